From an optimization exercise on the open Yosys and OpenROAD flow, aimed at a short achievable clock period and few clock cycles; shortcuts taken in it are not production practice. The RTL was checked by simulation tests, not by an equivalence proof against the original design. Order is by start time. A run may have started before the one above it ended, and the first run may already hold edits. Not every run is shown, and edits may drop behaviour that the tests do not exercise. No activity file was given, so power comes from the tool's default toggle rates.

==> design.v <==
 `timescale 1ns / 1ps
module alu (
	input wire [31:0] a, b,   
	input wire [3:0] oper,   
	output reg [31:0] result   
	);
localparam
	PC_NEXT    = 0,
	PC_JUMP    = 1,
	PC_JR      = 2,
	PC_BEQ     = 4,
	PC_BNE     = 5;
localparam
	EXE_A_RS     = 0,
	EXE_A_SA     = 1,
	EXE_A_LINK   = 2,
	EXE_A_BRANCH = 3;
localparam
	EXE_B_RT     = 0,
	EXE_B_IMM    = 1,
	EXE_B_LINK   = 2,
	EXE_B_BRANCH = 3;
localparam
	EXE_ALU_ADD    = 0,
	EXE_ALU_SUB    = 1,
	EXE_ALU_SLT    = 2,
	EXE_ALU_LUI    = 3,
	EXE_ALU_AND    = 4,
	EXE_ALU_OR     = 5,
	EXE_ALU_SR     = 9;
localparam
	WB_ADDR_RD    = 0,
	WB_ADDR_RT    = 1,
	WB_ADDR_LINK  = 2;
localparam
	WB_DATA_ALU   = 0,
	WB_DATA_MEM   = 1;
localparam
	PC_RESET  = 32'h0000_0000;
localparam   
	INST_R          = 6'b000000,   
	R_FUNC_SRL      = 6'b000010,   
	R_FUNC_JR       = 6'b001000,
	R_FUNC_ADD      = 6'b100000,
	R_FUNC_SUB      = 6'b100010,
	R_FUNC_AND      = 6'b100100,
	R_FUNC_OR       = 6'b100101,
	R_FUNC_SLT      = 6'b101010,
	INST_J          = 6'b000010,
	INST_JAL        = 6'b000011,
	INST_BEQ        = 6'b000100,
	INST_BNE        = 6'b000101,
	INST_ADDI       = 6'b001000,
	INST_SLTI       = 6'b001010,
	INST_ANDI       = 6'b001100,
	INST_ORI        = 6'b001101,
	INST_LUI        = 6'b001111,
	INST_LW         = 6'b100011,
	INST_SW         = 6'b101011;
localparam
	GPR_ZERO = 0,
	GPR_AT = 1,
	GPR_V0 = 2,
	GPR_V1 = 3,
	GPR_A0 = 4,
	GPR_A1 = 5,
	GPR_A2 = 6,
	GPR_A3 = 7,
	GPR_T0 = 8,
	GPR_T1 = 9,
	GPR_T2 = 10,
	GPR_T3 = 11,
	GPR_T4 = 12,
	GPR_T5 = 13,
	GPR_T6 = 14,
	GPR_T7 = 15,
	GPR_S0 = 16,
	GPR_S1 = 17,
	GPR_S2 = 18,
	GPR_S3 = 19,
	GPR_S4 = 20,
	GPR_S5 = 21,
	GPR_S6 = 22,
	GPR_S7 = 23,
	GPR_T8 = 24,
	GPR_T9 = 25,
	GPR_K0 = 26,
	GPR_K1 = 27,
	GPR_GP = 28,
	GPR_SP = 29,
	GPR_FP = 30,
	GPR_RA = 31;
	always @(*) begin
		result = 0;
		case (oper)
			EXE_ALU_ADD: begin
				result = a + b;
			end
			EXE_ALU_SUB: begin
				result = a - b;
			end
			EXE_ALU_SLT: begin
				result = $signed(a) < $signed(b);
			end
			EXE_ALU_AND: begin
				result = a & b;
			end
			EXE_ALU_OR: begin
				result = a | b;
			end
			EXE_ALU_LUI: begin
				result = b << 16;
			end
			EXE_ALU_SR: begin
				result = b >> a[4:0];
			end
		endcase
	end
endmodule
 `timescale 1ns / 1ps
module regfile (
	input wire clk,   
	input wire [4:0] addr_a,
	output wire [31:0] data_a,
	input wire [4:0] addr_b,
	output wire [31:0] data_b,
	input wire en_w,
	input wire [4:0] addr_w,
	input wire [31:0] data_w
	);
	reg [31:0] regfile [1:31];   
	always @(negedge clk) begin
		if (en_w && addr_w != 0)
			regfile[addr_w] <= data_w;
	end
	assign data_a = (addr_a == 0) ? 0 : regfile[addr_a];
	assign data_b = (addr_b == 0) ? 0 : regfile[addr_b];
endmodule
 `timescale 1ns / 1ps
module controller ( 
	input wire clk,   
	input wire rst,   
	input wire [31:0] inst,   
	input wire is_jump_exe,   
	input wire [4:0] regw_addr_exe,   
	input wire wb_wen_exe,   
	input wire is_jump_mem,   
	input wire [4:0] regw_addr_mem,   
	input wire wb_wen_mem,   
	output reg [2:0] pc_src,   
	output reg imm_ext,   
	output reg [1:0] exe_a_src,   
	output reg [1:0] exe_b_src,   
	output reg [3:0] exe_alu_oper,   
	output reg mem_ren,   
	output reg mem_wen,   
	output reg [1:0] wb_addr_src,   
	output reg wb_data_src,   
	output reg wb_wen,   
	output reg unrecognized,   
	output reg if_rst,   
	output reg if_en,   
	input wire if_valid,   
	output reg id_rst,
	output reg id_en,
	input wire id_valid,
	output reg exe_rst,
	output reg exe_en,
	input wire exe_valid,
	output reg mem_rst,
	output reg mem_en,
	input wire mem_valid,
	output reg wb_rst,
	output reg wb_en,
	input wire wb_valid,
	output reg [1:0] forwards,
	output reg [1:0] forwardt,
	input wire mem_ren_exe,
	input wire mem_ren_mem,
	input wire predict_wrong
	);
localparam
	PC_NEXT    = 0,
	PC_JUMP    = 1,
	PC_JR      = 2,
	PC_BEQ     = 4,
	PC_BNE     = 5;
localparam
	EXE_A_RS     = 0,
	EXE_A_SA     = 1,
	EXE_A_LINK   = 2,
	EXE_A_BRANCH = 3;
localparam
	EXE_B_RT     = 0,
	EXE_B_IMM    = 1,
	EXE_B_LINK   = 2,
	EXE_B_BRANCH = 3;
localparam
	EXE_ALU_ADD    = 0,
	EXE_ALU_SUB    = 1,
	EXE_ALU_SLT    = 2,
	EXE_ALU_LUI    = 3,
	EXE_ALU_AND    = 4,
	EXE_ALU_OR     = 5,
	EXE_ALU_SR     = 9;
localparam
	WB_ADDR_RD    = 0,
	WB_ADDR_RT    = 1,
	WB_ADDR_LINK  = 2;
localparam
	WB_DATA_ALU   = 0,
	WB_DATA_MEM   = 1;
localparam
	PC_RESET  = 32'h0000_0000;
localparam   
	INST_R          = 6'b000000,   
	R_FUNC_SRL      = 6'b000010,   
	R_FUNC_JR       = 6'b001000,
	R_FUNC_ADD      = 6'b100000,
	R_FUNC_SUB      = 6'b100010,
	R_FUNC_AND      = 6'b100100,
	R_FUNC_OR       = 6'b100101,
	R_FUNC_SLT      = 6'b101010,
	INST_J          = 6'b000010,
	INST_JAL        = 6'b000011,
	INST_BEQ        = 6'b000100,
	INST_BNE        = 6'b000101,
	INST_ADDI       = 6'b001000,
	INST_SLTI       = 6'b001010,
	INST_ANDI       = 6'b001100,
	INST_ORI        = 6'b001101,
	INST_LUI        = 6'b001111,
	INST_LW         = 6'b100011,
	INST_SW         = 6'b101011;
localparam
	GPR_ZERO = 0,
	GPR_AT = 1,
	GPR_V0 = 2,
	GPR_V1 = 3,
	GPR_A0 = 4,
	GPR_A1 = 5,
	GPR_A2 = 6,
	GPR_A3 = 7,
	GPR_T0 = 8,
	GPR_T1 = 9,
	GPR_T2 = 10,
	GPR_T3 = 11,
	GPR_T4 = 12,
	GPR_T5 = 13,
	GPR_T6 = 14,
	GPR_T7 = 15,
	GPR_S0 = 16,
	GPR_S1 = 17,
	GPR_S2 = 18,
	GPR_S3 = 19,
	GPR_S4 = 20,
	GPR_S5 = 21,
	GPR_S6 = 22,
	GPR_S7 = 23,
	GPR_T8 = 24,
	GPR_T9 = 25,
	GPR_K0 = 26,
	GPR_K1 = 27,
	GPR_GP = 28,
	GPR_SP = 29,
	GPR_FP = 30,
	GPR_RA = 31;
	reg rs_used, rt_used;
	reg is_save;
	always @(*) begin
		pc_src = PC_NEXT;
		imm_ext = 0;
		exe_a_src = EXE_A_RS;
		exe_b_src = EXE_B_RT;
		exe_alu_oper = EXE_ALU_ADD;
		mem_ren = 0;
		mem_wen = 0;
		wb_addr_src = WB_ADDR_RD;
		wb_data_src = WB_DATA_ALU;
		wb_wen = 0;
		rs_used = 0;
		rt_used = 0;
		unrecognized = 0;
		is_save = 0;
		case (inst[31:26])
			INST_R: begin
				case (inst[5:0])
					R_FUNC_JR: begin
						pc_src = PC_JR;
						rs_used = 1;
					end
					R_FUNC_ADD: begin
						exe_alu_oper = EXE_ALU_ADD;
						wb_addr_src = WB_ADDR_RD;
						wb_data_src = WB_DATA_ALU;
						wb_wen = 1;
						rs_used = 1;
						rt_used = 1;
					end
					R_FUNC_SUB: begin
						exe_alu_oper = EXE_ALU_SUB;
						wb_addr_src = WB_ADDR_RD;
						wb_data_src = WB_DATA_ALU;
						wb_wen = 1;
						rs_used = 1;
						rt_used = 1;
					end
					R_FUNC_AND: begin
						exe_alu_oper = EXE_ALU_AND;
						wb_addr_src = WB_ADDR_RD;
						wb_data_src = WB_DATA_ALU;
						wb_wen = 1;
						rs_used = 1;
						rt_used = 1;
					end
					R_FUNC_OR: begin
						exe_alu_oper = EXE_ALU_OR;
						wb_addr_src = WB_ADDR_RD;
						wb_data_src = WB_DATA_ALU;
						wb_wen = 1;
						rs_used = 1;
						rt_used = 1;
					end
					R_FUNC_SLT: begin
						exe_alu_oper = EXE_ALU_SLT;
						wb_addr_src = WB_ADDR_RD;
						wb_data_src = WB_DATA_ALU;
						wb_wen = 1;
						rs_used = 1;
						rt_used = 1;
					end
					R_FUNC_SRL: begin
						exe_alu_oper = EXE_ALU_SR;
						exe_a_src = EXE_A_SA;
						wb_addr_src = WB_ADDR_RD;
						wb_data_src = WB_DATA_ALU;
						wb_wen = 1;
						rt_used = 1;
					end
					default: begin
						unrecognized = 1;
					end
				endcase
			end
			INST_J: begin
				pc_src = PC_JUMP;
			end
			INST_JAL: begin
				pc_src = PC_JUMP;
				exe_a_src = EXE_A_LINK;
				exe_b_src = EXE_B_LINK;
				exe_alu_oper = EXE_ALU_ADD;
				wb_addr_src = WB_ADDR_LINK;
				wb_data_src = WB_DATA_ALU;
				wb_wen = 1;
			end
			INST_BEQ: begin
				pc_src = PC_BEQ;
				exe_a_src = EXE_A_BRANCH;
				exe_b_src = EXE_A_BRANCH;
				exe_alu_oper = EXE_ALU_ADD;
				imm_ext = 1;
				rs_used = 1;
				rt_used = 1;
			end
			INST_BNE: begin
				pc_src = PC_BNE;
				exe_a_src = EXE_A_BRANCH;
				exe_b_src = EXE_A_BRANCH;
				exe_alu_oper = EXE_ALU_ADD;
				imm_ext = 1;
				rs_used = 1;
				rt_used = 1;
			end
			INST_ADDI: begin
				imm_ext = 1;
				exe_b_src = EXE_B_IMM;
				exe_alu_oper = EXE_ALU_ADD;
				wb_addr_src = WB_ADDR_RT;
				wb_data_src = WB_DATA_ALU;
				wb_wen = 1;
				rs_used = 1;
			end
			INST_ANDI: begin
				imm_ext = 0;
				exe_b_src = EXE_B_IMM;
				exe_alu_oper = EXE_ALU_AND;
				wb_addr_src = WB_ADDR_RT;
				wb_data_src = WB_DATA_ALU;
				wb_wen = 1;
				rs_used = 1;
			end
			INST_ORI: begin
				imm_ext = 0;
				exe_b_src = EXE_B_IMM;
				exe_alu_oper = EXE_ALU_OR;
				wb_addr_src = WB_ADDR_RT;
				wb_data_src = WB_DATA_ALU;
				wb_wen = 1;
				rs_used = 1;
			end
			INST_SLTI: begin
				imm_ext = 1;
				exe_b_src = EXE_B_IMM;
				exe_alu_oper = EXE_ALU_SLT;
				wb_addr_src = WB_ADDR_RT;
				wb_data_src = WB_DATA_ALU;
				wb_wen = 1;
				rs_used = 1;
			end
			INST_LW: begin
				imm_ext = 1;
				exe_a_src = EXE_A_RS;
				exe_b_src = EXE_B_IMM;
				exe_alu_oper = EXE_ALU_ADD;
				mem_ren = 1;
				wb_addr_src = WB_ADDR_RT;
				wb_data_src = WB_DATA_MEM;
				wb_wen = 1;
				rs_used = 1;
			end
			INST_SW: begin
				imm_ext = 1;
				exe_a_src = EXE_A_RS;
				exe_b_src = EXE_B_IMM;
				exe_alu_oper = EXE_ALU_ADD;
				mem_wen = 1;
				rs_used = 1;
				rt_used = 1;
				is_save = 1;
			end
			INST_LUI: begin
				imm_ext = 1;
				exe_alu_oper = EXE_ALU_LUI;
				wb_addr_src = WB_ADDR_RT;
				wb_data_src = WB_DATA_ALU;
				exe_b_src = EXE_B_IMM;
				wb_wen = 1;
				rt_used = 1;
			end
			default: begin
				unrecognized = 1;
			end
		endcase
	end
	reg reg_stall;
	reg branch_stall;
	wire [4:0] addr_rs, addr_rt;
	assign
		addr_rs = inst[25:21],
		addr_rt = inst[20:16];
	always @(*) begin
		reg_stall = 0;
		forwards = 0;
		forwardt = 0;
		if (rs_used && addr_rs != 0) begin
			if (regw_addr_exe == addr_rs && wb_wen_exe) begin
				if (mem_ren_exe == 1) begin
					reg_stall = 1;
				end
				else 
					forwards = 1;
			end
			else if (regw_addr_mem == addr_rs && wb_wen_mem) begin
				if (mem_ren_mem == 0)
					forwards = 2;
				else
					forwards = 3;
			end
		end
		if (rt_used && addr_rt != 0) begin
			if (regw_addr_exe == addr_rt && wb_wen_exe) begin
				if (mem_ren_exe == 1) begin
					reg_stall = 1;
				end
				else 
					forwardt = 1;
			end
			else if (regw_addr_mem == addr_rt && wb_wen_mem) begin
				if (mem_ren_mem == 0)
					forwardt = 2;
				else
					forwardt = 3;
			end
		end
	end
	always @(*) begin
		branch_stall = 0;
		if (pc_src == PC_JUMP || pc_src == PC_JR || is_jump_exe || is_jump_mem) 
			branch_stall = 1;
	end
	always @(*) begin
		if_rst = 0;
		if_en = 1;
		id_rst = 0;
		id_en = 1;
		exe_rst = 0;
		exe_en = 1;
		mem_rst = 0;
		mem_en = 1;
		wb_rst = 0;
		wb_en = 1;
		if (rst) begin
			if_rst = 1;
			id_rst = 1;
			exe_rst = 1;
			mem_rst = 1;
			wb_rst = 1;
		end
		else if (predict_wrong) begin
			id_rst = 1;
			exe_rst = 1;
			mem_rst = 1;
		end
		else if (reg_stall) begin
			if_en = 0;
			id_en = 0;
			exe_rst = 1;
		end
		else if (branch_stall) begin
			id_rst = 1;
		end
	end
endmodule
 `timescale 1ns / 1ps
module datapath (
	input wire clk,   
	output reg [31:0] inst_data_id,   
	output reg is_jump_exe,   
	output reg [4:0] regw_addr_exe,   
	output reg wb_wen_exe,   
	output reg is_jump_mem,   
	output reg [4:0] regw_addr_mem,   
	output reg wb_wen_mem,   
	input wire [2:0] pc_src_ctrl,   
	input wire imm_ext_ctrl,   
	input wire [1:0] exe_a_src_ctrl,   
	input wire [1:0] exe_b_src_ctrl,   
	input wire [3:0] exe_alu_oper_ctrl,   
	input wire mem_ren_ctrl,   
	input wire mem_wen_ctrl,   
	input wire [1:0] wb_addr_src_ctrl,   
	input wire wb_data_src_ctrl,   
	input wire wb_wen_ctrl,   
	input wire if_rst,   
	input wire if_en,   
	output reg if_valid,   
	output reg inst_ren,   
	output reg [31:0] inst_addr,   
	input wire [31:0] inst_data,   
	input wire id_rst,
	input wire id_en,
	output reg id_valid,
	input wire exe_rst,
	input wire exe_en,
	output reg exe_valid,
	input wire mem_rst,
	input wire mem_en,
	output reg mem_valid,
	output wire mem_ren,   
	output wire mem_wen,   
	output wire [31:0] mem_addr,   
	output wire [31:0] mem_dout,   
	input wire [31:0] mem_din,   
	input wire wb_rst,
	input wire wb_en,
	output reg wb_valid,
	input wire [1:0] forwards,
	input wire [1:0] forwardt,
	output reg mem_ren_exe,
	output reg mem_ren_mem,
	output reg predict_wrong
	);
localparam
	PC_NEXT    = 0,
	PC_JUMP    = 1,
	PC_JR      = 2,
	PC_BEQ     = 4,
	PC_BNE     = 5;
localparam
	EXE_A_RS     = 0,
	EXE_A_SA     = 1,
	EXE_A_LINK   = 2,
	EXE_A_BRANCH = 3;
localparam
	EXE_B_RT     = 0,
	EXE_B_IMM    = 1,
	EXE_B_LINK   = 2,
	EXE_B_BRANCH = 3;
localparam
	EXE_ALU_ADD    = 0,
	EXE_ALU_SUB    = 1,
	EXE_ALU_SLT    = 2,
	EXE_ALU_LUI    = 3,
	EXE_ALU_AND    = 4,
	EXE_ALU_OR     = 5,
	EXE_ALU_SR     = 9;
localparam
	WB_ADDR_RD    = 0,
	WB_ADDR_RT    = 1,
	WB_ADDR_LINK  = 2;
localparam
	WB_DATA_ALU   = 0,
	WB_DATA_MEM   = 1;
localparam
	PC_RESET  = 32'h0000_0000;
localparam   
	INST_R          = 6'b000000,   
	R_FUNC_SRL      = 6'b000010,   
	R_FUNC_JR       = 6'b001000,
	R_FUNC_ADD      = 6'b100000,
	R_FUNC_SUB      = 6'b100010,
	R_FUNC_AND      = 6'b100100,
	R_FUNC_OR       = 6'b100101,
	R_FUNC_SLT      = 6'b101010,
	INST_J          = 6'b000010,
	INST_JAL        = 6'b000011,
	INST_BEQ        = 6'b000100,
	INST_BNE        = 6'b000101,
	INST_ADDI       = 6'b001000,
	INST_SLTI       = 6'b001010,
	INST_ANDI       = 6'b001100,
	INST_ORI        = 6'b001101,
	INST_LUI        = 6'b001111,
	INST_LW         = 6'b100011,
	INST_SW         = 6'b101011;
localparam
	GPR_ZERO = 0,
	GPR_AT = 1,
	GPR_V0 = 2,
	GPR_V1 = 3,
	GPR_A0 = 4,
	GPR_A1 = 5,
	GPR_A2 = 6,
	GPR_A3 = 7,
	GPR_T0 = 8,
	GPR_T1 = 9,
	GPR_T2 = 10,
	GPR_T3 = 11,
	GPR_T4 = 12,
	GPR_T5 = 13,
	GPR_T6 = 14,
	GPR_T7 = 15,
	GPR_S0 = 16,
	GPR_S1 = 17,
	GPR_S2 = 18,
	GPR_S3 = 19,
	GPR_S4 = 20,
	GPR_S5 = 21,
	GPR_S6 = 22,
	GPR_S7 = 23,
	GPR_T8 = 24,
	GPR_T9 = 25,
	GPR_K0 = 26,
	GPR_K1 = 27,
	GPR_GP = 28,
	GPR_SP = 29,
	GPR_FP = 30,
	GPR_RA = 31;
	reg [2:0] pc_src_exe, pc_src_mem;
	reg [1:0] exe_a_src_exe, exe_b_src_exe;
	reg [3:0] exe_alu_oper_exe;
	reg mem_wen_exe, mem_wen_mem;
	reg wb_data_src_exe, wb_data_src_mem, wb_data_src_wb;
	reg [31:0] inst_addr_id, inst_addr_exe, inst_addr_mem, inst_addr_wb;
	wire [31:0] inst_addr_next;
	reg [31:0] inst_addr_next_id;
	reg [4:0] regw_addr_id;
	wire [4:0] addr_rs, addr_rt, addr_rd, data_sa;
	wire [31:0] data_rs, data_rt, data_imm;
	reg [31:0] inst_addr_next_exe;
	reg [31:0] inst_data_exe;
	reg [31:0] data_rs_exe, data_rt_exe, data_imm_exe;
	reg [4:0] data_sa_exe;
	reg [31:0] opa_exe, opb_exe;
	wire [31:0] alu_out_exe;
	wire rs_rt_equal_exe;
	reg is_branch_exe;
	reg [31:0] inst_addr_next_mem;
	reg [31:0] inst_data_mem;
	reg [31:0] data_rs_mem;
	reg [31:0] data_rt_mem;
	reg [31:0] alu_out_mem;
	reg [31:0] branch_target_mem;
	reg rs_rt_equal_mem;
	reg is_branch_mem;
	reg wb_wen_wb;
	reg [31:0] alu_out_wb;
	reg [31:0] mem_din_wb;
	reg [4:0] regw_addr_wb;
	reg [31:0] regw_data_wb;
	assign
		inst_addr_next = inst_addr + 4;
	always @(*) begin
		if_valid = ~if_rst & if_en;
		inst_ren = ~if_rst;
	end
	always @(posedge clk) begin
		if (if_rst) begin
			inst_addr <= 0;
		end
		else if (if_en) begin
			if (is_branch_mem)
				inst_addr <= branch_target_mem;
			else
				inst_addr <= inst_addr_next;
		end
	end
	always @(posedge clk) begin
		if (id_rst) begin
			id_valid <= 0;
			inst_addr_id <= 0;
			inst_data_id <= 0;
			inst_addr_next_id <= 0;
		end
		else if (id_en) begin
			id_valid <= if_valid;
			inst_addr_id <= inst_addr;
			inst_data_id <= inst_data;
			inst_addr_next_id <= inst_addr_next;
		end
	end
	assign
		addr_rs = inst_data_id[25:21],
		addr_rt = inst_data_id[20:16],
		addr_rd = inst_data_id[15:11],
		data_sa = inst_data_id[10:6],
		data_imm = imm_ext_ctrl ? {{16{inst_data_id[15]}}, inst_data_id[15:0]} : {16'b0, inst_data_id[15:0]};
	always @(*) begin
		regw_addr_id = inst_data_id[15:11];
		case (wb_addr_src_ctrl)
			WB_ADDR_RD: regw_addr_id = addr_rd;
			WB_ADDR_RT: regw_addr_id = addr_rt;
			WB_ADDR_LINK: regw_addr_id = 5'd31;
		endcase
	end
	regfile REGFILE (
		.clk(clk),
		.addr_a(addr_rs),
		.data_a(data_rs),
		.addr_b(addr_rt),
		.data_b(data_rt),
		.en_w(wb_wen_wb),
		.addr_w(regw_addr_wb),
		.data_w(regw_data_wb)
		);
	always @(posedge clk) begin
		if (exe_rst) begin
			exe_valid <= 0;
			inst_addr_exe <= 0;
			inst_data_exe <= 0;
			inst_addr_next_exe <= 0;
			regw_addr_exe <= 0;
			pc_src_exe <= 0;
			exe_a_src_exe <= 0;
			exe_b_src_exe <= 0;
			data_rs_exe <= 0;
			data_rt_exe <= 0;
			data_imm_exe <= 0;
			exe_alu_oper_exe <= 0;
			mem_ren_exe <= 0;
			mem_wen_exe <= 0;
			wb_data_src_exe <= 0;
			wb_wen_exe <= 0;
		end
		else if (exe_en) begin
			exe_valid <= id_valid;
			inst_addr_exe <= inst_addr_id;
			inst_data_exe <= inst_data_id;
			inst_addr_next_exe <= inst_addr_next_id;
			regw_addr_exe <= regw_addr_id;
			pc_src_exe <= pc_src_ctrl;
			exe_a_src_exe <= exe_a_src_ctrl;
			exe_b_src_exe <= exe_b_src_ctrl;
			data_sa_exe <= data_sa;
			if (forwards == 3)
				data_rs_exe <= mem_din;
			else if (forwards == 2)
				data_rs_exe <= alu_out_mem;
			else if (forwards == 1)
				data_rs_exe <= alu_out_exe;
			else
				data_rs_exe <= data_rs;
			if (forwardt == 3)
				data_rt_exe <= mem_din;
			else if (forwardt == 2)
				data_rt_exe <= alu_out_mem;
			else if (forwardt == 1)
				data_rt_exe <= alu_out_exe;
			else
				data_rt_exe <= data_rt;
			data_imm_exe <= data_imm;
			exe_alu_oper_exe <= exe_alu_oper_ctrl;
			mem_ren_exe <= mem_ren_ctrl;
			mem_wen_exe <= mem_wen_ctrl;
			wb_data_src_exe <= wb_data_src_ctrl;
			wb_wen_exe <= wb_wen_ctrl;
		end
	end
	always @(*) begin
		is_jump_exe = (pc_src_exe == PC_JUMP) || (pc_src_exe == PC_JR);
		is_branch_exe = (pc_src_exe != PC_NEXT);
	end
	assign
		rs_rt_equal_exe = (data_rs_exe == data_rt_exe);
	always @(*) begin
		opa_exe = data_rs_exe;
		opb_exe = data_rt_exe;
		case (exe_a_src_exe)
			EXE_A_RS: opa_exe = data_rs_exe;
			EXE_A_SA: opa_exe = {27'b0, data_sa_exe};
			EXE_A_LINK: opa_exe = 0;
			EXE_A_BRANCH: opa_exe = inst_addr_next_exe;
		endcase
		case (exe_b_src_exe)
			EXE_B_RT: opb_exe = data_rt_exe;
			EXE_B_IMM: opb_exe = data_imm_exe;
			EXE_B_LINK: opb_exe = inst_addr_next_exe;   
			EXE_B_BRANCH: opb_exe = {data_imm_exe[29:0],2'b00};
		endcase
	end
	alu ALU (
		.a(opa_exe),
		.b(opb_exe),
		.oper(exe_alu_oper_exe),
		.result(alu_out_exe)
		);
	always @(posedge clk) begin
		if (mem_rst) begin
			mem_valid <= 0;
			pc_src_mem <= 0;
			inst_addr_mem <= 0;
			inst_data_mem <= 0;
			inst_addr_next_mem <= 0;
			regw_addr_mem <= 0;
			data_rs_mem <= 0;
			data_rt_mem <= 0;
			alu_out_mem <= 0;
			mem_ren_mem <= 0;
			mem_wen_mem <= 0;
			wb_data_src_mem <= 0;
			wb_wen_mem <= 0;
			rs_rt_equal_mem <= 0;
		end
		else if (mem_en) begin
			mem_valid <= exe_valid;
			pc_src_mem <= pc_src_exe;
			inst_addr_mem <= inst_addr_exe;
			inst_data_mem <= inst_data_exe;
			inst_addr_next_mem <= inst_addr_next_exe;
			regw_addr_mem <= regw_addr_exe;
			data_rs_mem <= data_rs_exe;
			data_rt_mem <= data_rt_exe;
			alu_out_mem <= alu_out_exe;
			mem_ren_mem <= mem_ren_exe;
			mem_wen_mem <= mem_wen_exe;
			wb_data_src_mem <= wb_data_src_exe;
			wb_wen_mem <= wb_wen_exe;
			rs_rt_equal_mem <= rs_rt_equal_exe;
		end
	end
	always @(*) begin
		is_jump_mem = (pc_src_mem == PC_JUMP) || (pc_src_mem == PC_JR);
		is_branch_mem = (pc_src_mem != PC_NEXT);
	end
	always @(*) begin
		case (pc_src_mem)
			PC_JUMP: branch_target_mem = {inst_addr_exe[31:28],inst_data_mem[25:0],2'b00};
			PC_JR: branch_target_mem = data_rs_mem;
			PC_BEQ: branch_target_mem = rs_rt_equal_mem? alu_out_mem : inst_addr_next;
			PC_BNE: branch_target_mem = rs_rt_equal_mem? inst_addr_next : alu_out_mem;
			default: branch_target_mem = inst_addr_next_mem;   
		endcase
		if (pc_src_mem == PC_BEQ && rs_rt_equal_mem || pc_src_mem == PC_BNE && !rs_rt_equal_mem)
			predict_wrong = 1;
		else predict_wrong = 0;
	end
	assign
		mem_ren = mem_ren_mem,
		mem_wen = mem_wen_mem,
		mem_addr = alu_out_mem,
		mem_dout = data_rt_mem;
	always @(posedge clk) begin
		if (wb_rst) begin
			wb_valid <= 0;
			wb_wen_wb <= 0;
			wb_data_src_wb <= 0;
			regw_addr_wb <= 0;
			alu_out_wb <= 0;
			mem_din_wb <= 0;
			inst_addr_wb <= 0;
		end
		else if (wb_en) begin
			inst_addr_wb <= inst_addr_mem;
			wb_valid <= mem_valid;
			wb_wen_wb <= wb_wen_mem;
			wb_data_src_wb <= wb_data_src_mem;
			regw_addr_wb <= regw_addr_mem;
			alu_out_wb <= alu_out_mem;
			mem_din_wb <= mem_din;
		end
	end
	always @(*) begin
		regw_data_wb = alu_out_wb;
		case (wb_data_src_wb)
			WB_DATA_ALU: regw_data_wb = alu_out_wb;
			WB_DATA_MEM: regw_data_wb = mem_din_wb;
		endcase
	end
endmodule
 `timescale 1ns / 1ps
module mips_core (
	input wire clk,   
	input wire rst,   
	output wire [31:0] inst_addr,   
	input wire [31:0] inst_data,   
	output wire mem_wen,   
	output wire [31:0] mem_addr,   
	output wire [31:0] mem_dout,   
	input wire [31:0] mem_din   
	);
	wire [31:0] inst_data_ctrl;
	wire [2:0] pc_src_ctrl;
	wire imm_ext_ctrl;
	wire [1:0] exe_a_src_ctrl, exe_b_src_ctrl;
	wire [3:0] exe_alu_oper_ctrl;
	wire mem_ren_ctrl;
	wire mem_wen_ctrl;
	wire [1:0] wb_addr_src_ctrl;
	wire wb_data_src_ctrl;
	wire wb_wen_ctrl;
	wire is_jump_exe, is_jump_mem;
	wire [4:0] regw_addr_exe, regw_addr_mem;
	wire wb_wen_exe, wb_wen_mem;
	wire if_rst, if_en, if_valid;
	wire id_rst, id_en, id_valid;
	wire exe_rst, exe_en, exe_valid;
	wire mem_rst, mem_en, mem_valid;
	wire wb_rst, wb_en, wb_valid;
	wire [1:0] forwards;
	wire [1:0] forwardt;
	wire predict_wrong;
	wire mem_ren_exe, mem_ren_mem;
	controller CONTROLLER (
		.clk(clk),
		.rst(rst),
		.inst(inst_data_ctrl),
		.is_jump_exe(is_jump_exe),
		.regw_addr_exe(regw_addr_exe),
		.wb_wen_exe(wb_wen_exe),
		.is_jump_mem(is_jump_mem),
		.regw_addr_mem(regw_addr_mem),
		.wb_wen_mem(wb_wen_mem),
		.pc_src(pc_src_ctrl),
		.imm_ext(imm_ext_ctrl),
		.exe_a_src(exe_a_src_ctrl),
		.exe_b_src(exe_b_src_ctrl),
		.exe_alu_oper(exe_alu_oper_ctrl),
		.mem_ren(mem_ren_ctrl),
		.mem_wen(mem_wen_ctrl),
		.wb_addr_src(wb_addr_src_ctrl),
		.wb_data_src(wb_data_src_ctrl),
		.wb_wen(wb_wen_ctrl),
		.unrecognized(),
		.if_rst(if_rst),
		.if_en(if_en),
		.if_valid(if_valid),
		.id_rst(id_rst),
		.id_en(id_en),
		.id_valid(id_valid),
		.exe_rst(exe_rst),
		.exe_en(exe_en),
		.exe_valid(exe_valid),
		.mem_rst(mem_rst),
		.mem_en(mem_en),
		.mem_valid(mem_valid),
		.wb_rst(wb_rst),
		.wb_en(wb_en),
		.wb_valid(wb_valid),
		.forwards(forwards),
		.forwardt(forwardt),
		.mem_ren_exe(mem_ren_exe),
		.mem_ren_mem(mem_ren_mem),
		.predict_wrong(predict_wrong)
	);
	datapath DATAPATH (
		.clk(clk),
		.inst_data_id(inst_data_ctrl),
		.is_jump_exe(is_jump_exe),
		.regw_addr_exe(regw_addr_exe),
		.wb_wen_exe(wb_wen_exe),
		.is_jump_mem(is_jump_mem),
		.regw_addr_mem(regw_addr_mem),
		.wb_wen_mem(wb_wen_mem),
		.pc_src_ctrl(pc_src_ctrl),
		.imm_ext_ctrl(imm_ext_ctrl),
		.exe_a_src_ctrl(exe_a_src_ctrl),
		.exe_b_src_ctrl(exe_b_src_ctrl),
		.exe_alu_oper_ctrl(exe_alu_oper_ctrl),
		.mem_ren_ctrl(mem_ren_ctrl),
		.mem_wen_ctrl(mem_wen_ctrl),
		.wb_addr_src_ctrl(wb_addr_src_ctrl),
		.wb_data_src_ctrl(wb_data_src_ctrl),
		.wb_wen_ctrl(wb_wen_ctrl),
		.if_rst(if_rst),
		.if_en(if_en),
		.if_valid(if_valid),
		.inst_ren(),
		.inst_addr(inst_addr),
		.inst_data(inst_data),
		.id_rst(id_rst),
		.id_en(id_en),
		.id_valid(id_valid),
		.exe_rst(exe_rst),
		.exe_en(exe_en),
		.exe_valid(exe_valid),
		.mem_rst(mem_rst),
		.mem_en(mem_en),
		.mem_valid(mem_valid),
		.mem_ren(),
		.mem_wen(mem_wen),
		.mem_addr(mem_addr),
		.mem_dout(mem_dout),
		.mem_din(mem_din),
		.wb_rst(wb_rst),
		.wb_en(wb_en),
		.wb_valid(wb_valid),
		.forwards(forwards),
		.forwardt(forwardt),
		.mem_ren_exe(mem_ren_exe),
		.mem_ren_mem(mem_ren_mem),
		.predict_wrong(predict_wrong)
	);
endmodule
==> run.sh <==
#!/bin/bash
# synth_recipe.tcl (not shown) runs the flow's synth.tcl, then flattens the netlist and writes it again
# the make line also repeats each setting of config.mk as NAME=value (left out here)
make -C /OpenROAD-flow-scripts/flow DESIGN_CONFIG=/design/flow/config.mk WORK_HOME=/design/flow/orfs CLKGATE_MAP_FILE= SYNTH_SCRIPT=/design/flow/synth_recipe.tcl finish
==> config.mk <==
export PLATFORM = sky130hd
export DESIGN_NAME = mips_core
export DESIGN_NICKNAME = mips_core
export VERILOG_FILES = /design/flow/design.v
export SDC_FILE = /design/flow/constraint.sdc
export NUM_CORES = 4
export LEC_CHECK = 0
export CAP_MARGIN = 20
export CORE_MARGIN = 2
export CORE_UTILIZATION = 40
export PLACE_DENSITY = 0.6
export SLEW_MARGIN = 20
==> constraint.sdc <==
create_clock -name core_clock -period 6.0 [get_ports {clk}]
set_input_delay 1.2000 -clock core_clock [delete_from_list [all_inputs] [get_ports {clk}]]
set_output_delay 1.2000 -clock core_clock [all_outputs]
set_load 0.01 [all_outputs]
==> results of run 1 <==
-- registers in the layout, summed over array words and instances (netlist names), 11 cells and up --
register,count
DATAPATH.REGFILE.regfile,992
DATAPATH.alu_out_mem,32
DATAPATH.alu_out_wb,32
DATAPATH.data_rs_exe,32
DATAPATH.data_rs_mem,32
DATAPATH.data_rt_exe,32
DATAPATH.data_rt_mem,32
DATAPATH.inst_addr,32
DATAPATH.inst_addr_next_exe,32
DATAPATH.inst_addr_next_id,32
DATAPATH.inst_addr_next_mem,32
DATAPATH.inst_data_id,32
DATAPATH.mem_din_wb,32
DATAPATH.inst_data_mem,26
DATAPATH.data_imm_exe,16
DATAPATH.inst_data_exe,11
-- worst max-delay path: cells and delay by family (launching register included) --
| family | cells | cell delay [ns] |
|---|---|---|
| buf+inv | 2 | 0.40 |
| compound gates | 6 | 2.16 |
| fa+ha+maj | 1 | 0.40 |
| flops | 1 | 0.69 |
| simple gates | 5 | 1.76 |
-- cell families (layout without fill, tap and decap cells) --
logic type	Yosys count	count (layout)	synth area share, %
other	0	4	0
and+or+nand+nor	1206	1206	8.21
buffers and inverters	509	1720	2.95
muxes	893	893	22.9
xor gates and xnor gates	104	104	1.26
AOI/OAI and AO/OA	843	843	7.73
DFF	1480	1480	54.9
adders and majority gates	116	116	2.03
-- per-stage QoR --
| stage | worst slack [ns] | area, µm² |
|---|---|---|
| finish | 0.437 | 86000 |
| global route | 0.239 | 86000 |
| CTS | 0.562 | 86000 |
| detailed placement | 0.584 | 76900 |
| global placement | 0.617 | 76900 |
| floorplan | 0.442 | 72100 |
-- layer usage --
| metal | global-route usage [%] | wire (µm) | share of wire, % |
|---|---|---|---|
| met1 | 33.5 | 97200 | 38 |
| met2 | 44.1 | 124000 | 48 |
| met3 | 6.65 | 21100 | 8.2 |
| met4 | 16.1 | 14100 | 5.5 |
| met5 | 0 | 15 | 0.0059 |
-- final cells by class --
type	count	area [µm²]
antenna	4	10.0
clock buffer	191	4420
clock inverter	1095	4710
fill	15900	92800
inverter	125	469
multi-input combinational	3162	30700
sequential	1480	39700
tap	2355	2950
timing repair buffer	309	3160
-- synthesized netlist by cell type, drive strengths merged, types with 114 or more instances --
cell type  count  share of area [%]
mux2i        232                3.3
o21ai        182                1.3
a21oi        261                1.8
dfxtp        483                 13
ha           114                2.0
inv          125               0.65
nand2        269                1.4
clkbuf       193                1.0
and2         153                1.3
buf          190                1.3
mux4         592                 18
nor2         358                1.9
edfxtp       997                 42
-- where the power goes --
| part | internal, mW | switching [mW] |
|---|---|---|
| clock network | 6.82 | 5.97 |
| registers | 11.3 | 0.584 |
| logic | 1.89 | 2.88 |
-- path summary, 6_finish.rpt --
path	from	endpoint	slack, ns	cells after the start
max	DATAPATH.exe_a_src_exe[1]$_SDFF_PP0_	DATAPATH.data_rt_exe[29]$_SDFF_PP0_	0.44	14
min	DATAPATH.inst_data_exe[16]$_SDFF_PP0_	DATAPATH.inst_data_mem[16]$_SDFF_PP0_	0.43	1
max reg2reg	DATAPATH.exe_a_src_exe[1]$_SDFF_PP0_	DATAPATH.data_rt_exe[29]$_SDFF_PP0_	0.44	14
min reg2reg	DATAPATH.inst_data_exe[16]$_SDFF_PP0_	DATAPATH.inst_data_mem[16]$_SDFF_PP0_	0.43	1
==> results.txt, run 1 <==
Yosys:
- The share of synthesized registers carrying an async set or reset is 0%.
- In this run the cell area of the synthesized design comes to 0.0721 mm².
- The post-synthesis sequential area ratio is 54.9%.
- After synthesis the netlist holds a flip-flop and latch count of 1480.
- For this run, the leading register cell type out of synthesis is edfxtp_1.
- The number of synthesized flops with an enable pin is 997.
- The Yosys step of the flow raised 4 warnings.
- Dividing the synthesized area by the synthesized cell count gives 14.0 µm².
- The number of nets in the synthesized netlist is 5333.
- The count of mapped cells out of synthesis is 5151.
- The number of unique standard cell types used by synthesis is 103.

Floorplan:
- The core area is 0.179 mm².
- The I/O pin total is 163.
- The initial core utilization is 40.3%.
- The floorplan die width is 429 µm.
- The initialized floorplan defines 155 standard-cell rows.
- The die height is 429 µm.
- The die covers 0.184 mm².

Detailed routing:
- The detailed router placed 51.8k vias in this run.
- The detailed-routing iteration count for the pre-antenna-repair pass is 6.
- The post-detailed-route DRC marker count is 0.
- The initial DRC count is 5280.
- The wire length after detailed routing is 256 mm.
- After detailed routing, the average wire length per cell comes to 29.4 µm.
- In the routed layout, each cell is associated on average with a via count of 5.93.
- The count of nets left with antenna violations after detail routing is 0.

Clock network:
- The root buffer cell chosen for the clock tree is clkbuf_16.
- The total CTS buffers is 162.
- The maximum buffer depth of the clock tree is 3.
- TritonCTS built the clock tree.
- Once the clock tree was built, the setup fixing pass inserted 0 buffers.
- Buffers inserted to repair hold after CTS numbered 0.
- After clock tree synthesis, the repair step resized 0 gates.
- For this design, the sink count on the clock tree is 1480.
- Clock-pin slew was measured on the worst setup and hold paths at 0.06 ns.
- The insertion delay of the later-clocked pin in the worst-skew pair is 0.83 ns.
- The clock tree synthesis step divided the H-tree into 4 levels.

GRT:
- Across every metal layer, demand over resource in global routing totals 27.4%.
- Summed over all layers, the global routing overflow is 0.
- The via count of the first global-routing pass was 52.9k.
- Entering global routing, the biggest net connects 114 pins.
- The first global-routing pass estimated 363 mm of wire.
- The initial antenna violation count is 10.

Place:
- In this run, placement finished with an instance count of 7432.
- Routability-driven placement finished with a final weighted congestion of 1.01.
- The HPWL after detailed placement is 163 mm.
- Port buffering added 162 buffers.

Pwr:
- The design draws 29.5 mW.
- The cell leakage power is 33.2 nW.
- The peak supply drop is 0.280 mV.
- The power density over the cells is 343 mW/mm².

STA:
- The worst-case hold slack is 0.425 ns.
- Setup violations remaining at the end of the flow were counted as 0.
- Across the routed clock network, the largest skew measured is 0.0631 ns.
- The max-slew headroom at the worst pin is 26.1%.
- The number of failing hold endpoints at the final stage is 0.
- Setup repair after global routing left no endpoint under its margin.
- The maximum clock frequency is 0.180 GHz.
- Setup total negative slack on the finished layout was measured at 0 ns.
- After layout, the worst path uses 92.7% of the clock period.
- The number of pins exceeding their max-slew limit in the final report is 0.
- The clock period minus worst slack is 5.56 ns.
- For the pin with the worst max-slew slack, the measured transition is 1.11 ns.

Layout:
- The count of cells in the finished layout, fillers not included, comes to 8721.
- Leaving out fill and tap cells, the most frequent cell in the layout is inv_1.
- Of the cells placed in the final design, the portion with a size suffix greater than 1 is 18.7%.
- The area growth from synthesis to final layout is 19.4%.
- The utilization after layout is 48.1%.
- The net count of the finished layout is 6414.
- In the layout the commonest cells are 1132 x inv_1, 997 x edfxtp_1, 592 x mux4_2.

Critical path:
- The worst setup path is captured at a flop.
- In this design, the stage delay of the slowest critical-path cell is 0.69 ns.
- The cell at the slowest stage of the critical path is dfxtp_1.
- The sort of element at the start of the critical path is a flop.
- At the worst endpoint, the required time is 6.69 ns.
- At the worst endpoint, the arrival time is 6.25 ns.
- The category of the most critical setup path is flop to flop.
- The largest fanout of any net on the critical path is 32.
- Walking the worst path, the cells encountered are and2_4 > a22o_1 > ha_1 > inv_1 > nand4_1 > a2111oi_2 > o31a_1 > o21ai_0 > nor4_1 > a2111oi_0 > nor3_1 > buf_4 > a2bb2oi_1 > nor2_1.

Min path:
- The path category of the worst min-delay check is flop to flop.

Outcome:
- The run finished with no timing, DRC or antenna violations.

Job:
- The number of max-cap violations is 0.
Testbench counts, summed over its fixed seeds: cycles 27,454.
==> run 2, diff against run 1 <==
==> design.v (replaced) <==
 `timescale 1ns / 1ps
module alu (
	input wire [31:0] a, b,
	input wire [4:0] sa,
	input wire op_add, op_sub, op_and, op_or, op_slt, op_srl, op_pass,
	output wire [31:0] result
	);
	wire [31:0] bx = op_sub ? ~b : b;
	wire [31:0] sum = a + bx + {31'b0, op_sub};
	wire lt = (a[31] ^ b[31]) ? a[31] : sum[31];
	wire [31:0] shr = b >> sa;
	assign result = ({32{op_add}} & sum)
		| ({32{op_and}} & (a & b))
		| ({32{op_or}} & (a | b))
		| {31'b0, op_slt & lt}
		| ({32{op_srl}} & shr)
		| ({32{op_pass}} & b);
endmodule
 `timescale 1ns / 1ps
module regfile (
	input wire clk,
	input wire [4:0] addr_a,
	output wire [31:0] data_a,
	input wire [4:0] addr_b,
	output wire [31:0] data_b,
	input wire en_w,
	input wire [4:0] addr_w,
	input wire [31:0] data_w
	);
	reg [31:0] regfile [1:31];   
	always @(posedge clk) begin
		if (en_w && addr_w != 0)
			regfile[addr_w] <= data_w;
	end
	assign data_a = (addr_a == 0) ? 32'b0 : regfile[addr_a];
	assign data_b = (addr_b == 0) ? 32'b0 : regfile[addr_b];
endmodule
 `timescale 1ns / 1ps
module controller (
	input wire [31:0] inst,
	output reg rs_used,       
	output reg rt_used,       
	output reg b_is_rt,       
	output reg [2:0] b_imm,   
	output reg wen,           
	output reg [4:0] dst,     
	output reg is_load,
	output reg is_store,
	output reg is_branch,
	output reg is_beq,
	output reg is_jr,
	output reg op_add,        
	output reg op_sub,        
	output reg op_and,
	output reg op_or,
	output reg op_slt,
	output reg op_srl,
	output reg op_pass       
	);
localparam
	PC_NEXT    = 0,
	PC_JUMP    = 1,
	PC_JR      = 2,
	PC_BEQ     = 4,
	PC_BNE     = 5;
localparam
	EXE_A_RS     = 0,
	EXE_A_SA     = 1,
	EXE_A_LINK   = 2,
	EXE_A_BRANCH = 3;
localparam
	EXE_B_RT     = 0,
	EXE_B_IMM    = 1,
	EXE_B_LINK   = 2,
	EXE_B_BRANCH = 3;
localparam
	EXE_ALU_ADD    = 0,
	EXE_ALU_SUB    = 1,
	EXE_ALU_SLT    = 2,
	EXE_ALU_LUI    = 3,
	EXE_ALU_AND    = 4,
	EXE_ALU_OR     = 5,
	EXE_ALU_SR     = 9;
localparam
	WB_ADDR_RD    = 0,
	WB_ADDR_RT    = 1,
	WB_ADDR_LINK  = 2;
localparam
	WB_DATA_ALU   = 0,
	WB_DATA_MEM   = 1;
localparam
	PC_RESET  = 32'h0000_0000;
localparam   
	INST_R          = 6'b000000,   
	R_FUNC_SRL      = 6'b000010,   
	R_FUNC_JR       = 6'b001000,
	R_FUNC_ADD      = 6'b100000,
	R_FUNC_SUB      = 6'b100010,
	R_FUNC_AND      = 6'b100100,
	R_FUNC_OR       = 6'b100101,
	R_FUNC_SLT      = 6'b101010,
	INST_J          = 6'b000010,
	INST_JAL        = 6'b000011,
	INST_BEQ        = 6'b000100,
	INST_BNE        = 6'b000101,
	INST_ADDI       = 6'b001000,
	INST_SLTI       = 6'b001010,
	INST_ANDI       = 6'b001100,
	INST_ORI        = 6'b001101,
	INST_LUI        = 6'b001111,
	INST_LW         = 6'b100011,
	INST_SW         = 6'b101011;
localparam
	GPR_ZERO = 0,
	GPR_AT = 1,
	GPR_V0 = 2,
	GPR_V1 = 3,
	GPR_A0 = 4,
	GPR_A1 = 5,
	GPR_A2 = 6,
	GPR_A3 = 7,
	GPR_T0 = 8,
	GPR_T1 = 9,
	GPR_T2 = 10,
	GPR_T3 = 11,
	GPR_T4 = 12,
	GPR_T5 = 13,
	GPR_T6 = 14,
	GPR_T7 = 15,
	GPR_S0 = 16,
	GPR_S1 = 17,
	GPR_S2 = 18,
	GPR_S3 = 19,
	GPR_S4 = 20,
	GPR_S5 = 21,
	GPR_S6 = 22,
	GPR_S7 = 23,
	GPR_T8 = 24,
	GPR_T9 = 25,
	GPR_K0 = 26,
	GPR_K1 = 27,
	GPR_GP = 28,
	GPR_SP = 29,
	GPR_FP = 30,
	GPR_RA = 31;
	always @(*) begin
		rs_used = 0; rt_used = 0; b_is_rt = 0; b_imm = 0;
		wen = 0; dst = inst[15:11];
		is_load = 0; is_store = 0; is_branch = 0; is_beq = 0; is_jr = 0;
		op_add = 0; op_sub = 0; op_and = 0; op_or = 0; op_slt = 0; op_srl = 0; op_pass = 0;
		case (inst[31:26])
			INST_R: begin
				case (inst[5:0])
					R_FUNC_JR: begin is_jr = 1; rs_used = 1; end
					R_FUNC_ADD: begin op_add = 1; wen = 1; rs_used = 1; rt_used = 1; b_is_rt = 1; end
					R_FUNC_SUB: begin op_add = 1; op_sub = 1; wen = 1; rs_used = 1; rt_used = 1; b_is_rt = 1; end
					R_FUNC_AND: begin op_and = 1; wen = 1; rs_used = 1; rt_used = 1; b_is_rt = 1; end
					R_FUNC_OR:  begin op_or = 1; wen = 1; rs_used = 1; rt_used = 1; b_is_rt = 1; end
					R_FUNC_SLT: begin op_slt = 1; op_sub = 1; wen = 1; rs_used = 1; rt_used = 1; b_is_rt = 1; end
					R_FUNC_SRL: begin op_srl = 1; wen = 1; rt_used = 1; b_is_rt = 1; end
					default: ;
				endcase
			end
			INST_JAL: begin op_pass = 1; b_imm = 3; wen = 1; dst = 5'd31; end
			INST_BEQ: begin is_branch = 1; is_beq = 1; rs_used = 1; rt_used = 1; b_is_rt = 1; end
			INST_BNE: begin is_branch = 1; rs_used = 1; rt_used = 1; b_is_rt = 1; end
			INST_ADDI: begin op_add = 1; b_imm = 0; wen = 1; dst = inst[20:16]; rs_used = 1; end
			INST_SLTI: begin op_slt = 1; op_sub = 1; b_imm = 0; wen = 1; dst = inst[20:16]; rs_used = 1; end
			INST_ANDI: begin op_and = 1; b_imm = 1; wen = 1; dst = inst[20:16]; rs_used = 1; end
			INST_ORI:  begin op_or = 1; b_imm = 1; wen = 1; dst = inst[20:16]; rs_used = 1; end
			INST_LUI:  begin op_pass = 1; b_imm = 2; wen = 1; dst = inst[20:16]; end
			INST_LW:   begin op_add = 1; b_imm = 0; is_load = 1; wen = 1; dst = inst[20:16]; rs_used = 1; end
			INST_SW:   begin op_add = 1; b_imm = 0; is_store = 1; rs_used = 1; rt_used = 1; end
			default: ;
		endcase
		if (dst == 5'd0)
			wen = 0;
	end
endmodule
 `timescale 1ns / 1ps
module datapath (
	input wire clk,
	input wire rst,
	output wire [31:0] inst_addr,
	input wire [31:0] inst_data,
	output wire mem_wen,
	output wire [31:0] mem_addr,
	output wire [31:0] mem_dout,
	input wire [31:0] mem_din
	);
localparam
	PC_NEXT    = 0,
	PC_JUMP    = 1,
	PC_JR      = 2,
	PC_BEQ     = 4,
	PC_BNE     = 5;
localparam
	EXE_A_RS     = 0,
	EXE_A_SA     = 1,
	EXE_A_LINK   = 2,
	EXE_A_BRANCH = 3;
localparam
	EXE_B_RT     = 0,
	EXE_B_IMM    = 1,
	EXE_B_LINK   = 2,
	EXE_B_BRANCH = 3;
localparam
	EXE_ALU_ADD    = 0,
	EXE_ALU_SUB    = 1,
	EXE_ALU_SLT    = 2,
	EXE_ALU_LUI    = 3,
	EXE_ALU_AND    = 4,
	EXE_ALU_OR     = 5,
	EXE_ALU_SR     = 9;
localparam
	WB_ADDR_RD    = 0,
	WB_ADDR_RT    = 1,
	WB_ADDR_LINK  = 2;
localparam
	WB_DATA_ALU   = 0,
	WB_DATA_MEM   = 1;
localparam
	PC_RESET  = 32'h0000_0000;
localparam   
	INST_R          = 6'b000000,   
	R_FUNC_SRL      = 6'b000010,   
	R_FUNC_JR       = 6'b001000,
	R_FUNC_ADD      = 6'b100000,
	R_FUNC_SUB      = 6'b100010,
	R_FUNC_AND      = 6'b100100,
	R_FUNC_OR       = 6'b100101,
	R_FUNC_SLT      = 6'b101010,
	INST_J          = 6'b000010,
	INST_JAL        = 6'b000011,
	INST_BEQ        = 6'b000100,
	INST_BNE        = 6'b000101,
	INST_ADDI       = 6'b001000,
	INST_SLTI       = 6'b001010,
	INST_ANDI       = 6'b001100,
	INST_ORI        = 6'b001101,
	INST_LUI        = 6'b001111,
	INST_LW         = 6'b100011,
	INST_SW         = 6'b101011;
localparam
	GPR_ZERO = 0,
	GPR_AT = 1,
	GPR_V0 = 2,
	GPR_V1 = 3,
	GPR_A0 = 4,
	GPR_A1 = 5,
	GPR_A2 = 6,
	GPR_A3 = 7,
	GPR_T0 = 8,
	GPR_T1 = 9,
	GPR_T2 = 10,
	GPR_T3 = 11,
	GPR_T4 = 12,
	GPR_T5 = 13,
	GPR_T6 = 14,
	GPR_T7 = 15,
	GPR_S0 = 16,
	GPR_S1 = 17,
	GPR_S2 = 18,
	GPR_S3 = 19,
	GPR_S4 = 20,
	GPR_S5 = 21,
	GPR_S6 = 22,
	GPR_S7 = 23,
	GPR_T8 = 24,
	GPR_T9 = 25,
	GPR_K0 = 26,
	GPR_K1 = 27,
	GPR_GP = 28,
	GPR_SP = 29,
	GPR_FP = 30,
	GPR_RA = 31;
	reg [31:0] pc;
	wire [31:0] pc4 = pc + 32'd4;
	wire [5:0] if_op = inst_data[31:26];
	wire if_jump = (if_op == INST_J) || (if_op == INST_JAL);
	wire if_rs_eq_rt = (inst_data[25:21] == inst_data[20:16]);
	wire if_pred = ((if_op == INST_BEQ) && if_rs_eq_rt) || ((if_op == INST_BNE) && !if_rs_eq_rt);
	wire [31:0] jump_target = {4'b0000, inst_data[25:0], 2'b00};
	wire [16:0] bt_lo = {1'b0, pc4[17:2]} + {1'b0, inst_data[15:0]};
	wire [13:0] pc4_hi_inc = pc4[31:18] + 14'd1;
	wire [13:0] pc4_hi_dec = pc4[31:18] - 14'd1;
	wire [13:0] bt_hi = (bt_lo[16] == inst_data[15]) ? pc4[31:18] : (bt_lo[16] ? pc4_hi_inc : pc4_hi_dec);
	wire [31:0] branch_target = {bt_hi, bt_lo[15:0], pc4[1:0]};
	reg id_valid;
	reg [31:0] id_inst;
	reg [31:0] id_pc4;
	reg [31:0] id_alt;    
	reg id_pred;
	wire d_rs_used, d_rt_used, d_b_is_rt, d_wen, d_load, d_store, d_branch, d_beq, d_jr;
	wire [2:0] d_b_imm;
	wire [4:0] d_dst;
	wire d_add, d_sub, d_and, d_or, d_slt, d_srl, d_pass;
	controller CONTROLLER (
		.inst(id_inst),
		.rs_used(d_rs_used), .rt_used(d_rt_used), .b_is_rt(d_b_is_rt), .b_imm(d_b_imm),
		.wen(d_wen), .dst(d_dst),
		.is_load(d_load), .is_store(d_store), .is_branch(d_branch), .is_beq(d_beq), .is_jr(d_jr),
		.op_add(d_add), .op_sub(d_sub), .op_and(d_and), .op_or(d_or), .op_slt(d_slt),
		.op_srl(d_srl), .op_pass(d_pass)
	);
	wire [4:0] rs = id_inst[25:21];
	wire [4:0] rt = id_inst[20:16];
	reg ex_wen, ex_load, ex_store, ex_branch, ex_beq, ex_pred;
	reg [4:0] ex_dst;
	reg mem_wen_r, mem_load, mem_store;
	reg [4:0] mem_dst;
	reg [31:0] mem_res;
	reg [31:0] mem_sd;
	wire [31:0] rf_rs, rf_rt;
	wire [31:0] mem_wdata = mem_load ? mem_din : mem_res;
	regfile REGFILE (
		.clk(clk),
		.addr_a(rs), .data_a(rf_rs),
		.addr_b(rt), .data_b(rf_rt),
		.en_w(mem_wen_r), .addr_w(mem_dst), .data_w(mem_wdata)
	);
	wire rs_ex_hit = ex_wen && (ex_dst == rs);
	wire rt_ex_hit = ex_wen && (ex_dst == rt);
	wire rs_mem_hit = mem_wen_r && (mem_dst == rs);
	wire rt_mem_hit = mem_wen_r && (mem_dst == rt);
	wire [31:0] fwd_rs = rs_mem_hit ? mem_wdata : rf_rs;
	wire [31:0] fwd_rt = rt_mem_hit ? mem_wdata : rf_rt;
	wire stall = id_valid && (
		(d_rs_used && rs_ex_hit && (ex_load || d_jr)) ||
		(d_rt_used && rt_ex_hit && ex_load));
	reg [31:0] ex_a, ex_b, ex_sd, ex_alt;
	reg [4:0] ex_sa;
	reg ex_byp_a, ex_byp_b, ex_byp_sd;
	reg ex_add, ex_sub, ex_and, ex_or, ex_slt, ex_srl, ex_pass;
	wire [31:0] opa = ex_byp_a ? mem_res : ex_a;
	wire [31:0] opb = ex_byp_b ? mem_res : ex_b;
	wire [31:0] sd = ex_byp_sd ? mem_res : ex_sd;
	wire [31:0] alu_out;
	alu ALU (
		.a(opa), .b(opb), .sa(ex_sa),
		.op_add(ex_add), .op_sub(ex_sub), .op_and(ex_and), .op_or(ex_or),
		.op_slt(ex_slt), .op_srl(ex_srl), .op_pass(ex_pass),
		.result(alu_out)
	);
	wire ex_eq = (opa == opb);
	wire ex_taken = ex_beq ? ex_eq : !ex_eq;
	wire mispredict = ex_branch && (ex_taken != ex_pred);
	wire jr_redirect = id_valid && d_jr && !stall && !mispredict;
	always @(posedge clk) begin
		if (rst)
			pc <= PC_RESET;
		else if (mispredict)
			pc <= ex_alt;
		else if (stall)
			pc <= pc;
		else if (jr_redirect)
			pc <= fwd_rs;
		else if (if_jump)
			pc <= jump_target;
		else if (if_pred)
			pc <= branch_target;
		else
			pc <= pc4;
	end
	assign inst_addr = pc;
	always @(posedge clk) begin
		if (rst || mispredict || (jr_redirect))
			id_valid <= 0;
		else if (!stall)
			id_valid <= 1;
	end
	always @(posedge clk) begin
		if (!stall) begin
			id_inst <= inst_data;
			id_pc4 <= pc4;
			id_alt <= if_pred ? pc4 : branch_target;
			id_pred <= if_pred;
		end
	end
	wire id_go = id_valid && !stall && !mispredict;
	always @(posedge clk) begin
		if (rst || !id_go) begin
			ex_wen <= 0;
			ex_load <= 0;
			ex_store <= 0;
			ex_branch <= 0;
		end
		else begin
			ex_wen <= d_wen;
			ex_load <= d_load;
			ex_store <= d_store;
			ex_branch <= d_branch;
		end
	end
	always @(posedge clk) begin
		ex_dst <= d_dst;
		ex_beq <= d_beq;
		ex_pred <= id_pred;
		ex_alt <= id_alt;
		ex_sa <= id_inst[10:6];
		ex_add <= d_add;
		ex_sub <= d_sub;
		ex_and <= d_and;
		ex_or <= d_or;
		ex_slt <= d_slt;
		ex_srl <= d_srl;
		ex_pass <= d_pass;
		ex_a <= fwd_rs;
		ex_byp_a <= rs_ex_hit;
		ex_sd <= fwd_rt;
		ex_byp_sd <= rt_ex_hit;
		if (d_b_is_rt) begin
			ex_b <= fwd_rt;
			ex_byp_b <= rt_ex_hit;
		end
		else begin
			ex_byp_b <= 0;
			case (d_b_imm)
				3'd0: ex_b <= {{16{id_inst[15]}}, id_inst[15:0]};
				3'd1: ex_b <= {16'b0, id_inst[15:0]};
				3'd2: ex_b <= {id_inst[15:0], 16'b0};
				default: ex_b <= id_pc4;
			endcase
		end
	end
	always @(posedge clk) begin
		if (rst) begin
			mem_wen_r <= 0;
			mem_load <= 0;
			mem_store <= 0;
		end
		else begin
			mem_wen_r <= ex_wen;
			mem_load <= ex_load;
			mem_store <= ex_store;
		end
	end
	always @(posedge clk) begin
		mem_dst <= ex_dst;
		mem_res <= alu_out;
		mem_sd <= sd;
	end
	assign
		mem_wen = mem_store,
		mem_addr = mem_res,
		mem_dout = mem_sd;
endmodule
 `timescale 1ns / 1ps
module mips_core (
	input wire clk,   
	input wire rst,   
	output wire [31:0] inst_addr,   
	input wire [31:0] inst_data,   
	output wire mem_wen,   
	output wire [31:0] mem_addr,   
	output wire [31:0] mem_dout,   
	input wire [31:0] mem_din   
	);
	datapath DATAPATH (
		.clk(clk),
		.rst(rst),
		.inst_addr(inst_addr),
		.inst_data(inst_data),
		.mem_wen(mem_wen),
		.mem_addr(mem_addr),
		.mem_dout(mem_dout),
		.mem_din(mem_din)
	);
endmodule
==> run 2 against run 1 <==
  * Via count shrank 18%
  * Synthesized area shrank 7.6%
  * Design area shrank 11%
  * Synthesized cell count shrank 14%
  * First-iteration DRC count shrank 6.6%
  * Hold slack lost 0.093 ns
  * Register-to-register slack is essentially flat
  * Critical path depth grew 10
  * Final cell count shrank 21%
  * Critical endpoint is now DATAPATH.pc[31]$_SDFFE_PP0P_
  * Highest routed layer unchanged
==> results.txt, run 2 <==
GRT:
- The total grt overflow is 0 (unchanged).
- The via count of the first global-routing pass was 42.2k (-20%).
- The combined global-route utilization of all metal layers is 26.0% (-1.4 points).
- The initial antenna violation count is 2 (-8).
- The global-route wire length before repair was 314 mm (-14%).
- The pin count of the biggest net entering global routing is 102 (-11%).

Yosys:
- The synthesis-stage register bit count is 1356 (-8.4%).
- The number of synthesized flops with an enable pin is 1087 (+9.0%).
- After synthesis, the cell types taking the most area are edfxtp_1 49%, mux4_2 19%, dfxtp_1 8.1%.
- After synthesis, the most frequently instantiated cells are 1087 x edfxtp_1, 566 x mux4_2, 269 x dfxtp_1, 263 x mux2i_1, 254 x nor2_1.
- The area share of the largest cell type after synthesis is 49.0% (+7.5 points).
- The warning count from the yosys run was 3 (-1).
- The summed instance area of the synthesized netlist is 0.0666 mm² (-7.6%).
- The mean post-synth cell area was 15.1 µm² (+7.8%).
- The post-synthesis sequential area ratio was 57.1% (+2.1 points).
- The count of mapped cells out of synthesis is 4416 (-14%).
- The number of unique standard cell types used by synthesis is 86 (-17%).
- The share of synthesized registers carrying an async set or reset is 0% (unchanged).
- The most common cell in the netlist is edfxtp_1.
- The most instantiated flip-flop cell in the synthesis netlist is edfxtp_1.
- The cell type contributing the most total cell area after synthesis is edfxtp_1.
- The total nets after synthesis was 4608 (-14%).

STA:
- The clock period minus worst slack came to 5.57 ns (+0.00667 ns).
- The minimum setup slack in the final design is 0.431 ns (-0.00667 ns).
- Setup repair after global routing left no endpoint under its margin.
- The sum of negative setup slack is 0 ns (unchanged).
- The worst-case hold slack is 0.332 ns (-0.0929 ns).
- The max-slew headroom at the worst pin is 18.9% (-7.2 points).
- The transition at the pin with the smallest max-transition slack is 1.22 ns (+0.111 ns).
- The setup skew after layout was 0.0228 ns (-0.0403 ns).
- The number of pins exceeding their max-slew limit in the final report is 0 (unchanged).
- The final count of negative-setup-slack endpoints is 0 (unchanged).
- The number of failing hold endpoints at the final stage was 0 (unchanged).
- The period utilization is 92.8% (+0.11 points).
- The maximum clock frequency came to 0.180 GHz (-0.12%).

Layout:
- From synthesis to final layout, the design area changed by 14.5%.
- The number of cells in the finished layout apart from fillers is 6912 (-21%).
- The flip-flop count of the largest register after layout is 992 (unchanged).
- The cell area after layout is 0.0763 mm² (-11%).
- The area taken by flip-flops and latches is 0.0381 mm² (-4.0%).
- The number of inserted filler cells in the final layout is 14.4k (-9.9%).
- The fraction of final layout cells sized beyond drive strength 1 came to 23.2% (+4.5 points).
- The commonest non-fill, non-tap cell in the layout is edfxtp_1.
- The utilization after layout is 46.2% (-1.9 points).
- The top cell types in the final layout, fill and taps aside, are 1087 x edfxtp_1, 566 x mux4_2, 261 x mux2i_1.
- The number of nets in the final layout is 4793 (-25%).
- DATAPATH.REGFILE.regfile holds more flip-flops than any other register.
- The area taken by multi-input logic gates is 0.0269 mm² (-12%).

Floorplan:
- The initial core utilization was 40.3% (about the same).
- The floorplan die width is 412 µm (-3.8%).
- The die area is 0.170 mm² (-7.5%).
- The die height is 412 µm (-3.8%).
- The I/O pin total is 163 (unchanged).
- The core area was 0.165 mm² (-7.6%).
- The number of cell rows was 149 (-3.9%).

Clock network:
- The maximum level of the CTS H-tree was 4 (unchanged).
- The insertion delay of the later-clocked pin in the worst-skew pair is 0.80 ns (-0.03 ns).
- The total CTS buffers was 146 (-9.9%).
- The count of hold buffers inserted by post-cts repair was 0 (unchanged).
- The clock sink count came to 1356 (-8.4%).
- The TritonCTS clock tree is yes.
- The clock-pin slew reported for the worst setup and hold paths after clock tree synthesis came to 0.06 ns (about the same).
- The post-CTS setup buffer count is 0 (unchanged).
- In this run the clock root is driven by a clkbuf_16.
- The maximum buffer depth of the clock tree is 3 (unchanged).

Pwr:
- The combinational share of power is 11.6% (-4.6 points).
- The portion of total power attributed to the clock network is 40.8% (-2.6 points).
- The total design power is 22.3 mW (-24%).
- The sequential share of power is 47.6% (+7.2 points).
- The proportion of total power due to net switching is 25.1% (-6.9 points).
- The cell leakage power is 26.4 nW (-21%).
- The cell-internal power is 16.7 mW (-17%).
- The net switching component of the power was 5.62 mW (-41%).
- The peak supply drop was 0.316 mV (+13%).
- The power density over the cells is 293 mW/mm² (-14%).

Detailed routing:
- The initial DRC count is 4933 (-6.6%).
- The wire length per cell after detailed routing came to 32.1 µm (+9.4%).
- The post-detailed-route DRC marker count is 0 (unchanged).
- The via density per instance is 6.15 (+3.7%).
- The count of nets left with antenna violations after detail routing is 0 (unchanged).
- The wire length after detailed routing is 222 mm (-13%).
- The via count is 42.5k (-18%).
- The detailed-routing iteration count for the pre-antenna-repair pass was 5 (-1).

Min path:
- The path category of the worst min-delay check is flop to flop.
- The startpoint identified for the worst hold timing path is DATAPATH.id_alt[27]$_DFFE_PN_.

Critical path:
- The critical path arrival is 6.24 ns (about the same).
- The endpoint type of the worst setup path is a flop.
- The critical path launch point is DATAPATH.pc[2]$_SDFFE_PP0P_.
- The largest fanout of any net on the critical path is 8 (-75%).
- The required time of the critical path is 6.67 ns (-0.02 ns).
- The delay of the slowest critical-path stage was 0.47 ns (-0.22 ns).
- The combined buffer and inverter count along the critical path came to 5 (+3).
- The launch instance of the worst register-to-register path is DATAPATH.pc[2]$_SDFFE_PP0P_.
- STA classifies the critical path startpoint as a flop.
- The critical path goes through ha_1 > nand3_1 > nor3_2 > buf_4 > nand2_1 > xor2_1 > inv_1 > ha_1 > nand4_1 > o21ai_2 > inv_1 > buf_4 > ha_1 > a21oi_1 > o21ai_0 > nor2b_1 > nor4_1 > buf_4 > o41ai_2 > mux2_2 > nor2_1 > xnor2_1 > a221oi_2 > nor3_1.
- The critical path is of the flop to flop type.
- The cell at the slowest stage of the critical path is dfxtp_1.
- Among cell families on the critical path, the largest total delay comes from simple AND/OR/NAND/NOR gates.

Outcome:
- The flow ran to the end and the layout has no timing, DRC or antenna violations.

Place:
- The total placed cells including tap cells is 6641 (-11%).
- The instance area after placement was 0.0714 mm² (-7.1%).
- The minimum setup slack after placement came to -0.457 ns (-1.04 ns).
- The HPWL after detailed placement came to 144 mm (-11%).
- The weighted congestion at the end of routability-driven global placement is 0.933 (-7.2%).
- The number of buffers added on ports is 162 (unchanged).

Job:
- The number of max-cap violations is 0 (unchanged).
==> run 2: cell count changes after synthesis, moves of 50 or more <==
cell,before,now
nor2_1,356,254
and2_1,152,12
a211oi_1,20,90
and3_1,70,17
edfxtp_1,997,1087
dfxtp_1,483,269
nor2b_1,96,12
xnor2_1,37,87
==> run 2: worst register-to-register path, cell delays in order, from the launching register on <==
cell and delay, ns:
dfxtp_1 0.47, ha_1 0.24, nand3_1 0.18, nor3_2 0.34, buf_4 0.24, nand2_1 0.08
xor2_1 0.23, inv_1 0.10, ha_1 0.43, nand4_1 0.19, o21ai_2 0.25, inv_1 0.07
buf_4 0.18, ha_1 0.33, a21oi_1 0.09, o21ai_0 0.30, nor2b_1 0.23, nor4_1 0.08
buf_4 0.16, o41ai_2 0.36, mux2_2 0.39, nor2_1 0.12, xnor2_1 0.09, a221oi_2 0.26
nor3_1 0.07
==> run 2: cells by family after synthesis <==
| family | synth area share, % |
|---|---|
| muxes | 23.9 |
| DFF | 57.1 |
| adders and majority gates | 2.40 |
| xor gates and xnor gates | 1.75 |
| AOI/OAI and AO/OA | 7.00 |
| buffers and inverters | 2.95 |
| and+or+nand+nor | 4.92 |
==> run 2: area by class of cell <==
cell class | count | area share (%)
inverters | 154 | 0.761
multi-input cells | 2601 | 35.3
clock buffers | 174 | 5.04
diodes | 2 | 0.00656
flip-flops and latches | 1356 | 49.9
repair buffers | 342 | 4.15
well taps | 2189 | 3.59
clock inverters | 94 | 1.23
==> run 2: final timing paths <==
path,to,slack [ns],depth (start not counted)
worst min-delay path,DATAPATH.ex_alt[27]$_DFF_P_,0.33,0
worst max register to register,DATAPATH.pc[31]$_SDFFE_PP0P_,0.43,24
worst max-delay path,DATAPATH.pc[31]$_SDFFE_PP0P_,0.43,24
worst min register to register,DATAPATH.ex_alt[27]$_DFF_P_,0.33,0
==> run 2: timing repair <==
item                                    in CTS  in global routing
endpoints found under the hold margin        0                  0
endpoints found under the setup margin       0                  7
gates resized for setup                      0                  4
==> run 2: power groups by stage <==
stage / Clock [mW] / Sequential (mW) / Combinational [mW]
6_report: 9.12 / 10.6 / 2.59
5_1_grt: 9.58 / 10.6 / 2.75
4_1_cts: 9.23 / 10.6 / 2.55
3_5_place_dp: 0 / 10.8 / 2.55
3_3_place_gp: 0 / 10.8 / 2.54
2_1_floorplan: 0 / 10.7 / 1.63
==> run 2: routing by layer <==
metal	part of all wire (%)	vias to the layer above	track usage, %
li1	-	18000	-
met1	39	22100	33.9
met2	48	2056	42.0
met3	8.2	409	5.04
met4	5.3	2	12.5
met5	0.0059	-	0
Testbench counts for the RTL of run 2, summed over its fixed seeds: cycles 22,628.
==> run 3, diff against run 2 <==
--- a/design.v
+++ b/design.v
@@ -1,13 +1,13 @@
  `timescale 1ns / 1ps
 module alu (
-	input wire [31:0] a, b,
+	input wire [31:0] a, b,   
 	input wire [4:0] sa,
 	input wire op_add, op_sub, op_and, op_or, op_slt, op_srl, op_pass,
 	output wire [31:0] result
 	);
-	wire [31:0] bx = op_sub ? ~b : b;
-	wire [31:0] sum = a + bx + {31'b0, op_sub};
-	wire lt = (a[31] ^ b[31]) ? a[31] : sum[31];
+	wire [31:0] sum;
+	prefix_add #(32) ADDER (.a(a), .b(b), .cin(op_sub), .sum(sum), .cout());
+	wire lt = (a[31] ^ ~b[31]) ? a[31] : sum[31];
 	wire [31:0] shr = b >> sa;
 	assign result = ({32{op_add}} & sum)
 		| ({32{op_and}} & (a & b))
@@ -16,6 +16,36 @@
 		| ({32{op_srl}} & shr)
 		| ({32{op_pass}} & b);
 endmodule
+module prefix_add #(parameter W = 32) (
+	input wire [W-1:0] a, b,
+	input wire cin,
+	output wire [W-1:0] sum,
+	output wire cout
+	);
+	localparam N = W + 1;   
+	localparam L = (N <= 2) ? 1 : (N <= 4) ? 2 : (N <= 8) ? 3 : (N <= 16) ? 4 : (N <= 32) ? 5 : 6;
+	wire [N-1:0] g [0:L];
+	wire [N-1:0] p [0:L];
+	assign g[0] = {a & b, cin};
+	assign p[0] = {a ^ b, 1'b0};
+	genvar k, i;
+	generate
+		for (k = 0; k < L; k = k + 1) begin : level
+			for (i = 0; i < N; i = i + 1) begin : col
+				if (((i >> k) & 1) == 1) begin : merge
+					assign g[k+1][i] = g[k][i] | (p[k][i] & g[k][((i >> k) << k) - 1]);
+					assign p[k+1][i] = p[k][i] & p[k][((i >> k) << k) - 1];
+				end
+				else begin : pass
+					assign g[k+1][i] = g[k][i];
+					assign p[k+1][i] = p[k][i];
+				end
+			end
+		end
+	endgenerate
+	assign sum = p[0][N-1:1] ^ g[L][N-2:0];
+	assign cout = g[L][N-1];
+endmodule
  `timescale 1ns / 1ps
 module regfile (
 	input wire clk,
@@ -275,22 +305,15 @@
 	GPR_FP = 30,
 	GPR_RA = 31;
 	reg [31:0] pc;
-	wire [31:0] pc4 = pc + 32'd4;
+	wire [29:0] pc4_w;
+	prefix_add #(30) PC_INC (.a(pc[31:2]), .b(30'd0), .cin(1'b1), .sum(pc4_w), .cout());
+	wire [31:0] pc4 = {pc4_w, pc[1:0]};
 	wire [5:0] if_op = inst_data[31:26];
 	wire if_jump = (if_op == INST_J) || (if_op == INST_JAL);
-	wire if_rs_eq_rt = (inst_data[25:21] == inst_data[20:16]);
-	wire if_pred = ((if_op == INST_BEQ) && if_rs_eq_rt) || ((if_op == INST_BNE) && !if_rs_eq_rt);
 	wire [31:0] jump_target = {4'b0000, inst_data[25:0], 2'b00};
-	wire [16:0] bt_lo = {1'b0, pc4[17:2]} + {1'b0, inst_data[15:0]};
-	wire [13:0] pc4_hi_inc = pc4[31:18] + 14'd1;
-	wire [13:0] pc4_hi_dec = pc4[31:18] - 14'd1;
-	wire [13:0] bt_hi = (bt_lo[16] == inst_data[15]) ? pc4[31:18] : (bt_lo[16] ? pc4_hi_inc : pc4_hi_dec);
-	wire [31:0] branch_target = {bt_hi, bt_lo[15:0], pc4[1:0]};
 	reg id_valid;
 	reg [31:0] id_inst;
 	reg [31:0] id_pc4;
-	reg [31:0] id_alt;    
-	reg id_pred;
 	wire d_rs_used, d_rt_used, d_b_is_rt, d_wen, d_load, d_store, d_branch, d_beq, d_jr;
 	wire [2:0] d_b_imm;
 	wire [4:0] d_dst;
@@ -305,11 +328,22 @@
 	);
 	wire [4:0] rs = id_inst[25:21];
 	wire [4:0] rt = id_inst[20:16];
-	reg ex_wen, ex_load, ex_store, ex_branch, ex_beq, ex_pred;
+	wire id_rs_eq_rt = (rs == rt);
+	wire id_pred = d_branch && (d_beq == id_rs_eq_rt);
+	wire [15:0] bt_lo;
+	wire bt_c;
+	prefix_add #(16) BT_ADD (.a(id_pc4[17:2]), .b(id_inst[15:0]), .cin(1'b0), .sum(bt_lo), .cout(bt_c));
+	wire [13:0] pc_hi_inc, pc_hi_dec;
+	prefix_add #(14) HI_INC (.a(id_pc4[31:18]), .b(14'd0), .cin(1'b1), .sum(pc_hi_inc), .cout());
+	prefix_add #(14) HI_DEC (.a(id_pc4[31:18]), .b(14'h3FFF), .cin(1'b0), .sum(pc_hi_dec), .cout());
+	wire [13:0] bt_hi = (bt_c == id_inst[15]) ? id_pc4[31:18] : (bt_c ? pc_hi_inc : pc_hi_dec);
+	wire [31:0] branch_target = {bt_hi, bt_lo, id_pc4[1:0]};
+	reg ex_wen, ex_load, ex_store, ex_branch;
 	reg [4:0] ex_dst;
 	reg mem_wen_r, mem_load, mem_store;
 	reg [4:0] mem_dst;
 	reg [31:0] mem_res;
+	reg [31:0] mem_res_n;   
 	reg [31:0] mem_sd;
 	wire [31:0] rf_rs, rf_rt;
 	wire [31:0] mem_wdata = mem_load ? mem_din : mem_res;
@@ -330,11 +364,11 @@
 		(d_rt_used && rt_ex_hit && ex_load));
 	reg [31:0] ex_a, ex_b, ex_sd, ex_alt;
 	reg [4:0] ex_sa;
-	reg ex_byp_a, ex_byp_b, ex_byp_sd;
+	reg ex_byp_a, ex_byp_b, ex_byp_bn, ex_byp_sd, ex_mis_eq;
 	reg ex_add, ex_sub, ex_and, ex_or, ex_slt, ex_srl, ex_pass;
-	wire [31:0] opa = ex_byp_a ? mem_res : ex_a;
-	wire [31:0] opb = ex_byp_b ? mem_res : ex_b;
-	wire [31:0] sd = ex_byp_sd ? mem_res : ex_sd;
+	wire [31:0] opa = ex_a | ({32{ex_byp_a}} & mem_res);
+	wire [31:0] opb = ex_b | ({32{ex_byp_b}} & mem_res) | ({32{ex_byp_bn}} & mem_res_n);
+	wire [31:0] sd = ex_sd | ({32{ex_byp_sd}} & mem_res);
 	wire [31:0] alu_out;
 	alu ALU (
 		.a(opa), .b(opb), .sa(ex_sa),
@@ -343,28 +377,21 @@
 		.result(alu_out)
 	);
 	wire ex_eq = (opa == opb);
-	wire ex_taken = ex_beq ? ex_eq : !ex_eq;
-	wire mispredict = ex_branch && (ex_taken != ex_pred);
+	wire mispredict = ex_branch && (ex_eq == ex_mis_eq);
 	wire jr_redirect = id_valid && d_jr && !stall && !mispredict;
+	wire br_redirect = id_valid && id_pred && !stall && !mispredict;
+	wire [31:0] pc_seq = jr_redirect ? fwd_rs : br_redirect ? branch_target : if_jump ? jump_target : pc4;
 	always @(posedge clk) begin
 		if (rst)
 			pc <= PC_RESET;
 		else if (mispredict)
 			pc <= ex_alt;
-		else if (stall)
-			pc <= pc;
-		else if (jr_redirect)
-			pc <= fwd_rs;
-		else if (if_jump)
-			pc <= jump_target;
-		else if (if_pred)
-			pc <= branch_target;
-		else
-			pc <= pc4;
+		else if (!stall)
+			pc <= pc_seq;
 	end
 	assign inst_addr = pc;
 	always @(posedge clk) begin
-		if (rst || mispredict || (jr_redirect))
+		if (rst || mispredict || jr_redirect || br_redirect)
 			id_valid <= 0;
 		else if (!stall)
 			id_valid <= 1;
@@ -373,8 +400,6 @@
 		if (!stall) begin
 			id_inst <= inst_data;
 			id_pc4 <= pc4;
-			id_alt <= if_pred ? pc4 : branch_target;
-			id_pred <= if_pred;
 		end
 	end
 	wire id_go = id_valid && !stall && !mispredict;
@@ -394,9 +419,7 @@
 	end
 	always @(posedge clk) begin
 		ex_dst <= d_dst;
-		ex_beq <= d_beq;
-		ex_pred <= id_pred;
-		ex_alt <= id_alt;
+		ex_alt <= id_pred ? id_pc4 : branch_target;
 		ex_sa <= id_inst[10:6];
 		ex_add <= d_add;
 		ex_sub <= d_sub;
@@ -405,18 +428,21 @@
 		ex_slt <= d_slt;
 		ex_srl <= d_srl;
 		ex_pass <= d_pass;
-		ex_a <= fwd_rs;
+		ex_mis_eq <= d_beq ? !id_pred : id_pred;
+		ex_a <= rs_ex_hit ? 32'b0 : fwd_rs;
 		ex_byp_a <= rs_ex_hit;
-		ex_sd <= fwd_rt;
+		ex_sd <= rt_ex_hit ? 32'b0 : fwd_rt;
 		ex_byp_sd <= rt_ex_hit;
 		if (d_b_is_rt) begin
-			ex_b <= fwd_rt;
-			ex_byp_b <= rt_ex_hit;
+			ex_b <= rt_ex_hit ? 32'b0 : (d_sub ? ~fwd_rt : fwd_rt);
+			ex_byp_b <= rt_ex_hit && !d_sub;
+			ex_byp_bn <= rt_ex_hit && d_sub;
 		end
 		else begin
 			ex_byp_b <= 0;
+			ex_byp_bn <= 0;
 			case (d_b_imm)
-				3'd0: ex_b <= {{16{id_inst[15]}}, id_inst[15:0]};
+				3'd0: ex_b <= d_sub ? ~{{16{id_inst[15]}}, id_inst[15:0]} : {{16{id_inst[15]}}, id_inst[15:0]};
 				3'd1: ex_b <= {16'b0, id_inst[15:0]};
 				3'd2: ex_b <= {id_inst[15:0], 16'b0};
 				default: ex_b <= id_pc4;
@@ -438,6 +464,7 @@
 	always @(posedge clk) begin
 		mem_dst <= ex_dst;
 		mem_res <= alu_out;
+		mem_res_n <= ~alu_out;
 		mem_sd <= sd;
 	end
 	assign
--- a/config.mk
+++ b/config.mk
@@ -9,4 +9,5 @@
 export CORE_MARGIN = 2
 export CORE_UTILIZATION = 40
 export PLACE_DENSITY = 0.6
+export SETUP_SLACK_MARGIN = 3.0
 export SLEW_MARGIN = 20
==> run 3 against run 2 <==
  * Still clean on timing, DRC and antenna
  * Wire length increased by 7.3%
  * Die area fell by 0.79%
  * Power up 2.4%
  * Maximum frequency increased by 46%
  * Critical endpoint is now DATAPATH.pc[28]$_SDFFE_PP0P_
==> results.txt, run 3 <==
Clock network:
- The clock-pin slew reported for the worst setup and hold paths after clock tree synthesis came to 0.07 ns (about the same).
- The maximum buffer depth of the clock tree came to 3 (unchanged).
- The insertion delay of the later-clocked pin in the worst-skew pair came to 0.81 ns (about the same).
- TritonCTS built the clock tree.
- The total CTS buffers is 146 (unchanged).
- The count of hold buffers inserted by post-cts repair was 0 (unchanged).
- Clock tree synthesis selected as its root buffer the cell clkbuf_16.
- The clock sink count was 1357 (+0.074%).
- The maximum level of the CTS H-tree was 4 (unchanged).

Yosys:
- By count the netlist is led by 1056 x edfxtp_1, 542 x mux4_2, 301 x dfxtp_1, 263 x nor2_1, 241 x nand2_1.
- The most instantiated flip-flop cell in the synthesis netlist is edfxtp_1.
- The share of synthesized registers carrying an async set or reset came to 0% (unchanged).
- The most common cell in the netlist is edfxtp_1.
- Sorting the synthesized cells by area gives the leading types as edfxtp_1 48%, mux4_2 18%, dfxtp_1 9.1%.
- The summed instance area of the synthesized netlist is 0.0661 mm² (-0.79%).
- The warning count from the yosys run is 7 (+4).
- The biggest area contributor in the post-synthesis netlist is edfxtp_1.
- The count of mapped cells out of synthesis came to 4429 (+0.29%).
- The synthesis-stage register bit count is 1357 (+0.074%).
- The post-synthesis sequential area ratio is 57.1% (about the same).
- The area share of the largest cell type after synthesis is 48.0% (-1.0 points).
- The mean post-synth cell area is 14.9 µm² (-1.1%).
- The total nets after synthesis is 4594 (-0.30%).
- The number of synthesized flops with an enable pin is 1056 (-2.9%).
- The number of unique standard cell types used by synthesis is 82 (-4.7%).

GRT:
- The global routing met3 resource utilization is 4.99% (-0.043 points).
- The global-route wire length before repair is 332 mm (+5.7%).
- The via count of the first global-routing pass was 43.5k (+3.0%).
- The initial antenna violation count is 4 (+2).
- The total grt overflow came to 0 (unchanged).
- The pin count of the biggest net entering global routing is 76 (-25%).
- The routing usage on met1 is 36.3% (+2.5 points).
- The most used routing layer is met2.
- The combined global-route utilization of all metal layers is 27.8% (+1.8 points).
- The met2 capacity usage during global routing is 44.3% (+2.4 points).

Detailed routing:
- The count of nets left with antenna violations after detail routing was 0 (unchanged).
- The via density per instance is 6.31 (+2.6%).
- The wire length per cell after detailed routing is 33.7 µm (+4.8%).
- The initial DRC count is 5529 (+12%).
- The via count is 44.7k (+5.0%).
- The post-detailed-route DRC marker count is 0 (unchanged).
- The detailed-routing iteration count for the pre-antenna-repair pass is 6 (+1).
- The wire length after detailed routing is 238 mm (+7.3%).

Place:
- The total placed cells including tap cells is 6579 (-0.93%).
- The weighted congestion at the end of routability-driven global placement is 0.987 (+5.9%).
- The HPWL after detailed placement is 150 mm (+4.1%).
- The number of buffers added on ports came to 162 (unchanged).

Critical path:
- The delay of the slowest critical-path stage was 0.58 ns (+0.11 ns).
- The critical path arrival is 4.51 ns (-1.73 ns).
- The cell at the slowest stage of the critical path is or4_4.
- The largest fanout of any net on the critical path is 7 (-1).
- The critical path goes through clkbuf_16 > a221o_2 > ha_4 > nor4_4 > nand4_1 > or3_4 > a31o_4 > buf_6 > or4_4 > nor2_2 > o21ai_1 > a311oi_1.
- The endpoint type of the worst setup path is a flop.
- STA classifies the critical path startpoint as a flop.
- The required time of the critical path came to 6.70 ns (+0.03 ns).
- The category of the most critical setup path is flop to flop.

Floorplan:
- The number of cell rows is 149 (unchanged).
- The core area was 0.164 mm² (-0.45%).
- The floorplan die width was 410 µm (-0.39%).
- The die area is 0.168 mm² (-0.79%).
- The initial core utilization is 40.2% (-0.14 points).
- The I/O pin total was 163 (unchanged).
- The die height is 410 µm (-0.39%).

Layout:
- Ranked by flip-flop count, first place goes to DATAPATH.REGFILE.regfile.
- The area growth from synthesis to final layout is 21.1%.
- The library cell used most frequently in the layout, excluding fill and tap cells, is edfxtp_1.
- The fraction of final layout cells sized beyond drive strength 1 was 31.8% (+8.6 points).
- The utilization after layout was 48.7% (+2.5 points).
- The flip-flop count of the largest register after layout was 992 (unchanged).
- The number of cells in the finished layout apart from fillers is 7076 (+2.4%).
- The area taken by flip-flops and latches is 0.0379 mm² (-0.53%).
- The number of inserted filler cells in the final layout came to 14.0k (-2.7%).
- The number of nets in the final layout is 4932 (+2.9%).
- In the layout the commonest cells are 1056 x edfxtp_1, 542 x mux4_2, 259 x buf_4.
- The area taken by multi-input logic gates is 0.0288 mm² (+7.2%).

STA:
- The number of pins exceeding their max-slew limit in the final report is 0 (unchanged).
- Setup repair after global routing could not meet its margin everywhere.
- The transition at the pin with the smallest max-transition slack was 1.10 ns (-0.114 ns).
- The sum of negative setup slack is 0 ns (unchanged).
- The period utilization came to 63.5% (-29 points).
- The clock period minus worst slack is 3.81 ns (-1.76 ns).
- The maximum clock frequency is 0.263 GHz (+46%).
- The number of failing hold endpoints at the final stage is 0 (unchanged).
- The final count of negative-setup-slack endpoints is 0 (unchanged).
- The worst-case hold slack is 0.400 ns (+0.0677 ns).
- The setup skew after layout is 0.0257 ns (+0.00288 ns).
- The max-slew headroom at the worst pin is 26.4% (+7.5 points).

Pwr:
- The sequential share of power was 46.0% (-1.6 points).
- The peak supply drop is 0.341 mV (+7.9%).
- The net switching component of the power is 5.88 mW (+4.7%).
- The combinational share of power is 13.9% (+2.3 points).
- The portion of total power attributed to the clock network is 40.0% (-0.8 points).
- The total design power was 22.9 mW (+2.4%).
- The proportion of total power due to net switching was 25.7% (+0.58 points).
- The cell-internal power is 17.0 mW (+1.6%).
- The power density over the cells was 286 mW/mm² (-2.5%).
- The cell leakage power is 28.3 nW (+7.5%).

Outcome:
- The flow ran to the end and the layout has no timing, DRC or antenna violations.

Min path:
- The worst hold path belongs to the class flop to flop.

Job:
- The number of max-cap violations is 0 (unchanged).
==> run 3: logic make-up after synthesis <==
group | share of synthesized area (%)
DFF | 57.1
AOI/OAI and AO/OA | 8.50
muxes | 22.5
and+or+nand+nor | 5.18
buffers and inverters | 2.81
xor gates and xnor gates | 1.88
adders and majority gates | 1.99
==> run 3: cell type report <==
cell class	count	share of cell area [%]
sequential	1357	47.3
multi-input combinational	2619	36.0
timing repair buffer	519	6.66
clock buffer	191	4.97
tap	2189	3.42
clock inverter	74	0.972
inverter	124	0.586
antenna	3	0.00938
==> run 3: worst max-delay path: cells and delay by family, from the launching register on <==
| family | cells | cell delay (ns) |
|---|---|---|
| flops | 1 | 0.41 |
| compound gates | 4 | 1.03 |
| fa+ha+maj | 1 | 0.27 |
| simple gates | 5 | 1.69 |
| buf+inv | 2 | 0.30 |
==> run 3: worst paths after layout <==
kind,depth (start not counted),slack (ns),start,end
worst min-delay path,0,0.40,DATAPATH.ex_dst[1]$_DFF_P_,DATAPATH.mem_dst[1]$_DFF_P_
worst max register to register,12,2.19,DATAPATH.ex_byp_b$_SDFF_PN0_,DATAPATH.pc[28]$_SDFFE_PP0P_
worst max-delay path,12,2.19,DATAPATH.ex_byp_b$_SDFF_PN0_,DATAPATH.pc[28]$_SDFFE_PP0P_
worst min register to register,0,0.40,DATAPATH.ex_dst[1]$_DFF_P_,DATAPATH.mem_dst[1]$_DFF_P_
==> run 3: power groups by stage <==
stage	clock network (mW)	logic, mW	registers (mW)
after floorplan	0	1.66	10.6
after global placement	0	2.56	10.8
after detailed placement	0	2.56	10.8
after CTS	9.23	2.95	10.5
after global routing	9.56	3.32	10.5
final	9.15	3.18	10.5
==> run 3: per-stage QoR <==
stage          instance area, µm²  setup WS (ns)
4_1_cts                     78500           2.22
3_5_place_dp                70800           1.35
2_1_floorplan               66400           2.62
6_report                    80000           2.19
5_1_grt                     80000           2.14
3_3_place_gp                70800           1.37
==> run 3: metal layers <==
layer,up-vias,share of wire (%)
met2,2378,47
met4,2,6.0
met3,503,8.7
li1,18400,-
met5,-,0.018
met1,23400,38
==> run 3: repair_timing <==
| item | CTS | global route |
|---|---|---|
| resized for setup | 393 | 162 |
| pin swaps | 80 | 92 |
| setup endpoints to repair | 408 | 312 |
| buffers inserted | 128 | 83 |
| gates cloned | 13 | 5 |
Testbench counts for the RTL of run 3, summed over its fixed seeds: cycles 23,869.
==> run 4, diff against run 3 <==
--- a/design.v
+++ b/design.v
@@ -311,9 +311,18 @@
 	wire [5:0] if_op = inst_data[31:26];
 	wire if_jump = (if_op == INST_J) || (if_op == INST_JAL);
 	wire [31:0] jump_target = {4'b0000, inst_data[25:0], 2'b00};
+	wire if_rs_eq_rt = (inst_data[25:21] == inst_data[20:16]);
+	wire if_pred = ((if_op == INST_BEQ) && if_rs_eq_rt) || ((if_op == INST_BNE) && !if_rs_eq_rt);
+	wire [9:0] fast_lo;
+	wire fast_c;
+	prefix_add #(10) FAST_ADD (.a(pc[11:2]), .b(inst_data[9:0]), .cin(1'b1), .sum(fast_lo), .cout(fast_c));
+	wire fast_ok = fast_c ? (inst_data[15:10] == 6'h3F) : (inst_data[15:10] == 6'h00);
+	wire if_fast = if_pred && fast_ok;
+	wire [31:0] fast_target = {pc[31:12], fast_lo, pc[1:0]};
 	reg id_valid;
 	reg [31:0] id_inst;
 	reg [31:0] id_pc4;
+	reg id_pred;   
 	wire d_rs_used, d_rt_used, d_b_is_rt, d_wen, d_load, d_store, d_branch, d_beq, d_jr;
 	wire [2:0] d_b_imm;
 	wire [4:0] d_dst;
@@ -328,8 +337,6 @@
 	);
 	wire [4:0] rs = id_inst[25:21];
 	wire [4:0] rt = id_inst[20:16];
-	wire id_rs_eq_rt = (rs == rt);
-	wire id_pred = d_branch && (d_beq == id_rs_eq_rt);
 	wire [15:0] bt_lo;
 	wire bt_c;
 	prefix_add #(16) BT_ADD (.a(id_pc4[17:2]), .b(id_inst[15:0]), .cin(1'b0), .sum(bt_lo), .cout(bt_c));
@@ -376,11 +383,13 @@
 		.op_slt(ex_slt), .op_srl(ex_srl), .op_pass(ex_pass),
 		.result(alu_out)
 	);
-	wire ex_eq = (opa == opb);
+	wire eq_regs = (ex_a == ex_b);
+	wire eq_mem_b = (mem_res == ex_b);
+	wire eq_a_mem = (ex_a == mem_res);
+	wire ex_eq = ex_byp_a ? (ex_byp_b || eq_mem_b) : (ex_byp_b ? eq_a_mem : eq_regs);
 	wire mispredict = ex_branch && (ex_eq == ex_mis_eq);
 	wire jr_redirect = id_valid && d_jr && !stall && !mispredict;
-	wire br_redirect = id_valid && id_pred && !stall && !mispredict;
-	wire [31:0] pc_seq = jr_redirect ? fwd_rs : br_redirect ? branch_target : if_jump ? jump_target : pc4;
+	wire [31:0] pc_seq = jr_redirect ? fwd_rs : if_jump ? jump_target : if_fast ? fast_target : pc4;
 	always @(posedge clk) begin
 		if (rst)
 			pc <= PC_RESET;
@@ -391,7 +400,7 @@
 	end
 	assign inst_addr = pc;
 	always @(posedge clk) begin
-		if (rst || mispredict || jr_redirect || br_redirect)
+		if (rst || mispredict || jr_redirect)
 			id_valid <= 0;
 		else if (!stall)
 			id_valid <= 1;
@@ -400,6 +409,7 @@
 		if (!stall) begin
 			id_inst <= inst_data;
 			id_pc4 <= pc4;
+			id_pred <= if_fast;
 		end
 	end
 	wire id_go = id_valid && !stall && !mispredict;
==> run 4 against run 3 <==
  * Largest power group unchanged
  * Sequential cell count increased by 1
  * Register-to-register slack got worse by 0.23 ns
  * Highest routed layer unchanged
  * Maximum frequency decreased by 5.6%
  * Clock skew increased by 0.0027 ns
  * Critical path depth increased by 6
  * Sequential power about the same
  * Core utilization decreased by 0.23 points
==> results.txt, run 4 <==
Outcome:
- The flow ran to the end and the layout has no timing, DRC or antenna violations.

Min path:
- The worst hold path terminates at DATAPATH.mem_dst[4]$_DFF_P_.
- The min-delay analysis places its worst path in the category flop to flop.
- The hold path depth was 0 (unchanged).
- The origin of the worst min-delay path is DATAPATH.ex_dst[4]$_DFF_P_.

Floorplan:
- The die height is 413 µm (+0.70%).
- The core area came to 0.167 mm² (+1.5%).
- The floorplan die width is 413 µm (+0.70%).
- The die area is 0.171 mm² (+1.4%).
- The number of cell rows came to 150 (+0.67%).
- The I/O pin total is 163 (unchanged).
- The initial core utilization is 40.2% (about the same).

GRT:
- The initial antenna violation count came to 4 (unchanged).
- The global-route wire length before repair came to 331 mm (about the same).
- The combined global-route utilization of all metal layers is 27.4% (-0.42 points).
- The via count of the first global-routing pass is 44.3k (+1.8%).
- The pin count of the biggest net entering global routing came to 72 (-5.3%).
- The total grt overflow is 0 (unchanged).

Layout:
- The library cell used most frequently in the layout, excluding fill and tap cells, is edfxtp_1.
- The top cell types in the final layout, fill and taps aside, are 1057 x edfxtp_1, 522 x mux4_2, 236 x nor2_1.
- The flip-flop count of the largest register after layout is 992 (unchanged).
- The register containing the most flip-flops in the final layout is DATAPATH.REGFILE.regfile.
- The number of cells in the finished layout apart from fillers is 7216 (+2.0%).
- The area growth from synthesis to final layout is 20.6%.
- The number of nets in the final layout is 5065 (+2.7%).
- The fraction of final layout cells sized beyond drive strength 1 is 30.2% (-1.6 points).
- The number of inserted filler cells in the final layout is 13.9k (-0.41%).

Place:
- The number of buffers added on ports is 162 (unchanged).
- The HPWL after detailed placement is 150 mm (-0.39%).
- The total placed cells including tap cells is 6730 (+2.3%).
- The weighted congestion at the end of routability-driven global placement was 0.990 (+0.25%).

Yosys:
- In the post-synthesis netlist, the biggest area contributors are edfxtp_1 47%, mux4_2 18%, dfxtp_1 9.0%.
- The post-synthesis sequential area ratio is 56.4% (-0.75 points).
- The most common cell in the netlist is edfxtp_1.
- The total nets after synthesis is 4725 (+2.9%).
- The xor and xnor fraction of the mapped netlist area is 2.71% (+0.82 points).
- The summed instance area of the synthesized netlist is 0.0670 mm² (+1.4%).
- The mean post-synth cell area came to 14.7 µm² (-1.2%).
- The share of synthesized registers carrying an async set or reset is 0% (unchanged).
- The number of unique standard cell types used by synthesis is 91 (+11%).
- The multiplexer share of the synthesized area is 21.6% (-0.94 points).
- The cell type contributing the most total cell area after synthesis is edfxtp_1.
- The number of synthesized flops with an enable pin is 1057 (+0.095%).
- The synthesis-stage register bit count is 1358 (+0.074%).
- The basic-gate share of the synthesized area counting and, or, nand and nor cells was 5.50% (+0.32 points).
- The count of mapped cells out of synthesis is 4547 (+2.7%).
- The compound-cell area share of the yosys netlist is 8.76% (+0.26 points).
- The most used flip-flop cell after synthesis is edfxtp_1.
- The warning count from the yosys run is 8 (+1).
- The combinational family with the most area after synthesis is multiplexers.
- Counting instances in the post-synthesis netlist gives the leading cell types as 1057 x edfxtp_1, 522 x mux4_2, 301 x dfxtp_1, 278 x nor2_1, 229 x nand2_1.
- The area share of the largest cell type after synthesis is 47.4% (-0.62 points).
- The arithmetic-cell share of the synthesized area counting full adders, half adders and majority gates is 2.24% (+0.25 points).

STA:
- The number of failing hold endpoints at the final stage is 0 (unchanged).
- The sum of negative setup slack is 0 ns (unchanged).
- The worst-case hold slack is 0.399 ns (-0.000454 ns).
- The number of pins exceeding their max-slew limit in the final report is 0 (unchanged).
- The final count of negative-setup-slack endpoints is 0 (unchanged).
- The maximum clock frequency is 0.248 GHz (-5.6%).
- Setup repair after global routing could not meet its margin everywhere.
- The transition at the pin with the smallest max-transition slack is 1.12 ns (+0.0201 ns).
- The clock period minus worst slack came to 4.03 ns (+0.227 ns).
- The max-slew headroom at the worst pin is 25.0% (-1.3 points).
- The setup skew after layout is 0.0284 ns (+0.00271 ns).
- The period utilization came to 67.2% (+3.8 points).

Pwr:
- The peak supply drop is 0.223 mV (-35%).
- The total design power was 22.9 mW (+0.18%).
- The cell leakage power was 28.6 nW (+1.1%).
- The power density over the cells came to 283 mW/mm² (-0.81%).

Clock network:
- The maximum level of the CTS H-tree is 4 (unchanged).
- The clock sink count is 1358 (+0.074%).
- The clock-pin slew reported for the worst setup and hold paths after clock tree synthesis came to 0.06 ns (about the same).
- The insertion delay of the later-clocked pin in the worst-skew pair was 0.80 ns (about the same).
- TritonCTS built the clock tree.
- The buffer type at the clock tree root is clkbuf_16.
- The total CTS buffers is 149 (+2.1%).
- The maximum buffer depth of the clock tree is 3 (unchanged).

Detailed routing:
- The via count is 46.0k (+2.9%).
- The routed length on met1 was 92.3 mm (+1.1%).
- The detailed-routing iteration count for the pre-antenna-repair pass is 8 (+2).
- The count of nets left with antenna violations after detail routing came to 0 (unchanged).
- The top layer used by detailed routing is met5.
- The wire length per cell after detailed routing is 33.0 µm (-2.1%).
- The via density per instance is 6.37 (+0.92%).
- The wire length on met2 is 108 mm (-3.9%).
- The post-detailed-route DRC marker count is 0 (unchanged).
- The initial DRC count is 6315 (+14%).
- The routed length on met3 is 23.4 mm (+13%).
- The wire length after detailed routing is 238 mm (-0.14%).

Critical path:
- The worst-case reg-to-reg path depth is 18 (+6).
- STA classifies the critical path startpoint as a flop.
- The critical path arrival is 4.73 ns (+0.22 ns).
- The launch instance of the worst register-to-register path is DATAPATH.ex_byp_b$_SDFF_PN0_.
- The required time of the critical path is 6.70 ns (about the same).
- The critical path launch point is DATAPATH.ex_byp_b$_SDFF_PN0_.
- The endpoint type of the worst setup path is a flop.
- The largest fanout of any net on the critical path is 6 (-1).
- The capturing point of the worst reg2reg path is DATAPATH.mem_res_n[0]$_DFF_P_.
- The reg2reg setup slack was 1.97 ns (-0.23 ns).
- The critical path in this run is classified as flop to flop.

Job:
- The number of max-cap violations is 0 (unchanged).
run 4: changes by cell type after synthesis, sizes merged, moves of 19 or more:
cell	delta
xor2	+64
a21oi	+29
clkbuf	-29
a22oi	-28
o21ai	+23
and2	-22
o211ai	-21
a221oi	+20
mux4	-20
nor2b	+19
run 4: area by class of cell:
| cell class | count | area, µm² | share of cell area [%] |
|---|---|---|---|
| well taps | 2204 | 2760 | 3.41 |
| repair buffers | 507 | 5480 | 6.78 |
| multi-input cells | 2755 | 29300 | 36.3 |
| clock buffers | 196 | 4010 | 4.96 |
| flip-flops and latches | 1358 | 38000 | 47.0 |
| inverters | 116 | 458 | 0.567 |
| clock inverters | 79 | 832 | 1.03 |
| diodes | 1 | 2.50 | 0.00310 |
run 4: per-stage QoR:
stage                     setup slack (ns)  area [µm²]  util (%)
after floorplan                       2.28       67300         -
after global placement                1.44       71700      43.0
after detailed placement              1.39       71700      43.0
after CTS                             2.14       79600      47.7
after global routing                  1.89       80800      48.4
final                                 1.97       80800      48.4
run 4: metal layers:
metal | vias to the layer above | track usage (%)
li1 | 18900 | -
met1 | 23800 | 37.1
met2 | 2743 | 41.9
met3 | 538 | 5.23
met4 | 2 | 14.3
met5 | - | 0
run 4: worst max path at each step:
stage | to | slack, ns
floorplan | DATAPATH.mem_res[31]$_DFF_P_ | 2.28
global placement | DATAPATH.mem_res[31]$_DFF_P_ | 1.44
detailed placement | DATAPATH.mem_res[31]$_DFF_P_ | 1.39
CTS | DATAPATH.mem_res[31]$_DFF_P_ | 2.14
global route | DATAPATH.mem_res_n[0]$_DFF_P_ | 1.89
finish | DATAPATH.mem_res_n[0]$_DFF_P_ | 1.97
run 4: cells by family after synthesis:
logic type / Yosys count
xor gates and xnor gates: 207
muxes: 788
AOI/OAI and AO/OA: 859
and+or+nand+nor: 786
DFF: 1358
buffers and inverters: 437
adders and majority gates: 112
run 4: critical path, stage by stage, from the launching register on:
cell and delay [ns]:
dfxtp_4 0.39, a221o_1 0.40, fa_2 0.37, a211oi_2 0.23, o21bai_2 0.12, a41oi_2 0.17, o31a_1 0.32, nor4_4 0.08
buf_4 0.16, o21a_1 0.22, o211ai_1 0.22, nand2_1 0.11, a31o_2 0.22, fa_2 0.34, nor2b_2 0.15, a211oi_2 0.04
o21ai_1 0.14, nor3_2 0.08, buf_4 0.15
run 4: what timing repair did:
| item | CTS | global route |
|---|---|---|
| endpoints found under the setup margin | 356 | 233 |
| hold buffers | 0 | 0 |
| resized for setup | 412 | 144 |
| hold endpoints to repair | 0 | 0 |
| setup buffers | 139 | 53 |
| cloned | 11 | 7 |
| pin swaps | 51 | 45 |
run 4: power breakdown:
part	internal, mW	total [mW]	switching (mW)
Clock	5.27	9.23	3.96
Sequential	10.3	10.6	0.278
Combinational	1.33	3.06	1.72
Testbench counts for the RTL of run 4, summed over its fixed seeds: cycles 22,628.
==> run 5, diff against run 4 <==
--- a/design.v
+++ b/design.v
@@ -2,11 +2,22 @@
 module alu (
 	input wire [31:0] a, b,   
 	input wire [4:0] sa,
+	input wire [31:0] a_reg, b_reg,   
+	input wire [31:0] res, res_n,     
+	input wire sel_rr,   
+	input wire sel_mr,   
+	input wire sel_rm,   
+	input wire sel_rn,   
 	input wire op_add, op_sub, op_and, op_or, op_slt, op_srl, op_pass,
 	output wire [31:0] result
 	);
-	wire [31:0] sum;
-	prefix_add #(32) ADDER (.a(a), .b(b), .cin(op_sub), .sum(sum), .cout());
+	wire [31:0] sum_rr, sum_mr, sum_rm, sum_rn;
+	prefix_add #(32) ADD_RR (.a(a_reg), .b(b_reg), .cin(op_sub), .sum(sum_rr), .cout());
+	prefix_add #(32) ADD_MR (.a(res), .b(b_reg), .cin(op_sub), .sum(sum_mr), .cout());
+	prefix_add #(32) ADD_RM (.a(a_reg), .b(res), .cin(1'b0), .sum(sum_rm), .cout());
+	prefix_add #(32) ADD_RN (.a(a_reg), .b(res_n), .cin(1'b1), .sum(sum_rn), .cout());
+	wire [31:0] sum = ({32{sel_rr}} & sum_rr) | ({32{sel_mr}} & sum_mr)
+		| ({32{sel_rm}} & sum_rm) | ({32{sel_rn}} & sum_rn);
 	wire lt = (a[31] ^ ~b[31]) ? a[31] : sum[31];
 	wire [31:0] shr = b >> sa;
 	assign result = ({32{op_add}} & sum)
@@ -319,10 +330,13 @@
 	wire fast_ok = fast_c ? (inst_data[15:10] == 6'h3F) : (inst_data[15:10] == 6'h00);
 	wire if_fast = if_pred && fast_ok;
 	wire [31:0] fast_target = {pc[31:12], fast_lo, pc[1:0]};
+	wire [29:0] bt_w;
+	prefix_add #(30) BT_ADD (.a(pc[31:2]), .b({{14{inst_data[15]}}, inst_data[15:0]}), .cin(1'b1), .sum(bt_w), .cout());
 	reg id_valid;
 	reg [31:0] id_inst;
 	reg [31:0] id_pc4;
 	reg id_pred;   
+	reg [31:0] id_target;
 	wire d_rs_used, d_rt_used, d_b_is_rt, d_wen, d_load, d_store, d_branch, d_beq, d_jr;
 	wire [2:0] d_b_imm;
 	wire [4:0] d_dst;
@@ -337,14 +351,6 @@
 	);
 	wire [4:0] rs = id_inst[25:21];
 	wire [4:0] rt = id_inst[20:16];
-	wire [15:0] bt_lo;
-	wire bt_c;
-	prefix_add #(16) BT_ADD (.a(id_pc4[17:2]), .b(id_inst[15:0]), .cin(1'b0), .sum(bt_lo), .cout(bt_c));
-	wire [13:0] pc_hi_inc, pc_hi_dec;
-	prefix_add #(14) HI_INC (.a(id_pc4[31:18]), .b(14'd0), .cin(1'b1), .sum(pc_hi_inc), .cout());
-	prefix_add #(14) HI_DEC (.a(id_pc4[31:18]), .b(14'h3FFF), .cin(1'b0), .sum(pc_hi_dec), .cout());
-	wire [13:0] bt_hi = (bt_c == id_inst[15]) ? id_pc4[31:18] : (bt_c ? pc_hi_inc : pc_hi_dec);
-	wire [31:0] branch_target = {bt_hi, bt_lo, id_pc4[1:0]};
 	reg ex_wen, ex_load, ex_store, ex_branch;
 	reg [4:0] ex_dst;
 	reg mem_wen_r, mem_load, mem_store;
@@ -368,8 +374,10 @@
 	wire [31:0] fwd_rt = rt_mem_hit ? mem_wdata : rf_rt;
 	wire stall = id_valid && (
 		(d_rs_used && rs_ex_hit && (ex_load || d_jr)) ||
-		(d_rt_used && rt_ex_hit && ex_load));
-	reg [31:0] ex_a, ex_b, ex_sd, ex_alt;
+		(d_rt_used && rt_ex_hit && ex_load) ||
+		(d_rs_used && d_b_is_rt && !d_branch && rs_ex_hit && rt_ex_hit));
+	reg [31:0] ex_a, ex_b, ex_sd, ex_pc4, ex_target;
+	reg ex_pred;
 	reg [4:0] ex_sa;
 	reg ex_byp_a, ex_byp_b, ex_byp_bn, ex_byp_sd, ex_mis_eq;
 	reg ex_add, ex_sub, ex_and, ex_or, ex_slt, ex_srl, ex_pass;
@@ -379,6 +387,9 @@
 	wire [31:0] alu_out;
 	alu ALU (
 		.a(opa), .b(opb), .sa(ex_sa),
+		.a_reg(ex_a), .b_reg(ex_b), .res(mem_res), .res_n(mem_res_n),
+		.sel_rr(!ex_byp_a && !ex_byp_b && !ex_byp_bn), .sel_mr(ex_byp_a),
+		.sel_rm(ex_byp_b), .sel_rn(ex_byp_bn),
 		.op_add(ex_add), .op_sub(ex_sub), .op_and(ex_and), .op_or(ex_or),
 		.op_slt(ex_slt), .op_srl(ex_srl), .op_pass(ex_pass),
 		.result(alu_out)
@@ -390,13 +401,13 @@
 	wire mispredict = ex_branch && (ex_eq == ex_mis_eq);
 	wire jr_redirect = id_valid && d_jr && !stall && !mispredict;
 	wire [31:0] pc_seq = jr_redirect ? fwd_rs : if_jump ? jump_target : if_fast ? fast_target : pc4;
+	wire [31:0] ex_alt = ex_pred ? ex_pc4 : ex_target;
+	wire [31:0] pc_keep = rst ? PC_RESET : (stall ? pc : pc_seq);
 	always @(posedge clk) begin
-		if (rst)
-			pc <= PC_RESET;
-		else if (mispredict)
+		if (mispredict && !rst)
 			pc <= ex_alt;
-		else if (!stall)
-			pc <= pc_seq;
+		else
+			pc <= pc_keep;
 	end
 	assign inst_addr = pc;
 	always @(posedge clk) begin
@@ -410,6 +421,7 @@
 			id_inst <= inst_data;
 			id_pc4 <= pc4;
 			id_pred <= if_fast;
+			id_target <= {bt_w, pc[1:0]};
 		end
 	end
 	wire id_go = id_valid && !stall && !mispredict;
@@ -429,7 +441,9 @@
 	end
 	always @(posedge clk) begin
 		ex_dst <= d_dst;
-		ex_alt <= id_pred ? id_pc4 : branch_target;
+		ex_pred <= id_pred;
+		ex_pc4 <= id_pc4;
+		ex_target <= id_target;
 		ex_sa <= id_inst[10:6];
 		ex_add <= d_add;
 		ex_sub <= d_sub;
==> run 5 against run 4 <==
  * Still clean
  * Sequential power rose by 6%
  * Global-route usage is 1.0 points higher
  * Hold slack got worse by 0.058 ns
  * Clock power rose by 5.0%
  * Via count is 9.5% higher
  * Highest routed layer unchanged
==> results.txt, run 5 <==
STA:
- The number of pins exceeding their max-slew limit in the final report is 0 (unchanged).
- The max-slew headroom at the worst pin is 13.1% (-12 points).
- The setup skew after layout is 0.0623 ns (+0.0339 ns).
- The sum of negative setup slack is 0 ns (unchanged).
- The final count of negative-setup-slack endpoints came to 0 (unchanged).
- The number of failing hold endpoints at the final stage is 0 (unchanged).
- The maximum clock frequency is 0.295 GHz (+19%).
- The clock period minus worst slack was 3.38 ns (-0.651 ns).
- The transition at the pin with the smallest max-transition slack was 1.30 ns (+0.180 ns).
- Setup repair after global routing could not meet its margin everywhere.
- The period utilization is 56.4% (-11 points).

Floorplan:
- The die height is 428 µm (+3.6%).
- The floorplan die width is 428 µm (+3.6%).
- The die area is 0.184 mm² (+7.4%).
- The core area is 0.179 mm² (+7.1%).
- The initial core utilization is 40.3% (+0.17 points).
- The number of cell rows is 155 (+3.3%).
- The I/O pin total is 163 (unchanged).

Layout:
- The cell area after layout is 0.0895 mm² (+11%).
- The commonest non-fill, non-tap cell in the layout is edfxtp_1.
- The fraction of final layout cells sized beyond drive strength 1 is 34.0% (+3.8 points).
- The area growth from synthesis to final layout is 24.2%.
- The number of nets in the final layout is 5730 (+13%).
- The top cell types in the final layout, fill and taps aside, are 1119 x edfxtp_1, 551 x mux4_2, 357 x buf_4.
- The flip-flop count of the largest register after layout is 992 (unchanged).
- The number of inserted filler cells in the final layout is 14.8k (+6.2%).
- The register containing the most flip-flops in the final layout is DATAPATH.REGFILE.regfile.

Place:
- The HPWL after detailed placement was 169 mm (+12%).
- The weighted congestion at the end of routability-driven global placement was 0.960 (-3.0%).
- The instance area after placement is 0.0772 mm² (+7.6%).
- The number of buffers added on ports was 162 (unchanged).

Yosys:
- The multiplexer share of the synthesized area was 21.3% (-0.27 points).
- The most common cell in the netlist is edfxtp_1.
- The most used flip-flop cell after synthesis is edfxtp_1.
- The compound-cell area share of the yosys netlist is 9.37% (+0.61 points).
- The total nets after synthesis is 5209 (+10%).
- The summed instance area of the synthesized netlist is 0.0720 mm² (+7.5%).
- The xor and xnor fraction of the mapped netlist area is 3.03% (+0.32 points).
- Sorting the synthesized cells by how often they occur yields 1119 x edfxtp_1, 551 x mux4_2, 332 x nor2_1, 300 x dfxtp_1, 262 x a21oi_1.
- The largest total area in the synthesized netlist belongs to edfxtp_1.
- The synthesis-stage register bit count was 1419 (+4.5%).
- The arithmetic-cell share of the synthesized area counting full adders, half adders and majority gates is 3.36% (+1.1 points).
- The post-synthesis sequential area ratio is 55.0% (-1.4 points).
- The mean post-synth cell area came to 14.5 µm² (-1.5%).
- The area share of the largest cell type after synthesis is 46.6% (-0.72 points).
- The count of mapped cells out of synthesis was 4963 (+9.1%).
- The basic-gate share of the synthesized area counting and, or, nand and nor cells is 5.47% (-0.026 points).
- The combinational family with the most area after synthesis is multiplexers.
- The share of synthesized registers carrying an async set or reset was 0% (unchanged).
- Sorting the synthesized cells by area gives the leading types as edfxtp_1 47%, mux4_2 17%, dfxtp_1 8.3%.
- The number of synthesized flops with an enable pin is 1119 (+5.9%).
- The number of unique standard cell types used by synthesis came to 96 (+5.5%).
- The warning count from the yosys run is 6 (-2).

Clock network:
- The total CTS buffers is 155 (+4.0%).
- The insertion delay of the later-clocked pin in the worst-skew pair came to 0.86 ns (+0.06 ns).
- The count of hold buffers inserted by post-cts repair came to 0 (unchanged).
- The maximum buffer depth of the clock tree came to 3 (unchanged).
- The clock-pin slew reported for the worst setup and hold paths after clock tree synthesis is 0.06 ns (about the same).
- The maximum level of the CTS H-tree is 4 (unchanged).
- The clock sink count is 1419 (+4.5%).
- TritonCTS built the clock tree.
- The cell sitting at the root of the clock tree is a clkbuf_16.

Pwr:
- The power density over the cells is 277 mW/mm² (-2.1%).
- The proportion of total power due to net switching is 27.3% (+1.2 points).
- The portion of total power attributed to the clock network is 39.0% (-1.3 points).
- The cell-internal power was 18.0 mW (+6.5%).
- The combinational share of power came to 15.9% (+2.6 points).
- The net switching component of the power is 6.77 mW (+13%).
- The sequential share of power is 45.0% (-1.3 points).
- The cell leakage power is 31.8 nW (+11%).
- The peak supply drop came to 0.362 mV (+62%).

Critical path:
- The delay of the slowest critical-path stage is 0.65 ns (+0.25 ns).
- The worst setup path is of the flop to flop kind.
- The required time of the critical path is 6.70 ns (about the same).
- The kind of cell with the highest combined delay along the critical path is compound AO/OA/AOI/OAI gates.
- The critical path arrival is 4.09 ns (-0.64 ns).
- Counting stages on the worst path, the most repeated cell is a21o_1.
- On the critical path, the stage with the largest delay is an instance of nor2_1.
- The largest fanout of any net on the critical path is 5 (-1).
- Traced cell by cell, the critical path runs through ha_1 > a21o_1 > a21o_1 > a21oi_1 > nor2_1 > nor2_2 > o21bai_2 > xor2_1 > a32o_2 > a211o_1 > a221o_1.
- The worst setup path is captured at a flop.
- The combined buffer and inverter count along the critical path is 0 (-2).
- The sort of element at the start of the critical path is a flop.

Detailed routing:
- The count of nets left with antenna violations after detail routing is 0 (unchanged).
- The initial DRC count is 6003 (-4.9%).
- The post-detailed-route DRC marker count is 0 (unchanged).
- The wire length per cell after detailed routing came to 33.6 µm (+2.0%).
- The via count is 50.3k (+9.5%).
- The via density per instance is 6.32 (-0.88%).
- The wire length after detailed routing was 268 mm (+13%).
- The detailed-routing iteration count for the pre-antenna-repair pass is 6 (-2).

GRT:
- The pin count of the biggest net entering global routing was 60 (-17%).
- The combined global-route utilization of all metal layers came to 28.4% (+1.0 points).
- The global-route wire length before repair is 371 mm (+12%).
- The total grt overflow came to 0 (unchanged).
- The initial antenna violation count was 4 (unchanged).
- The via count of the first global-routing pass came to 49.3k (+11%).

Job:
- The number of max-cap violations is 0 (unchanged).

Outcome:
- The flow ran to the end and the layout has no timing, DRC or antenna violations.

Min path:
- The tightest min-delay check is of the flop to flop type.
## run 5: changes by cell type after synthesis, moves of 28 or more
cell | before | now
o21ai_0 | 125 | 171
xnor2_1 | 101 | 141
ha_1 | 99 | 158
clkbuf_1 | 181 | 212
edfxtp_1 | 1057 | 1119
mux4_2 | 522 | 551
a221o_1 | 56 | 28
nor2_1 | 278 | 332
nor2b_1 | 45 | 76
a21oi_1 | 208 | 262
nand2_1 | 229 | 197
## run 5: layout make-up
type / instances / area, µm² / area share [%]
Tap cell: 2355 / 2950 / 3.29
Timing Repair inverter: 4 / 27.5 / 0.0308
Clock inverter: 88 / 952 / 1.06
Timing Repair Buffer: 684 / 7330 / 8.19
Antenna cell: 7 / 17.5 / 0.0196
Multi-Input combinational cell: 3125 / 33900 / 37.9
Sequential cell: 1419 / 39800 / 44.5
Clock buffer: 193 / 4120 / 4.60
Inverter: 95 / 379 / 0.424
## run 5: path summary, 6_finish.rpt
path                                    startpoint                              to  slack (ns)  cells after the start
setup / recovery      DATAPATH.ex_a[11]$_SDFF_PP0_    DATAPATH.mem_res[23]$_DFF_P_        2.62                     11
hold / removal    DATAPATH.id_target[12]$_DFFE_PP_  DATAPATH.ex_target[12]$_DFF_P_        0.34                      0
setup reg to reg      DATAPATH.ex_a[11]$_SDFF_PP0_    DATAPATH.mem_res[23]$_DFF_P_        2.62                     11
hold reg to reg   DATAPATH.id_target[12]$_DFFE_PP_  DATAPATH.ex_target[12]$_DFF_P_        0.34                      0
## run 5: what timing repair did
item,CTS,global route
resized for setup,653,222
endpoints found under the setup margin,440,472
pin swaps,126,111
setup buffers,219,122
gates cloned,25,14
## run 5: metrics by stage
| step | util [%] | power (mW) | hold slack (ns) | instances | worst slack [ns] |
|---|---|---|---|---|---|
| after floorplan | - | 13.3 | 0.323 | 4963 | 2.23 |
| after global placement | 43.2 | 14.5 | 0.324 | 7302 | 1.24 |
| after detailed placement | 43.2 | 14.6 | 0.329 | 7302 | 1.18 |
| after CTS | 48.8 | 24.6 | 0.342 | 7827 | 2.68 |
| after global routing | 50.1 | 25.5 | 0.346 | 7963 | 2.50 |
| final | 50.1 | 24.8 | 0.342 | 7970 | 2.62 |
## run 5: logic make-up after synthesis
logic type | Yosys count
AND/OR/NAND/NOR | 842
adder cells (fa/ha/maj) | 180
AO/OA/AOI/OAI | 1009
multiplexers | 840
XOR/XNOR | 249
flip-flops | 1419
buffers and inverters | 424
## run 5: per-layer routing
metal / track usage, % / wire length, µm / vias to the layer above
met5: 0 / 34 / -
met4: 18.7 / 21300 / 4
met3: 5.51 / 22500 / 729
met2: 45.8 / 127000 / 2793
met1: 34.7 / 97800 / 25900
li1: - / - / 20900
## run 5: power groups by stage
stage | logic, mW | registers, mW | clock network, mW
final | 3.95 | 11.2 | 9.69
after global routing | 4.16 | 11.2 | 10.2
after CTS | 3.67 | 11.2 | 9.75
after detailed placement | 3.15 | 11.4 | 0
after global placement | 3.13 | 11.4 | 0
after floorplan | 2.09 | 11.2 | 0
Testbench counts for the RTL of run 5, summed over its fixed seeds: cycles 22,675.
==> run 6, diff against run 5 <==
--- a/design.v
+++ b/design.v
@@ -4,34 +4,35 @@
 	input wire [4:0] sa,
 	input wire [31:0] a_reg, b_reg,   
 	input wire [31:0] res, res_n,     
-	input wire sel_rr,   
-	input wire sel_mr,   
-	input wire sel_rm,   
-	input wire sel_rn,   
-	input wire op_add, op_sub, op_and, op_or, op_slt, op_srl, op_pass,
+	input wire sub,      
+	input wire [3:0] sum_sel,   
+	input wire [3:0] slt_sel,   
+	input wire op_and, op_or, op_srl,
 	output wire [31:0] result
 	);
 	wire [31:0] sum_rr, sum_mr, sum_rm, sum_rn;
-	prefix_add #(32) ADD_RR (.a(a_reg), .b(b_reg), .cin(op_sub), .sum(sum_rr), .cout());
-	prefix_add #(32) ADD_MR (.a(res), .b(b_reg), .cin(op_sub), .sum(sum_mr), .cout());
-	prefix_add #(32) ADD_RM (.a(a_reg), .b(res), .cin(1'b0), .sum(sum_rm), .cout());
-	prefix_add #(32) ADD_RN (.a(a_reg), .b(res_n), .cin(1'b1), .sum(sum_rn), .cout());
-	wire [31:0] sum = ({32{sel_rr}} & sum_rr) | ({32{sel_mr}} & sum_mr)
-		| ({32{sel_rm}} & sum_rm) | ({32{sel_rn}} & sum_rn);
-	wire lt = (a[31] ^ ~b[31]) ? a[31] : sum[31];
+	wire c_rr, c_mr, c_rn;
+	prefix_add #(32) ADD_RR (.a(a_reg), .b(b_reg), .cin(sub), .sum(sum_rr), .cout(), .cmsb(c_rr));
+	prefix_add #(32) ADD_MR (.a(res), .b(b_reg), .cin(sub), .sum(sum_mr), .cout(), .cmsb(c_mr));
+	prefix_add #(32) ADD_RM (.a(a_reg), .b(res), .cin(1'b0), .sum(sum_rm), .cout(), .cmsb());
+	prefix_add #(32) ADD_RN (.a(a_reg), .b(res_n), .cin(1'b1), .sum(sum_rn), .cout(), .cmsb(c_rn));
+	wire [31:0] sum = ({32{sum_sel[0]}} & sum_rr) | ({32{sum_sel[1]}} & sum_mr)
+		| ({32{sum_sel[2]}} & sum_rm) | ({32{sum_sel[3]}} & sum_rn);
+	wire carry31 = (slt_sel[0] & c_rr) | (slt_sel[1] & c_mr) | (slt_sel[3] & c_rn);
+	wire is_slt = |slt_sel;
+	wire lt = (a[31] ^ ~b[31]) ? a[31] : ~carry31;
 	wire [31:0] shr = b >> sa;
-	assign result = ({32{op_add}} & sum)
-		| ({32{op_and}} & (a & b))
+	wire [31:0] other = ({32{op_and}} & (a & b))
 		| ({32{op_or}} & (a | b))
-		| {31'b0, op_slt & lt}
-		| ({32{op_srl}} & shr)
-		| ({32{op_pass}} & b);
+		| ({32{op_srl}} & shr);
+	assign result = sum | other | {31'b0, is_slt & lt};
 endmodule
 module prefix_add #(parameter W = 32) (
 	input wire [W-1:0] a, b,
 	input wire cin,
 	output wire [W-1:0] sum,
-	output wire cout
+	output wire cout,
+	output wire cmsb   
 	);
 	localparam N = W + 1;   
 	localparam L = (N <= 2) ? 1 : (N <= 4) ? 2 : (N <= 8) ? 3 : (N <= 16) ? 4 : (N <= 32) ? 5 : 6;
@@ -56,6 +57,7 @@
 	endgenerate
 	assign sum = p[0][N-1:1] ^ g[L][N-2:0];
 	assign cout = g[L][N-1];
+	assign cmsb = g[L][N-2];
 endmodule
  `timescale 1ns / 1ps
 module regfile (
@@ -317,7 +319,7 @@
 	GPR_RA = 31;
 	reg [31:0] pc;
 	wire [29:0] pc4_w;
-	prefix_add #(30) PC_INC (.a(pc[31:2]), .b(30'd0), .cin(1'b1), .sum(pc4_w), .cout());
+	prefix_add #(30) PC_INC (.a(pc[31:2]), .b(30'd0), .cin(1'b1), .sum(pc4_w), .cout(), .cmsb());
 	wire [31:0] pc4 = {pc4_w, pc[1:0]};
 	wire [5:0] if_op = inst_data[31:26];
 	wire if_jump = (if_op == INST_J) || (if_op == INST_JAL);
@@ -326,16 +328,18 @@
 	wire if_pred = ((if_op == INST_BEQ) && if_rs_eq_rt) || ((if_op == INST_BNE) && !if_rs_eq_rt);
 	wire [9:0] fast_lo;
 	wire fast_c;
-	prefix_add #(10) FAST_ADD (.a(pc[11:2]), .b(inst_data[9:0]), .cin(1'b1), .sum(fast_lo), .cout(fast_c));
+	prefix_add #(10) FAST_ADD (.a(pc[11:2]), .b(inst_data[9:0]), .cin(1'b1), .sum(fast_lo), .cout(fast_c), .cmsb());
+	wire fast_hi = (inst_data[15:10] == 6'h3F) || (inst_data[15:10] == 6'h00);
 	wire fast_ok = fast_c ? (inst_data[15:10] == 6'h3F) : (inst_data[15:10] == 6'h00);
-	wire if_fast = if_pred && fast_ok;
+	wire if_fast = if_pred && fast_hi;
 	wire [31:0] fast_target = {pc[31:12], fast_lo, pc[1:0]};
 	wire [29:0] bt_w;
-	prefix_add #(30) BT_ADD (.a(pc[31:2]), .b({{14{inst_data[15]}}, inst_data[15:0]}), .cin(1'b1), .sum(bt_w), .cout());
+	prefix_add #(30) BT_ADD (.a(pc[31:2]), .b({{14{inst_data[15]}}, inst_data[15:0]}), .cin(1'b1), .sum(bt_w), .cout(), .cmsb());
 	reg id_valid;
 	reg [31:0] id_inst;
 	reg [31:0] id_pc4;
 	reg id_pred;   
+	reg id_bad;    
 	reg [31:0] id_target;
 	wire d_rs_used, d_rt_used, d_b_is_rt, d_wen, d_load, d_store, d_branch, d_beq, d_jr;
 	wire [2:0] d_b_imm;
@@ -377,10 +381,11 @@
 		(d_rt_used && rt_ex_hit && ex_load) ||
 		(d_rs_used && d_b_is_rt && !d_branch && rs_ex_hit && rt_ex_hit));
 	reg [31:0] ex_a, ex_b, ex_sd, ex_pc4, ex_target;
-	reg ex_pred;
+	reg ex_pred, ex_bad, ex_beq;
 	reg [4:0] ex_sa;
 	reg ex_byp_a, ex_byp_b, ex_byp_bn, ex_byp_sd, ex_mis_eq;
-	reg ex_add, ex_sub, ex_and, ex_or, ex_slt, ex_srl, ex_pass;
+	reg ex_sub, ex_and, ex_or, ex_srl;
+	reg [3:0] ex_sum_sel, ex_slt_sel;
 	wire [31:0] opa = ex_a | ({32{ex_byp_a}} & mem_res);
 	wire [31:0] opb = ex_b | ({32{ex_byp_b}} & mem_res) | ({32{ex_byp_bn}} & mem_res_n);
 	wire [31:0] sd = ex_sd | ({32{ex_byp_sd}} & mem_res);
@@ -388,30 +393,38 @@
 	alu ALU (
 		.a(opa), .b(opb), .sa(ex_sa),
 		.a_reg(ex_a), .b_reg(ex_b), .res(mem_res), .res_n(mem_res_n),
-		.sel_rr(!ex_byp_a && !ex_byp_b && !ex_byp_bn), .sel_mr(ex_byp_a),
-		.sel_rm(ex_byp_b), .sel_rn(ex_byp_bn),
-		.op_add(ex_add), .op_sub(ex_sub), .op_and(ex_and), .op_or(ex_or),
-		.op_slt(ex_slt), .op_srl(ex_srl), .op_pass(ex_pass),
+		.sub(ex_sub), .sum_sel(ex_sum_sel), .slt_sel(ex_slt_sel),
+		.op_and(ex_and), .op_or(ex_or), .op_srl(ex_srl),
 		.result(alu_out)
 	);
 	wire eq_regs = (ex_a == ex_b);
 	wire eq_mem_b = (mem_res == ex_b);
 	wire eq_a_mem = (ex_a == mem_res);
 	wire ex_eq = ex_byp_a ? (ex_byp_b || eq_mem_b) : (ex_byp_b ? eq_a_mem : eq_regs);
-	wire mispredict = ex_branch && (ex_eq == ex_mis_eq);
-	wire jr_redirect = id_valid && d_jr && !stall && !mispredict;
+	wire mispredict = ex_branch && !mis_r && (ex_bad || (ex_eq == ex_mis_eq));
+	wire ex_taken = ex_beq ? ex_eq : !ex_eq;
+	reg mis_r;
+	reg [31:0] mis_pc4, mis_target;
+	reg mis_to_pc4;
+	always @(posedge clk) begin
+		mis_r <= mispredict && !rst;
+		mis_pc4 <= ex_pc4;
+		mis_target <= ex_target;
+		mis_to_pc4 <= ex_bad ? !ex_taken : ex_pred;
+	end
+	wire [31:0] mis_pc = mis_to_pc4 ? mis_pc4 : mis_target;
+	wire jr_redirect = id_valid && d_jr && !stall && !mis_r;
 	wire [31:0] pc_seq = jr_redirect ? fwd_rs : if_jump ? jump_target : if_fast ? fast_target : pc4;
-	wire [31:0] ex_alt = ex_pred ? ex_pc4 : ex_target;
 	wire [31:0] pc_keep = rst ? PC_RESET : (stall ? pc : pc_seq);
 	always @(posedge clk) begin
-		if (mispredict && !rst)
-			pc <= ex_alt;
+		if (mis_r && !rst)
+			pc <= mis_pc;
 		else
 			pc <= pc_keep;
 	end
 	assign inst_addr = pc;
 	always @(posedge clk) begin
-		if (rst || mispredict || jr_redirect)
+		if (rst || mis_r || jr_redirect)
 			id_valid <= 0;
 		else if (!stall)
 			id_valid <= 1;
@@ -421,10 +434,11 @@
 			id_inst <= inst_data;
 			id_pc4 <= pc4;
 			id_pred <= if_fast;
+			id_bad <= if_fast && !fast_ok;
 			id_target <= {bt_w, pc[1:0]};
 		end
 	end
-	wire id_go = id_valid && !stall && !mispredict;
+	wire id_go = id_valid && !stall && !mis_r;
 	always @(posedge clk) begin
 		if (rst || !id_go) begin
 			ex_wen <= 0;
@@ -442,18 +456,19 @@
 	always @(posedge clk) begin
 		ex_dst <= d_dst;
 		ex_pred <= id_pred;
+		ex_bad <= id_bad;
+		ex_beq <= d_beq;
 		ex_pc4 <= id_pc4;
 		ex_target <= id_target;
 		ex_sa <= id_inst[10:6];
-		ex_add <= d_add;
 		ex_sub <= d_sub;
 		ex_and <= d_and;
 		ex_or <= d_or;
-		ex_slt <= d_slt;
 		ex_srl <= d_srl;
-		ex_pass <= d_pass;
+		ex_sum_sel <= {4{d_add}} & sum_choice | {3'b0, d_pass};
+		ex_slt_sel <= {4{d_slt}} & sum_choice;
 		ex_mis_eq <= d_beq ? !id_pred : id_pred;
-		ex_a <= rs_ex_hit ? 32'b0 : fwd_rs;
+		ex_a <= (rs_ex_hit || d_pass) ? 32'b0 : fwd_rs;
 		ex_byp_a <= rs_ex_hit;
 		ex_sd <= rt_ex_hit ? 32'b0 : fwd_rt;
 		ex_byp_sd <= rt_ex_hit;
@@ -473,6 +488,8 @@
 			endcase
 		end
 	end
+	wire b_hit = d_b_is_rt && rt_ex_hit;
+	wire [3:0] sum_choice = {b_hit && d_sub, b_hit && !d_sub, rs_ex_hit, !rs_ex_hit && !b_hit};
 	always @(posedge clk) begin
 		if (rst) begin
 			mem_wen_r <= 0;
@@ -480,9 +497,9 @@
 			mem_store <= 0;
 		end
 		else begin
-			mem_wen_r <= ex_wen;
-			mem_load <= ex_load;
-			mem_store <= ex_store;
+			mem_wen_r <= ex_wen && !mis_r;
+			mem_load <= ex_load && !mis_r;
+			mem_store <= ex_store && !mis_r;
 		end
 	end
 	always @(posedge clk) begin
==> run 6 against run 5 <==
  * Sequential cell count grew 72
  * Die area rose by 2.3%
  * Via count rose by 3.4%
  * Maximum frequency up 5.3%
  * Clock skew rose by 0.0020 ns
  * Setup slack better by 0.17 ns
  * Sequential share of layout area is 0.084 points higher
  * Power grew 6.4%
  * Combinational power is 7.1% higher
  * Register-to-register slack improved by 0.17 ns
==> results.txt, run 6 <==
Critical path:
- The worst register-to-register path begins at DATAPATH.id_inst[31]$_DFFE_PP_.
- The critical path's most frequent cell is buf_6.
- The largest fanout of any net on the critical path came to 5 (unchanged).
- The endpoint type of the worst setup path is a flop.
- The critical path launch point is DATAPATH.id_inst[31]$_DFFE_PP_.
- The cell at the slowest stage of the critical path is edfxtp_1.
- Broken down by cell family, the worst path's largest delay share belongs to simple AND/OR/NAND/NOR gates.
- The worst-case reg-to-reg path depth is 14 (+3).
- The critical path goes through or2_4 > or3_4 > nor2b_4 > buf_6 > a21o_4 > nand2_4 > nor2_4 > o311ai_4 > a21boi_4 > buf_12 > clkinvlp_4 > buf_4 > buf_6 > clkbuf_16.
- The critical path arrival was 3.82 ns (-0.27 ns).
- The delay of the slowest critical-path stage is 0.51 ns (-0.14 ns).
- The category of the most critical setup path is flop to flop.
- The combined buffer and inverter count along the critical path is 6 (+6).
- The path length in cells of the critical path is 14 (+3).
- The required time of the critical path is 6.60 ns (-0.10 ns).
- The worst setup path is launched from a flop.

STA:
- The worst-case hold slack was 0.321 ns (-0.0201 ns).
- The maximum clock frequency is 0.311 GHz (+5.3%).
- The number of failing hold endpoints at the final stage came to 0 (unchanged).
- The max-slew headroom at the worst pin was 24.8% (+12 points).
- Setup repair after global routing could not meet its margin everywhere.
- The setup skew after layout is 0.0644 ns (+0.00204 ns).
- The minimum setup slack in the final design is 2.79 ns (+0.170 ns).
- The clock period minus worst slack is 3.21 ns (-0.170 ns).
- The final count of negative-setup-slack endpoints is 0 (unchanged).
- The transition at the pin with the smallest max-transition slack came to 1.13 ns (-0.177 ns).
- The number of pins exceeding their max-slew limit in the final report is 0 (unchanged).
- The period utilization is 53.6% (-2.8 points).
- The sum of negative setup slack came to 0 ns (unchanged).

Detailed routing:
- The initial DRC count is 6510 (+8.4%).
- The detailed-routing iteration count for the pre-antenna-repair pass came to 6 (unchanged).
- The via count is 52.0k (+3.4%).
- The count of nets left with antenna violations after detail routing came to 0 (unchanged).
- The wire length after detailed routing is 276 mm (+2.9%).
- The post-detailed-route DRC marker count is 0 (unchanged).
- The via density per instance is 6.31 (about the same).
- The wire length per cell after detailed routing was 33.5 µm (-0.48%).

Clock network:
- The total CTS buffers is 166 (+7.1%).
- TritonCTS built the clock tree.
- The clock sink count is 1491 (+5.1%).
- The maximum buffer depth of the clock tree is 3 (unchanged).
- The maximum level of the CTS H-tree is 4 (unchanged).
- The clock-pin slew reported for the worst setup and hold paths after clock tree synthesis came to 0.06 ns (about the same).
- The count of hold buffers inserted by post-cts repair is 0 (unchanged).
- The tree is rooted in a clkbuf_16.
- The insertion delay of the later-clocked pin in the worst-skew pair is 0.84 ns (-0.02 ns).

Floorplan:
- The core area came to 0.183 mm² (+2.5%).
- The floorplan die width is 433 µm (+1.2%).
- The die height is 433 µm (+1.2%).
- The die area is 0.188 mm² (+2.3%).
- The I/O pin total is 163 (unchanged).
- The initial core utilization is 40.3% (-0.054 points).
- The number of cell rows is 157 (+1.3%).

Layout:
- The fraction of final layout cells sized beyond drive strength 1 is 34.4% (+0.42 points).
- Ranked by flip-flop count, first place goes to DATAPATH.REGFILE.regfile.
- The utilization after layout was 50.6% (+0.48 points).
- The number of nets in the final layout is 5876 (+2.5%).
- Leaving out fill and tap cells, the most frequent cells in the layout are 1120 x edfxtp_1, 560 x mux4_2, 398 x buf_4.
- Leaving out fill and tap cells, the most frequent cell in the layout is edfxtp_1.
- Compared with the post-synthesis result, the final layout area differs by 25.6%.
- The flip-flop count of the largest register after layout is 992 (unchanged).

GRT:
- After global routing, the most crowded layer is met2.
- The met2 capacity usage during global routing came to 43.9% (-1.9 points).
- The via count of the first global-routing pass was 49.5k (+0.34%).
- The total grt overflow is 0 (unchanged).
- The global-route wire length before repair was 373 mm (+0.38%).
- The combined global-route utilization of all metal layers is 28.2% (-0.14 points).
- The global routing met3 resource utilization is 5.81% (+0.29 points).
- The pin count of the biggest net entering global routing is 97 (+62%).
- The routing usage on met1 is 35.6% (+0.91 points).
- The initial antenna violation count was 12 (+8).

Pwr:
- The peak supply drop came to 0.254 mV (-30%).
- The sequential share of power was 44.5% (-0.5 points).
- The combinational share of power is 16.0% (about the same).
- The cell leakage power is 33.2 nW (+4.2%).
- The power density over the cells came to 285 mW/mm² (+2.9%).
- The portion of total power attributed to the clock network is 39.5% (+0.5 points).
- The proportion of total power due to net switching was 27.0% (-0.27 points).
- The cell-internal power is 19.3 mW (+6.8%).
- The net switching component of the power is 7.13 mW (+5.4%).

Yosys:
- In the post-synthesis netlist, the cell with the most instances is edfxtp_1.
- The number of synthesized flops with an enable pin came to 1120 (+0.089%).
- The synthesis-stage register bit count is 1491 (+5.1%).
- The total nets after synthesis was 5271 (+1.2%).
- The most used flip-flop cell after synthesis is edfxtp_1.
- The post-synthesis sequential area ratio was 55.7% (+0.70 points).
- Sorting the synthesized cells by area gives the leading types as edfxtp_1 46%, mux4_2 17%, dfxtp_1 10%.
- The share of synthesized registers carrying an async set or reset was 0% (unchanged).
- Ranked by instance count, the synthesized netlist is headed by 1120 x edfxtp_1, 560 x mux4_2, 371 x dfxtp_1, 277 x nor2_1, 276 x a21oi_1.
- The warning count from the yosys run is 6 (unchanged).
- edfxtp_1 takes more of the synthesized area than any other cell.
- The area share of the largest cell type after synthesis is 45.6% (-1.0 points).
- The number of unique standard cell types used by synthesis came to 102 (+6.3%).
- The mean post-synth cell area is 14.7 µm² (+1.1%).
- The count of mapped cells out of synthesis came to 5025 (+1.2%).
- The summed instance area of the synthesized netlist is 0.0737 mm² (+2.4%).

Place:
- The number of buffers added on ports is 162 (unchanged).
- The HPWL after detailed placement came to 169 mm (+0.50%).
- The minimum setup slack after placement was 1.54 ns (+0.360 ns).
- The weighted congestion at the end of routability-driven global placement is 1.00 (+4.2%).

Min path:
- In this run the worst hold path is classified as flop to flop.
- The hold path depth is 0 (unchanged).
- The startpoint identified for the worst hold timing path is DATAPATH.ex_pc4[25]$_DFF_P_.

Job:
- The number of max-cap violations is 0 (unchanged).

Outcome:
- The run finished with no timing, DRC or antenna violations.
## run 6: logic make-up (layout without fill, tap and decap cells)
family,Yosys count,after routing,synth area share (%)
DFF,1491,1491,55.7
AOI/OAI and AO/OA,990,990,8.94
and+or+nand+nor,862,864,5.66
muxes,855,855,21.2
buffers and inverters,410,1152,2.41
xor gates and xnor gates,236,236,2.80
adders and majority gates,180,180,3.28
other,1,10,0.00509
## run 6: routing by layer
| layer | vias to the layer above | wire, µm |
|---|---|---|
| met3 | 765 | 26500 |
| met5 | - | 98 |
| met1 | 26600 | 101000 |
| li1 | 21400 | - |
| met4 | 14 | 22400 |
| met2 | 3276 | 126000 |
## run 6: timing repair
action	CTS	global route
pin swaps	60	158
buffers inserted	193	205
endpoints found under the setup margin	461	327
gates cloned	13	40
resized for setup	519	375
## run 6: final timing paths
path	endpoint	slack (ns)
setup / recovery	DATAPATH.id_pc4[25]$_DFFE_PP_	2.79
hold / removal	DATAPATH.mis_pc4[25]$_DFF_P_	0.32
setup reg to reg	DATAPATH.id_pc4[25]$_DFFE_PP_	2.79
hold reg to reg	DATAPATH.mis_pc4[25]$_DFF_P_	0.32
## run 6: stage by stage
stage | cells | total power [mW] | cell area [µm²]
2_1_floorplan | 5025 | 13.9 | 74000
3_3_place_gp | 7472 | 15.2 | 78700
3_5_place_dp | 7474 | 15.2 | 78800
4_1_cts | 7987 | 25.9 | 88400
5_1_grt | 8235 | 27.1 | 92600
6_report | 8242 | 26.4 | 92600
## run 6: power groups by stage
stage	clock, mW	sequential (mW)	combinational [mW]
floorplan	0	11.8	2.12
global placement	0	12.0	3.17
detailed placement	0	12.0	3.20
CTS	10.5	11.7	3.71
global route	10.9	11.8	4.43
finish	10.4	11.7	4.23
## run 6: cell type report
cell class | count | area, µm²
fill | 15200 | 90500
multi-input combinational | 3126 | 34100
timing repair inverter | 1 | 7.51
timing repair buffer | 749 | 8170
sequential | 1491 | 41300
clock inverter | 93 | 1070
clock buffer | 214 | 4450
antenna | 9 | 22.5
inverter | 95 | 370
tap | 2464 | 3080
Testbench counts for the RTL of run 6, summed over its fixed seeds: cycles 23,076.
==> run 7, diff against run 6 <==
--- a/design.v
+++ b/design.v
@@ -5,7 +5,7 @@
 	input wire [31:0] a_reg, b_reg,   
 	input wire [31:0] res, res_n,     
 	input wire sub,      
-	input wire [3:0] sum_sel,   
+	input wire [4:0] sum_sel,   
 	input wire [3:0] slt_sel,   
 	input wire op_and, op_or, op_srl,
 	output wire [31:0] result
@@ -16,8 +16,9 @@
 	prefix_add #(32) ADD_MR (.a(res), .b(b_reg), .cin(sub), .sum(sum_mr), .cout(), .cmsb(c_mr));
 	prefix_add #(32) ADD_RM (.a(a_reg), .b(res), .cin(1'b0), .sum(sum_rm), .cout(), .cmsb());
 	prefix_add #(32) ADD_RN (.a(a_reg), .b(res_n), .cin(1'b1), .sum(sum_rn), .cout(), .cmsb(c_rn));
+	wire [31:0] sum_mm = {res[30:0], 1'b0};
 	wire [31:0] sum = ({32{sum_sel[0]}} & sum_rr) | ({32{sum_sel[1]}} & sum_mr)
-		| ({32{sum_sel[2]}} & sum_rm) | ({32{sum_sel[3]}} & sum_rn);
+		| ({32{sum_sel[2]}} & sum_rm) | ({32{sum_sel[3]}} & sum_rn) | ({32{sum_sel[4]}} & sum_mm);
 	wire carry31 = (slt_sel[0] & c_rr) | (slt_sel[1] & c_mr) | (slt_sel[3] & c_rn);
 	wire is_slt = |slt_sel;
 	wire lt = (a[31] ^ ~b[31]) ? a[31] : ~carry31;
@@ -62,21 +63,31 @@
  `timescale 1ns / 1ps
 module regfile (
 	input wire clk,
-	input wire [4:0] addr_a,
+	input wire [31:0] sel_a,   
 	output wire [31:0] data_a,
-	input wire [4:0] addr_b,
+	input wire [31:0] sel_b,   
 	output wire [31:0] data_b,
 	input wire en_w,
 	input wire [4:0] addr_w,
 	input wire [31:0] data_w
 	);
-	reg [31:0] regfile [1:31];   
+	reg [31:0] rf [0:31];   
 	always @(posedge clk) begin
 		if (en_w && addr_w != 0)
-			regfile[addr_w] <= data_w;
+			rf[addr_w] <= data_w;
 	end
-	assign data_a = (addr_a == 0) ? 32'b0 : regfile[addr_a];
-	assign data_b = (addr_b == 0) ? 32'b0 : regfile[addr_b];
+	reg [31:0] rd_a, rd_b;
+	integer i;
+	always @(*) begin
+		rd_a = 32'b0;
+		rd_b = 32'b0;
+		for (i = 1; i < 32; i = i + 1) begin
+			rd_a = rd_a | (sel_a[i] ? rf[i] : 32'b0);
+			rd_b = rd_b | (sel_b[i] ? rf[i] : 32'b0);
+		end
+	end
+	assign data_a = rd_a;
+	assign data_b = rd_b;
 endmodule
  `timescale 1ns / 1ps
 module controller (
@@ -324,6 +335,9 @@
 	wire [5:0] if_op = inst_data[31:26];
 	wire if_jump = (if_op == INST_J) || (if_op == INST_JAL);
 	wire [31:0] jump_target = {4'b0000, inst_data[25:0], 2'b00};
+	wire if_jal = (if_op == INST_JAL);
+	wire if_ret = (if_op == INST_R) && (inst_data[5:0] == R_FUNC_JR) && (inst_data[25:21] == 5'd31);
+	reg [31:0] ras;
 	wire if_rs_eq_rt = (inst_data[25:21] == inst_data[20:16]);
 	wire if_pred = ((if_op == INST_BEQ) && if_rs_eq_rt) || ((if_op == INST_BNE) && !if_rs_eq_rt);
 	wire [9:0] fast_lo;
@@ -335,11 +349,23 @@
 	wire [31:0] fast_target = {pc[31:12], fast_lo, pc[1:0]};
 	wire [29:0] bt_w;
 	prefix_add #(30) BT_ADD (.a(pc[31:2]), .b({{14{inst_data[15]}}, inst_data[15:0]}), .cin(1'b1), .sum(bt_w), .cout(), .cmsb());
+	wire f_rs_used, f_rt_used, f_jr;
+	controller PREDECODE (
+		.inst(inst_data),
+		.rs_used(f_rs_used), .rt_used(f_rt_used), .b_is_rt(), .b_imm(),
+		.wen(), .dst(),
+		.is_load(), .is_store(), .is_branch(), .is_beq(), .is_jr(f_jr),
+		.op_add(), .op_sub(), .op_and(), .op_or(), .op_slt(),
+		.op_srl(), .op_pass()
+	);
 	reg id_valid;
 	reg [31:0] id_inst;
+	reg [31:0] id_rs_sel, id_rt_sel;   
+	reg id_h_rs, id_h_rt, id_h_jr;     
 	reg [31:0] id_pc4;
 	reg id_pred;   
 	reg id_bad;    
+	reg id_ret;    
 	reg [31:0] id_target;
 	wire d_rs_used, d_rt_used, d_b_is_rt, d_wen, d_load, d_store, d_branch, d_beq, d_jr;
 	wire [2:0] d_b_imm;
@@ -366,8 +392,8 @@
 	wire [31:0] mem_wdata = mem_load ? mem_din : mem_res;
 	regfile REGFILE (
 		.clk(clk),
-		.addr_a(rs), .data_a(rf_rs),
-		.addr_b(rt), .data_b(rf_rt),
+		.sel_a(id_rs_sel), .data_a(rf_rs),
+		.sel_b(id_rt_sel), .data_b(rf_rt),
 		.en_w(mem_wen_r), .addr_w(mem_dst), .data_w(mem_wdata)
 	);
 	wire rs_ex_hit = ex_wen && (ex_dst == rs);
@@ -377,15 +403,15 @@
 	wire [31:0] fwd_rs = rs_mem_hit ? mem_wdata : rf_rs;
 	wire [31:0] fwd_rt = rt_mem_hit ? mem_wdata : rf_rt;
 	wire stall = id_valid && (
-		(d_rs_used && rs_ex_hit && (ex_load || d_jr)) ||
-		(d_rt_used && rt_ex_hit && ex_load) ||
-		(d_rs_used && d_b_is_rt && !d_branch && rs_ex_hit && rt_ex_hit));
+		(id_h_rs && rs_ex_hit && (ex_load || id_h_jr)) ||
+		(id_h_rt && rt_ex_hit && ex_load));
 	reg [31:0] ex_a, ex_b, ex_sd, ex_pc4, ex_target;
-	reg ex_pred, ex_bad, ex_beq;
+	reg ex_pred, ex_bad, ex_beq, ex_ret;
 	reg [4:0] ex_sa;
 	reg ex_byp_a, ex_byp_b, ex_byp_bn, ex_byp_sd, ex_mis_eq;
 	reg ex_sub, ex_and, ex_or, ex_srl;
-	reg [3:0] ex_sum_sel, ex_slt_sel;
+	reg [4:0] ex_sum_sel;
+	reg [3:0] ex_slt_sel;
 	wire [31:0] opa = ex_a | ({32{ex_byp_a}} & mem_res);
 	wire [31:0] opb = ex_b | ({32{ex_byp_b}} & mem_res) | ({32{ex_byp_bn}} & mem_res_n);
 	wire [31:0] sd = ex_sd | ({32{ex_byp_sd}} & mem_res);
@@ -401,20 +427,23 @@
 	wire eq_mem_b = (mem_res == ex_b);
 	wire eq_a_mem = (ex_a == mem_res);
 	wire ex_eq = ex_byp_a ? (ex_byp_b || eq_mem_b) : (ex_byp_b ? eq_a_mem : eq_regs);
-	wire mispredict = ex_branch && !mis_r && (ex_bad || (ex_eq == ex_mis_eq));
+	wire ret_ok = ex_byp_a ? (mem_res == ex_target) : (ex_a == ex_target);
+	wire mispredict = !mis_r && ((ex_branch && (ex_bad || (ex_eq == ex_mis_eq))) || (ex_ret && !ret_ok));
 	wire ex_taken = ex_beq ? ex_eq : !ex_eq;
 	reg mis_r;
-	reg [31:0] mis_pc4, mis_target;
-	reg mis_to_pc4;
+	reg [31:0] mis_pc4, mis_target, mis_ret;
+	reg mis_to_pc4, mis_is_ret;
 	always @(posedge clk) begin
 		mis_r <= mispredict && !rst;
 		mis_pc4 <= ex_pc4;
 		mis_target <= ex_target;
+		mis_ret <= opa;
+		mis_is_ret <= ex_ret;
 		mis_to_pc4 <= ex_bad ? !ex_taken : ex_pred;
 	end
-	wire [31:0] mis_pc = mis_to_pc4 ? mis_pc4 : mis_target;
-	wire jr_redirect = id_valid && d_jr && !stall && !mis_r;
-	wire [31:0] pc_seq = jr_redirect ? fwd_rs : if_jump ? jump_target : if_fast ? fast_target : pc4;
+	wire [31:0] mis_pc = mis_is_ret ? mis_ret : mis_to_pc4 ? mis_pc4 : mis_target;
+	wire jr_redirect = id_valid && d_jr && !id_ret && !stall && !mis_r;
+	wire [31:0] pc_seq = jr_redirect ? fwd_rs : if_jump ? jump_target : if_ret ? ras : if_fast ? fast_target : pc4;
 	wire [31:0] pc_keep = rst ? PC_RESET : (stall ? pc : pc_seq);
 	always @(posedge clk) begin
 		if (mis_r && !rst)
@@ -430,12 +459,22 @@
 			id_valid <= 1;
 	end
 	always @(posedge clk) begin
+		if (if_jal && !stall && !mis_r && !jr_redirect)
+			ras <= pc4;
+	end
+	always @(posedge clk) begin
 		if (!stall) begin
+			id_ret <= if_ret;
 			id_inst <= inst_data;
+			id_h_rs <= f_rs_used;
+			id_h_rt <= f_rt_used;
+			id_h_jr <= f_jr && !if_ret;
+			id_rs_sel <= 32'd1 << inst_data[25:21];
+			id_rt_sel <= 32'd1 << inst_data[20:16];
 			id_pc4 <= pc4;
 			id_pred <= if_fast;
 			id_bad <= if_fast && !fast_ok;
-			id_target <= {bt_w, pc[1:0]};
+			id_target <= if_ret ? ras : {bt_w, pc[1:0]};
 		end
 	end
 	wire id_go = id_valid && !stall && !mis_r;
@@ -445,8 +484,10 @@
 			ex_load <= 0;
 			ex_store <= 0;
 			ex_branch <= 0;
+			ex_ret <= 0;
 		end
 		else begin
+			ex_ret <= id_ret;
 			ex_wen <= d_wen;
 			ex_load <= d_load;
 			ex_store <= d_store;
@@ -465,8 +506,8 @@
 		ex_and <= d_and;
 		ex_or <= d_or;
 		ex_srl <= d_srl;
-		ex_sum_sel <= {4{d_add}} & sum_choice | {3'b0, d_pass};
-		ex_slt_sel <= {4{d_slt}} & sum_choice;
+		ex_sum_sel <= {5{d_add}} & sum_choice | {4'b0, d_pass};
+		ex_slt_sel <= {4{d_slt}} & sum_choice[3:0];
 		ex_mis_eq <= d_beq ? !id_pred : id_pred;
 		ex_a <= (rs_ex_hit || d_pass) ? 32'b0 : fwd_rs;
 		ex_byp_a <= rs_ex_hit;
@@ -489,7 +530,8 @@
 		end
 	end
 	wire b_hit = d_b_is_rt && rt_ex_hit;
-	wire [3:0] sum_choice = {b_hit && d_sub, b_hit && !d_sub, rs_ex_hit, !rs_ex_hit && !b_hit};
+	wire [4:0] sum_choice = {rs_ex_hit && b_hit && !d_sub, !rs_ex_hit && b_hit && d_sub,
+		!rs_ex_hit && b_hit && !d_sub, rs_ex_hit && !b_hit, !rs_ex_hit && !b_hit};
 	always @(posedge clk) begin
 		if (rst) begin
 			mem_wen_r <= 0;
--- a/config.mk
+++ b/config.mk
@@ -7,7 +7,7 @@
 export LEC_CHECK = 0
 export CAP_MARGIN = 20
 export CORE_MARGIN = 2
-export CORE_UTILIZATION = 40
-export PLACE_DENSITY = 0.6
-export SETUP_SLACK_MARGIN = 3.0
+export CORE_UTILIZATION = 60
+export PLACE_DENSITY = 0.75
+export SETUP_SLACK_MARGIN = 3.5
 export SLEW_MARGIN = 20
==> run 7 against run 6 <==
  * The run now fails in global routing (5_1_grt)
  * Synthesized cell count is 14% higher
  * Synthesized area increased by 0.32%
==> results.txt, run 7 <==
Outcome:
- The flow did not finish.
- The step where the flow halted is global routing (5_1_grt).
- The first error in the log reads "[ERROR GRT-0232] Routing congestion too high. Check the congestion heatmap in the GUI".

Yosys:
- Among all cell types in the netlist, the one instantiated most often is edfxtp_1.
- In the synthesized netlist, the cells that appear most often are 1220 x edfxtp_1, 494 x a221oi_1, 453 x a22o_1, 400 x dfxtp_1, 316 x clkbuf_1.
- Sorting the synthesized cells by area gives the leading types as edfxtp_1 50%, dfxtp_1 11%, a221oi_1 5.8%.
- The number of unique standard cell types used by synthesis was 98 (-3.9%).
- The most instantiated flip-flop cell in the synthesis netlist is edfxtp_1.
- The biggest area contributor in the post-synthesis netlist is edfxtp_1.
- The total nets after synthesis is 5998 (+14%).
- The summed instance area of the synthesized netlist is 0.0740 mm² (+0.32%).
- The area share of the largest cell type after synthesis is 49.5% (+3.9 points).
- The synthesis-stage register bit count was 1620 (+8.7%).
- The warning count from the yosys run is 6 (unchanged).
- The mean post-synth cell area is 12.9 µm² (-12%).
- The post-synthesis sequential area ratio is 60.3% (+4.7 points).
- The share of synthesized registers carrying an async set or reset is 0% (unchanged).
- The number of synthesized flops with an enable pin is 1220 (+8.9%).
- The count of mapped cells out of synthesis was 5752 (+14%).

Clock network:
- The total CTS buffers is 162 (-2.4%).
- The maximum level of the CTS H-tree is 4 (unchanged).
- The maximum buffer depth of the clock tree is 3 (unchanged).
- The clock sink count was 1620 (+8.7%).
- The count of hold buffers inserted by post-cts repair is 0 (unchanged).
- The buffer type at the clock tree root is clkbuf_16.

Place:
- The HPWL after detailed placement is 219 mm (+29%).
- The weighted congestion at the end of routability-driven global placement is 1.06 (+5.6%).
- The number of buffers added on ports is 162 (unchanged).
- The minimum setup slack after placement is 1.37 ns (-0.164 ns).
- The total placed cells including tap cells came to 7376 (-1.3%).

GRT:
- After global routing the overflow that remains totals 13.
- The initial antenna violation count came to 65.
- Entering global routing, the biggest net connects 83 pins.
- The combined global-route utilization of all metal layers is 71.5%.

Floorplan:
- The I/O pin total is 163 (unchanged).
- The number of cell rows is 128 (-18%).
- The floorplan die width is 355 µm (-18%).
- The die height is 355 µm (-18%).
- The initial core utilization came to 60.6% (+20 points).

STA:
- After global-route timing repair, the worst endpoint was DATAPATH.mem_res[31]$_DFF_P_/D.
- After the last repair the worst path ends at a sequential cell input.
[run 7: cell count changes after synthesis, moves of 80 or more]
cell	previous run	this run
mux4_2	560	10
a221oi_1	38	494
a22o_1	1	453
clkbuf_1	169	316
nand4_1	25	159
edfxtp_1	1120	1220
nor3_1	47	129
mux2i_1	257	177
[run 7: metal layers]
metal,global-route usage (%),GRT overflow
met4,68.2,9
met3,56.6,0
met1,72.9,1
met2,86.4,3
met5,36.8,0
[run 7: worst max path at each step]
stage                     slack [ns]                        start  cells past startpoint                               end
after floorplan                 2.60                 inst_data[1]                     10  DATAPATH.id_target[17]$_DFFE_PN_
after global placement          1.48                inst_data[15]                     12  DATAPATH.id_target[31]$_DFFE_PN_
after detailed placement        1.37                inst_data[21]                     11         DATAPATH.pc[14]$_DFFE_PP_
after CTS                       2.87  DATAPATH.ex_a[7]$_SDFF_PP0_                     11      DATAPATH.mem_res[31]$_DFF_P_
[run 7: power by group through the flow]
stage | Sequential [mW] | Clock (mW) | Combinational (mW)
detailed placement | 13.2 | 0 | 3.24
global placement | 13.2 | 0 | 3.18
CTS | 12.9 | 10.2 | 4.12
floorplan | 12.9 | 0 | 2.00
[run 7: timing repair]
item | in CTS
gates cloned | 40
buffers inserted | 522
resized for setup | 1549
setup endpoints to repair | 1741
hold endpoints to repair | 0
pin swaps | 318
[run 7: logic make-up after synthesis]
family	after synthesis	share of synthesized area, %
AO/OA/AOI/OAI	1905	20.1
XOR/XNOR	270	3.20
adder cells (fa/ha/maj)	180	3.27
buffers and inverters	496	2.62
flip-flops	1620	60.3
multiplexers	204	2.96
other	1	0.00507
AND/OR/NAND/NOR	1076	7.48
[run 7: per-stage QoR]
| step | hold WS (ns) | cell area [µm²] |
|---|---|---|
| 4_1_cts | 0.326 | 93500 |
| 3_5_place_dp | 0.312 | 78900 |
| 3_3_place_gp | 0.310 | 78900 |
| 2_1_floorplan | 0.310 | 74900 |
Testbench counts for the RTL of run 7, summed over its fixed seeds: cycles 22,787.
==> run 8, diff against run 7 <==
--- a/design.v
+++ b/design.v
@@ -5,7 +5,7 @@
 	input wire [31:0] a_reg, b_reg,   
 	input wire [31:0] res, res_n,     
 	input wire sub,      
-	input wire [4:0] sum_sel,   
+	input wire [3:0] sum_sel,   
 	input wire [3:0] slt_sel,   
 	input wire op_and, op_or, op_srl,
 	output wire [31:0] result
@@ -16,9 +16,8 @@
 	prefix_add #(32) ADD_MR (.a(res), .b(b_reg), .cin(sub), .sum(sum_mr), .cout(), .cmsb(c_mr));
 	prefix_add #(32) ADD_RM (.a(a_reg), .b(res), .cin(1'b0), .sum(sum_rm), .cout(), .cmsb());
 	prefix_add #(32) ADD_RN (.a(a_reg), .b(res_n), .cin(1'b1), .sum(sum_rn), .cout(), .cmsb(c_rn));
-	wire [31:0] sum_mm = {res[30:0], 1'b0};
 	wire [31:0] sum = ({32{sum_sel[0]}} & sum_rr) | ({32{sum_sel[1]}} & sum_mr)
-		| ({32{sum_sel[2]}} & sum_rm) | ({32{sum_sel[3]}} & sum_rn) | ({32{sum_sel[4]}} & sum_mm);
+		| ({32{sum_sel[2]}} & sum_rm) | ({32{sum_sel[3]}} & sum_rn);
 	wire carry31 = (slt_sel[0] & c_rr) | (slt_sel[1] & c_mr) | (slt_sel[3] & c_rn);
 	wire is_slt = |slt_sel;
 	wire lt = (a[31] ^ ~b[31]) ? a[31] : ~carry31;
@@ -63,31 +62,21 @@
  `timescale 1ns / 1ps
 module regfile (
 	input wire clk,
-	input wire [31:0] sel_a,   
+	input wire [4:0] addr_a,
 	output wire [31:0] data_a,
-	input wire [31:0] sel_b,   
+	input wire [4:0] addr_b,
 	output wire [31:0] data_b,
 	input wire en_w,
 	input wire [4:0] addr_w,
 	input wire [31:0] data_w
 	);
-	reg [31:0] rf [0:31];   
+	reg [31:0] regfile [1:31];   
 	always @(posedge clk) begin
 		if (en_w && addr_w != 0)
-			rf[addr_w] <= data_w;
+			regfile[addr_w] <= data_w;
 	end
-	reg [31:0] rd_a, rd_b;
-	integer i;
-	always @(*) begin
-		rd_a = 32'b0;
-		rd_b = 32'b0;
-		for (i = 1; i < 32; i = i + 1) begin
-			rd_a = rd_a | (sel_a[i] ? rf[i] : 32'b0);
-			rd_b = rd_b | (sel_b[i] ? rf[i] : 32'b0);
-		end
-	end
-	assign data_a = rd_a;
-	assign data_b = rd_b;
+	assign data_a = (addr_a == 0) ? 32'b0 : regfile[addr_a];
+	assign data_b = (addr_b == 0) ? 32'b0 : regfile[addr_b];
 endmodule
  `timescale 1ns / 1ps
 module controller (
@@ -349,19 +338,8 @@
 	wire [31:0] fast_target = {pc[31:12], fast_lo, pc[1:0]};
 	wire [29:0] bt_w;
 	prefix_add #(30) BT_ADD (.a(pc[31:2]), .b({{14{inst_data[15]}}, inst_data[15:0]}), .cin(1'b1), .sum(bt_w), .cout(), .cmsb());
-	wire f_rs_used, f_rt_used, f_jr;
-	controller PREDECODE (
-		.inst(inst_data),
-		.rs_used(f_rs_used), .rt_used(f_rt_used), .b_is_rt(), .b_imm(),
-		.wen(), .dst(),
-		.is_load(), .is_store(), .is_branch(), .is_beq(), .is_jr(f_jr),
-		.op_add(), .op_sub(), .op_and(), .op_or(), .op_slt(),
-		.op_srl(), .op_pass()
-	);
 	reg id_valid;
 	reg [31:0] id_inst;
-	reg [31:0] id_rs_sel, id_rt_sel;   
-	reg id_h_rs, id_h_rt, id_h_jr;     
 	reg [31:0] id_pc4;
 	reg id_pred;   
 	reg id_bad;    
@@ -392,8 +370,8 @@
 	wire [31:0] mem_wdata = mem_load ? mem_din : mem_res;
 	regfile REGFILE (
 		.clk(clk),
-		.sel_a(id_rs_sel), .data_a(rf_rs),
-		.sel_b(id_rt_sel), .data_b(rf_rt),
+		.addr_a(rs), .data_a(rf_rs),
+		.addr_b(rt), .data_b(rf_rt),
 		.en_w(mem_wen_r), .addr_w(mem_dst), .data_w(mem_wdata)
 	);
 	wire rs_ex_hit = ex_wen && (ex_dst == rs);
@@ -403,15 +381,15 @@
 	wire [31:0] fwd_rs = rs_mem_hit ? mem_wdata : rf_rs;
 	wire [31:0] fwd_rt = rt_mem_hit ? mem_wdata : rf_rt;
 	wire stall = id_valid && (
-		(id_h_rs && rs_ex_hit && (ex_load || id_h_jr)) ||
-		(id_h_rt && rt_ex_hit && ex_load));
+		(d_rs_used && rs_ex_hit && (ex_load || (d_jr && !id_ret))) ||
+		(d_rt_used && rt_ex_hit && ex_load) ||
+		(d_rs_used && d_b_is_rt && !d_branch && rs_ex_hit && rt_ex_hit));
 	reg [31:0] ex_a, ex_b, ex_sd, ex_pc4, ex_target;
 	reg ex_pred, ex_bad, ex_beq, ex_ret;
 	reg [4:0] ex_sa;
 	reg ex_byp_a, ex_byp_b, ex_byp_bn, ex_byp_sd, ex_mis_eq;
 	reg ex_sub, ex_and, ex_or, ex_srl;
-	reg [4:0] ex_sum_sel;
-	reg [3:0] ex_slt_sel;
+	reg [3:0] ex_sum_sel, ex_slt_sel;
 	wire [31:0] opa = ex_a | ({32{ex_byp_a}} & mem_res);
 	wire [31:0] opb = ex_b | ({32{ex_byp_b}} & mem_res) | ({32{ex_byp_bn}} & mem_res_n);
 	wire [31:0] sd = ex_sd | ({32{ex_byp_sd}} & mem_res);
@@ -466,11 +444,6 @@
 		if (!stall) begin
 			id_ret <= if_ret;
 			id_inst <= inst_data;
-			id_h_rs <= f_rs_used;
-			id_h_rt <= f_rt_used;
-			id_h_jr <= f_jr && !if_ret;
-			id_rs_sel <= 32'd1 << inst_data[25:21];
-			id_rt_sel <= 32'd1 << inst_data[20:16];
 			id_pc4 <= pc4;
 			id_pred <= if_fast;
 			id_bad <= if_fast && !fast_ok;
@@ -506,8 +479,8 @@
 		ex_and <= d_and;
 		ex_or <= d_or;
 		ex_srl <= d_srl;
-		ex_sum_sel <= {5{d_add}} & sum_choice | {4'b0, d_pass};
-		ex_slt_sel <= {4{d_slt}} & sum_choice[3:0];
+		ex_sum_sel <= {4{d_add}} & sum_choice | {3'b0, d_pass};
+		ex_slt_sel <= {4{d_slt}} & sum_choice;
 		ex_mis_eq <= d_beq ? !id_pred : id_pred;
 		ex_a <= (rs_ex_hit || d_pass) ? 32'b0 : fwd_rs;
 		ex_byp_a <= rs_ex_hit;
@@ -530,8 +503,7 @@
 		end
 	end
 	wire b_hit = d_b_is_rt && rt_ex_hit;
-	wire [4:0] sum_choice = {rs_ex_hit && b_hit && !d_sub, !rs_ex_hit && b_hit && d_sub,
-		!rs_ex_hit && b_hit && !d_sub, rs_ex_hit && !b_hit, !rs_ex_hit && !b_hit};
+	wire [3:0] sum_choice = {b_hit && d_sub, b_hit && !d_sub, rs_ex_hit, !rs_ex_hit && !b_hit};
 	always @(posedge clk) begin
 		if (rst) begin
 			mem_wen_r <= 0;
--- a/config.mk
+++ b/config.mk
@@ -7,7 +7,7 @@
 export LEC_CHECK = 0
 export CAP_MARGIN = 20
 export CORE_MARGIN = 2
-export CORE_UTILIZATION = 60
-export PLACE_DENSITY = 0.75
+export CORE_UTILIZATION = 40
+export PLACE_DENSITY = 0.6
 export SETUP_SLACK_MARGIN = 3.5
 export SLEW_MARGIN = 20
==> run 8 against run 7 <==
  * The run now finishes clean
  * Synthesized cell count is 6.9% lower
  * Synthesized area is 3.9% higher
==> results.txt, run 8 <==
Clock network:
- The clock-pin slew reported for the worst setup and hold paths after clock tree synthesis is 0.06 ns.
- The total CTS buffers is 169 (+4.3%).
- The buffer type at the clock tree root is clkbuf_16.
- The TritonCTS clock tree is yes.
- The maximum level of the CTS H-tree is 4 (unchanged).
- At the later pin of the worst-skew pair, clock insertion delay measures 0.85 ns.
- The maximum buffer depth of the clock tree came to 3 (unchanged).
- The count of hold buffers inserted by post-cts repair is 0 (unchanged).
- The clock sink count is 1564 (-3.5%).

Critical path:
- The reg2reg setup slack is 2.78 ns.
- The critical path in this run is classified as flop to flop.
- The endpoint type of the worst setup path is a flop.
- For the worst setup path, the data required time is 6.55 ns.
- The critical path arrival is 3.77 ns.
- STA classifies the critical path startpoint as a flop.
- The largest fanout of any net on the critical path is 5.

Pwr:
- In this run, the clock network consumes 37.6% of the power.
- The completed layout was analyzed and its total power is 28.0 mW.
- The combinational share of power is 18.2%.
- The cell-internal power is 20.3 mW.
- The proportion of total power due to net switching is 27.6%.
- The cell leakage power is 37.3 nW.
- The peak supply drop is 0.339 mV.
- The sequential share of power is 44.2%.
- The power density over the cells is 271 mW/mm².
- In this run the power spent charging and discharging nets is 7.73 mW.

Layout:
- Leaving out fill and tap cells, the most frequent cell in the layout is edfxtp_1.
- Cells with a size suffix above 1 make up 43.3% of the layout.
- The area taken by multi-input logic gates is 0.0378 mm².
- At the end of the flow, the number of nets in the layout was 6538.
- The register with the most flip-flops in the layout has 992 of them.
- Leaving out fill and tap cells, the most frequent cells in the layout are 1155 x edfxtp_1, 557 x mux4_2, 460 x buf_4.
- The register containing the most flip-flops in the final layout is DATAPATH.REGFILE.regfile.
- The number of inserted filler cells in the final layout is 15.1k.
- The area taken by flip-flops and latches is 0.0432 mm².
- From synthesis to final layout, the design area changed by 34.2%.

Yosys:
- The post-synthesis sequential area ratio is 55.8% (-4.6 points).
- The warning count from the yosys run is 6 (unchanged).
- The most common cell in the netlist is edfxtp_1.
- The synthesis-stage register bit count came to 1564 (-3.5%).
- The number of synthesized flops with an enable pin is 1155 (-5.3%).
- The most used flip-flop cell after synthesis is edfxtp_1.
- The biggest area contributor in the post-synthesis netlist is edfxtp_1.
- The number of unique standard cell types used by synthesis was 95 (-3.1%).
- Ranked by instance count, the synthesized netlist is headed by 1155 x edfxtp_1, 557 x mux4_2, 409 x dfxtp_1, 342 x nor2_1, 278 x a21oi_1.
- The mean post-synth cell area is 14.4 µm² (+12%).
- The share of synthesized registers carrying an async set or reset came to 0% (unchanged).
- The summed instance area of the synthesized netlist is 0.0768 mm² (+3.9%).
- Yosys attributes the largest share of cell area to edfxtp_1 45%, mux4_2 16%, dfxtp_1 11%.
- The count of mapped cells out of synthesis is 5353 (-6.9%).
- The area share of the largest cell type after synthesis came to 45.1% (-4.4 points).
- The total nets after synthesis is 5599 (-6.7%).

STA:
- The routed design could run at a clock period as short as 3.22 ns.
- The final count of negative-setup-slack endpoints is 0.
- Clock skew on the completed layout was measured at 0.0455 ns.
- The number of pins exceeding their max-slew limit in the final report is 0.
- Of the available clock period, the critical path in the final layout requires 53.6%.
- The number of failing hold endpoints at the final stage is 0.
- The maximum clock frequency is 0.311 GHz.
- Setup repair after global routing could not meet its margin everywhere.
- The worst-case hold slack is 0.325 ns.
- In the post-route analysis, the smallest setup slack over all paths is 2.78 ns.
- The sum of negative setup slack is 0 ns.
- The max-slew headroom at the worst pin is 32.0%.
- At the pin with the least slew margin, the transition time is 1.02 ns.

GRT:
- The pin count of the biggest net entering global routing is 55.
- The global-route wire length before repair is 424 mm.
- The initial antenna violation count is 13.
- The via count of the first global-routing pass came to 55.7k.
- The total grt overflow is 0.
- Global routing consumed, over all layers together, 30.7% of the routing resources.

Place:
- The HPWL after detailed placement came to 186 mm (-15%).
- The weighted congestion at the end of routability-driven global placement is 0.993 (-6.0%).
- The number of buffers added on ports is 162 (unchanged).
- The minimum setup slack after placement is 1.34 ns (-0.0379 ns).

Floorplan:
- The number of cell rows is 160 (+25%).
- The floorplan die width came to 442 µm (+25%).
- The floorplan step defined a core boundary enclosing 0.191 mm².
- The die height came to 442 µm (+25%).
- The initial core utilization is 40.3% (-20 points).
- The I/O pin total is 163 (unchanged).
- The die covers 0.196 mm².

Detailed routing:
- The count of nets left with antenna violations once routing finished came out at 0.
- The initial DRC count is 6674.
- The routed layout has 56.5k vias.
- For this run, the detailed router's first-pass iteration total came to 8.
- The post-detailed-route DRC marker count is 0.
- The wire length per cell after detailed routing is 34.4 µm.
- The final layout contains routed wiring with a total length of 308 mm.
- The via density per instance is 6.32.

Outcome:
- The flow ran to the end and the layout has no timing, DRC or antenna violations.

Min path:
- The path category of the worst min-delay check is flop to flop.
- In this run the most critical hold path is launched from DATAPATH.ex_pc4[3]$_DFF_P_.

Job:
- Max-cap violations in this run came to 0.
run 8: critical path, cell delays in order (launching register included):
cell and delay [ns]:
dfxtp_4 0.41, buf_12 0.13, buf_16 0.14, buf_12 0.13, buf_16 0.12, buf_4 0.13
mux4_2 0.50, mux4_2 0.49, mux2i_4 0.32, o22ai_4 0.19, o21ai_2 0.25, o22ai_1 0.11
run 8: power by group through the flow:
stage,clock network (mW),registers (mW),logic (mW)
2_1_floorplan,0,12.4,2.31
3_3_place_gp,0,12.7,3.45
3_5_place_dp,0,12.7,3.49
4_1_cts,10.6,12.4,4.67
5_1_grt,11.0,12.4,5.31
6_report,10.5,12.4,5.10
run 8: per-layer routing:
layer  global-route usage, %  share of wire [%]  wire length [µm]
met5                       0              0.026                80
met4                    21.6                8.9             27500
met3                    6.22                9.4             28900
met2                    48.9                 46            142000
met1                    37.4                 35            109000
run 8: final timing paths:
| path | end | depth (start not counted) |
|---|---|---|
| hold / removal | DATAPATH.mis_pc4[3]$_DFF_P_ | 0 |
| setup reg to reg | DATAPATH.pc[7]$_DFFE_PP_ | 11 |
| setup / recovery | DATAPATH.pc[7]$_DFFE_PP_ | 11 |
| hold reg to reg | DATAPATH.mis_pc4[3]$_DFF_P_ | 0 |
run 8: area by class of cell:
type,instances,share of cell area (%)
antenna,7,0.0170
sequential,1564,41.9
timing repair buffer,1090,12.6
clock buffer,216,4.50
inverter,92,0.377
timing repair inverter,10,0.0728
tap,2511,3.05
multi-input combinational,3365,36.7
clock inverter,88,0.836
run 8: cell families (layout without fill, tap and decap cells):
family | count (synthesis) | count (layout) | synth area share, %
compound gates | 1058 | 1060 | 9.09
other cells | 1 | 8 | 0.00488
flops | 1564 | 1564 | 55.8
xor+xnor | 278 | 278 | 3.17
fa+ha+maj | 180 | 180 | 3.15
simple gates | 976 | 980 | 5.96
buf+inv | 430 | 1496 | 2.42
mux | 866 | 866 | 20.4
run 8: what timing repair did:
| action | in CTS | in global routing |
|---|---|---|
| gates cloned | 76 | 11 |
| pin swaps | 300 | 259 |
| resized for setup | 1548 | 387 |
| endpoints found under the setup margin | 942 | 1019 |
| buffers inserted | 564 | 147 |
run 8: stage by stage:
| step | util, % | cells | cell area, µm² |
|---|---|---|---|
| floorplan | - | 5353 | 78000 |
| finish | 54.1 | 8943 | 103000 |
| global placement | 43.4 | 7834 | 82800 |
| detailed placement | 43.4 | 7834 | 82800 |
| CTS | 52.5 | 8778 | 100000 |
| global route | 54.1 | 8938 | 103000 |
Testbench counts for the RTL of run 8, summed over its fixed seeds: cycles 22,834.
==> run 9, diff against run 8 <==
==> design.v: back to that of run 7 <==
--- a/config.mk
+++ b/config.mk
@@ -9,5 +9,5 @@
 export CORE_MARGIN = 2
 export CORE_UTILIZATION = 40
 export PLACE_DENSITY = 0.6
-export SETUP_SLACK_MARGIN = 3.5
+export SETUP_SLACK_MARGIN = 3.0
 export SLEW_MARGIN = 20
==> run 9 against run 8 <==
  * Critical path type unchanged
  * Die area fell by 3.7%
  * Combinational power fell by 18%
  * Clock power rose by 5%
  * Hold slack got worse by 0.0020 ns
  * Sequential share of layout area rose by 7.4 points
  * Register-to-register slack improved by 0.06 ns
  * Power rose by 0.33%
  * Final cell count fell by 0.48%
  * Wire length rose by 20%
  * Via count rose by 14%
==> results.txt, run 9 <==
Layout:
- The number of nets in the final layout is 6514 (-0.37%).
- Counting flops per register, the top entry is DATAPATH.REGFILE.rf.
- The utilization after layout is 49.6% (-4.5 points).
- The commonest non-fill, non-tap cell in the layout is edfxtp_1.
- Leaving out fill and tap cells, the most frequent cells in the layout are 1220 x edfxtp_1, 471 x a221oi_1, 461 x buf_4.
- The area growth from synthesis to final layout is 23.1%.
- The cell area after layout was 0.0910 mm² (-12%).
- The fraction of final layout cells sized beyond drive strength 1 is 21.4% (-22 points).
- The number of cells in the finished layout apart from fillers is 8900 (-0.48%).
- The flip-flop count of the largest register after layout is 992 (unchanged).

Yosys:
- The warning count from the yosys run is 6 (unchanged).
- The mean post-synth cell area is 12.9 µm² (-10%).
- The number of synthesized flops with an enable pin is 1220 (+5.6%).
- The cell type contributing the most total cell area after synthesis is edfxtp_1.
- The share of synthesized registers carrying an async set or reset is 0% (unchanged).
- For this run, the leading register cell type out of synthesis is edfxtp_1.
- The total nets after synthesis is 5998 (+7.1%).
- The summed instance area of the synthesized netlist is 0.0740 mm² (-3.7%).
- The area share of the largest cell type after synthesis came to 49.5% (+4.4 points).
- The synthesis-stage register bit count came to 1620 (+3.6%).
- The post-synthesis sequential area ratio was 60.3% (+4.6 points).
- The count of mapped cells out of synthesis is 5752 (+7.5%).
- By count the netlist is led by 1220 x edfxtp_1, 494 x a221oi_1, 453 x a22o_1, 400 x dfxtp_1, 316 x clkbuf_1.
- Among all cell types in the netlist, the one instantiated most often is edfxtp_1.
- Yosys attributes the largest share of cell area to edfxtp_1 50%, dfxtp_1 11%, a221oi_1 5.8%.
- The number of unique standard cell types used by synthesis is 98 (+3.2%).

GRT:
- The total grt overflow is 0 (unchanged).
- The pin count of the biggest net entering global routing is 60 (+9.1%).
- The initial antenna violation count is 21 (+8).
- The via count of the first global-routing pass is 59.6k (+7.1%).
- The global-route wire length before repair was 494 mm (+16%).
- The combined global-route utilization of all metal layers is 38.2% (+7.5 points).

Pwr:
- The cell-internal power is 20.2 mW (-0.41%).
- The sequential share of power was 45.8% (+1.6 points).
- The peak supply drop is 0.228 mV (-33%).
- The net switching component of the power is 7.91 mW (+2.3%).
- The proportion of total power due to net switching was 28.2% (+0.54 points).
- The cell leakage power is 32.6 nW (-12%).
- The portion of total power attributed to the clock network is 39.3% (+1.7 points).
- The power density over the cells is 308 mW/mm² (+14%).
- The total design power came to 28.1 mW (+0.33%).
- The combinational share of power was 14.9% (-3.3 points).

Critical path:
- The delay of the slowest critical-path stage is 0.52 ns (+0.02 ns).
- The signal on the critical path passes through fa_2 > a211oi_4 > o21ai_2 > and3_4 > o2111a_2 > o21a_4 > o21ai_4 > a21oi_2 > or4_4 > a221o_1.
- The worst-case reg-to-reg path depth came to 10 (-1).
- The worst setup path is launched from a flop.
- The reg2reg setup slack is 2.84 ns (+0.06 ns).
- The required time of the critical path is 6.75 ns (+0.20 ns).
- The worst setup path is captured at a flop.
- The worst register-to-register path begins at DATAPATH.mem_res[0]$_DFF_P_.
- The critical path arrival is 3.90 ns (+0.13 ns).
- The largest individual stage delay along the critical path comes from the cell or4_4.
- The critical path is of the flop to flop type.
- The worst register-to-register path ends at DATAPATH.mem_res[31]$_DFF_P_.
- The largest fanout of any net on the critical path came to 5 (unchanged).

STA:
- The minimum setup slack in the final design was 2.84 ns (+0.0630 ns).
- The sum of negative setup slack is 0 ns (unchanged).
- The final count of negative-setup-slack endpoints is 0 (unchanged).
- The worst-case hold slack is 0.323 ns (-0.00197 ns).
- The number of pins exceeding their max-slew limit in the final report is 0 (unchanged).
- The maximum clock frequency came to 0.317 GHz (+2.0%).
- The number of failing hold endpoints at the final stage is 0 (unchanged).
- The period utilization came to 52.6% (-1.0 points).
- The setup skew after layout was 0.0491 ns (+0.00352 ns).
- Setup repair after global routing could not meet its margin everywhere.
- The clock period minus worst slack was 3.16 ns (-0.0630 ns).
- The max-slew headroom at the worst pin is 20.8% (-11 points).
- The transition at the pin with the smallest max-transition slack came to 1.18 ns (+0.165 ns).

Detailed routing:
- The initial DRC count is 12.9k (+94%).
- The post-detailed-route DRC marker count is 0 (unchanged).
- The via count is 64.4k (+14%).
- The wire length on met2 is 154 mm (+7.8%).
- The wire length after detailed routing was 371 mm (+20%).
- The count of nets left with antenna violations after detail routing is 0 (unchanged).
- The top layer used by detailed routing is met5.
- The wire length per cell after detailed routing is 41.7 µm (+21%).
- The detailed-routing iteration count for the pre-antenna-repair pass was 9 (+1).
- The via density per instance is 7.23 (+14%).
- The routed length on met3 is 55.8 mm (+93%).
- The routed length on met1 was 118 mm (+8.3%).

Floorplan:
- The I/O pin total came to 163 (unchanged).
- The die area is 0.188 mm² (-3.7%).
- The initial core utilization is 40.3% (about the same).
- The number of cell rows came to 157 (-1.9%).
- The core area is 0.183 mm² (-3.7%).
- The die height came to 434 µm (-1.9%).
- The floorplan die width is 434 µm (-1.9%).

Place:
- The total placed cells including tap cells is 8214 (+4.9%).
- The minimum setup slack after placement is 1.33 ns (-0.00775 ns).
- The number of buffers added on ports is 162 (unchanged).
- The HPWL after detailed placement is 228 mm (+22%).
- The instance area after placement is 0.0796 mm² (-3.8%).
- The weighted congestion at the end of routability-driven global placement is 0.996 (+0.29%).

Clock network:
- The maximum buffer depth of the clock tree is 3 (unchanged).
- The maximum level of the CTS H-tree came to 4 (unchanged).
- The total CTS buffers is 169 (unchanged).
- TritonCTS built the clock tree.
- The buffer type at the clock tree root is clkbuf_16.
- The count of hold buffers inserted by post-cts repair was 0 (unchanged).
- The insertion delay of the later-clocked pin in the worst-skew pair came to 0.87 ns (+0.02 ns).
- The clock sink count came to 1620 (+3.6%).
- The clock-pin slew reported for the worst setup and hold paths after clock tree synthesis was 0.07 ns (about the same).

Min path:
- The tightest min-delay check is of the flop to flop type.
- For hold timing, the worst endpoint is DATAPATH.mis_pc4[8]$_DFF_P_.
- The hold path depth is 0 (unchanged).
- The worst hold path begins at DATAPATH.ex_pc4[8]$_DFF_P_.

Job:
- The number of max-cap violations was 0 (unchanged).

Outcome:
- The flow ran to the end and the layout has no timing, DRC or antenna violations.
==> run 9: cell types whose count changed in the layout (fill, tap and decap cells not counted), moves of 66 or more <==
cell and change:
nand4_1 +127, buf_16 -84, buf_6 -232, a222oi_1 +68, mux4_2 -547, a22o_1 +450
a221oi_1 +462, buf_12 -82, nor3_1 +66
==> run 9: repair_timing <==
item	CTS	global route
buffers inserted	215	120
pin swaps	94	121
gates cloned	10	2
gates resized for setup	474	289
endpoints found under the setup margin	673	550
==> run 9: kinds of logic after synthesis <==
group,share of synthesized area (%)
muxes,2.96
other,0.00507
buffers and inverters,2.62
adders and majority gates,3.27
AOI/OAI and AO/OA,20.1
xor gates and xnor gates,3.20
and+or+nand+nor,7.48
DFF,60.3
==> run 9: critical path, delay by kind of cell (launching register included) <==
kind / cells / cell delay, ns
simple gates: 2 / 0.71
flops: 1 / 0.38
fa+ha+maj: 1 / 0.44
compound gates: 7 / 1.49
==> run 9: how the worst max path moves through the flow <==
stage,start,endpoint,depth (start not counted)
4_1_cts,DATAPATH.mem_wen_r$_SDFF_PP0_,DATAPATH.REGFILE.rf[12][27]$_DFFE_PP_,3
5_1_grt,DATAPATH.mem_res[24]$_DFF_P_,DATAPATH.mem_res[31]$_DFF_P_,10
3_5_place_dp,inst_data[25],DATAPATH.pc[17]$_DFFE_PP_,12
2_1_floorplan,DATAPATH.mem_dst[3]$_DFF_P_,DATAPATH.REGFILE.rf[26][0]$_DFFE_PP_,3
6_report,DATAPATH.mem_res[0]$_DFF_P_,DATAPATH.mem_res[31]$_DFF_P_,10
3_3_place_gp,inst_data[23],DATAPATH.pc[17]$_DFFE_PP_,12
==> run 9: power by group through the flow <==
stage / clock network (mW) / registers, mW / logic [mW]
3_3_place_gp: 0 / 13.1 / 3.26
2_1_floorplan: 0 / 12.9 / 1.95
6_report: 11.0 / 12.9 / 4.19
4_1_cts: 10.9 / 12.8 / 3.69
5_1_grt: 11.4 / 12.9 / 4.31
3_5_place_dp: 0 / 13.1 / 3.29
==> run 9: metal layers <==
layer	track usage [%]	vias to the layer above
li1	-	24500
met1	44.1	31100
met2	55.3	6594
met3	14.2	2139
met4	33.8	20
met5	1.04	-
==> run 9: area by class of cell <==
class	instances	area, µm²
antenna	22	55.1
clock buffer	215	4580
clock inverter	102	1150
fill	15800	92400
inverter	111	449
multi-input combinational	3645	30300
sequential	1620	44900
tap	2464	3080
timing repair buffer	719	6530
timing repair inverter	2	12.5
Testbench counts for the RTL of run 9, summed over its fixed seeds: cycles 22,787.

## static timing again, ports no longer ideal
In the flow no input, the clock included, has a driving cell. The finished layouts below were timed again as built, in two steps. Step 1, drivers: a clkbuf_16 drives clk and a buf_2 each remaining input, both assumed. Step 2, shift: input delay + t, output delay - t, t = (earliest + latest rising clock arrival at the registers) / 2. This alone moves slack from input paths to output paths. Slacks: no drivers / after step 1 / after step 2; pairs: no drivers / after step 1.
run	t (ns)	setup slack, ns	hold WS [ns]	slew at the worst register clock pin (ns)	worst slew at a driven data input, ns
run 2	0.882	0.431 / 0.431 / -0.198	0.332 / 0.332 / 0.332	0.07 / 0.07	0.06
run 3	0.890	2.192 / 2.192 / 1.815	0.400 / 0.400 / 0.400	0.07 / 0.07	0.08
run 4	0.877	1.965 / 1.965 / 1.965	0.399 / 0.399 / 0.399	0.06 / 0.06	0.07
run 5	0.913	2.616 / 2.616 / 1.918	0.342 / 0.342 / 0.342	0.07 / 0.07	0.06
run 6	0.897	2.786 / 2.786 / 2.096	0.321 / 0.321 / 0.321	0.07 / 0.07	0.09
run 8	0.913	2.782 / 2.782 / 2.091	0.325 / 0.325 / 0.325	0.07 / 0.07	0.05
run 9	0.941	2.845 / 2.845 / 2.137	0.323 / 0.323 / 0.323	0.07 / 0.07	0.09
Met with ideal ports but missed after step 2: setup timing in run 2. For run 9, which loses most, drivers alone change the setup slack by 0.000 ns; drivers and shift together by -0.708 ns.
